Source: an optimization exercise on an open RTL-to-GDS flow (aim: small area and a short achievable clock period). Production flows keep margins and buffers that such runs may drop. The RTL was checked by simulation tests, not by an equivalence proof against the original design. The runs stand in the order in which they began. Some may have run side by side, so a run need not build on the results above it, and the first need not be the original design. Some runs may be left out. An edit can pass the tests and still lose a function that they never use. No activity file was given, so power comes from the tool's default toggle rates.

==> design/flow/design.v <==
module  SingleCycleProcessor(DBtheRegVal, PC, DBtheReg, Instr, clk, reset);
	output  [31:0]  DBtheRegVal;
	output  [31:0]  PC;
	input   [3:0]   DBtheReg;
	input   [31:0]  Instr;
	input           clk, reset;
	wire            PCSrc, MemtoReg, MemWrite, ALUSrc, RegWrite;
	wire    [1:0]   ImmSrc, RegSrc;
	wire    [2:0]   ALUControl;
	wire    [31:0]  PCPrime, PCPlus4, PCPlus8, Result, ReadData,
                  ALUResult, SrcA, SrcB, RD2, WriteData, ExtImm;
	wire    [3:0]   RA1, RA2, ALUFlags;
	reg     [31:0]  PC;
	controlunit     u1(PCSrc, MemtoReg, MemWrite, ALUControl, ALUSrc, ImmSrc, RegWrite, RegSrc, Instr, ALUFlags, clk);
	regfile         u3(SrcA, RD2, RA1, RA2, Instr[15:12], Result, PCPlus8, RegWrite, clk, reset, DBtheRegVal, DBtheReg);
	extend          u4(ExtImm, Instr[23:0], ImmSrc);
	alu             u5(ALUResult, ALUFlags, ALUControl, SrcA, SrcB);
	dmem            u6(ReadData, ALUResult, WriteData, MemWrite, clk);
	always @(posedge clk, posedge reset) begin
		if(reset)
			PC <= 0;
		else
			PC <= PCPrime;
	end
	assign  PCPrime = PCSrc ? Result : PCPlus4;
	assign  PCPlus4 = PC + 4'h4;
	assign  PCPlus8 = PCPlus4 + 4'h4;
	assign  Result  = MemtoReg ? ReadData : ALUResult;
	assign  RA1     = RegSrc[0] ? 4'd15 : Instr[19:16];
	assign  RA2     = RegSrc[1] ? Instr[15:12] : Instr[3:0];
	assign  SrcB    = ALUSrc ? ExtImm : RD2;
	assign  WriteData = RD2;
endmodule
module controlunit(PCSrc, MemtoReg, MemWrite, ALUControl, ALUSrc, ImmSrc, RegWrite, RegSrc,
                   Instr, ALUFlags, clk);
	output          PCSrc, MemtoReg, MemWrite, ALUSrc, RegWrite;
	output [1:0]    ImmSrc, RegSrc;
	output [2:0]    ALUControl;
	input  [31:0]   Instr;
	input  [3:0]    ALUFlags;
	input           clk;
	reg             N,Z,C,V;
	reg             CondEx;
	reg    [1:0]    FlagW;
	reg    [2:0]    ALUControl;
	reg             NoWrite;
	wire   [3:0]    Cond, Rd;
	wire   [1:0]    Op;
	wire   [5:0]    Funct;
	wire            S;
	wire            Branch, MemW, RegW, ALUOp;
	wire            PCS;
	assign  Cond  = Instr[31:28];
	assign  Op    = Instr[27:26];
	assign  Funct = Instr[25:20];
	assign  Rd    = Instr[15:12];
	assign  S     = Instr[20];
	assign  Branch   = (Op == 2'b10);
	assign  MemtoReg = (Op == 2'b01) && (Funct[0]);
	assign  MemW     = (Op == 2'b01) && (!Funct[0]);
	assign  ALUSrc   = !((Op == 2'b00) && (!Funct[5]));
	assign  ImmSrc   = Op;
	assign  RegW     = (Op == 2'b00) || ((Op == 2'b01) && Funct[0]);
	assign  RegSrc[1]= (Op == 2'b01) && (!Funct[0]);
	assign  RegSrc[0]= (Op == 2'b10);
	assign  ALUOp    = (Op == 2'b00);
	assign  PCS = ((Rd==4'd15) && RegW) || Branch;
	always @(ALUOp,Funct,S) begin
		case(ALUOp)
			1'b0:   {ALUControl, FlagW, NoWrite} = 5'b000_00_0;
			1'b1:   case({Funct[4:1], S})
						5'b0100_0:  {ALUControl, FlagW, NoWrite} = 6'b000_00_0;   
						5'b0100_1:  {ALUControl, FlagW, NoWrite} = 6'b000_11_0;   
						5'b0010_0:  {ALUControl, FlagW, NoWrite} = 6'b001_00_0;   
						5'b0010_1:  {ALUControl, FlagW, NoWrite} = 6'b001_11_0;   
						5'b0000_0:  {ALUControl, FlagW, NoWrite} = 6'b010_00_0;   
						5'b0000_1:  {ALUControl, FlagW, NoWrite} = 6'b010_10_0;   
						5'b1100_0:  {ALUControl, FlagW, NoWrite} = 6'b011_00_0;   
						5'b1100_1:  {ALUControl, FlagW, NoWrite} = 6'b011_10_0;   
						5'b1010_1:  {ALUControl, FlagW, NoWrite} = 6'b001_11_1;   
						5'b0001_0:  {ALUControl, FlagW, NoWrite} = 6'b100_11_0;   
						5'b0001_1:  {ALUControl, FlagW, NoWrite} = 6'b100_11_0;   
						default:    {ALUControl, FlagW, NoWrite} = 6'b00_00_0;  
					endcase
			default: {ALUControl, FlagW, NoWrite} = 6'b00_00_0;
		endcase
	end
	always @(posedge clk) begin
		N <= (FlagW[1] && CondEx) ? ALUFlags[3] : N;
		Z <= (FlagW[1] && CondEx) ? ALUFlags[2] : Z;
		C <= (FlagW[0] && CondEx) ? ALUFlags[1] : C;
		V <= (FlagW[0] && CondEx) ? ALUFlags[0] : V;
    end
	always @(Cond, N, Z, C, V) begin
		case(Cond)
			4'b0000:    CondEx = Z;                      
			4'b0001:    CondEx = !Z;                     
			4'b0010:    CondEx = C;                      
			4'b0011:    CondEx = !C;                     
			4'b0100:    CondEx = N;                      
			4'b0101:    CondEx = !N;                     
			4'b0110:    CondEx = V;                      
			4'b0111:    CondEx = !V;                     
			4'b1000:    CondEx = (!Z) && C;              
			4'b1001:    CondEx = Z || (!C);              
			4'b1010:    CondEx = !(N ^ V);               
			4'b1011:    CondEx = N ^ V;                  
			4'b1100:    CondEx = (!Z) && (!(N ^ V));     
			4'b1101:    CondEx = Z || (N ^ V);           
			4'b1110:    CondEx = 1;                      
			default:    CondEx = 1;
		endcase
	end
	assign  PCSrc = PCS && CondEx;
	assign  RegWrite = RegW && CondEx && (!NoWrite);
	assign  MemWrite = MemW && CondEx;
endmodule
module regfile(RD1, RD2, A1, A2, A3, WD3, R15, WE3, clk, reset, DBtheRegVal, DBtheReg);
	output  [31:0]  RD1, RD2;
	input   [3:0]   A1, A2, A3;
	input   [31:0]  WD3, R15;
	input           WE3, clk, reset;
	output  [31:0]  DBtheRegVal;
	input   [3:0]   DBtheReg;
	reg     [31:0]  rf[14:0];
	always @(posedge clk, posedge reset) begin
		if(reset) begin
			rf[0] <= 32'b0; 
			rf[1] <= 32'b0;
			rf[2] <= 32'b0;
			rf[3] <= 32'b0;
			rf[4] <= 32'b0;
			rf[5] <= 32'b0;
			rf[6] <= 32'b0;
			rf[7] <= 32'b0;
			rf[8] <= 32'b0;
			rf[9] <= 32'b0;
			rf[10] <= 32'b0;
			rf[11] <= 32'b0;
			rf[12] <= 32'b0;
			rf[13] <= 32'b0;
			rf[14] <= 32'b0;
		end
		else if(WE3)
			rf[A3] <= WD3;
		else begin
			rf[0] <= rf[0];
			rf[1] <= rf[1];
			rf[2] <= rf[2];
			rf[3] <= rf[3];
			rf[4] <= rf[4];
			rf[5] <= rf[5];
			rf[6] <= rf[6];
			rf[7] <= rf[7];
			rf[8] <= rf[8];
			rf[9] <= rf[9];
			rf[10] <= rf[10];
			rf[11] <= rf[11];
			rf[12] <= rf[12];
			rf[13] <= rf[13];
			rf[14] <= rf[14];
		end
	end
	assign  RD1 = (A1 == 4'd15) ? R15 : rf[A1];
	assign  RD2 = (A2 == 4'd15) ? R15 : rf[A2];
	assign  DBtheRegVal = (DBtheReg == 4'd15) ? R15 : rf[DBtheReg];
endmodule
module  extend(ExtImm, theData, ImmSrc);
	output  [31:0]  ExtImm;
	input   [23:0]  theData;
	input   [1:0]   ImmSrc;
	reg     [31:0]  ExtImm;
	always  @(theData, ImmSrc) begin
		case(ImmSrc)
			2'b00:  ExtImm = {24'b0, theData[7:0]};                      
			2'b01:  ExtImm = {20'b0, theData[11:0]};                     
			2'b10:  ExtImm = { {6{theData[23]}}, theData[23:0], 2'b00};  
			default:  ExtImm = 32'b0;
		endcase
	end
endmodule
module alu(ALUResult, ALUFlags, ALUControl, SrcA, SrcB);
	output  [31:0]  ALUResult;
	output  [3:0]   ALUFlags;
	input   [2:0]   ALUControl;
	input   [31:0]  SrcA, SrcB;
	reg     [31:0]  ALUResult;
	reg             N,Z,C,V;
	always @(ALUControl,SrcA,SrcB) begin
		case(ALUControl)
			3'b000: begin   {C, ALUResult} = SrcA + SrcB;      
							Z = (ALUResult == 32'b0);
							N = ALUResult[31];
							V = SrcA[31] && SrcB[31] && (!ALUResult[31]) 
								|| (!SrcA[31]) && (!SrcB[31]) && ALUResult[31];
					end
			3'b001: begin   {C, ALUResult} = SrcA + (-SrcB);   
							C = !C;
							Z = (ALUResult == 32'b0);
							N = ALUResult[31];
							V = SrcA[31] && (!SrcB[31]) && (!ALUResult[31])
								|| (!SrcA[31]) && (SrcB[31]) && ALUResult[31];
					end
			3'b010: begin  ALUResult = SrcA & SrcB;           
							Z = (ALUResult == 32'b0);
							N = ALUResult[31];
							V = 0;     
							C = 0;     
					end
			3'b011: begin   ALUResult = SrcA | SrcB;           
							Z = (ALUResult == 32'b0);
							N = ALUResult[31];
							V = 0;     
							C = 0;     
					end
			3'b100: begin   ALUResult = SrcA ^ SrcB;           
							Z = (ALUResult == 32'b0);
							N = ALUResult[31];
							V = 0;     
							C = 0;     
					end
			default:begin ALUResult = 32'b0;
						  {N, Z, C, V} = 4'b0100; 
					end
		endcase
	end
	assign ALUFlags = {N,Z,C,V};
endmodule
module dmem(RD, A, WD, WE, clk);
	output  [31:0]  RD;
	input   [31:0]  A, WD;
	input           WE, clk;
	reg     [31:0]  RD;
	reg     [31:0]  dMem [7:0];
	always @(posedge clk) begin
		if(WE)
			dMem[A[4:2]] <= WD;
	end
	always @(A, dMem[A[4:2]]) begin
		RD = dMem[A[4:2]];
	end
endmodule
==> design/flow/run.sh <==
#!/bin/bash
# synth_recipe.tcl (not shown) runs the flow's synth.tcl, then flattens the netlist and writes it again
# the make line also repeats each setting of config.mk as NAME=value (left out here)
make -C /OpenROAD-flow-scripts/flow DESIGN_CONFIG=/design/flow/config.mk WORK_HOME=/design/flow/orfs CLKGATE_MAP_FILE= SYNTH_SCRIPT=/design/flow/synth_recipe.tcl finish
==> design/flow/config.mk <==
export PLATFORM = sky130hd
export DESIGN_NAME = SingleCycleProcessor
export DESIGN_NICKNAME = SingleCycleProcessor
export VERILOG_FILES = /design/flow/design.v
export SDC_FILE = /design/flow/constraint.sdc
export NUM_CORES = 4
export LEC_CHECK = 0
export CAP_MARGIN = 20
export CORE_MARGIN = 2
export CORE_UTILIZATION = 30
export SLEW_MARGIN = 20
==> design/flow/constraint.sdc <==
create_clock -name core_clock -period 10.0 [get_ports {clk}]
set_input_delay 2.0000 -clock core_clock [delete_from_list [all_inputs] [get_ports {clk}]]
set_output_delay 2.0000 -clock core_clock [all_outputs]
set_load 0.01 [all_outputs]
==> results of run 1 <==
## worst max-delay path, stage by stage
cell	delay (ns)
clkdlybuf4s50_1	0.49
nor3b_1	0.33
buf_4	0.29
mux2_2	0.49
nand2_1	0.33
nor2_4	0.16
buf_12	0.22
buf_4	0.18
a222oi_1	0.78
o21ai_1	0.51
nor3_1	0.35
o22ai_1	0.13
buf_4	0.21
a22oi_1	0.25
ha_1	0.35
buf_4	0.25
a221oi_1	0.32
nand3_1	0.23
a2111oi_1	0.80
and4b_1	0.30
nand4_1	0.17
a2111o_1	0.50
nor4b_1	0.48
nand4_1	0.14
nand2_1	0.14
## where the power goes
part | switching (mW) | internal, mW | leakage (nW)
logic | 3.82 | 2.24 | 11.0
registers | 1.25 | 4.14 | 9.03
clock network | 1.45 | 1.96 | 1.46
total | 6.52 | 8.34 | 21.4
## cells by family (layout without fill, tap and decap cells)
group	count (synthesis)	count (layout)	share of synthesized area
AO/OA/AOI/OAI	1413	1413	0.216
AND/OR/NAND/NOR	1098	1098	0.116
flip-flops	772	772	0.442
multiplexers	586	586	0.140
buffers and inverters	465	632	0.0403
adder cells (fa/ha/maj)	106	106	0.0287
XOR/XNOR	97	97	0.0182
other	0	5	0
## state kept, by name (all words and copies together), names as in the netlist
| register | flops |
|---|---|
| u1.N | 1 |
| u6.dMem | 256 |
| PC | 32 |
| u1.V | 1 |
| u1.C | 1 |
| u3.rf | 480 |
| u1.Z | 1 |
## cell type report
class	instances	area (um2)
Fill cell	15300	99500
Timing Repair Buffer	384	3570
Clock inverter	49	684
Clock buffer	109	2330
Tap cell	2044	2560
Antenna cell	5	12.5
Inverter	90	342
Multi-Input combinational cell	3300	24700
Sequential cell	772	20600
## through the flow
| step | std cells | power [mW] | hold slack [ns] | utilization | worst slack, ns |
|---|---|---|---|---|---|
| 2_1_floorplan | 4537 | 8.31 | 0.489 | - | 0.279 |
| 3_3_place_gp | 6588 | 11.1 | 0.546 | 0.335 | -0.606 |
| 3_5_place_dp | 6590 | 11.2 | 0.552 | 0.336 | -0.458 |
| 4_1_cts | 6748 | 14.6 | 0.566 | 0.355 | 0.261 |
| 5_1_grt | 6749 | 15.3 | 0.587 | 0.355 | 0.0229 |
| 6_report | 6753 | 14.9 | 0.569 | 0.355 | 0.121 |
## layer usage
layer  track usage  vias to the layer above  part of all wire
met3         0.100                     1028              0.13
met5       0.00484                        -            0.0011
met2         0.417                     3670              0.41
met4         0.162                       24             0.068
li1              -                    17800                 -
met1         0.376                    21900              0.39
## cells in the final DEF (no fill, tap or decap), types with 34 or more instances in the layout
master           instances
dfrtp_1                512
edfxtp_1               260
clkbuf_16               86
xnor2_1                 67
a221oi_1                56
nand2_1                272
o21a_1                  38
a31oi_1                 34
mux2_2                 437
o21ai_0                172
buf_4                  249
nand3_1                162
a21o_1                  37
nor2_4                  47
a222oi_1                92
inv_1                   87
nand2b_1                36
mux2i_1                139
nor3_1                  65
and3_1                  39
a22oi_1                454
clkdlybuf4s50_1        101
a22o_1                  54
o22ai_1                 74
nor2_1                 193
a21oi_1                214
nand4_1                103
ha_1                   104
## worst min-delay path by stage
stage	slack, ns	start	to	cells past startpoint
2_1_floorplan	0.49	u3.rf[4][9]$_DFFE_PP0P_	u3.rf[4][9]$_DFFE_PP0P_	2
3_3_place_gp	0.55	u3.rf[4][31]$_DFFE_PP0P_	u3.rf[4][31]$_DFFE_PP0P_	1
3_5_place_dp	0.55	u3.rf[8][11]$_DFFE_PP0P_	u3.rf[8][11]$_DFFE_PP0P_	2
4_1_cts	0.57	u3.rf[8][11]$_DFFE_PP0P_	u3.rf[8][11]$_DFFE_PP0P_	2
5_1_grt	0.59	u3.rf[5][27]$_DFFE_PP0P_	u3.rf[5][27]$_DFFE_PP0P_	1
6_report	0.57	u3.rf[3][31]$_DFFE_PP0P_	u3.rf[3][31]$_DFFE_PP0P_	1
## what timing repair did
| item | CTS | global route |
|---|---|---|
| gates resized for setup | 0 | 2 |
| endpoints found under the hold margin | 0 | 0 |
| hold buffers | 0 | 0 |
| setup endpoints to repair | 0 | 1 |
==> summary.txt, run 1 <==
Worst setup path
  – Crit end category: flop
  – R2r setup slk: 1.56 ns
  – Critical path class: in -> reg
  – Reg-to-Reg End: u1.Z$_DFFE_PP_
  – RR Startpoint: PC[2]$_DFF_PP0_
  – Critical Path RT: 10.59 ns
  – Reg2Reg Depth: 23
  – Worst setup endpoint: u1.Z$_DFFE_PP_
  – CP Launch Type: input port
  – Crit path DAT: 10.47 ns
  – CP max FO: 20
  – Crit path launch: Instr[26]

Logic synthesis
  – Synth Area per Inst: 10.3 um2
  – Seq/Total Area, Yosys: 0.442
  – Synth top cells by count: dfrtp_1, a22oi_1, mux2_2
  – Yosys top cell by area: dfrtp_1
  – #FFs+latches synth: 772
  – Yosys warning count: 7
  – Synth unique cells: 93
  – Async S/R FF share, synth: 0.663
  – Mapped Cells: 4537
  – Post-synth EDFFs: 260
  – Post-synth top area share: 0.274
  – Synthesized area: 46700 um2
  – Top_reg_cell synth: dfrtp_1
  – Cell with the most instances after synthesis: dfrtp_1
  – Syn nets: 4681
  – Ranking of synthesized cells by area: dfrtp_1, edfxtp_1, mux2_2

Layout
  – Share of cells above drive strength 1: 0.209
  – Nets: 4776
  – Finished Cell Area: 54900 um2
  – Syn-to-layout area delta: 17.5%

Timing
  – Final Setup Violations: 0
  – Final slew viol count: 0
  – Clk_skew: 0.0675 ns
  – Ratio of final minimum period to clock period: 0.988
  – Time the worst path needs with I/O delays and setup: 9.88 ns
  – Setup TNS: 0 ns
  – Slew HR: 0.180
  – Worst Tran Pin Value: 1.23 ns
  – RSZ-0062 raised after global routing: no
  – Fin. Hold Viols: 0
  – Fmax: 0.101 GHz

Routing
  – Drt wl/cell: 35.0 um
  – Starting DRT DRC Count: 8803
  – DRT antenna net count: 0
  – Number of vias in the routed layout: 44.5k
  – DR vias/cell: 6.59
  – Total wire length: 236000 um
  – Drc violations: 0
  – Drt first pass iters: 11

Die
  – Starting Density: 0.302
  – Die width: 399 um
  – Area of the die: 159000 um2
  – Top-level I/O count: 102
  – Chip height: 399 um
  – Core Area: 154000 um2
  – Num rows: 144

GRT
  – Gr ovfl total: 0
  – Initial antenna violation count: 16
  – GRT Util Overall: 0.290
  – Largest net degree at the start of global routing: 149
  – First-pass GRT wire length: 330000 um
  – Vias in the first global route: 42.5k

CTS
  – Htree depth: 3
  – Clock latency (worst-skew pair): 0.74 ns
  – Num CTS Buffers: 84
  – Root Buffer: clkbuf_16
  – CTS tree: built
  – Post-CTS setup buffer count: 0
  – CTS Sinks: 772
  – Worst-path clk slew: 0.07 ns
  – Clock buffer depth: 3

Placement
  – Dpl hpwl: 159000 um
  – Port buffer count: 101
  – Gpl congestion: 1.03
  – Post-DP Area: 51800 um2

Job
  – Max-cap violations: 0

Power and ir drop
  – Cell Pwr Density: 271 nW/um2
  – Maximum VDD drop: 0.161 mV
  – Static Leakage: 21.4 nW

Hold path
  – Hold/Removal Path Class: reg -> reg

Status
  – Status: complete, no violations
==> run 2, diff against run 1 <==
==> design/flow/design.v (replaced) <==
module  SingleCycleProcessor(DBtheRegVal, PC, DBtheReg, Instr, clk, reset);
	output  [31:0]  DBtheRegVal;
	output  [31:0]  PC;
	input   [3:0]   DBtheReg;
	input   [31:0]  Instr;
	input           clk, reset;
	reg     [31:0]  PC;
	wire    [3:0]   Rn = Instr[19:16];
	wire    [3:0]   Rd = Instr[15:12];
	wire    [3:0]   Rm = Instr[3:0];
	wire            CondEx, RegWrite, MemWrite, PCSrc, MemtoReg, Branch, IsStr;
	wire            UseRegB, Sub, FlagNZ, FlagCV;
	wire    [1:0]   LogicOp;
	wire            IsLogic;
	wire    [31:0]  PCPlus4 = {PC[31:2] + 30'd1, PC[1:0]};
	wire    [31:0]  PCPlus8 = {PC[31:2] + 30'd2, PC[1:0]};
	wire    [31:0]  SrcA, RD2, ALUResult, ReadData, ExtImm;
	wire    [3:0]   ALUFlags;
	wire    [31:0]  Result = MemtoReg ? ReadData : ALUResult;
	controlunit u1(.Instr(Instr), .ALUFlags(ALUFlags), .clk(clk),
	               .CondEx(CondEx), .RegWrite(RegWrite), .MemWrite(MemWrite),
	               .PCSrc(PCSrc), .MemtoReg(MemtoReg), .Branch(Branch), .IsStr(IsStr),
	               .UseRegB(UseRegB), .Sub(Sub), .IsLogic(IsLogic), .LogicOp(LogicOp),
	               .FlagNZ(FlagNZ), .FlagCV(FlagCV));
	regfile     u3(.clk(clk), .reset(reset), .Rn(Rn), .UseR15A(Branch),
	               .RB(IsStr ? Rd : Rm), .Rd(Rd), .WE(RegWrite), .WD(Result),
	               .R15(PCPlus8), .DBtheReg(DBtheReg),
	               .RDA(SrcA), .RDB(RD2), .DBtheRegVal(DBtheRegVal));
	extend      u4(.ExtImm(ExtImm), .theData(Instr[23:0]), .ImmSrc(Instr[27:26]));
	alu         u5(.ALUResult(ALUResult), .ALUFlags(ALUFlags), .Sub(Sub),
	               .IsLogic(IsLogic), .LogicOp(LogicOp),
	               .SrcA(SrcA), .SrcB(UseRegB ? RD2 : ExtImm));
	wire    [4:0]   AddrLo = SrcA[4:0] + Instr[4:0];
	dmem        u6(.RD(ReadData), .Addr(AddrLo[4:2]), .WD(RD2), .WE(MemWrite), .clk(clk));
	always @(posedge clk, posedge reset) begin
		if (reset)
			PC <= 32'b0;
		else
			PC <= PCSrc ? Result : PCPlus4;
	end
endmodule
module controlunit(Instr, ALUFlags, clk, CondEx, RegWrite, MemWrite, PCSrc, MemtoReg,
                   Branch, IsStr, UseRegB, Sub, IsLogic, LogicOp, FlagNZ, FlagCV);
	input  [31:0]   Instr;
	input  [3:0]    ALUFlags;
	input           clk;
	output          CondEx, RegWrite, MemWrite, PCSrc, MemtoReg, Branch, IsStr;
	output          UseRegB, Sub, IsLogic, FlagNZ, FlagCV;
	output [1:0]    LogicOp;
	reg             N, Z, C, V;
	reg             CondEx;
	wire   [3:0]    Cond = Instr[31:28];
	wire   [1:0]    Op   = Instr[27:26];
	wire   [3:0]    Cmd  = Instr[24:21];
	wire            S    = Instr[20];
	wire            RdIs15 = &Instr[15:12];
	wire            IsDP  = (Op == 2'b00);
	wire            IsMem = (Op == 2'b01);
	assign          Branch   = (Op == 2'b10);
	assign          MemtoReg = IsMem & S;
	assign          IsStr    = IsMem & ~S;
	assign          UseRegB  = IsDP & ~Instr[25];
	wire            cADD = (Cmd == 4'b0100);
	wire            cSUB = (Cmd == 4'b0010);
	wire            cAND = (Cmd == 4'b0000);
	wire            cORR = (Cmd == 4'b1100);
	wire            cCMP = (Cmd == 4'b1010) & S;
	wire            cEOR = (Cmd == 4'b0001);
	assign          Sub     = IsDP & (cSUB | cCMP);
	assign          IsLogic = IsDP & (cAND | cORR | cEOR);
	assign          LogicOp = {cEOR, cORR};       
	wire            NoWrite = IsDP & cCMP;
	wire            FW1 = IsDP & ((S & (cADD | cSUB | cAND | cORR | cCMP)) | cEOR);
	wire            FW0 = IsDP & ((S & (cADD | cSUB | cCMP)) | cEOR);
	wire            RegW = IsDP | MemtoReg;
	always @(posedge clk) begin
		if (FlagNZ) begin
			N <= ALUFlags[3];
			Z <= ALUFlags[2];
		end
		if (FlagCV) begin
			C <= ALUFlags[1];
			V <= ALUFlags[0];
		end
	end
	always @(*) begin
		case (Cond)
			4'b0000:    CondEx = Z;
			4'b0001:    CondEx = !Z;
			4'b0010:    CondEx = C;
			4'b0011:    CondEx = !C;
			4'b0100:    CondEx = N;
			4'b0101:    CondEx = !N;
			4'b0110:    CondEx = V;
			4'b0111:    CondEx = !V;
			4'b1000:    CondEx = (!Z) && C;
			4'b1001:    CondEx = Z || (!C);
			4'b1010:    CondEx = !(N ^ V);
			4'b1011:    CondEx = N ^ V;
			4'b1100:    CondEx = (!Z) && (!(N ^ V));
			4'b1101:    CondEx = Z || (N ^ V);
			default:    CondEx = 1'b1;
		endcase
	end
	assign  FlagNZ   = FW1 & CondEx;
	assign  FlagCV   = FW0 & CondEx;
	assign  PCSrc    = ((RdIs15 & RegW) | Branch) & CondEx;
	assign  RegWrite = RegW & ~NoWrite & ~RdIs15 & CondEx;
	assign  MemWrite = IsStr & CondEx;
endmodule
module regfile(clk, reset, Rn, UseR15A, RB, Rd, WE, WD, R15, DBtheReg, RDA, RDB, DBtheRegVal);
	input           clk, reset;
	input   [3:0]   Rn, RB, Rd, DBtheReg;
	input           UseR15A, WE;
	input   [31:0]  WD, R15;
	output  [31:0]  RDA, RDB, DBtheRegVal;
	reg     [31:0]  rf [0:14];
	reg     [14:0]  vld;
	wire    [14:0]  wen;
	genvar g;
	generate
		for (g = 0; g < 15; g = g + 1) begin : w
			assign wen[g] = WE & (Rd == g);
			always @(posedge clk)
				if (wen[g])
					rf[g] <= WD;
		end
	endgenerate
	always @(posedge clk, posedge reset) begin
		if (reset)
			vld <= 15'b0;
		else
			vld <= vld | wen;
	end
	reg     [31:0]  a, b, d;
	integer i;
	always @(*) begin
		a = UseR15A || Rn == 4'd15 ? R15 : 32'b0;
		b = RB == 4'd15 ? R15 : 32'b0;
		d = DBtheReg == 4'd15 ? R15 : 32'b0;
		for (i = 0; i < 15; i = i + 1) begin
			a = a | (rf[i] & {32{vld[i] && !UseR15A && Rn == i}});
			b = b | (rf[i] & {32{vld[i] && RB == i}});
			d = d | (rf[i] & {32{vld[i] && DBtheReg == i}});
		end
	end
	assign  RDA = a;
	assign  RDB = b;
	assign  DBtheRegVal = d;
endmodule
module  extend(ExtImm, theData, ImmSrc);
	output  [31:0]  ExtImm;
	input   [23:0]  theData;
	input   [1:0]   ImmSrc;
	reg     [31:0]  ExtImm;
	always  @(*) begin
		case(ImmSrc)
			2'b00:  ExtImm = {24'b0, theData[7:0]};                      
			2'b01:  ExtImm = {20'b0, theData[11:0]};                     
			2'b10:  ExtImm = { {6{theData[23]}}, theData[23:0], 2'b00};  
			default:  ExtImm = 32'b0;
		endcase
	end
endmodule
module alu(ALUResult, ALUFlags, Sub, IsLogic, LogicOp, SrcA, SrcB);
	output  [31:0]  ALUResult;
	output  [3:0]   ALUFlags;
	input           Sub, IsLogic;
	input   [1:0]   LogicOp;
	input   [31:0]  SrcA, SrcB;
	wire    [31:0]  B = SrcB ^ {32{Sub}};
	wire    [33:0]  s = {1'b0, SrcA, 1'b1} + {1'b0, B, Sub};
	wire    [31:0]  Sum = s[32:1];
	wire            Cout = s[33];
	reg     [31:0]  Logic;
	always @(*) begin
		case (LogicOp)
			2'b00:   Logic = SrcA & SrcB;
			2'b01:   Logic = SrcA | SrcB;
			default: Logic = SrcA ^ SrcB;
		endcase
	end
	assign  ALUResult = IsLogic ? Logic : Sum;
	wire    N = ALUResult[31];
	wire    Z = ~|ALUResult;
	wire    C = ~IsLogic & Cout;
	wire    V = ~IsLogic & ((SrcA[31] & B[31] & ~Sum[31]) | (~SrcA[31] & ~B[31] & Sum[31]));
	assign  ALUFlags = {N, Z, C, V};
endmodule
module dmem(RD, Addr, WD, WE, clk);
	output  [31:0]  RD;
	input   [2:0]   Addr;
	input   [31:0]  WD;
	input           WE, clk;
	reg     [31:0]  mem [0:7];
	genvar g;
	generate
		for (g = 0; g < 8; g = g + 1) begin : w
			always @(posedge clk)
				if (WE && Addr == g)
					mem[g] <= WD;
		end
	endgenerate
	reg     [31:0]  r;
	integer i;
	always @(*) begin
		r = 32'b0;
		for (i = 0; i < 8; i = i + 1)
			r = r | (mem[i] & {32{Addr == i}});
	end
	assign  RD = r;
endmodule
==> run 2 against run 1 <==
Net effect:
- sequential share of layout area grew 11 points
- largest cell class is now registers
- die area shrank 11%
- routed wire length shrank 18%
- combinational power shrank 48%
- clock-buffer cell count shrank 10
- power shrank 27%
- highest routed layer unchanged
- register-to-register slack gained 0.78 ns
- sequential power shrank about 20%
- final cell count shrank 20%
==> summary.txt, run 2 <==
Status
  – Status: complete, no violations

Worst setup path
  – Cell mode on critical path: o21ai_0
  – Crit path DAT: 9.70 ns (-0.77 ns)
  – CP max FO: 18 (-10%)
  – Slowest-stage cell, CP: or3b_1
  – Max incr delay on CP: 0.75 ns (-0.05 ns)
  – Critical path class: in -> reg
  – Crit path launch: Instr[26]
  – R2r setup slk: 2.34 ns (+0.78 ns)
  – Crit end category: flop
  – RR Startpoint: PC[3]$_DFF_PP0_
  – CP Launch Type: input port
  – Critical path cell sequence: clkdlybuf4s50_1 -> or3b_1 -> mux2i_1 -> and2b_1 -> buf_12 -> a221oi_1 -> nand4_1 -> a22oi_1 -> xor2_1 -> ha_1 -> a21oi_1 -> o21ai_0 -> a31o_2 -> a221oi_1 -> a31oi_1 -> o21ai_0 -> nand2b_1 -> xnor2_1 -> o21ai_0 -> buf_4 -> a211oi_1 -> nand4_1 -> or4b_1 -> nor3_2
  – Critical Path RT: 10.51 ns (-0.08 ns)

Die
  – Chip height: 375 um (-5.8%)
  – Core Area: 137000 um2 (-11%)
  – Area of the die: 141000 um2 (-11%)
  – Num rows: 136 (-5.6%)
  – Top-level I/O count: 102 (unchanged)
  – Starting Density: 0.302 (-0.000945)
  – Die width: 375 um (-5.8%)

Logic synthesis
  – Top_reg_cell synth: edfxtp_1
  – #FFs+latches synth: 787 (+1.9%)
  – Cell with the most instances after synthesis: edfxtp_1
  – Syn nets: 3583 (-23%)
  – Yosys top cell by area: edfxtp_1
  – Post-synth top area share: 0.537 (+0.263)
  – Mapped Cells: 3443 (-24%)
  – Yosys warning count: 8 (+1)
  – Ranking of synthesized cells by area: edfxtp_1, a22oi_1, ha_1
  – Post-synth EDFFs: 740 (+180%)
  – Synth top cells by count: edfxtp_1, a22oi_1, nand2_1
  – Seq/Total Area, Yosys: 0.566 (+0.124)
  – Synthesized area: 41400 um2 (-11%)
  – Async S/R FF share, synth: 0.0597 (-0.603)
  – Synth Area per Inst: 12.0 um2 (+17%)
  – Synth unique cells: 87 (-6.5%)

GRT
  – GRT Util Overall: 0.265 (-0.0241)
  – GR Util met3: 0.0897 (-0.0108)
  – Grt met1 use: 0.344 (-0.0320)
  – Gr ovfl total: 0 (unchanged)
  – First-pass GRT wire length: 267000 um (-19%)
  – Global routing's busiest layer: met2
  – Vias in the first global route: 34.3k (-19%)
  – Met2 usage: 0.393 (-0.0239)
  – Largest net degree at the start of global routing: 53 (-64%)
  – Initial antenna violation count: 9 (-7)

Placement
  – Port buffer count: 101 (unchanged)
  – Dpl hpwl: 124000 um (-22%)
  – Placed Cells: 5266 (-20%)
  – Post-DP Area: 45600 um2 (-12%)
  – Gpl congestion: 0.993 (-3.3%)

CTS
  – Clock latency (worst-skew pair): 0.70 ns (-0.04 ns)
  – Hold-fix buffers, CTS: 0 (unchanged)
  – PostCTS Resize Cnt: 0 (unchanged)
  – Post-CTS setup buffer count: 0 (unchanged)
  – Num CTS Buffers: 86 (+2.4%)
  – CTS Sinks: 787 (+1.9%)
  – Htree depth: 3 (unchanged)
  – CTS tree: built
  – Clock buffer depth: 3 (unchanged)
  – Worst-path clk slew: 0.06 ns (about the same)
  – Root Buffer: clkbuf_16

Hold path
  – Hold path startpoint: u3.vld[9]$_DFF_PP0_
  – Hold/Removal Path Class: reg -> reg

Power and ir drop
  – Total power: 10.8 mW (-27%)
  – Cell Pwr Density: 222 nW/um2 (-18%)
  – Static Leakage: 16.4 nW (-24%)
  – Maximum VDD drop: 0.119 mV (-26%)

Routing
  – Drc violations: 0 (unchanged)
  – Drt wl/cell: 35.5 um (+1.7%)
  – Drt first pass iters: 13 (+2)
  – Total wire length: 193000 um (-18%)
  – Starting DRT DRC Count: 8517 (-3.2%)
  – Number of vias in the routed layout: 36.4k (-18%)
  – DR vias/cell: 6.70 (+1.7%)
  – DRT antenna net count: 0 (unchanged)

Timing
  – Fmax: 0.109 GHz (+7.5%)
  – Time the worst path needs with I/O delays and setup: 9.19 ns (-0.691 ns)
  – Ratio of final minimum period to clock period: 0.919 (-0.0691)
  – Final Setup Violations: 0 (unchanged)
  – Worst Tran Pin Value: 1.22 ns (-0.00702 ns)
  – RSZ-0062 raised after global routing: no
  – Clk_skew: 0.0480 ns (-0.0195 ns)
  – Final slew viol count: 0 (unchanged)
  – Slew HR: 0.176 (-0.00393)
  – Setup TNS: 0 ns (unchanged)
  – Hold_ws: 0.605 ns (+0.0353 ns)
  – Fin. Hold Viols: 0 (unchanged)

Layout
  – Syn-to-layout area delta: 17.6% (about the same)
  – Max FFs per register: 480 (unchanged)
  – Finished Cell Area: 48600 um2 (-11%)
  – Most common cell after layout, fill and taps aside: edfxtp_1
  – Reg area: 23400 um2 (+13%)
  – Final Non-Filler Cells: 5433 (-20%)
  – Fillers: 13.3k (-13%)
  – Most frequent cells in the layout: edfxtp_1, a22oi_1, nand2_1
  – Top reg by flops: u3.rf
  – Share of cells above drive strength 1: 0.137 (-0.0723)
  – Nets: 3701 (-23%)
  – Area of the multi-input gates: 17100 um2 (-31%)

Job
  – Max-cap violations: 0 (unchanged)
[run 2: cell count changes in the layout (fill, tap and decap cells not counted), sizes merged, moves of 78 or more]
cell    before  now
edfxtp     260  740
dfrtp      512   47
mux2       438   21
mux2i      139   38
a22oi      455  365
buf        283  193
o21ai      185  107
[run 2: metrics by stage]
stage / setup WS, ns / util
6_report: 0.812 / 0.354
5_1_grt: 0.562 / 0.354
4_1_cts: 1.20 / 0.354
3_5_place_dp: 0.496 / 0.333
3_3_place_gp: 0.621 / 0.333
2_1_floorplan: 2.29 / -
[run 2: report_power, final]
part           total [mW]  switching, mW  internal [mW]
Clock                3.35           1.40           1.95
Combinational        3.13           2.10           1.03
Sequential           4.29          0.255           4.03
Total                10.8           3.75           7.02
[run 2: cell families (layout without fill, tap and decap cells)]
family          after synthesis  after routing  share of synthesized area
xor+xnor                    119            119                     0.0254
simple gates                856            856                      0.105
compound gates             1134           1134                      0.206
other cells                   0              9                          0
mux                          93             93                     0.0335
fa+ha+maj                   102            102                     0.0309
flops                       787            787                      0.566
buf+inv                     352            539                     0.0327
[run 2: worst max-delay path: cells and delay by family]
family | cells | cell delay, ns
AOI/OAI and AO/OA | 10 | 2.68
xor gates and xnor gates | 2 | 0.27
adders and majority gates | 1 | 0.44
buffers and inverters | 3 | 0.93
muxes | 1 | 0.40
and+or+nand+nor | 7 | 2.93
[run 2: final cells by class]
| type | count | share of cell area |
|---|---|---|
| tap | 1794 | 0.0462 |
| sequential | 787 | 0.481 |
| timing repair buffer | 294 | 0.0537 |
| antenna | 9 | 0.000463 |
| clock buffer | 99 | 0.0459 |
| multi-input combinational | 2304 | 0.351 |
| clock inverter | 58 | 0.0147 |
| inverter | 88 | 0.00679 |
[run 2: layer usage]
metal  wire, um  up-vias
met5         12        -
met4      12800        2
met3      28300      929
met2      81300     3430
met1      70800    17800
li1           -    14200
[run 2: worst paths after layout]
path                                  endpoint  cells after the start
hold reg to reg            u3.vld[9]$_DFF_PP0_                      1
setup reg to reg                u1.Z$_DFFE_PP_                     24
setup / recovery                u1.Z$_DFFE_PP_                     24
hold / removal             u3.vld[9]$_DFF_PP0_                      1
min in group asynchronous     PC[28]$_DFF_PP0_                      3
max in group asynchronous  u3.vld[0]$_DFF_PP0_                      3
==> run 3, diff against run 2 <==
==> design/flow/design.v (replaced) <==
module  SingleCycleProcessor(DBtheRegVal, PC, DBtheReg, Instr, clk, reset);
	output  [31:0]  DBtheRegVal;
	output  [31:0]  PC;
	input   [3:0]   DBtheReg;
	input   [31:0]  Instr;
	input           clk, reset;
	reg     [31:0]  PC;
	reg     [31:0]  rf [0:14];
	reg     [14:0]  vld;
	reg     [31:0]  mem [0:7];
	reg             N, Z, C, V;
	wire    [3:0]   Rn = Instr[19:16];
	wire    [3:0]   Rd = Instr[15:12];
	wire    [3:0]   Rm = Instr[3:0];
	wire            RegWrite, MemWrite, PCSrc, MemtoReg, Branch, IsStr;
	wire            UseRegB, Sub, IsLogic, FlagNZ, FlagCV;
	wire    [1:0]   LogicOp;
	controlunit u1(.Instr(Instr), .Flags({N, Z, C, V}),
	               .RegWrite(RegWrite), .MemWrite(MemWrite), .PCSrc(PCSrc),
	               .MemtoReg(MemtoReg), .Branch(Branch), .IsStr(IsStr),
	               .UseRegB(UseRegB), .Sub(Sub), .IsLogic(IsLogic), .LogicOp(LogicOp),
	               .FlagNZ(FlagNZ), .FlagCV(FlagCV));
	wire    [28:0]  PCHiInc = PC[31:3] + 29'd1;
	wire    [31:0]  PCPlus8 = {PCHiInc, PC[2:0]};
	wire    [31:0]  PCPlus4 = PC[2] ? {PCHiInc, 1'b0, PC[1:0]} : {PC[31:3], 1'b1, PC[1:0]};
	wire    [3:0]   RB = IsStr ? Rd : Rm;
	wire    [15:0]  selA, selB, selD;
	genvar g;
	generate
		for (g = 0; g < 15; g = g + 1) begin : sel
			assign selA[g] = vld[g] & ~Branch & (Rn == g);
			assign selB[g] = vld[g] & (RB == g);
			assign selD[g] = vld[g] & (DBtheReg == g);
		end
	endgenerate
	assign  selA[15] = Branch | (Rn == 4'd15);
	assign  selB[15] = (RB == 4'd15);
	assign  selD[15] = (DBtheReg == 4'd15);
	wire    [31:0]  SrcA, RD2;
	aor16   rda(.s(selA), .d0(rf[0]), .d1(rf[1]), .d2(rf[2]), .d3(rf[3]), .d4(rf[4]),
	            .d5(rf[5]), .d6(rf[6]), .d7(rf[7]), .d8(rf[8]), .d9(rf[9]), .d10(rf[10]),
	            .d11(rf[11]), .d12(rf[12]), .d13(rf[13]), .d14(rf[14]), .d15(PCPlus8), .y(SrcA));
	aor16   rdb(.s(selB), .d0(rf[0]), .d1(rf[1]), .d2(rf[2]), .d3(rf[3]), .d4(rf[4]),
	            .d5(rf[5]), .d6(rf[6]), .d7(rf[7]), .d8(rf[8]), .d9(rf[9]), .d10(rf[10]),
	            .d11(rf[11]), .d12(rf[12]), .d13(rf[13]), .d14(rf[14]), .d15(PCPlus8), .y(RD2));
	aor16   rdd(.s(selD), .d0(rf[0]), .d1(rf[1]), .d2(rf[2]), .d3(rf[3]), .d4(rf[4]),
	            .d5(rf[5]), .d6(rf[6]), .d7(rf[7]), .d8(rf[8]), .d9(rf[9]), .d10(rf[10]),
	            .d11(rf[11]), .d12(rf[12]), .d13(rf[13]), .d14(rf[14]), .d15(PCPlus8), .y(DBtheRegVal));
	wire    [31:0]  ExtImm, ALUResult;
	wire    [3:0]   ALUFlags;
	extend  u4(.ExtImm(ExtImm), .theData(Instr[23:0]), .ImmSrc(Instr[27:26]));
	alu     u5(.ALUResult(ALUResult), .ALUFlags(ALUFlags), .Sub(Sub),
	           .IsLogic(IsLogic), .LogicOp(LogicOp),
	           .SrcA(SrcA), .SrcB(UseRegB ? RD2 : ExtImm));
	wire    [4:0]   AddrLo = SrcA[4:0] + Instr[4:0];
	wire    [7:0]   selM;
	generate
		for (g = 0; g < 8; g = g + 1) begin : msel
			assign selM[g] = (AddrLo[4:2] == g);
		end
	endgenerate
	wire    [31:0]  ReadData;
	aor8    rdm(.s(selM), .d0(mem[0]), .d1(mem[1]), .d2(mem[2]), .d3(mem[3]),
	            .d4(mem[4]), .d5(mem[5]), .d6(mem[6]), .d7(mem[7]), .y(ReadData));
	wire    [31:0]  Result = MemtoReg ? ReadData : ALUResult;
	always @(posedge clk, posedge reset) begin
		if (reset)
			PC <= 32'b0;
		else
			PC <= PCSrc ? Result : PCPlus4;
	end
	wire    [14:0]  wen;
	generate
		for (g = 0; g < 15; g = g + 1) begin : wr
			assign wen[g] = RegWrite & (Rd == g);
			always @(posedge clk)
				if (wen[g])
					rf[g] <= Result;
		end
		for (g = 0; g < 8; g = g + 1) begin : mw
			always @(posedge clk)
				if (MemWrite & selM[g])
					mem[g] <= RD2;
		end
	endgenerate
	always @(posedge clk, posedge reset) begin
		if (reset)
			vld <= 15'b0;
		else
			vld <= vld | wen;
	end
	always @(posedge clk) begin
		if (FlagNZ) begin
			N <= ALUFlags[3];
			Z <= ALUFlags[2];
		end
		if (FlagCV) begin
			C <= ALUFlags[1];
			V <= ALUFlags[0];
		end
	end
endmodule
module controlunit(Instr, Flags, RegWrite, MemWrite, PCSrc, MemtoReg,
                   Branch, IsStr, UseRegB, Sub, IsLogic, LogicOp, FlagNZ, FlagCV);
	input  [31:0]   Instr;
	input  [3:0]    Flags;
	output          RegWrite, MemWrite, PCSrc, MemtoReg, Branch, IsStr;
	output          UseRegB, Sub, IsLogic, FlagNZ, FlagCV;
	output [1:0]    LogicOp;
	wire            N = Flags[3], Z = Flags[2], C = Flags[1], V = Flags[0];
	reg             CondEx;
	wire   [3:0]    Cond = Instr[31:28];
	wire   [1:0]    Op   = Instr[27:26];
	wire   [3:0]    Cmd  = Instr[24:21];
	wire            S    = Instr[20];
	wire            RdIs15 = &Instr[15:12];
	wire            IsDP  = (Op == 2'b00);
	wire            IsMem = (Op == 2'b01);
	assign          Branch   = (Op == 2'b10);
	assign          MemtoReg = IsMem & S;
	assign          IsStr    = IsMem & ~S;
	assign          UseRegB  = IsDP & ~Instr[25];
	wire            cADD = (Cmd == 4'b0100);
	wire            cSUB = (Cmd == 4'b0010);
	wire            cAND = (Cmd == 4'b0000);
	wire            cORR = (Cmd == 4'b1100);
	wire            cCMP = (Cmd == 4'b1010) & S;
	wire            cEOR = (Cmd == 4'b0001);
	assign          Sub     = IsDP & (cSUB | cCMP);
	assign          IsLogic = IsDP & (cAND | cORR | cEOR);
	assign          LogicOp = {cEOR, cORR};       
	wire            NoWrite = cCMP;
	wire            FW1 = IsDP & ((S & (cADD | cSUB | cAND | cORR | cCMP)) | cEOR);
	wire            FW0 = IsDP & ((S & (cADD | cSUB | cCMP)) | cEOR);
	wire            RegW = IsDP | MemtoReg;
	always @(*) begin
		case (Cond)
			4'b0000:    CondEx = Z;
			4'b0001:    CondEx = !Z;
			4'b0010:    CondEx = C;
			4'b0011:    CondEx = !C;
			4'b0100:    CondEx = N;
			4'b0101:    CondEx = !N;
			4'b0110:    CondEx = V;
			4'b0111:    CondEx = !V;
			4'b1000:    CondEx = (!Z) && C;
			4'b1001:    CondEx = Z || (!C);
			4'b1010:    CondEx = !(N ^ V);
			4'b1011:    CondEx = N ^ V;
			4'b1100:    CondEx = (!Z) && (!(N ^ V));
			4'b1101:    CondEx = Z || (N ^ V);
			default:    CondEx = 1'b1;
		endcase
	end
	assign  FlagNZ   = FW1 & CondEx;
	assign  FlagCV   = FW0 & CondEx;
	assign  PCSrc    = ((RdIs15 & RegW) | Branch) & CondEx;
	assign  RegWrite = RegW & ~(IsDP & NoWrite) & ~RdIs15 & CondEx;
	assign  MemWrite = IsStr & CondEx;
endmodule
module aor16(s, d0, d1, d2, d3, d4, d5, d6, d7, d8, d9, d10, d11, d12, d13, d14, d15, y);
	input   [15:0]  s;
	input   [31:0]  d0, d1, d2, d3, d4, d5, d6, d7, d8, d9, d10, d11, d12, d13, d14, d15;
	output  [31:0]  y;
	assign  y = ((d0  & {32{s[0]}})  | (d1  & {32{s[1]}}))  | ((d2  & {32{s[2]}})  | (d3  & {32{s[3]}}))
	          | ((d4  & {32{s[4]}})  | (d5  & {32{s[5]}}))  | ((d6  & {32{s[6]}})  | (d7  & {32{s[7]}}))
	          | ((d8  & {32{s[8]}})  | (d9  & {32{s[9]}}))  | ((d10 & {32{s[10]}}) | (d11 & {32{s[11]}}))
	          | ((d12 & {32{s[12]}}) | (d13 & {32{s[13]}})) | ((d14 & {32{s[14]}}) | (d15 & {32{s[15]}}));
endmodule
module  extend(ExtImm, theData, ImmSrc);
	output  [31:0]  ExtImm;
	input   [23:0]  theData;
	input   [1:0]   ImmSrc;
	reg     [31:0]  ExtImm;
	always  @(*) begin
		case(ImmSrc)
			2'b00:  ExtImm = {24'b0, theData[7:0]};                      
			2'b01:  ExtImm = {20'b0, theData[11:0]};                     
			2'b10:  ExtImm = { {6{theData[23]}}, theData[23:0], 2'b00};  
			default:  ExtImm = 32'b0;
		endcase
	end
endmodule
module alu(ALUResult, ALUFlags, Sub, IsLogic, LogicOp, SrcA, SrcB);
	output  [31:0]  ALUResult;
	output  [3:0]   ALUFlags;
	input           Sub, IsLogic;
	input   [1:0]   LogicOp;
	input   [31:0]  SrcA, SrcB;
	wire    [31:0]  B = SrcB ^ {32{Sub}};
	wire    [33:0]  s = {1'b0, SrcA, 1'b1} + {1'b0, B, Sub};
	wire    [31:0]  Sum = s[32:1];
	wire            Cout = s[33];
	reg     [31:0]  Logic;
	always @(*) begin
		case (LogicOp)
			2'b00:   Logic = SrcA & SrcB;
			2'b01:   Logic = SrcA | SrcB;
			default: Logic = SrcA ^ SrcB;
		endcase
	end
	assign  ALUResult = IsLogic ? Logic : Sum;
	wire    [31:0]  P = SrcA ^ B;
	wire    [31:0]  K = {SrcA[30:0] | B[30:0], Sub};
	wire            ZSum = ~|(P ^ K);
	wire            ZLogic = ~|Logic;
	wire    N = ALUResult[31];
	wire    Z = IsLogic ? ZLogic : ZSum;
	wire    C = ~IsLogic & Cout;
	wire    V = ~IsLogic & ((SrcA[31] & B[31] & ~Sum[31]) | (~SrcA[31] & ~B[31] & Sum[31]));
	assign  ALUFlags = {N, Z, C, V};
endmodule
module aor8(s, d0, d1, d2, d3, d4, d5, d6, d7, y);
	input   [7:0]   s;
	input   [31:0]  d0, d1, d2, d3, d4, d5, d6, d7;
	output  [31:0]  y;
	assign  y = ((d0 & {32{s[0]}}) | (d1 & {32{s[1]}})) | ((d2 & {32{s[2]}}) | (d3 & {32{s[3]}}))
	          | ((d4 & {32{s[4]}}) | (d5 & {32{s[5]}})) | ((d6 & {32{s[6]}}) | (d7 & {32{s[7]}}));
endmodule
--- a/design/flow/config.mk
+++ b/design/flow/config.mk
@@ -7,5 +7,6 @@
 export LEC_CHECK = 0
 export CAP_MARGIN = 20
 export CORE_MARGIN = 2
-export CORE_UTILIZATION = 30
+export CORE_UTILIZATION = 50
 export SLEW_MARGIN = 20
+export SYNTH_HIERARCHICAL = 1
==> run 3 against run 2 <==
Net effect:
- routed wire length down 12%
- clock skew up 0.010 ns
- critical path type unchanged
- clock power down 5%
- critical path depth up 2
- register-to-register slack better by 0.11 ns
- still clean
- flip-flop and latch count unchanged
- highest routed layer unchanged
- design area down 3.4%
- largest cell class unchanged
- power down 5.1%
- synthesized cell count down 2.6%
- sequential share of layout area up 1.7 points
- setup slack better by 0.10 ns
- global-route usage up 12 points
==> summary.txt, run 3 <==
Worst setup path
  – Crit path buffers/inverters: 6 (+3)
  – CP Launch Type: input port
  – RR Startpoint: PC[3]$_DFFE_PP0P_
  – CP max FO: 23 (+5)
  – Crit path launch: Instr[27]
  – Slowest-stage cell, CP: a2111oi_0
  – Reg2Reg Depth: 22 (-8.3%)
  – CP top delay family: compound AO/OA/AOI/OAI gates
  – Crit path DAT: 9.63 ns (-0.07 ns)
  – Reg-to-Reg End: PC[30]$_DFFE_PP0P_
  – Max incr delay on CP: 0.83 ns (+0.08 ns)
  – Critical path class: in -> reg
  – Critical Path RT: 10.54 ns (+0.03 ns)
  – Worst setup endpoint: PC[30]$_DFFE_PP0P_
  – Crit end category: flop
  – R2r setup slk: 2.45 ns (+0.11 ns)
  – Levels on crit path: 26 (+8.3%)

Layout
  – Most common cell after layout, fill and taps aside: edfxtp_1
  – Top reg by flops: rf
  – Most frequent cells in the layout: edfxtp_1, a22o_1, a221oi_1
  – Share of cells above drive strength 1: 0.118 (-0.0192)
  – Final Non-Filler Cells: 4586 (-16%)
  – Syn-to-layout area delta: 10.6%
  – Finished Cell Area: 47000 um2 (-3.4%)
  – Fillers: 6863 (-49%)
  – Max FFs per register: 480 (unchanged)
  – Nets: 3553 (-4.0%)

Logic synthesis
  – Synth Area per Inst: 12.7 um2 (+5.5%)
  – Syn nets: 3523 (-1.7%)
  – Top_reg_cell synth: edfxtp_1
  – Ranking of synthesized cells by area: edfxtp_1, a22o_1, a221oi_1
  – Post-synth EDFFs: 740 (unchanged)
  – Yosys top cell by area: edfxtp_1
  – Post-synth top area share: 0.523 (-0.0145)
  – Async S/R FF share, synth: 0.0597 (unchanged)
  – Synth top cells by count: edfxtp_1, a22o_1, a221oi_1
  – Mux cell area share after synthesis: 0.0221 (-0.0114)
  – Adder-cell share of the synthesized area: 0.0389 (+0.00800)
  – Seq/Total Area, Yosys: 0.551 (-0.0153)
  – Synth unique cells: 84 (-3.4%)
  – Yosys warning count: 14 (+6)
  – Synthesized area: 42500 um2 (+2.8%)
  – Simple-Gate Fraction of Synth Area: 0.0834 (-0.0218)
  – Cell with the most instances after synthesis: edfxtp_1
  – #FFs+latches synth: 787 (unchanged)
  – Largest family of logic cells by synthesized area: compound AO/OA/AOI/OAI gates
  – Mapped Cells: 3353 (-2.6%)
  – Synth Area in XOR/XNOR: 0.0278 (+0.00244)
  – Synth Area in Compound Gates: 0.222 (+0.0160)

CTS
  – Hold-fix buffers, CTS: 0 (unchanged)
  – Root Buffer: clkbuf_16
  – Post-CTS setup buffer count: 0 (unchanged)
  – Clock buffer depth: 3 (unchanged)
  – Worst-path clk slew: 0.06 ns (about the same)
  – PostCTS Resize Cnt: 0 (unchanged)
  – CTS tree: built
  – Num CTS Buffers: 83 (-3.5%)
  – Clock latency (worst-skew pair): 0.67 ns (-0.03 ns)
  – CTS Sinks: 787 (unchanged)
  – Htree depth: 3 (unchanged)

Die
  – Die width: 296 um (-21%)
  – Core Area: 84000 um2 (-39%)
  – Chip height: 296 um (-21%)
  – Top-level I/O count: 102 (unchanged)
  – Num rows: 106 (-22%)
  – Area of the die: 87300 um2 (-38%)
  – Starting Density: 0.506 (+0.205)

Power and ir drop
  – Cell Pwr Density: 217 nW/um2 (-1.8%)
  – Total power: 10.2 mW (-5.1%)
  – Static Leakage: 16.0 nW (-2.3%)
  – Maximum VDD drop: 0.157 mV (+32%)

Timing
  – Fmax: 0.110 GHz (+1.1%)
  – Time the worst path needs with I/O delays and setup: 9.09 ns (-0.0999 ns)
  – Worst Tran Pin Value: 1.32 ns (+0.102 ns)
  – Final Setup Violations: 0 (unchanged)
  – Slew HR: 0.117 (-0.0596)
  – Clk_skew: 0.0580 ns (+0.00999 ns)
  – Final slew viol count: 0 (unchanged)
  – Fin. Hold Viols: 0 (unchanged)
  – Ratio of final minimum period to clock period: 0.909 (-0.00999)
  – RSZ-0062 raised after global routing: no
  – Setup TNS: 0 ns (unchanged)
  – Hold_ws: 0.556 ns (-0.0490 ns)

GRT
  – GRT Util Overall: 0.383 (+0.118)
  – First-pass GRT wire length: 236000 um (-12%)
  – Global routing's busiest layer: met2
  – GR Util met3: 0.118 (+0.0280)
  – Largest net degree at the start of global routing: 66 (+25%)
  – Gr ovfl total: 0 (unchanged)
  – Grt met1 use: 0.498 (+0.154)
  – Initial antenna violation count: 4 (-5)
  – Met2 usage: 0.582 (+0.189)
  – Vias in the first global route: 32.9k (-4.1%)

Placement
  – Gpl congestion: 1.02 (+3.1%)
  – Post-DP Area: 44200 um2 (-3.1%)
  – Placed Cells: 4432 (-16%)
  – Dpl hpwl: 107000 um (-13%)
  – Port buffer count: 101 (unchanged)

Routing
  – Drt first pass iters: 7 (-6)
  – Total wire length: 170000 um (-12%)
  – DRT antenna net count: 0 (unchanged)
  – DR vias/cell: 7.49 (+12%)
  – Drc violations: 0 (unchanged)
  – Drt wl/cell: 37.1 um (+4.4%)
  – Number of vias in the routed layout: 34.3k (-5.6%)
  – Starting DRT DRC Count: 5238 (-38%)

Hold path
  – Hold/Removal Path Class: reg -> reg

Job
  – Max-cap violations: 0 (unchanged)

Status
  – Status: complete, no violations
==> run 3: changes by cell type in the layout (fill, tap and decap cells not counted), sizes merged, moves of 43 or more <==
cell | before | now
mux2 | 21 | 64
nand4 | 76 | 156
a222oi | 99 | 0
nand3 | 92 | 37
a22oi | 365 | 131
nor2 | 178 | 123
a21oi | 148 | 71
a221oi | 125 | 387
buf | 193 | 106
a22o | 109 | 394
inv | 89 | 136
nand2 | 250 | 105
==> run 3: per-stage QoR <==
stage               utilization  setup WS, ns
floorplan                     -          2.81
global placement          0.526         0.619
detailed placement        0.526         0.575
CTS                       0.559          1.20
global route              0.560         0.450
finish                    0.560         0.912
==> run 3: how the worst min path moves through the flow <==
stage	startpoint	end	slack, ns	depth (start not counted)
after global routing	vld[8]$_DFF_PP0_	vld[8]$_DFF_PP0_	0.56	1
after global placement	vld[8]$_DFF_PP0_	vld[8]$_DFF_PP0_	0.53	1
after CTS	vld[8]$_DFF_PP0_	vld[8]$_DFF_PP0_	0.54	1
final	vld[7]$_DFF_PP0_	vld[7]$_DFF_PP0_	0.56	1
after detailed placement	vld[8]$_DFF_PP0_	vld[8]$_DFF_PP0_	0.52	1
after floorplan	vld[0]$_DFF_PP0_	vld[0]$_DFF_PP0_	0.46	1
==> run 3: per-layer routing <==
| layer | vias up | part of all wire |
|---|---|---|
| met3 | 692 | 0.14 |
| met2 | 2834 | 0.43 |
| li1 | 13900 | - |
| met5 | - | 0.00015 |
| met4 | 4 | 0.059 |
| met1 | 16900 | 0.37 |
==> run 3: area by class of cell <==
class	instances	area (um2)	area share
Timing Repair Buffer	207	1830	0.0390
Antenna cell	2	5.00	0.000107
Tap cell	1134	1420	0.0302
Multi-Input combinational cell	2171	17100	0.363
Clock buffer	107	2250	0.0479
Sequential cell	787	23400	0.498
Clock inverter	45	527	0.0112
Inverter	133	499	0.0106
==> run 3: power breakdown <==
part | total, mW | internal [mW] | leakage (nW) | switching (mW)
Combinational | 2.80 | 0.857 | 7.37 | 1.94
Clock | 3.19 | 1.83 | 1.34 | 1.35
Sequential | 4.23 | 4.05 | 7.32 | 0.188
==> run 3: cell families after synthesis <==
group,count (synthesis)
buffers and inverters,395
XOR/XNOR,135
AND/OR/NAND/NOR,651
adder cells (fa/ha/maj),132
flip-flops,787
multiplexers,86
AO/OA/AOI/OAI,1167
==> run 3: Yosys stat by module, one instance, submodules excluded <==
module / area [um2] / copies in the design
alu: 5410 / 1
extend: 272 / 1
controlunit: 423 / 1
SingleCycleProcessor: 26600 / 1
aor8: 1320 / 1
aor16: 2820 / 3
==> run 3: worst reg2reg max path, stage by stage (launching register included) <==
cell,delay (ns)
dfrtp_1,0.52
ha_1,0.31
nand3_1,0.27
nor2_1,0.68
nand3_1,0.18
xnor2_1,0.31
a22o_1,0.25
a221oi_1,0.26
nand4_1,0.55
mux2_2,0.54
xor2_1,0.19
inv_1,0.07
ha_1,0.51
a21oi_1,0.15
o21ai_0,0.37
nor3_1,0.09
a2111oi_0,0.85
nor3_1,0.16
xnor2_1,0.20
o21ai_0,0.09
mux2_2,0.43
or2_2,0.34
o31a_1,0.11
==> run 4, diff against run 3 <==
--- a/design/flow/config.mk
+++ b/design/flow/config.mk
@@ -8,5 +8,7 @@
 export CAP_MARGIN = 20
 export CORE_MARGIN = 2
 export CORE_UTILIZATION = 50
+export SETUP_SLACK_MARGIN = 5
 export SLEW_MARGIN = 20
 export SYNTH_HIERARCHICAL = 1
+export TNS_END_PERCENT = 0
==> run 4 against run 3 <==
Net effect:
- critical path depth is 18 lower
- clock-buffer cell count fell by 4
- die area unchanged
- hold slack improved by 0.0097 ns
- sequential share of layout area is 3.3 points lower
- global-route usage is 2.0 points higher
- final cell count increased by 4.7%
- flip-flop and latch count is the same
- utilization grew 4.0 points
- fmax is 29% higher
==> summary.txt, run 4 <==
CTS
  – Clock buffer depth: 3 (unchanged)
  – Htree depth: 3 (unchanged)
  – CTS tree: built
  – CTS Sinks: 787 (unchanged)
  – Root Buffer: clkbuf_16
  – Hold-fix buffers, CTS: 0 (unchanged)
  – Clock latency (worst-skew pair): 0.67 ns (about the same)
  – Num CTS Buffers: 85 (+2.4%)
  – Worst-path clk slew: 0.06 ns (about the same)

Worst setup path
  – CP max FO: 32 (+39%)
  – Crit end category: output port
  – Reg2Reg Depth: 22 (unchanged)
  – Critical path cell sequence: clkdlybuf4s50_1 -> nor2_1 -> and3_1 -> buf_4 -> a22o_1 -> a221oi_1 -> nand4_1 -> clkdlybuf4s50_1
  – Critical path class: in -> out
  – Cell mode on critical path: clkdlybuf4s50_1
  – Max incr delay on CP: 0.69 ns (-0.14 ns)
  – Crit path DAT: 5.06 ns (-4.57 ns)
  – Critical Path RT: 8.00 ns (-2.54 ns)
  – Slowest-stage cell, CP: clkdlybuf4s50_1
  – CP Launch Type: input port

Status
  – Status: complete, no violations

Power and ir drop
  – Cell Pwr Density: 210 nW/um2 (-3.5%)
  – Static Leakage: 17.5 nW (+9.4%)
  – Maximum VDD drop: 0.195 mV (+24%)

Timing
  – Fmax: 0.142 GHz (+29%)
  – Time the worst path needs with I/O delays and setup: 7.06 ns (-2.03 ns)
  – Clk_skew: 0.0434 ns (-0.0146 ns)
  – Slew HR: 0.238 (+0.121)
  – Final Setup Violations: 0 (unchanged)
  – Setup TNS: 0 ns (unchanged)
  – RSZ-0062 raised after global routing: yes
  – Final slew viol count: 0 (unchanged)
  – Ratio of final minimum period to clock period: 0.706 (-0.203)
  – Fin. Hold Viols: 0 (unchanged)
  – Worst Tran Pin Value: 1.14 ns (-0.185 ns)

Die
  – Chip height: 296 um (unchanged)
  – Top-level I/O count: 102 (unchanged)
  – Starting Density: 0.506 (unchanged)
  – Num rows: 106 (unchanged)
  – Core Area: 84000 um2 (unchanged)
  – Die width: 296 um (unchanged)
  – Area of the die: 87300 um2 (unchanged)

Logic synthesis
  – Post-synth EDFFs: 740 (unchanged)
  – Cell with the most instances after synthesis: edfxtp_1
  – Post-synth top area share: 0.523 (unchanged)
  – Async S/R FF share, synth: 0.0597 (unchanged)
  – Yosys top cell by area: edfxtp_1
  – Yosys warning count: 14 (unchanged)
  – Ranking of synthesized cells by area: edfxtp_1, a22o_1, a221oi_1
  – #FFs+latches synth: 787 (unchanged)
  – Top_reg_cell synth: edfxtp_1
  – Seq/Total Area, Yosys: 0.551 (unchanged)
  – Mapped Cells: 3353 (unchanged)
  – Synth Area per Inst: 12.7 um2 (unchanged)
  – Synth top cells by count: edfxtp_1, a22o_1, a221oi_1
  – Synth unique cells: 84 (unchanged)
  – Synthesized area: 42500 um2 (unchanged)
  – Syn nets: 3523 (unchanged)

Routing
  – Drt first pass iters: 8 (+1)
  – Number of vias in the routed layout: 35.9k (+4.5%)
  – Top layer in use: met5
  – Total wire length: 180000 um (+5.8%)
  – Metal-1 WL: 65000 um (+3.0%)
  – Metal3 WL: 26800 um (+14%)
  – Starting DRT DRC Count: 5928 (+13%)
  – Drt wl/cell: 37.5 um (+1.0%)
  – Met2 wire length: 75900 um (+3.2%)
  – DRT antenna net count: 0 (unchanged)
  – Drc violations: 0 (unchanged)
  – DR vias/cell: 7.47 (-0.21%)

Placement
  – Port buffer count: 101 (unchanged)
  – Dpl hpwl: 107000 um (-0.26%)
  – Gpl congestion: 1.01 (-0.86%)

Layout
  – Syn-to-layout area delta: 18.4%
  – Most common cell after layout, fill and taps aside: edfxtp_1
  – Share of cells above drive strength 1: 0.216 (+0.0985)
  – Util after Layout: 0.599 (+0.0399)
  – Max FFs per register: 480 (unchanged)
  – Nets: 3764 (+5.9%)
  – Most frequent cells in the layout: edfxtp_1, a22o_1, a221oi_1
  – Top reg by flops: rf

GRT
  – First-pass GRT wire length: 248000 um (+4.8%)
  – Vias in the first global route: 34.3k (+4.5%)
  – GRT Util Overall: 0.403 (+0.0195)
  – Gr ovfl total: 0 (unchanged)
  – Largest net degree at the start of global routing: 66 (unchanged)
  – Initial antenna violation count: 5 (+1)

Hold path
  – Worst Hold Depth: 1 (unchanged)
  – Hold/Removal Path Class: reg -> reg

Job
  – Max-cap violations: 0 (unchanged)
[run 4: changes by cell type in the layout (fill, tap and decap cells not counted), moves of 23 or more]
cell / change
a221oi_1: -45
ha_1: -27
buf_4: +152
mux2_2: -23
a221oi_2: +44
mux2_4: +25
and3_4: +46
[run 4: layer usage]
metal | up-vias | global-route usage
met4 | 8 | 0.230
met3 | 822 | 0.149
li1 | 14400 | -
met5 | - | 0
met1 | 17700 | 0.512
met2 | 2988 | 0.592
[run 4: modules after synthesis, one instance, submodules excluded]
module                cells  flops+latches  copies in the design
SingleCycleProcessor   1273            787                     1
alu                     790              0                     1
aor16                   336              0                     3
aor8                    184              0                     1
controlunit              61              0                     1
extend                   37              0                     1
[run 4: cell families (layout without fill, tap and decap cells)]
| kind of cell | after synthesis | count (layout) | synth area share |
|---|---|---|---|
| compound gates | 1167 | 1168 | 0.222 |
| xor+xnor | 135 | 135 | 0.0278 |
| fa+ha+maj | 132 | 132 | 0.0389 |
| buf+inv | 395 | 690 | 0.0548 |
| flops | 787 | 787 | 0.551 |
| mux | 86 | 88 | 0.0221 |
| other cells | 0 | 4 | 0 |
| simple gates | 651 | 664 | 0.0834 |
[run 4: critical path, delay by kind of cell]
family / cells / cell delay [ns]
buffers and inverters: 3 / 1.54
AOI/OAI and AO/OA: 2 / 0.88
and+or+nand+nor: 3 / 0.60
[run 4: worst paths after layout]
kind                            slack, ns            endpoint               from
worst max-delay path                 2.94      DBtheRegVal[0]        DBtheReg[3]
worst min-delay path                 0.57    vld[2]$_DFF_PP0_   vld[2]$_DFF_PP0_
worst max register to register       3.56  PC[30]$_DFFE_PP0P_  PC[3]$_DFFE_PP0P_
worst min register to register       0.57    vld[2]$_DFF_PP0_   vld[2]$_DFF_PP0_
max in group asynchronous            7.58    vld[8]$_DFF_PP0_              reset
min in group asynchronous            1.88  PC[28]$_DFFE_PP0P_              reset
[run 4: timing repair]
item	4_1_cts	5_1_grt
endpoints found under the setup margin	1443	1096
setup buffers	159	22
pin swaps	88	19
gates resized for setup	273	32
gates cloned	15	2
[run 4: layout make-up]
cell class,count,area (um2)
diodes,4,10.0
clock buffers,103,2210
clock inverters,54,589
fillers,6648,33600
inverters,133,504
multi-input cells,2187,18500
flip-flops and latches,787,23400
well taps,1134,1420
repair buffers,400,3660
[run 4: where the power goes]
| group | internal (mW) | total, mW | switching, mW |
|---|---|---|---|
| combinational | 1.11 | 3.13 | 2.02 |
| clock | 1.79 | 3.19 | 1.40 |
| sequential | 4.04 | 4.24 | 0.200 |
[run 4: metrics by stage]
step | cells | hold WS [ns] | power [mW] | worst slack, ns | cell area (um2)
after global placement | 4441 | 0.516 | 6.94 | 0.599 | 44600
after CTS | 4774 | 0.552 | 10.4 | 3.13 | 50000
after detailed placement | 4443 | 0.509 | 6.99 | 0.379 | 44600
final | 4802 | 0.565 | 10.6 | 2.94 | 50300
after floorplan | 3353 | 0.460 | 5.82 | 3.38 | 42800
after global routing | 4798 | 0.565 | 10.9 | 2.89 | 50300
==> run 5, diff against run 4 <==
--- a/design/flow/design.v
+++ b/design/flow/design.v
@@ -23,51 +23,51 @@
 	wire    [28:0]  PCHiInc = PC[31:3] + 29'd1;
 	wire    [31:0]  PCPlus8 = {PCHiInc, PC[2:0]};
 	wire    [31:0]  PCPlus4 = PC[2] ? {PCHiInc, 1'b0, PC[1:0]} : {PC[31:3], 1'b1, PC[1:0]};
-	wire    [3:0]   RB = IsStr ? Rd : Rm;
 	wire    [15:0]  selA, selB, selD;
+	wire            selImm = ~UseRegB & ~IsStr;
 	genvar g;
 	generate
 		for (g = 0; g < 15; g = g + 1) begin : sel
 			assign selA[g] = vld[g] & ~Branch & (Rn == g);
-			assign selB[g] = vld[g] & (RB == g);
+			assign selB[g] = vld[g] & ((IsStr & (Rd == g)) | (UseRegB & (Rm == g)));
 			assign selD[g] = vld[g] & (DBtheReg == g);
 		end
 	endgenerate
 	assign  selA[15] = Branch | (Rn == 4'd15);
-	assign  selB[15] = (RB == 4'd15);
+	assign  selB[15] = (IsStr & (Rd == 4'd15)) | (UseRegB & (Rm == 4'd15));
 	assign  selD[15] = (DBtheReg == 4'd15);
-	wire    [31:0]  SrcA, RD2;
+	wire    [31:0]  ExtImm;
+	extend  u4(.ExtImm(ExtImm), .theData(Instr[23:0]), .ImmSrc(Instr[27:26]));
+	wire    [31:0]  SrcA, SrcB, RD2;
 	aor16   rda(.s(selA), .d0(rf[0]), .d1(rf[1]), .d2(rf[2]), .d3(rf[3]), .d4(rf[4]),
 	            .d5(rf[5]), .d6(rf[6]), .d7(rf[7]), .d8(rf[8]), .d9(rf[9]), .d10(rf[10]),
 	            .d11(rf[11]), .d12(rf[12]), .d13(rf[13]), .d14(rf[14]), .d15(PCPlus8), .y(SrcA));
 	aor16   rdb(.s(selB), .d0(rf[0]), .d1(rf[1]), .d2(rf[2]), .d3(rf[3]), .d4(rf[4]),
 	            .d5(rf[5]), .d6(rf[6]), .d7(rf[7]), .d8(rf[8]), .d9(rf[9]), .d10(rf[10]),
 	            .d11(rf[11]), .d12(rf[12]), .d13(rf[13]), .d14(rf[14]), .d15(PCPlus8), .y(RD2));
+	assign  SrcB = RD2 | (ExtImm & {32{selImm}});
 	aor16   rdd(.s(selD), .d0(rf[0]), .d1(rf[1]), .d2(rf[2]), .d3(rf[3]), .d4(rf[4]),
 	            .d5(rf[5]), .d6(rf[6]), .d7(rf[7]), .d8(rf[8]), .d9(rf[9]), .d10(rf[10]),
 	            .d11(rf[11]), .d12(rf[12]), .d13(rf[13]), .d14(rf[14]), .d15(PCPlus8), .y(DBtheRegVal));
-	wire    [31:0]  ExtImm, ALUResult;
+	wire    [31:0]  Sum, Logic;
 	wire    [3:0]   ALUFlags;
-	extend  u4(.ExtImm(ExtImm), .theData(Instr[23:0]), .ImmSrc(Instr[27:26]));
-	alu     u5(.ALUResult(ALUResult), .ALUFlags(ALUFlags), .Sub(Sub),
-	           .IsLogic(IsLogic), .LogicOp(LogicOp),
-	           .SrcA(SrcA), .SrcB(UseRegB ? RD2 : ExtImm));
-	wire    [4:0]   AddrLo = SrcA[4:0] + Instr[4:0];
+	alu     u5(.Sum(Sum), .Logic(Logic), .ALUFlags(ALUFlags), .Sub(Sub),
+	           .IsLogic(IsLogic), .LogicOp(LogicOp), .SrcA(SrcA), .SrcB(SrcB));
 	wire    [7:0]   selM;
-	generate
-		for (g = 0; g < 8; g = g + 1) begin : msel
-			assign selM[g] = (AddrLo[4:2] == g);
-		end
-	endgenerate
+	msel    ms(.a(SrcA[4:0]), .b(Instr[4:0]), .sel(selM));
 	wire    [31:0]  ReadData;
 	aor8    rdm(.s(selM), .d0(mem[0]), .d1(mem[1]), .d2(mem[2]), .d3(mem[3]),
 	            .d4(mem[4]), .d5(mem[5]), .d6(mem[6]), .d7(mem[7]), .y(ReadData));
-	wire    [31:0]  Result = MemtoReg ? ReadData : ALUResult;
+	wire            UseSum = ~MemtoReg & ~IsLogic;
+	wire    [31:0]  NotSum = MemtoReg ? ReadData : (Logic & {32{IsLogic}});
+	wire    [31:0]  Result, PCNext;
+	ao21x32 resw(.y(Result), .a(Sum), .s(UseSum), .b(NotSum));
+	ao21x32 resp(.y(PCNext), .a(Sum), .s(UseSum & PCSrc), .b(PCSrc ? NotSum : PCPlus4));
 	always @(posedge clk, posedge reset) begin
 		if (reset)
 			PC <= 32'b0;
 		else
-			PC <= PCSrc ? Result : PCPlus4;
+			PC <= PCNext;
 	end
 	wire    [14:0]  wen;
 	generate
@@ -167,6 +167,12 @@
 	          | ((d8  & {32{s[8]}})  | (d9  & {32{s[9]}}))  | ((d10 & {32{s[10]}}) | (d11 & {32{s[11]}}))
 	          | ((d12 & {32{s[12]}}) | (d13 & {32{s[13]}})) | ((d14 & {32{s[14]}}) | (d15 & {32{s[15]}}));
 endmodule
+module ao21x32(y, a, s, b);
+	output  [31:0]  y;
+	input   [31:0]  a, b;
+	input           s;
+	assign  y = (a & {32{s}}) | b;
+endmodule
 module  extend(ExtImm, theData, ImmSrc);
 	output  [31:0]  ExtImm;
 	input   [23:0]  theData;
@@ -181,16 +187,16 @@
 		endcase
 	end
 endmodule
-module alu(ALUResult, ALUFlags, Sub, IsLogic, LogicOp, SrcA, SrcB);
-	output  [31:0]  ALUResult;
+module alu(Sum, Logic, ALUFlags, Sub, IsLogic, LogicOp, SrcA, SrcB);
+	output  [31:0]  Sum, Logic;
 	output  [3:0]   ALUFlags;
 	input           Sub, IsLogic;
 	input   [1:0]   LogicOp;
 	input   [31:0]  SrcA, SrcB;
 	wire    [31:0]  B = SrcB ^ {32{Sub}};
-	wire    [33:0]  s = {1'b0, SrcA, 1'b1} + {1'b0, B, Sub};
-	wire    [31:0]  Sum = s[32:1];
-	wire            Cout = s[33];
+	wire    [31:0]  P = SrcA ^ B;
+	wire            Cout, C31;
+	ksadd   add(.a(SrcA), .b(B), .p(P), .ci(Sub), .s(Sum), .co(Cout), .c31(C31));
 	reg     [31:0]  Logic;
 	always @(*) begin
 		case (LogicOp)
@@ -199,17 +205,684 @@
 			default: Logic = SrcA ^ SrcB;
 		endcase
 	end
-	assign  ALUResult = IsLogic ? Logic : Sum;
-	wire    [31:0]  P = SrcA ^ B;
 	wire    [31:0]  K = {SrcA[30:0] | B[30:0], Sub};
 	wire            ZSum = ~|(P ^ K);
 	wire            ZLogic = ~|Logic;
-	wire    N = ALUResult[31];
+	wire    N = IsLogic ? Logic[31] : Sum[31];
 	wire    Z = IsLogic ? ZLogic : ZSum;
 	wire    C = ~IsLogic & Cout;
-	wire    V = ~IsLogic & ((SrcA[31] & B[31] & ~Sum[31]) | (~SrcA[31] & ~B[31] & Sum[31]));
+	wire    V = ~IsLogic & (Cout ^ C31);
 	assign  ALUFlags = {N, Z, C, V};
 endmodule
+module ksadd(a, b, p, ci, s, co, c31);
+	input   [31:0]  a, b, p;    
+	input           ci;
+	output  [31:0]  s;
+	output          co, c31;
+	wire g0_0;
+	wire t0_0;
+	wire g0_1;
+	wire t0_1;
+	wire g0_2;
+	wire t0_2;
+	wire g0_3;
+	wire t0_3;
+	wire g0_4;
+	wire t0_4;
+	wire g0_5;
+	wire t0_5;
+	wire g0_6;
+	wire t0_6;
+	wire g0_7;
+	wire t0_7;
+	wire g0_8;
+	wire t0_8;
+	wire g0_9;
+	wire t0_9;
+	wire g0_10;
+	wire t0_10;
+	wire g0_11;
+	wire t0_11;
+	wire g0_12;
+	wire t0_12;
+	wire g0_13;
+	wire t0_13;
+	wire g0_14;
+	wire t0_14;
+	wire g0_15;
+	wire t0_15;
+	wire g0_16;
+	wire t0_16;
+	wire g0_17;
+	wire t0_17;
+	wire g0_18;
+	wire t0_18;
+	wire g0_19;
+	wire t0_19;
+	wire g0_20;
+	wire t0_20;
+	wire g0_21;
+	wire t0_21;
+	wire g0_22;
+	wire t0_22;
+	wire g0_23;
+	wire t0_23;
+	wire g0_24;
+	wire t0_24;
+	wire g0_25;
+	wire t0_25;
+	wire g0_26;
+	wire t0_26;
+	wire g0_27;
+	wire t0_27;
+	wire g0_28;
+	wire t0_28;
+	wire g0_29;
+	wire t0_29;
+	wire g0_30;
+	wire t0_30;
+	wire g0_31;
+	wire t0_31;
+	wire g1_1;
+	wire ci_n;
+	wire g1_2;
+	wire t1_2;
+	wire g1_3;
+	wire t1_3;
+	wire g1_4;
+	wire t1_4;
+	wire g1_5;
+	wire t1_5;
+	wire g1_6;
+	wire t1_6;
+	wire g1_7;
+	wire t1_7;
+	wire g1_8;
+	wire t1_8;
+	wire g1_9;
+	wire t1_9;
+	wire g1_10;
+	wire t1_10;
+	wire g1_11;
+	wire t1_11;
+	wire g1_12;
+	wire t1_12;
+	wire g1_13;
+	wire t1_13;
+	wire g1_14;
+	wire t1_14;
+	wire g1_15;
+	wire t1_15;
+	wire g1_16;
+	wire t1_16;
+	wire g1_17;
+	wire t1_17;
+	wire g1_18;
+	wire t1_18;
+	wire g1_19;
+	wire t1_19;
+	wire g1_20;
+	wire t1_20;
+	wire g1_21;
+	wire t1_21;
+	wire g1_22;
+	wire t1_22;
+	wire g1_23;
+	wire t1_23;
+	wire g1_24;
+	wire t1_24;
+	wire g1_25;
+	wire t1_25;
+	wire g1_26;
+	wire t1_26;
+	wire g1_27;
+	wire t1_27;
+	wire g1_28;
+	wire t1_28;
+	wire g1_29;
+	wire t1_29;
+	wire g1_30;
+	wire t1_30;
+	wire g1_31;
+	wire t1_31;
+	wire g1_32;
+	wire t1_32;
+	wire g2_2;
+	wire g2_3;
+	wire g2_4;
+	wire t2_4;
+	wire g2_5;
+	wire t2_5;
+	wire g2_6;
+	wire t2_6;
+	wire g2_7;
+	wire t2_7;
+	wire g2_8;
+	wire t2_8;
+	wire g2_9;
+	wire t2_9;
+	wire g2_10;
+	wire t2_10;
+	wire g2_11;
+	wire t2_11;
+	wire g2_12;
+	wire t2_12;
+	wire g2_13;
+	wire t2_13;
+	wire g2_14;
+	wire t2_14;
+	wire g2_15;
+	wire t2_15;
+	wire g2_16;
+	wire t2_16;
+	wire g2_17;
+	wire t2_17;
+	wire g2_18;
+	wire t2_18;
+	wire g2_19;
+	wire t2_19;
+	wire g2_20;
+	wire t2_20;
+	wire g2_21;
+	wire t2_21;
+	wire g2_22;
+	wire t2_22;
+	wire g2_23;
+	wire t2_23;
+	wire g2_24;
+	wire t2_24;
+	wire g2_25;
+	wire t2_25;
+	wire g2_26;
+	wire t2_26;
+	wire g2_27;
+	wire t2_27;
+	wire g2_28;
+	wire t2_28;
+	wire g2_29;
+	wire t2_29;
+	wire g2_30;
+	wire t2_30;
+	wire g2_31;
+	wire t2_31;
+	wire g2_32;
+	wire t2_32;
+	wire g3_4;
+	wire g3_5;
+	wire g1_1_n;
+	wire g3_6;
+	wire g3_7;
+	wire g3_8;
+	wire t3_8;
+	wire g3_9;
+	wire t3_9;
+	wire g3_10;
+	wire t3_10;
+	wire g3_11;
+	wire t3_11;
+	wire g3_12;
+	wire t3_12;
+	wire g3_13;
+	wire t3_13;
+	wire g3_14;
+	wire t3_14;
+	wire g3_15;
+	wire t3_15;
+	wire g3_16;
+	wire t3_16;
+	wire g3_17;
+	wire t3_17;
+	wire g3_18;
+	wire t3_18;
+	wire g3_19;
+	wire t3_19;
+	wire g3_20;
+	wire t3_20;
+	wire g3_21;
+	wire t3_21;
+	wire g3_22;
+	wire t3_22;
+	wire g3_23;
+	wire t3_23;
+	wire g3_24;
+	wire t3_24;
+	wire g3_25;
+	wire t3_25;
+	wire g3_26;
+	wire t3_26;
+	wire g3_27;
+	wire t3_27;
+	wire g3_28;
+	wire t3_28;
+	wire g3_29;
+	wire t3_29;
+	wire g3_30;
+	wire t3_30;
+	wire g3_31;
+	wire t3_31;
+	wire g3_32;
+	wire t3_32;
+	wire g4_8;
+	wire g4_9;
+	wire g4_10;
+	wire g2_2_n;
+	wire g4_11;
+	wire g2_3_n;
+	wire g4_12;
+	wire g4_13;
+	wire g4_14;
+	wire g4_15;
+	wire g4_16;
+	wire t4_16;
+	wire g4_17;
+	wire t4_17;
+	wire g4_18;
+	wire t4_18;
+	wire g4_19;
+	wire t4_19;
+	wire g4_20;
+	wire t4_20;
+	wire g4_21;
+	wire t4_21;
+	wire g4_22;
+	wire t4_22;
+	wire g4_23;
+	wire t4_23;
+	wire g4_24;
+	wire t4_24;
+	wire g4_25;
+	wire t4_25;
+	wire g4_26;
+	wire t4_26;
+	wire g4_27;
+	wire t4_27;
+	wire g4_28;
+	wire t4_28;
+	wire g4_29;
+	wire t4_29;
+	wire g4_30;
+	wire t4_30;
+	wire g4_31;
+	wire t4_31;
+	wire g4_32;
+	wire t4_32;
+	wire g5_16;
+	wire g5_17;
+	wire g5_18;
+	wire g5_19;
+	wire g5_20;
+	wire g3_4_n;
+	wire g5_21;
+	wire g3_5_n;
+	wire g5_22;
+	wire g3_6_n;
+	wire g5_23;
+	wire g3_7_n;
+	wire g5_24;
+	wire g5_25;
+	wire g5_26;
+	wire g5_27;
+	wire g5_28;
+	wire g5_29;
+	wire g5_30;
+	wire g5_31;
+	wire g5_32;
+	wire t5_32;
+	wire g6_32;
+	wire g6_32_n;
+	c_nand2 k1(.y(g0_0), .a(a[0]), .b(b[0]));
+	c_nor2 k2(.y(t0_0), .a(a[0]), .b(b[0]));
+	c_nand2 k3(.y(g0_1), .a(a[1]), .b(b[1]));
+	c_nor2 k4(.y(t0_1), .a(a[1]), .b(b[1]));
+	c_nand2 k5(.y(g0_2), .a(a[2]), .b(b[2]));
+	c_nor2 k6(.y(t0_2), .a(a[2]), .b(b[2]));
+	c_nand2 k7(.y(g0_3), .a(a[3]), .b(b[3]));
+	c_nor2 k8(.y(t0_3), .a(a[3]), .b(b[3]));
+	c_nand2 k9(.y(g0_4), .a(a[4]), .b(b[4]));
+	c_nor2 k10(.y(t0_4), .a(a[4]), .b(b[4]));
+	c_nand2 k11(.y(g0_5), .a(a[5]), .b(b[5]));
+	c_nor2 k12(.y(t0_5), .a(a[5]), .b(b[5]));
+	c_nand2 k13(.y(g0_6), .a(a[6]), .b(b[6]));
+	c_nor2 k14(.y(t0_6), .a(a[6]), .b(b[6]));
+	c_nand2 k15(.y(g0_7), .a(a[7]), .b(b[7]));
+	c_nor2 k16(.y(t0_7), .a(a[7]), .b(b[7]));
+	c_nand2 k17(.y(g0_8), .a(a[8]), .b(b[8]));
+	c_nor2 k18(.y(t0_8), .a(a[8]), .b(b[8]));
+	c_nand2 k19(.y(g0_9), .a(a[9]), .b(b[9]));
+	c_nor2 k20(.y(t0_9), .a(a[9]), .b(b[9]));
+	c_nand2 k21(.y(g0_10), .a(a[10]), .b(b[10]));
+	c_nor2 k22(.y(t0_10), .a(a[10]), .b(b[10]));
+	c_nand2 k23(.y(g0_11), .a(a[11]), .b(b[11]));
+	c_nor2 k24(.y(t0_11), .a(a[11]), .b(b[11]));
+	c_nand2 k25(.y(g0_12), .a(a[12]), .b(b[12]));
+	c_nor2 k26(.y(t0_12), .a(a[12]), .b(b[12]));
+	c_nand2 k27(.y(g0_13), .a(a[13]), .b(b[13]));
+	c_nor2 k28(.y(t0_13), .a(a[13]), .b(b[13]));
+	c_nand2 k29(.y(g0_14), .a(a[14]), .b(b[14]));
+	c_nor2 k30(.y(t0_14), .a(a[14]), .b(b[14]));
+	c_nand2 k31(.y(g0_15), .a(a[15]), .b(b[15]));
+	c_nor2 k32(.y(t0_15), .a(a[15]), .b(b[15]));
+	c_nand2 k33(.y(g0_16), .a(a[16]), .b(b[16]));
+	c_nor2 k34(.y(t0_16), .a(a[16]), .b(b[16]));
+	c_nand2 k35(.y(g0_17), .a(a[17]), .b(b[17]));
+	c_nor2 k36(.y(t0_17), .a(a[17]), .b(b[17]));
+	c_nand2 k37(.y(g0_18), .a(a[18]), .b(b[18]));
+	c_nor2 k38(.y(t0_18), .a(a[18]), .b(b[18]));
+	c_nand2 k39(.y(g0_19), .a(a[19]), .b(b[19]));
+	c_nor2 k40(.y(t0_19), .a(a[19]), .b(b[19]));
+	c_nand2 k41(.y(g0_20), .a(a[20]), .b(b[20]));
+	c_nor2 k42(.y(t0_20), .a(a[20]), .b(b[20]));
+	c_nand2 k43(.y(g0_21), .a(a[21]), .b(b[21]));
+	c_nor2 k44(.y(t0_21), .a(a[21]), .b(b[21]));
+	c_nand2 k45(.y(g0_22), .a(a[22]), .b(b[22]));
+	c_nor2 k46(.y(t0_22), .a(a[22]), .b(b[22]));
+	c_nand2 k47(.y(g0_23), .a(a[23]), .b(b[23]));
+	c_nor2 k48(.y(t0_23), .a(a[23]), .b(b[23]));
+	c_nand2 k49(.y(g0_24), .a(a[24]), .b(b[24]));
+	c_nor2 k50(.y(t0_24), .a(a[24]), .b(b[24]));
+	c_nand2 k51(.y(g0_25), .a(a[25]), .b(b[25]));
+	c_nor2 k52(.y(t0_25), .a(a[25]), .b(b[25]));
+	c_nand2 k53(.y(g0_26), .a(a[26]), .b(b[26]));
+	c_nor2 k54(.y(t0_26), .a(a[26]), .b(b[26]));
+	c_nand2 k55(.y(g0_27), .a(a[27]), .b(b[27]));
+	c_nor2 k56(.y(t0_27), .a(a[27]), .b(b[27]));
+	c_nand2 k57(.y(g0_28), .a(a[28]), .b(b[28]));
+	c_nor2 k58(.y(t0_28), .a(a[28]), .b(b[28]));
+	c_nand2 k59(.y(g0_29), .a(a[29]), .b(b[29]));
+	c_nor2 k60(.y(t0_29), .a(a[29]), .b(b[29]));
+	c_nand2 k61(.y(g0_30), .a(a[30]), .b(b[30]));
+	c_nor2 k62(.y(t0_30), .a(a[30]), .b(b[30]));
+	c_nand2 k63(.y(g0_31), .a(a[31]), .b(b[31]));
+	c_nor2 k64(.y(t0_31), .a(a[31]), .b(b[31]));
+	c_inv k65(.y(ci_n), .a(ci));
+	c_oai21 k66(.y(g1_1), .a(g0_0), .b(t0_0), .c(ci_n));
+	c_oai21 k67(.y(g1_2), .a(g0_1), .b(t0_1), .c(g0_0));
+	c_nor2 k68(.y(t1_2), .a(t0_1), .b(t0_0));
+	c_oai21 k69(.y(g1_3), .a(g0_2), .b(t0_2), .c(g0_1));
+	c_nor2 k70(.y(t1_3), .a(t0_2), .b(t0_1));
+	c_oai21 k71(.y(g1_4), .a(g0_3), .b(t0_3), .c(g0_2));
+	c_nor2 k72(.y(t1_4), .a(t0_3), .b(t0_2));
+	c_oai21 k73(.y(g1_5), .a(g0_4), .b(t0_4), .c(g0_3));
+	c_nor2 k74(.y(t1_5), .a(t0_4), .b(t0_3));
+	c_oai21 k75(.y(g1_6), .a(g0_5), .b(t0_5), .c(g0_4));
+	c_nor2 k76(.y(t1_6), .a(t0_5), .b(t0_4));
+	c_oai21 k77(.y(g1_7), .a(g0_6), .b(t0_6), .c(g0_5));
+	c_nor2 k78(.y(t1_7), .a(t0_6), .b(t0_5));
+	c_oai21 k79(.y(g1_8), .a(g0_7), .b(t0_7), .c(g0_6));
+	c_nor2 k80(.y(t1_8), .a(t0_7), .b(t0_6));
+	c_oai21 k81(.y(g1_9), .a(g0_8), .b(t0_8), .c(g0_7));
+	c_nor2 k82(.y(t1_9), .a(t0_8), .b(t0_7));
+	c_oai21 k83(.y(g1_10), .a(g0_9), .b(t0_9), .c(g0_8));
+	c_nor2 k84(.y(t1_10), .a(t0_9), .b(t0_8));
+	c_oai21 k85(.y(g1_11), .a(g0_10), .b(t0_10), .c(g0_9));
+	c_nor2 k86(.y(t1_11), .a(t0_10), .b(t0_9));
+	c_oai21 k87(.y(g1_12), .a(g0_11), .b(t0_11), .c(g0_10));
+	c_nor2 k88(.y(t1_12), .a(t0_11), .b(t0_10));
+	c_oai21 k89(.y(g1_13), .a(g0_12), .b(t0_12), .c(g0_11));
+	c_nor2 k90(.y(t1_13), .a(t0_12), .b(t0_11));
+	c_oai21 k91(.y(g1_14), .a(g0_13), .b(t0_13), .c(g0_12));
+	c_nor2 k92(.y(t1_14), .a(t0_13), .b(t0_12));
+	c_oai21 k93(.y(g1_15), .a(g0_14), .b(t0_14), .c(g0_13));
+	c_nor2 k94(.y(t1_15), .a(t0_14), .b(t0_13));
+	c_oai21 k95(.y(g1_16), .a(g0_15), .b(t0_15), .c(g0_14));
+	c_nor2 k96(.y(t1_16), .a(t0_15), .b(t0_14));
+	c_oai21 k97(.y(g1_17), .a(g0_16), .b(t0_16), .c(g0_15));
+	c_nor2 k98(.y(t1_17), .a(t0_16), .b(t0_15));
+	c_oai21 k99(.y(g1_18), .a(g0_17), .b(t0_17), .c(g0_16));
+	c_nor2 k100(.y(t1_18), .a(t0_17), .b(t0_16));
+	c_oai21 k101(.y(g1_19), .a(g0_18), .b(t0_18), .c(g0_17));
+	c_nor2 k102(.y(t1_19), .a(t0_18), .b(t0_17));
+	c_oai21 k103(.y(g1_20), .a(g0_19), .b(t0_19), .c(g0_18));
+	c_nor2 k104(.y(t1_20), .a(t0_19), .b(t0_18));
+	c_oai21 k105(.y(g1_21), .a(g0_20), .b(t0_20), .c(g0_19));
+	c_nor2 k106(.y(t1_21), .a(t0_20), .b(t0_19));
+	c_oai21 k107(.y(g1_22), .a(g0_21), .b(t0_21), .c(g0_20));
+	c_nor2 k108(.y(t1_22), .a(t0_21), .b(t0_20));
+	c_oai21 k109(.y(g1_23), .a(g0_22), .b(t0_22), .c(g0_21));
+	c_nor2 k110(.y(t1_23), .a(t0_22), .b(t0_21));
+	c_oai21 k111(.y(g1_24), .a(g0_23), .b(t0_23), .c(g0_22));
+	c_nor2 k112(.y(t1_24), .a(t0_23), .b(t0_22));
+	c_oai21 k113(.y(g1_25), .a(g0_24), .b(t0_24), .c(g0_23));
+	c_nor2 k114(.y(t1_25), .a(t0_24), .b(t0_23));
+	c_oai21 k115(.y(g1_26), .a(g0_25), .b(t0_25), .c(g0_24));
+	c_nor2 k116(.y(t1_26), .a(t0_25), .b(t0_24));
+	c_oai21 k117(.y(g1_27), .a(g0_26), .b(t0_26), .c(g0_25));
+	c_nor2 k118(.y(t1_27), .a(t0_26), .b(t0_25));
+	c_oai21 k119(.y(g1_28), .a(g0_27), .b(t0_27), .c(g0_26));
+	c_nor2 k120(.y(t1_28), .a(t0_27), .b(t0_26));
+	c_oai21 k121(.y(g1_29), .a(g0_28), .b(t0_28), .c(g0_27));
+	c_nor2 k122(.y(t1_29), .a(t0_28), .b(t0_27));
+	c_oai21 k123(.y(g1_30), .a(g0_29), .b(t0_29), .c(g0_28));
+	c_nor2 k124(.y(t1_30), .a(t0_29), .b(t0_28));
+	c_oai21 k125(.y(g1_31), .a(g0_30), .b(t0_30), .c(g0_29));
+	c_nor2 k126(.y(t1_31), .a(t0_30), .b(t0_29));
+	c_oai21 k127(.y(g1_32), .a(g0_31), .b(t0_31), .c(g0_30));
+	c_nor2 k128(.y(t1_32), .a(t0_31), .b(t0_30));
+	c_aoi21 k129(.y(g2_2), .a(g1_2), .b(t1_2), .c(ci));
+	c_aoi21 k130(.y(g2_3), .a(g1_3), .b(t1_3), .c(g1_1));
+	c_aoi21 k131(.y(g2_4), .a(g1_4), .b(t1_4), .c(g1_2));
+	c_nand2 k132(.y(t2_4), .a(t1_4), .b(t1_2));
+	c_aoi21 k133(.y(g2_5), .a(g1_5), .b(t1_5), .c(g1_3));
+	c_nand2 k134(.y(t2_5), .a(t1_5), .b(t1_3));
+	c_aoi21 k135(.y(g2_6), .a(g1_6), .b(t1_6), .c(g1_4));
+	c_nand2 k136(.y(t2_6), .a(t1_6), .b(t1_4));
+	c_aoi21 k137(.y(g2_7), .a(g1_7), .b(t1_7), .c(g1_5));
+	c_nand2 k138(.y(t2_7), .a(t1_7), .b(t1_5));
+	c_aoi21 k139(.y(g2_8), .a(g1_8), .b(t1_8), .c(g1_6));
+	c_nand2 k140(.y(t2_8), .a(t1_8), .b(t1_6));
+	c_aoi21 k141(.y(g2_9), .a(g1_9), .b(t1_9), .c(g1_7));
+	c_nand2 k142(.y(t2_9), .a(t1_9), .b(t1_7));
+	c_aoi21 k143(.y(g2_10), .a(g1_10), .b(t1_10), .c(g1_8));
+	c_nand2 k144(.y(t2_10), .a(t1_10), .b(t1_8));
+	c_aoi21 k145(.y(g2_11), .a(g1_11), .b(t1_11), .c(g1_9));
+	c_nand2 k146(.y(t2_11), .a(t1_11), .b(t1_9));
+	c_aoi21 k147(.y(g2_12), .a(g1_12), .b(t1_12), .c(g1_10));
+	c_nand2 k148(.y(t2_12), .a(t1_12), .b(t1_10));
+	c_aoi21 k149(.y(g2_13), .a(g1_13), .b(t1_13), .c(g1_11));
+	c_nand2 k150(.y(t2_13), .a(t1_13), .b(t1_11));
+	c_aoi21 k151(.y(g2_14), .a(g1_14), .b(t1_14), .c(g1_12));
+	c_nand2 k152(.y(t2_14), .a(t1_14), .b(t1_12));
+	c_aoi21 k153(.y(g2_15), .a(g1_15), .b(t1_15), .c(g1_13));
+	c_nand2 k154(.y(t2_15), .a(t1_15), .b(t1_13));
+	c_aoi21 k155(.y(g2_16), .a(g1_16), .b(t1_16), .c(g1_14));
+	c_nand2 k156(.y(t2_16), .a(t1_16), .b(t1_14));
+	c_aoi21 k157(.y(g2_17), .a(g1_17), .b(t1_17), .c(g1_15));
+	c_nand2 k158(.y(t2_17), .a(t1_17), .b(t1_15));
+	c_aoi21 k159(.y(g2_18), .a(g1_18), .b(t1_18), .c(g1_16));
+	c_nand2 k160(.y(t2_18), .a(t1_18), .b(t1_16));
+	c_aoi21 k161(.y(g2_19), .a(g1_19), .b(t1_19), .c(g1_17));
+	c_nand2 k162(.y(t2_19), .a(t1_19), .b(t1_17));
+	c_aoi21 k163(.y(g2_20), .a(g1_20), .b(t1_20), .c(g1_18));
+	c_nand2 k164(.y(t2_20), .a(t1_20), .b(t1_18));
+	c_aoi21 k165(.y(g2_21), .a(g1_21), .b(t1_21), .c(g1_19));
+	c_nand2 k166(.y(t2_21), .a(t1_21), .b(t1_19));
+	c_aoi21 k167(.y(g2_22), .a(g1_22), .b(t1_22), .c(g1_20));
+	c_nand2 k168(.y(t2_22), .a(t1_22), .b(t1_20));
+	c_aoi21 k169(.y(g2_23), .a(g1_23), .b(t1_23), .c(g1_21));
+	c_nand2 k170(.y(t2_23), .a(t1_23), .b(t1_21));
+	c_aoi21 k171(.y(g2_24), .a(g1_24), .b(t1_24), .c(g1_22));
+	c_nand2 k172(.y(t2_24), .a(t1_24), .b(t1_22));
+	c_aoi21 k173(.y(g2_25), .a(g1_25), .b(t1_25), .c(g1_23));
+	c_nand2 k174(.y(t2_25), .a(t1_25), .b(t1_23));
+	c_aoi21 k175(.y(g2_26), .a(g1_26), .b(t1_26), .c(g1_24));
+	c_nand2 k176(.y(t2_26), .a(t1_26), .b(t1_24));
+	c_aoi21 k177(.y(g2_27), .a(g1_27), .b(t1_27), .c(g1_25));
+	c_nand2 k178(.y(t2_27), .a(t1_27), .b(t1_25));
+	c_aoi21 k179(.y(g2_28), .a(g1_28), .b(t1_28), .c(g1_26));
+	c_nand2 k180(.y(t2_28), .a(t1_28), .b(t1_26));
+	c_aoi21 k181(.y(g2_29), .a(g1_29), .b(t1_29), .c(g1_27));
+	c_nand2 k182(.y(t2_29), .a(t1_29), .b(t1_27));
+	c_aoi21 k183(.y(g2_30), .a(g1_30), .b(t1_30), .c(g1_28));
+	c_nand2 k184(.y(t2_30), .a(t1_30), .b(t1_28));
+	c_aoi21 k185(.y(g2_31), .a(g1_31), .b(t1_31), .c(g1_29));
+	c_nand2 k186(.y(t2_31), .a(t1_31), .b(t1_29));
+	c_aoi21 k187(.y(g2_32), .a(g1_32), .b(t1_32), .c(g1_30));
+	c_nand2 k188(.y(t2_32), .a(t1_32), .b(t1_30));
+	c_oai21 k189(.y(g3_4), .a(g2_4), .b(t2_4), .c(ci_n));
+	c_inv k190(.y(g1_1_n), .a(g1_1));
+	c_oai21 k191(.y(g3_5), .a(g2_5), .b(t2_5), .c(g1_1_n));
+	c_oai21 k192(.y(g3_6), .a(g2_6), .b(t2_6), .c(g2_2));
+	c_oai21 k193(.y(g3_7), .a(g2_7), .b(t2_7), .c(g2_3));
+	c_oai21 k194(.y(g3_8), .a(g2_8), .b(t2_8), .c(g2_4));
+	c_nor2 k195(.y(t3_8), .a(t2_8), .b(t2_4));
+	c_oai21 k196(.y(g3_9), .a(g2_9), .b(t2_9), .c(g2_5));
+	c_nor2 k197(.y(t3_9), .a(t2_9), .b(t2_5));
+	c_oai21 k198(.y(g3_10), .a(g2_10), .b(t2_10), .c(g2_6));
+	c_nor2 k199(.y(t3_10), .a(t2_10), .b(t2_6));
+	c_oai21 k200(.y(g3_11), .a(g2_11), .b(t2_11), .c(g2_7));
+	c_nor2 k201(.y(t3_11), .a(t2_11), .b(t2_7));
+	c_oai21 k202(.y(g3_12), .a(g2_12), .b(t2_12), .c(g2_8));
+	c_nor2 k203(.y(t3_12), .a(t2_12), .b(t2_8));
+	c_oai21 k204(.y(g3_13), .a(g2_13), .b(t2_13), .c(g2_9));
+	c_nor2 k205(.y(t3_13), .a(t2_13), .b(t2_9));
+	c_oai21 k206(.y(g3_14), .a(g2_14), .b(t2_14), .c(g2_10));
+	c_nor2 k207(.y(t3_14), .a(t2_14), .b(t2_10));
+	c_oai21 k208(.y(g3_15), .a(g2_15), .b(t2_15), .c(g2_11));
+	c_nor2 k209(.y(t3_15), .a(t2_15), .b(t2_11));
+	c_oai21 k210(.y(g3_16), .a(g2_16), .b(t2_16), .c(g2_12));
+	c_nor2 k211(.y(t3_16), .a(t2_16), .b(t2_12));
+	c_oai21 k212(.y(g3_17), .a(g2_17), .b(t2_17), .c(g2_13));
+	c_nor2 k213(.y(t3_17), .a(t2_17), .b(t2_13));
+	c_oai21 k214(.y(g3_18), .a(g2_18), .b(t2_18), .c(g2_14));
+	c_nor2 k215(.y(t3_18), .a(t2_18), .b(t2_14));
+	c_oai21 k216(.y(g3_19), .a(g2_19), .b(t2_19), .c(g2_15));
+	c_nor2 k217(.y(t3_19), .a(t2_19), .b(t2_15));
+	c_oai21 k218(.y(g3_20), .a(g2_20), .b(t2_20), .c(g2_16));
+	c_nor2 k219(.y(t3_20), .a(t2_20), .b(t2_16));
+	c_oai21 k220(.y(g3_21), .a(g2_21), .b(t2_21), .c(g2_17));
+	c_nor2 k221(.y(t3_21), .a(t2_21), .b(t2_17));
+	c_oai21 k222(.y(g3_22), .a(g2_22), .b(t2_22), .c(g2_18));
+	c_nor2 k223(.y(t3_22), .a(t2_22), .b(t2_18));
+	c_oai21 k224(.y(g3_23), .a(g2_23), .b(t2_23), .c(g2_19));
+	c_nor2 k225(.y(t3_23), .a(t2_23), .b(t2_19));
+	c_oai21 k226(.y(g3_24), .a(g2_24), .b(t2_24), .c(g2_20));
+	c_nor2 k227(.y(t3_24), .a(t2_24), .b(t2_20));
+	c_oai21 k228(.y(g3_25), .a(g2_25), .b(t2_25), .c(g2_21));
+	c_nor2 k229(.y(t3_25), .a(t2_25), .b(t2_21));
+	c_oai21 k230(.y(g3_26), .a(g2_26), .b(t2_26), .c(g2_22));
+	c_nor2 k231(.y(t3_26), .a(t2_26), .b(t2_22));
+	c_oai21 k232(.y(g3_27), .a(g2_27), .b(t2_27), .c(g2_23));
+	c_nor2 k233(.y(t3_27), .a(t2_27), .b(t2_23));
+	c_oai21 k234(.y(g3_28), .a(g2_28), .b(t2_28), .c(g2_24));
+	c_nor2 k235(.y(t3_28), .a(t2_28), .b(t2_24));
+	c_oai21 k236(.y(g3_29), .a(g2_29), .b(t2_29), .c(g2_25));
+	c_nor2 k237(.y(t3_29), .a(t2_29), .b(t2_25));
+	c_oai21 k238(.y(g3_30), .a(g2_30), .b(t2_30), .c(g2_26));
+	c_nor2 k239(.y(t3_30), .a(t2_30), .b(t2_26));
+	c_oai21 k240(.y(g3_31), .a(g2_31), .b(t2_31), .c(g2_27));
+	c_nor2 k241(.y(t3_31), .a(t2_31), .b(t2_27));
+	c_oai21 k242(.y(g3_32), .a(g2_32), .b(t2_32), .c(g2_28));
+	c_nor2 k243(.y(t3_32), .a(t2_32), .b(t2_28));
+	c_aoi21 k244(.y(g4_8), .a(g3_8), .b(t3_8), .c(ci));
+	c_aoi21 k245(.y(g4_9), .a(g3_9), .b(t3_9), .c(g1_1));
+	c_inv k246(.y(g2_2_n), .a(g2_2));
+	c_aoi21 k247(.y(g4_10), .a(g3_10), .b(t3_10), .c(g2_2_n));
+	c_inv k248(.y(g2_3_n), .a(g2_3));
+	c_aoi21 k249(.y(g4_11), .a(g3_11), .b(t3_11), .c(g2_3_n));
+	c_aoi21 k250(.y(g4_12), .a(g3_12), .b(t3_12), .c(g3_4));
+	c_aoi21 k251(.y(g4_13), .a(g3_13), .b(t3_13), .c(g3_5));
+	c_aoi21 k252(.y(g4_14), .a(g3_14), .b(t3_14), .c(g3_6));
+	c_aoi21 k253(.y(g4_15), .a(g3_15), .b(t3_15), .c(g3_7));
+	c_aoi21 k254(.y(g4_16), .a(g3_16), .b(t3_16), .c(g3_8));
+	c_nand2 k255(.y(t4_16), .a(t3_16), .b(t3_8));
+	c_aoi21 k256(.y(g4_17), .a(g3_17), .b(t3_17), .c(g3_9));
+	c_nand2 k257(.y(t4_17), .a(t3_17), .b(t3_9));
+	c_aoi21 k258(.y(g4_18), .a(g3_18), .b(t3_18), .c(g3_10));
+	c_nand2 k259(.y(t4_18), .a(t3_18), .b(t3_10));
+	c_aoi21 k260(.y(g4_19), .a(g3_19), .b(t3_19), .c(g3_11));
+	c_nand2 k261(.y(t4_19), .a(t3_19), .b(t3_11));
+	c_aoi21 k262(.y(g4_20), .a(g3_20), .b(t3_20), .c(g3_12));
+	c_nand2 k263(.y(t4_20), .a(t3_20), .b(t3_12));
+	c_aoi21 k264(.y(g4_21), .a(g3_21), .b(t3_21), .c(g3_13));
+	c_nand2 k265(.y(t4_21), .a(t3_21), .b(t3_13));
+	c_aoi21 k266(.y(g4_22), .a(g3_22), .b(t3_22), .c(g3_14));
+	c_nand2 k267(.y(t4_22), .a(t3_22), .b(t3_14));
+	c_aoi21 k268(.y(g4_23), .a(g3_23), .b(t3_23), .c(g3_15));
+	c_nand2 k269(.y(t4_23), .a(t3_23), .b(t3_15));
+	c_aoi21 k270(.y(g4_24), .a(g3_24), .b(t3_24), .c(g3_16));
+	c_nand2 k271(.y(t4_24), .a(t3_24), .b(t3_16));
+	c_aoi21 k272(.y(g4_25), .a(g3_25), .b(t3_25), .c(g3_17));
+	c_nand2 k273(.y(t4_25), .a(t3_25), .b(t3_17));
+	c_aoi21 k274(.y(g4_26), .a(g3_26), .b(t3_26), .c(g3_18));
+	c_nand2 k275(.y(t4_26), .a(t3_26), .b(t3_18));
+	c_aoi21 k276(.y(g4_27), .a(g3_27), .b(t3_27), .c(g3_19));
+	c_nand2 k277(.y(t4_27), .a(t3_27), .b(t3_19));
+	c_aoi21 k278(.y(g4_28), .a(g3_28), .b(t3_28), .c(g3_20));
+	c_nand2 k279(.y(t4_28), .a(t3_28), .b(t3_20));
+	c_aoi21 k280(.y(g4_29), .a(g3_29), .b(t3_29), .c(g3_21));
+	c_nand2 k281(.y(t4_29), .a(t3_29), .b(t3_21));
+	c_aoi21 k282(.y(g4_30), .a(g3_30), .b(t3_30), .c(g3_22));
+	c_nand2 k283(.y(t4_30), .a(t3_30), .b(t3_22));
+	c_aoi21 k284(.y(g4_31), .a(g3_31), .b(t3_31), .c(g3_23));
+	c_nand2 k285(.y(t4_31), .a(t3_31), .b(t3_23));
+	c_aoi21 k286(.y(g4_32), .a(g3_32), .b(t3_32), .c(g3_24));
+	c_nand2 k287(.y(t4_32), .a(t3_32), .b(t3_24));
+	c_oai21 k288(.y(g5_16), .a(g4_16), .b(t4_16), .c(ci_n));
+	c_oai21 k289(.y(g5_17), .a(g4_17), .b(t4_17), .c(g1_1_n));
+	c_oai21 k290(.y(g5_18), .a(g4_18), .b(t4_18), .c(g2_2));
+	c_oai21 k291(.y(g5_19), .a(g4_19), .b(t4_19), .c(g2_3));
+	c_inv k292(.y(g3_4_n), .a(g3_4));
+	c_oai21 k293(.y(g5_20), .a(g4_20), .b(t4_20), .c(g3_4_n));
+	c_inv k294(.y(g3_5_n), .a(g3_5));
+	c_oai21 k295(.y(g5_21), .a(g4_21), .b(t4_21), .c(g3_5_n));
+	c_inv k296(.y(g3_6_n), .a(g3_6));
+	c_oai21 k297(.y(g5_22), .a(g4_22), .b(t4_22), .c(g3_6_n));
+	c_inv k298(.y(g3_7_n), .a(g3_7));
+	c_oai21 k299(.y(g5_23), .a(g4_23), .b(t4_23), .c(g3_7_n));
+	c_oai21 k300(.y(g5_24), .a(g4_24), .b(t4_24), .c(g4_8));
+	c_oai21 k301(.y(g5_25), .a(g4_25), .b(t4_25), .c(g4_9));
+	c_oai21 k302(.y(g5_26), .a(g4_26), .b(t4_26), .c(g4_10));
+	c_oai21 k303(.y(g5_27), .a(g4_27), .b(t4_27), .c(g4_11));
+	c_oai21 k304(.y(g5_28), .a(g4_28), .b(t4_28), .c(g4_12));
+	c_oai21 k305(.y(g5_29), .a(g4_29), .b(t4_29), .c(g4_13));
+	c_oai21 k306(.y(g5_30), .a(g4_30), .b(t4_30), .c(g4_14));
+	c_oai21 k307(.y(g5_31), .a(g4_31), .b(t4_31), .c(g4_15));
+	c_oai21 k308(.y(g5_32), .a(g4_32), .b(t4_32), .c(g4_16));
+	c_nor2 k309(.y(t5_32), .a(t4_32), .b(t4_16));
+	c_aoi21 k310(.y(g6_32), .a(g5_32), .b(t5_32), .c(ci));
+	c_xor2 k311(.y(s[0]), .a(p[0]), .b(ci));
+	c_xor2 k312(.y(s[1]), .a(p[1]), .b(g1_1));
+	c_xnor2 k313(.y(s[2]), .a(p[2]), .b(g2_2));
+	c_xnor2 k314(.y(s[3]), .a(p[3]), .b(g2_3));
+	c_xor2 k315(.y(s[4]), .a(p[4]), .b(g3_4));
+	c_xor2 k316(.y(s[5]), .a(p[5]), .b(g3_5));
+	c_xor2 k317(.y(s[6]), .a(p[6]), .b(g3_6));
+	c_xor2 k318(.y(s[7]), .a(p[7]), .b(g3_7));
+	c_xnor2 k319(.y(s[8]), .a(p[8]), .b(g4_8));
+	c_xnor2 k320(.y(s[9]), .a(p[9]), .b(g4_9));
+	c_xnor2 k321(.y(s[10]), .a(p[10]), .b(g4_10));
+	c_xnor2 k322(.y(s[11]), .a(p[11]), .b(g4_11));
+	c_xnor2 k323(.y(s[12]), .a(p[12]), .b(g4_12));
+	c_xnor2 k324(.y(s[13]), .a(p[13]), .b(g4_13));
+	c_xnor2 k325(.y(s[14]), .a(p[14]), .b(g4_14));
+	c_xnor2 k326(.y(s[15]), .a(p[15]), .b(g4_15));
+	c_xor2 k327(.y(s[16]), .a(p[16]), .b(g5_16));
+	c_xor2 k328(.y(s[17]), .a(p[17]), .b(g5_17));
+	c_xor2 k329(.y(s[18]), .a(p[18]), .b(g5_18));
+	c_xor2 k330(.y(s[19]), .a(p[19]), .b(g5_19));
+	c_xor2 k331(.y(s[20]), .a(p[20]), .b(g5_20));
+	c_xor2 k332(.y(s[21]), .a(p[21]), .b(g5_21));
+	c_xor2 k333(.y(s[22]), .a(p[22]), .b(g5_22));
+	c_xor2 k334(.y(s[23]), .a(p[23]), .b(g5_23));
+	c_xor2 k335(.y(s[24]), .a(p[24]), .b(g5_24));
+	c_xor2 k336(.y(s[25]), .a(p[25]), .b(g5_25));
+	c_xor2 k337(.y(s[26]), .a(p[26]), .b(g5_26));
+	c_xor2 k338(.y(s[27]), .a(p[27]), .b(g5_27));
+	c_xor2 k339(.y(s[28]), .a(p[28]), .b(g5_28));
+	c_xor2 k340(.y(s[29]), .a(p[29]), .b(g5_29));
+	c_xor2 k341(.y(s[30]), .a(p[30]), .b(g5_30));
+	c_xor2 k342(.y(s[31]), .a(p[31]), .b(g5_31));
+	c_inv k343(.y(g6_32_n), .a(g6_32));
+	assign co = g6_32_n;
+	assign c31 = g5_31;
+endmodule
+module c_inv(y, a);        output y; input a;       assign y = ~a;              endmodule
+module c_nand2(y, a, b);   output y; input a, b;    assign y = ~(a & b);        endmodule
+module c_nor2(y, a, b);    output y; input a, b;    assign y = ~(a | b);        endmodule
+module c_aoi21(y, a, b, c); output y; input a, b, c; assign y = ~(a | (b & c)); endmodule
+module c_oai21(y, a, b, c); output y; input a, b, c; assign y = ~(a & (b | c)); endmodule
+module c_xor2(y, a, b);    output y; input a, b;    assign y = a ^ b;           endmodule
+module c_xnor2(y, a, b);   output y; input a, b;    assign y = ~(a ^ b);        endmodule
 module aor8(s, d0, d1, d2, d3, d4, d5, d6, d7, y);
 	input   [7:0]   s;
 	input   [31:0]  d0, d1, d2, d3, d4, d5, d6, d7;
@@ -217,3 +890,21 @@
 	assign  y = ((d0 & {32{s[0]}}) | (d1 & {32{s[1]}})) | ((d2 & {32{s[2]}}) | (d3 & {32{s[3]}}))
 	          | ((d4 & {32{s[4]}}) | (d5 & {32{s[5]}})) | ((d6 & {32{s[6]}}) | (d7 & {32{s[7]}}));
 endmodule
+module msel(a, b, sel);
+	input   [4:0]   a, b;
+	output  [7:0]   sel;
+	wire            c2 = (a[1] & b[1]) | ((a[1] | b[1]) & a[0] & b[0]);
+	wire    [2:0]   b1 = b[4:2] + 3'd1;
+	reg     [7:0]   sel;
+	reg     [7:0]   t;
+	integer j, k;
+	always @(*) begin
+		for (j = 0; j < 8; j = j + 1)
+			t[j] = c2 ? (b1 == j) : (b[4:2] == j);
+		for (j = 0; j < 8; j = j + 1) begin
+			sel[j] = 1'b0;
+			for (k = 0; k < 8; k = k + 1)
+				sel[j] = sel[j] | ((a[4:2] == k) & t[(j - k) & 7]);
+		end
+	end
+endmodule
==> run 5 against run 4 <==
Net effect:
- routed wire length is 9.6% higher
- critical path depth is 13 higher
- largest power group unchanged
- first-iteration DRC count decreased by 1.2%
- synthesized area rose by 1.6%
- non-clock buffer count grew 23
- largest cell class unchanged
- setup slack improved by 0.74 ns
- critical path type is now in -> reg
- clock-buffer cell count rose by 7
==> summary.txt, run 5 <==
CTS
  – Hold-fix buffers, CTS: 0 (unchanged)
  – Clock buffer depth: 3 (unchanged)
  – Root Buffer: clkbuf_16
  – Clock latency (worst-skew pair): 0.71 ns (+0.04 ns)
  – Htree depth: 3 (unchanged)
  – CTS tree: built
  – Num CTS Buffers: 84 (-1.2%)
  – Worst-path clk slew: 0.06 ns (about the same)
  – CTS Sinks: 787 (unchanged)

Routing
  – Drc violations: 0 (unchanged)
  – Number of vias in the routed layout: 37.9k (+5.6%)
  – DR vias/cell: 7.59 (+1.6%)
  – Drt wl/cell: 39.5 um (+5.4%)
  – Total wire length: 197000 um (+9.6%)
  – DRT antenna net count: 0 (unchanged)
  – Drt first pass iters: 8 (unchanged)
  – Starting DRT DRC Count: 5857 (-1.2%)

Worst setup path
  – Critical Path RT: 10.41 ns (+2.41 ns)
  – Reg-to-Reg End: Z$_DFFE_PP_
  – RR Startpoint: PC[3]$_DFF_PP0_
  – Crit end category: flop
  – Crit path DAT: 6.72 ns (+1.66 ns)
  – R2r setup slk: 4.41 ns (+0.85 ns)
  – Reg2Reg Depth: 18 (-18%)
  – CP Launch Type: input port
  – Critical path class: in -> reg
  – CP max FO: 11 (-66%)

GRT
  – GRT Util Overall: 0.429 (+0.0266)
  – First-pass GRT wire length: 269000 um (+8.6%)
  – Global routing's busiest layer: met2
  – Initial antenna violation count: 10 (+5)
  – Vias in the first global route: 36.4k (+6.0%)
  – Gr ovfl total: 0 (unchanged)
  – Largest net degree at the start of global routing: 67 (+1.5%)
  – Met2 usage: 0.643 (+0.0513)
  – Grt met1 use: 0.524 (+0.0118)
  – GR Util met3: 0.162 (+0.0127)

Logic synthesis
  – Mapped Cells: 3502 (+4.4%)
  – Post-synth top area share: 0.515 (-0.00809)
  – Seq/Total Area, Yosys: 0.542 (-0.00852)
  – Yosys warning count: 15 (+1)
  – #FFs+latches synth: 787 (unchanged)
  – Adder-cell share of the synthesized area: 0.0287 (-0.0102)
  – Async S/R FF share, synth: 0.0597 (unchanged)
  – Synth Area per Inst: 12.3 um2 (-2.7%)
  – Synth unique cells: 88 (+4.8%)
  – Mux cell area share after synthesis: 0.00583 (-0.0163)
  – Synthesized area: 43200 um2 (+1.6%)
  – Cell with the most instances after synthesis: edfxtp_1
  – Largest family of logic cells by synthesized area: compound AO/OA/AOI/OAI gates
  – Syn nets: 3639 (+3.3%)
  – Simple-Gate Fraction of Synth Area: 0.0931 (+0.00967)
  – Synth top cells by count: edfxtp_1, a22o_1, a221oi_1
  – Ranking of synthesized cells by area: edfxtp_1, a22o_1, a221oi_1
  – Synth Area in Compound Gates: 0.247 (+0.0249)
  – Post-synth EDFFs: 740 (unchanged)
  – Yosys top cell by area: edfxtp_1
  – Top_reg_cell synth: edfxtp_1
  – Synth Area in XOR/XNOR: 0.0290 (+0.00119)

Placement
  – Port buffer count: 101 (unchanged)
  – Dpl hpwl: 121000 um (+14%)
  – Post-DP Area: 45000 um2 (+0.84%)
  – Gpl congestion: 1.02 (+0.99%)
  – Placed Cells: 4606 (+3.7%)

Layout
  – Util after Layout: 0.611 (+0.0116)
  – Finished Cell Area: 52200 um2 (+3.7%)
  – Top reg by flops: rf
  – Max FFs per register: 480 (unchanged)
  – Area of the multi-input gates: 19900 um2 (+7.4%)
  – Reg area: 23400 um2 (unchanged)
  – Most common cell after layout, fill and taps aside: edfxtp_1
  – Most frequent cells in the layout: edfxtp_1, a22o_1, a221oi_1
  – Final Non-Filler Cells: 4994 (+4.0%)
  – Syn-to-layout area delta: 20.9%
  – Share of cells above drive strength 1: 0.257 (+0.0408)
  – Nets: 3916 (+4.0%)
  – Fillers: 6810 (+2.4%)

Hold path
  – Hold/Removal Path Class: reg -> reg
  – Hold path startpoint: vld[8]$_DFF_PP0_
  – Hold path endpoint: vld[8]$_DFF_PP0_
  – Worst Hold Depth: 1 (unchanged)

Die
  – Chip height: 298 um (+0.77%)
  – Area of the die: 88700 um2 (+1.6%)
  – Die width: 298 um (+0.77%)
  – Starting Density: 0.505 (-0.000839)
  – Core Area: 85400 um2 (+1.7%)
  – Top-level I/O count: 102 (unchanged)
  – Num rows: 107 (+0.94%)

Power and ir drop
  – Static Leakage: 18.3 nW (+4.2%)
  – Cell Pwr Density: 204 nW/um2 (-2.9%)
  – Maximum VDD drop: 0.161 mV (-18%)

Timing
  – RSZ-0062 raised after global routing: yes
  – Final Setup Violations: 0 (unchanged)
  – Slew HR: 0.317 (+0.0791)
  – Fmax: 0.158 GHz (+12%)
  – Fin. Hold Viols: 0 (unchanged)
  – Clk_skew: 0.0474 ns (+0.00400 ns)
  – Worst Tran Pin Value: 1.02 ns (-0.121 ns)
  – Time the worst path needs with I/O delays and setup: 6.32 ns (-0.744 ns)
  – Ratio of final minimum period to clock period: 0.632 (-0.0744)
  – Hold_ws: 0.555 ns (-0.00979 ns)
  – Final slew viol count: 0 (unchanged)
  – Setup TNS: 0 ns (unchanged)

Job
  – Max-cap violations: 0 (unchanged)

Status
  – Status: complete, no violations
[run 5: worst max-delay path, stage by stage]
cell and delay, ns:
dlygate4sd2_1 0.32, nor3b_1 0.23, buf_4 0.21, nand3b_1 0.19, o22ai_2 0.49, and2_4 0.34
buf_4 0.27, a221oi_1 0.15, nand4_1 0.14, buf_4 0.18, a21o_1 0.17, xor2_2 0.26
nand2_1 0.19, o21ai_2 0.24, a21oi_2 0.11, o21ai_2 0.25, a21oi_2 0.10, o21ai_4 0.30
xor2_2 0.09, buf_4 0.17, a21o_2 0.29
[run 5: report_power, final]
part / total, mW / switching [mW] / internal [mW]
logic: 3.23 / 2.11 / 1.13
clock network: 3.18 / 1.39 / 1.79
registers: 4.22 / 0.247 / 3.97
[run 5: final cells by class]
type,instances,area share
inverter,129,0.00942
clock inverter,42,0.0100
timing repair buffer,423,0.0799
antenna,5,0.000240
clock buffer,110,0.0433
sequential,787,0.448
tap,1144,0.0274
multi-input combinational,2354,0.381
[run 5: cells by family (layout without fill, tap and decap cells)]
family          count (synthesis)  in the layout
simple gates                  755            766
flops                         787            787
buf+inv                       380            704
compound gates               1314           1321
fa+ha+maj                      99             99
mux                            24             25
xor+xnor                      143            143
other cells                     0              5
[run 5: routing by layer]
layer | part of all wire | vias up
met5 | 0.0012 | -
met1 | 0.35 | 18800
met2 | 0.43 | 3175
met3 | 0.14 | 945
met4 | 0.077 | 12
li1 | - | 15000
[run 5: worst max-delay path by stage]
stage                   start                    to  cells past startpoint  slack, ns
finish              Instr[20]   rf[1][24]$_DFFE_PP_                     21       3.68
global route        Instr[20]   rf[1][24]$_DFFE_PP_                     21       3.67
CTS                 Instr[26]      PC[19]$_DFF_PP0_                     25       3.93
detailed placement  Instr[17]   rf[5][16]$_DFFE_PP_                     17       1.09
global placement    Instr[17]  rf[12][16]$_DFFE_PP_                     17       1.15
floorplan           Instr[26]      PC[28]$_DFF_PP0_                     22       4.06
[run 5: metrics by stage]
stage	power (mW)	setup WS [ns]
after floorplan	5.69	4.06
after global placement	6.82	1.15
after detailed placement	6.86	1.09
after CTS	10.4	3.93
after global routing	10.9	3.67
final	10.6	3.68
[run 5: Yosys stat by module, one instance, submodules excluded, excerpt]
| module | copies in the design | cells inside | cell area [um2] | flip-flops and latches |
|---|---|---|---|---|
| SingleCycleProcessor | 1 | 1265 | 26500 | 787 |
| alu | 1 | 431 | 3170 | 0 |
| aor16 | 3 | 336 | 2820 | 0 |
| aor8 | 1 | 184 | 1320 | 0 |
| msel | 1 | 103 | 677 | 0 |
| controlunit | 1 | 61 | 423 | 0 |
| ao21x32 | 2 | 35 | 277 | 0 |
| extend | 1 | 37 | 275 | 0 |
| c_aoi21 | 57 | 1 | 8.76 | 0 |
| c_xnor2 | 10 | 1 | 8.76 | 0 |
| c_xor2 | 22 | 1 | 8.76 | 0 |
| c_oai21 | 78 | 1 | 5.00 | 0 |
| c_inv | 9 | 1 | 3.75 | 0 |
| c_nand2 | 78 | 1 | 3.75 | 0 |
| c_nor2 | 89 | 1 | 3.75 | 0 |
[run 5: repair_timing]
item,CTS,global route
pin swaps,106,55
setup endpoints to repair,1467,1182
endpoints found under the hold margin,0,0
buffers inserted,169,41
gates resized for setup,521,130
cloned,16,5
==> run 6, diff against run 5 <==
--- a/design/flow/design.v
+++ b/design/flow/design.v
@@ -23,29 +23,22 @@
 	wire    [28:0]  PCHiInc = PC[31:3] + 29'd1;
 	wire    [31:0]  PCPlus8 = {PCHiInc, PC[2:0]};
 	wire    [31:0]  PCPlus4 = PC[2] ? {PCHiInc, 1'b0, PC[1:0]} : {PC[31:3], 1'b1, PC[1:0]};
-	wire    [15:0]  selA, selB, selD;
-	wire            selImm = ~UseRegB & ~IsStr;
 	genvar g;
-	generate
-		for (g = 0; g < 15; g = g + 1) begin : sel
-			assign selA[g] = vld[g] & ~Branch & (Rn == g);
-			assign selB[g] = vld[g] & ((IsStr & (Rd == g)) | (UseRegB & (Rm == g)));
-			assign selD[g] = vld[g] & (DBtheReg == g);
-		end
-	endgenerate
-	assign  selA[15] = Branch | (Rn == 4'd15);
-	assign  selB[15] = (IsStr & (Rd == 4'd15)) | (UseRegB & (Rm == 4'd15));
-	assign  selD[15] = (DBtheReg == 4'd15);
+	wire    [15:0]  selA, selB, selD;
+	wire            selImm;
+	controlsel  u2(.Instr(Instr), .vld(vld), .DBtheReg(DBtheReg),
+	               .selA(selA), .selB(selB), .selD(selD), .selImm(selImm));
 	wire    [31:0]  ExtImm;
 	extend  u4(.ExtImm(ExtImm), .theData(Instr[23:0]), .ImmSrc(Instr[27:26]));
 	wire    [31:0]  SrcA, SrcB, RD2;
 	aor16   rda(.s(selA), .d0(rf[0]), .d1(rf[1]), .d2(rf[2]), .d3(rf[3]), .d4(rf[4]),
 	            .d5(rf[5]), .d6(rf[6]), .d7(rf[7]), .d8(rf[8]), .d9(rf[9]), .d10(rf[10]),
 	            .d11(rf[11]), .d12(rf[12]), .d13(rf[13]), .d14(rf[14]), .d15(PCPlus8), .y(SrcA));
-	aor16   rdb(.s(selB), .d0(rf[0]), .d1(rf[1]), .d2(rf[2]), .d3(rf[3]), .d4(rf[4]),
+	aor17   rdb(.s(selB), .d0(rf[0]), .d1(rf[1]), .d2(rf[2]), .d3(rf[3]), .d4(rf[4]),
 	            .d5(rf[5]), .d6(rf[6]), .d7(rf[7]), .d8(rf[8]), .d9(rf[9]), .d10(rf[10]),
-	            .d11(rf[11]), .d12(rf[12]), .d13(rf[13]), .d14(rf[14]), .d15(PCPlus8), .y(RD2));
-	assign  SrcB = RD2 | (ExtImm & {32{selImm}});
+	            .d11(rf[11]), .d12(rf[12]), .d13(rf[13]), .d14(rf[14]), .d15(PCPlus8),
+	            .si(selImm), .di(ExtImm), .y(SrcB));
+	assign  RD2 = SrcB;
 	aor16   rdd(.s(selD), .d0(rf[0]), .d1(rf[1]), .d2(rf[2]), .d3(rf[3]), .d4(rf[4]),
 	            .d5(rf[5]), .d6(rf[6]), .d7(rf[7]), .d8(rf[8]), .d9(rf[9]), .d10(rf[10]),
 	            .d11(rf[11]), .d12(rf[12]), .d13(rf[13]), .d14(rf[14]), .d15(PCPlus8), .y(DBtheRegVal));
@@ -158,6 +151,60 @@
 	assign  RegWrite = RegW & ~(IsDP & NoWrite) & ~RdIs15 & CondEx;
 	assign  MemWrite = IsStr & CondEx;
 endmodule
+module controlsel(Instr, vld, DBtheReg, selA, selB, selD, selImm);
+	input   [31:0]  Instr;
+	input   [14:0]  vld;
+	input   [3:0]   DBtheReg;
+	output  [15:0]  selA, selB, selD;
+	output          selImm;
+	wire    [1:0]   Op = Instr[27:26];
+	wire            Branch  = Op[1] & ~Op[0];
+	wire            IsStr   = ~Op[1] & Op[0] & ~Instr[20];
+	wire            UseRegB = ~Op[1] & ~Op[0] & ~Instr[25];
+	assign          selImm  = ~(IsStr | UseRegB);
+	wire    [3:0]   loA, loAu, hiA, loD, hiD, loM, hiM, loX, hiX;
+	dec2q   p0(.a(Instr[17:16]), .q(~Branch), .y(loA));
+	dec2    p1(.a(Instr[17:16]), .y(loAu));
+	dec2    p2(.a(Instr[19:18]), .y(hiA));
+	dec2q   p3(.a(Instr[13:12]), .q(IsStr),   .y(loD));
+	dec2    p4(.a(Instr[15:14]), .y(hiD));
+	dec2q   p5(.a(Instr[1:0]),   .q(UseRegB), .y(loM));
+	dec2    p6(.a(Instr[3:2]), .y(hiM));
+	dec2    p7(.a(DBtheReg[1:0]), .y(loX));
+	dec2    p8(.a(DBtheReg[3:2]), .y(hiX));
+	genvar g;
+	generate
+		for (g = 0; g < 15; g = g + 1) begin : s
+			and3s  a(.y(selA[g]), .a(loA[g % 4]), .b(hiA[g / 4]), .c(vld[g]));
+			selb2  b(.y(selB[g]), .a(loD[g % 4]), .b(hiD[g / 4]), .c(loM[g % 4]), .d(hiM[g / 4]), .v(vld[g]));
+			and3s  d(.y(selD[g]), .a(loX[g % 4]), .b(hiX[g / 4]), .c(vld[g]));
+		end
+	endgenerate
+	assign  selA[15] = Branch | (loAu[3] & hiA[3]);
+	assign  selB[15] = (loD[3] & hiD[3]) | (loM[3] & hiM[3]);
+	assign  selD[15] = loX[3] & hiX[3];
+endmodule
+module dec2q(a, q, y);
+	input   [1:0]   a;
+	input           q;
+	output  [3:0]   y;
+	assign  y = {a[1] & a[0] & q, a[1] & ~a[0] & q, ~a[1] & a[0] & q, ~a[1] & ~a[0] & q};
+endmodule
+module and3s(y, a, b, c);
+	output  y;
+	input   a, b, c;
+	assign  y = a & b & c;
+endmodule
+module selb2(y, a, b, c, d, v);
+	output  y;
+	input   a, b, c, d, v;
+	assign  y = v & ((a & b) | (c & d));
+endmodule
+module dec2(a, y);
+	input   [1:0]   a;
+	output  [3:0]   y;
+	assign  y = {a[1] & a[0], a[1] & ~a[0], ~a[1] & a[0], ~a[1] & ~a[0]};
+endmodule
 module aor16(s, d0, d1, d2, d3, d4, d5, d6, d7, d8, d9, d10, d11, d12, d13, d14, d15, y);
 	input   [15:0]  s;
 	input   [31:0]  d0, d1, d2, d3, d4, d5, d6, d7, d8, d9, d10, d11, d12, d13, d14, d15;
@@ -173,6 +220,17 @@
 	input           s;
 	assign  y = (a & {32{s}}) | b;
 endmodule
+module aor17(s, d0, d1, d2, d3, d4, d5, d6, d7, d8, d9, d10, d11, d12, d13, d14, d15, si, di, y);
+	input   [15:0]  s;
+	input           si;
+	input   [31:0]  d0, d1, d2, d3, d4, d5, d6, d7, d8, d9, d10, d11, d12, d13, d14, d15, di;
+	output  [31:0]  y;
+	assign  y = ((d0  & {32{s[0]}})  | (d1  & {32{s[1]}}))  | ((d2  & {32{s[2]}})  | (d3  & {32{s[3]}}))
+	          | ((d4  & {32{s[4]}})  | (d5  & {32{s[5]}}))  | ((d6  & {32{s[6]}})  | (d7  & {32{s[7]}}))
+	          | ((d8  & {32{s[8]}})  | (d9  & {32{s[9]}}))  | ((d10 & {32{s[10]}}) | (d11 & {32{s[11]}}))
+	          | ((d12 & {32{s[12]}}) | (d13 & {32{s[13]}})) | ((d14 & {32{s[14]}}) | (d15 & {32{s[15]}}))
+	          | (di & {32{si}});
+endmodule
 module  extend(ExtImm, theData, ImmSrc);
 	output  [31:0]  ExtImm;
 	input   [23:0]  theData;
==> run 6 against run 5 <==
Net effect:
- sequential share of layout area is 0.44 points higher
- setup slack better by 0.030 ns
- clock power hardly changed
- via count is 3.3% higher
- power is 2.8% lower
- design area is 0.98% lower
- clock skew is 0.0061 ns lower
- still clean
- die area is 0.27% lower
- largest cell class unchanged
- highest routed layer unchanged
- synthesized cell count is 0.40% higher
- register-to-register slack better by 0.09 ns
==> summary.txt, run 6 <==
Routing
  – DRT antenna net count: 0 (unchanged)
  – Total wire length: 208000 um (+5.5%)
  – Drt first pass iters: 14 (+6)
  – Drc violations: 0 (unchanged)
  – Starting DRT DRC Count: 7840 (+34%)
  – DR vias/cell: 7.87 (+3.8%)
  – Number of vias in the routed layout: 39.1k (+3.3%)
  – Drt wl/cell: 41.9 um (+6.0%)

Layout
  – Nets: 3885 (-0.79%)
  – Most common cell after layout, fill and taps aside: edfxtp_1
  – Most frequent cells in the layout: edfxtp_1, a22o_1, a221oi_1
  – Max FFs per register: 480 (unchanged)
  – Top reg by flops: rf
  – Share of cells above drive strength 1: 0.240 (-0.0166)
  – Syn-to-layout area delta: 20.1%

Worst setup path
  – Reg2Reg Depth: 14 (-4)
  – Critical Path RT: 10.39 ns (-0.02 ns)
  – Crit path buffers/inverters: 5 (unchanged)
  – Max incr delay on CP: 0.45 ns (-0.04 ns)
  – Crit path DAT: 6.68 ns (-0.04 ns)
  – Cell mode on critical path: nor2_4
  – Levels on crit path: 20 (-4.8%)
  – Crit end category: flop
  – Slowest-stage cell, CP: a311o_2
  – Critical path cell sequence: buf_2 -> nor2_4 -> and3_4 -> a22o_1 -> a221oi_2 -> nand4_1 -> buf_6 -> a31oi_4 -> nor2_4 -> mux2i_4 -> buf_12 -> buf_6 -> nor2_4 -> a221o_2 -> a311o_2 -> clkbuf_16 -> a22oi_1 -> nand4_1 -> a22o_2 -> a21o_2
  – CP Launch Type: input port
  – CP max FO: 8 (-3)
  – CP top delay family: compound AO/OA/AOI/OAI gates
  – Critical path class: in -> reg

CTS
  – Num CTS Buffers: 85 (+1.2%)
  – CTS Sinks: 787 (unchanged)
  – Clock latency (worst-skew pair): 0.69 ns (-0.02 ns)
  – CTS tree: built
  – Htree depth: 3 (unchanged)
  – Hold-fix buffers, CTS: 0 (unchanged)
  – Clock buffer depth: 3 (unchanged)
  – Root Buffer: clkbuf_16
  – Worst-path clk slew: 0.06 ns (about the same)

Die
  – Core Area: 85300 um2 (-0.16%)
  – Chip height: 297 um (-0.13%)
  – Die width: 297 um (-0.13%)
  – Top-level I/O count: 102 (unchanged)
  – Area of the die: 88500 um2 (-0.27%)
  – Num rows: 107 (unchanged)
  – Starting Density: 0.505 (-0.000586)

Logic synthesis
  – Syn nets: 3653 (+0.38%)
  – Mapped Cells: 3516 (+0.40%)
  – Synth Area per Inst: 12.2 um2 (-0.67%)
  – Yosys warning count: 15 (unchanged)
  – Synthesized area: 43100 um2 (-0.27%)

GRT
  – GRT Util Overall: 0.452 (+0.0228)
  – Gr ovfl total: 0 (unchanged)
  – First-pass GRT wire length: 281000 um (+4.5%)
  – Initial antenna violation count: 15 (+5)
  – Largest net degree at the start of global routing: 55 (-18%)
  – Vias in the first global route: 36.7k (+0.92%)

Status
  – Status: complete, no violations

Timing
  – Time the worst path needs with I/O delays and setup: 6.29 ns (-0.0298 ns)
  – Worst Tran Pin Value: 1.05 ns (+0.0314 ns)
  – Hold_ws: 0.589 ns (+0.0334 ns)
  – Fin. Hold Viols: 0 (unchanged)
  – Slew HR: 0.299 (-0.0178)
  – Ratio of final minimum period to clock period: 0.629 (-0.00298)
  – Fmax: 0.159 GHz (+0.47%)
  – Final slew viol count: 0 (unchanged)
  – Final Setup Violations: 0 (unchanged)
  – Setup TNS: 0 ns (unchanged)
  – RSZ-0062 raised after global routing: yes
  – Clk_skew: 0.0413 ns (-0.00609 ns)

Hold path
  – Worst Hold Depth: 1 (unchanged)
  – Hold/Removal Path Class: reg -> reg

Power and ir drop
  – Sw frac: 0.350 (-0.00193)
  – Maximum VDD drop: 0.166 mV (+2.9%)
  – Static Leakage: 18.0 nW (-1.6%)
  – Sequential group share of total power: 0.407 (+0.010)
  – Part of the power in combinational logic: 0.288 (-0.016)
  – Total power: 10.3 mW (-2.8%)
  – Cell Pwr Density: 200 nW/um2 (-1.8%)
  – Clock Power Share: 0.305 (+0.006)
  – Switching Power: 3.62 mW (-3.3%)
  – Internal: 6.73 mW (-2.5%)

Placement
  – Port buffer count: 101 (unchanged)
  – Dpl hpwl: 117000 um (-3.9%)
  – Gpl congestion: 1.03 (+0.14%)

Job
  – Max-cap violations: 0 (unchanged)
-- run 6: metrics by stage --
stage               utilization  area (um2)  std cells  worst slack (ns)
floorplan                     -       43100       3516              3.97
global placement          0.529       45100       4617              1.36
detailed placement        0.529       45100       4617              1.18
CTS                       0.593       50500       4911              3.97
global route              0.606       51700       4960              3.75
finish                    0.606       51700       4970              3.71
-- run 6: final timing paths --
check / startpoint / to / slack, ns
max: Instr[18] / rf[3][23]$_DFFE_PP_ / 3.71
min: vld[8]$_DFF_PP0_ / vld[8]$_DFF_PP0_ / 0.59
max reg2reg: PC[12]$_DFF_PP0_ / Z$_DFFE_PP_ / 4.50
min reg2reg: vld[8]$_DFF_PP0_ / vld[8]$_DFF_PP0_ / 0.59
max in group asynchronous: reset / PC[11]$_DFF_PP0_ / 7.57
min in group asynchronous: reset / PC[4]$_DFF_PP0_ / 1.89
-- run 6: power groups by stage --
stage / clock (mW) / combinational (mW) / sequential [mW]
6_report: 3.15 / 2.98 / 4.21
5_1_grt: 3.27 / 3.07 / 4.21
4_1_cts: 3.14 / 2.70 / 4.19
3_5_place_dp: 0 / 2.49 / 4.24
3_3_place_gp: 0 / 2.46 / 4.24
2_1_floorplan: 0 / 1.42 / 4.15
-- run 6: area by class of cell --
cell class	instances	area (um2)
inverter	126	477
sequential	787	23400
clock inverter	50	488
timing repair buffer	371	3930
tap	1144	1430
multi-input combinational	2377	19700
clock buffer	104	2240
antenna	11	27.5
fill	6756	33600
-- run 6: timing repair --
action	in CTS	in global routing
resized for setup	442	136
setup buffers	120	42
pin swaps	74	59
endpoints found under the setup margin	1518	1010
cloned	20	6
-- run 6: metal layers --
layer  routed length [um]  track usage  share of wire
met5                  214       0.0124         0.0010
met4                18800        0.317          0.090
met3                31800        0.188           0.15
met2                86200        0.650           0.41
met1                71200        0.549           0.34
==> run 7, diff against run 6 <==
==> design/flow/flow/run.sh (new file) <==
#!/bin/bash
# The standard layout, with plain buffers (sky130_fd_sc_hd__buf_2) on the
# ports instead of the resizer's default choice (a delay cell).
set -o pipefail
cp standard.sh standard_copy.sh.txt 2>/dev/null
export BUFFER_PORTS_ARGS="-buffer_cell sky130_fd_sc_hd__buf_2"
bash standard.sh > standard_flow.log 2>&1
==> design/flow/standard.sh (new file) <==
#!/bin/bash
# synth_recipe.tcl (not shown) runs the flow's synth.tcl, then flattens the netlist and writes it again
# the make line also repeats each setting of config.mk as NAME=value (left out here)
make -C /OpenROAD-flow-scripts/flow DESIGN_CONFIG=/design/flow/config.mk WORK_HOME=/design/flow/orfs CLKGATE_MAP_FILE= SYNTH_SCRIPT=/design/flow/synth_recipe.tcl "${@:-finish}"
removed: design/flow/run.sh
==> run 7 against run 6 <==
Net effect:
- highest routed layer unchanged
- synthesized area is the same
- critical path depth shrank 1
- global-route usage shrank 0.66 points
- fmax grew 2.6%
- largest cell class unchanged
- setup slack gained 0.16 ns
- sequential power is essentially flat
==> summary.txt, run 7 <==
Layout
  – Most common cell after layout, fill and taps aside: edfxtp_1
  – Fillers: 6935 (+2.6%)
  – Syn-to-layout area delta: 16.2%
  – Top reg by flops: rf
  – Most frequent cells in the layout: edfxtp_1, a22o_1, a221oi_1
  – Share of cells above drive strength 1: 0.227 (-0.0136)
  – Max FFs per register: 480 (unchanged)
  – Nets: 3818 (-1.7%)

GRT
  – First-pass GRT wire length: 278000 um (-1.2%)
  – Gr ovfl total: 0 (unchanged)
  – Grt met1 use: 0.539 (-0.00962)
  – Met2 usage: 0.647 (-0.00245)
  – Vias in the first global route: 36.5k (-0.55%)
  – Global routing's busiest layer: met2
  – Largest net degree at the start of global routing: 55 (unchanged)
  – Initial antenna violation count: 14 (-1)
  – GRT Util Overall: 0.445 (-0.00661)
  – GR Util met3: 0.199 (+0.0111)

CTS
  – Hold-fix buffers, CTS: 0 (unchanged)
  – CTS tree: built
  – Worst-path clk slew: 0.06 ns (about the same)
  – Htree depth: 3 (unchanged)
  – CTS Sinks: 787 (unchanged)
  – Clock latency (worst-skew pair): 0.70 ns (about the same)
  – Num CTS Buffers: 85 (unchanged)
  – Root Buffer: clkbuf_16
  – Clock buffer depth: 3 (unchanged)

Power and ir drop
  – Maximum VDD drop: 0.150 mV (-9.7%)
  – Sw frac: 0.344 (-0.00619)
  – Total power: 10.4 mW (+0.38%)
  – Static Leakage: 17.5 nW (-2.6%)
  – Part of the power in combinational logic: 0.275 (-0.013)
  – Switching Power: 3.57 mW (-1.4%)
  – Sequential group share of total power: 0.406 (about the same)
  – Internal: 6.82 mW (+1.3%)
  – Cell Pwr Density: 208 nW/um2 (+3.7%)
  – Clock Power Share: 0.319 (+0.014)

Placement
  – Dpl hpwl: 116000 um (-0.56%)
  – Port buffer count: 101 (unchanged)
  – Gpl congestion: 1.06 (+3.5%)

Logic synthesis
  – Syn nets: 3653 (unchanged)
  – Mapped Cells: 3516 (unchanged)
  – Synth Area per Inst: 12.2 um2 (unchanged)
  – Yosys warning count: 15 (unchanged)
  – Synthesized area: 43100 um2 (unchanged)

Timing
  – RSZ-0062 raised after global routing: yes
  – Fmax: 0.163 GHz (+2.6%)
  – Clk_skew: 0.0487 ns (+0.00746 ns)
  – Final Setup Violations: 0 (unchanged)
  – Final slew viol count: 0 (unchanged)
  – Time the worst path needs with I/O delays and setup: 6.13 ns (-0.159 ns)
  – Slew HR: 0.303 (+0.00332)
  – Ratio of final minimum period to clock period: 0.613 (-0.0159)
  – Setup TNS: 0 ns (unchanged)
  – Fin. Hold Viols: 0 (unchanged)
  – Worst Tran Pin Value: 1.04 ns (-0.00713 ns)

Die
  – Starting Density: 0.505 (unchanged)
  – Chip height: 297 um (unchanged)
  – Die width: 297 um (unchanged)
  – Num rows: 107 (unchanged)
  – Core Area: 85300 um2 (unchanged)
  – Top-level I/O count: 102 (unchanged)
  – Area of the die: 88500 um2 (unchanged)

Routing
  – Drc violations: 0 (unchanged)
  – Drt first pass iters: 14 (unchanged)
  – Total wire length: 203000 um (-2.6%)
  – Number of vias in the routed layout: 38.4k (-1.9%)
  – Drt wl/cell: 41.3 um (-1.3%)
  – DRT antenna net count: 0 (unchanged)
  – Starting DRT DRC Count: 7419 (-5.4%)
  – DR vias/cell: 7.83 (-0.58%)

Hold path
  – Hold/Removal Path Class: reg -> reg
  – Hold path startpoint: vld[6]$_DFF_PP0_
  – Hold path endpoint: vld[6]$_DFF_PP0_
  – Worst Hold Depth: 1 (unchanged)

Worst setup path
  – Crit end category: flop
  – Critical path cell sequence: buf_4 -> nor3b_2 -> and3b_1 -> a22oi_1 -> nor2b_4 -> buf_6 -> a22o_1 -> a221oi_2 -> and3_1 -> nand3_2 -> xor2_1 -> nor2_1 -> nor2_1 -> nand2_1 -> nor2_1 -> a21oi_2 -> o21ai_2 -> xor2_2 -> a21o_2
  – Reg2Reg Depth: 19 (+5)
  – CP Launch Type: input port
  – Critical path class: in -> reg
  – Slowest-stage cell, CP: buf_6
  – RR Startpoint: PC[11]$_DFF_PP0_
  – Cell mode on critical path: nor2_1
  – Reg-to-Reg End: V$_DFFE_PP_
  – Crit path DAT: 6.63 ns (-0.05 ns)
  – Max incr delay on CP: 0.38 ns (-0.07 ns)
  – R2r setup slk: 4.48 ns (-0.02 ns)
  – CP max FO: 22 (+14)
  – Critical Path RT: 10.50 ns (+0.11 ns)

Status
  – Status: complete, no violations

Job
  – Max-cap violations: 0 (unchanged)
run 7: cell count changes in the layout (fill, tap and decap cells not counted), moves of 11 or more:
cell             before  now
clkdlybuf4s15_2      12    0
nor2_2               30    8
a221oi_2             54   31
nor2_1              105  127
buf_12               53   24
buf_2                19   95
clkdlybuf4s50_1      50    0
xor2_1               74   89
xor2_2               31   20
buf_4               184  151
a221oi_1            266  289
run 7: power groups by stage:
stage	Clock (mW)	Sequential [mW]	Combinational [mW]
2_1_floorplan	0	4.15	1.42
3_3_place_gp	0	4.24	2.36
3_5_place_dp	0	4.24	2.40
4_1_cts	3.32	4.19	2.69
5_1_grt	3.46	4.21	2.95
6_report	3.31	4.21	2.86
run 7: metrics by stage:
stage          hold WS, ns  setup slack, ns  utilization  std cells  area (um2)
2_1_floorplan        0.463             3.97            -       3516       43100
3_3_place_gp         0.554             1.65        0.521       4601       44400
3_5_place_dp         0.538             1.74        0.521       4602       44500
4_1_cts              0.566             4.10        0.582       4877       49600
5_1_grt              0.600             3.90        0.587       4895       50000
6_report             0.583             3.87        0.587       4904       50000
run 7: layer usage:
metal | vias up | routed length (um)
li1 | 14800 | -
met1 | 18600 | 70000
met2 | 3781 | 84300
met3 | 1262 | 31200
met4 | 6 | 17100
met5 | - | 237
run 7: layout make-up:
| cell class | count | area [um2] | share of cell area |
|---|---|---|---|
| clock inverters | 53 | 658 | 0.0132 |
| diodes | 11 | 27.5 | 0.000550 |
| well taps | 1144 | 1430 | 0.0286 |
| inverters | 126 | 473 | 0.00945 |
| flip-flops and latches | 787 | 23400 | 0.468 |
| repair buffers | 308 | 2610 | 0.0522 |
| clock buffers | 102 | 2250 | 0.0450 |
| multi-input cells | 2373 | 19200 | 0.383 |
run 7: how the worst max path moves through the flow:
| stage | start | end |
|---|---|---|
| 3_5_place_dp | Instr[26] | rf[9][17]$_DFFE_PP_ |
| 2_1_floorplan | Instr[26] | PC[21]$_DFF_PP0_ |
| 3_3_place_gp | Instr[27] | mem[7][20]$_DFFE_PP_ |
| 6_report | Instr[20] | rf[7][26]$_DFFE_PP_ |
| 4_1_cts | Instr[26] | PC[29]$_DFF_PP0_ |
| 5_1_grt | Instr[26] | PC[29]$_DFF_PP0_ |
run 7: worst max-delay path: cells and delay by family:
kind	cells	cell delay [ns]
xor gates and xnor gates	2	0.67
and+or+nand+nor	9	2.15
buffers and inverters	2	0.56
AOI/OAI and AO/OA	6	1.20
run 7: what timing repair did:
item,4_1_cts,5_1_grt
setup buffers,105,15
gates cloned,15,1
endpoints found under the setup margin,935,1173
pin swaps,59,27
gates resized for setup,257,52
==> run 8, diff against run 7 <==
--- a/design/flow/design.v
+++ b/design/flow/design.v
@@ -51,11 +51,13 @@
 	wire    [31:0]  ReadData;
 	aor8    rdm(.s(selM), .d0(mem[0]), .d1(mem[1]), .d2(mem[2]), .d3(mem[3]),
 	            .d4(mem[4]), .d5(mem[5]), .d6(mem[6]), .d7(mem[7]), .y(ReadData));
-	wire            UseSum = ~MemtoReg & ~IsLogic;
-	wire    [31:0]  NotSum = MemtoReg ? ReadData : (Logic & {32{IsLogic}});
+	wire            uR = MemtoReg;
+	wire            uL = IsLogic;
+	wire            uS = ~MemtoReg & ~IsLogic;
 	wire    [31:0]  Result, PCNext;
-	ao21x32 resw(.y(Result), .a(Sum), .s(UseSum), .b(NotSum));
-	ao21x32 resp(.y(PCNext), .a(Sum), .s(UseSum & PCSrc), .b(PCSrc ? NotSum : PCPlus4));
+	sel3x32 resw(.y(Result), .a(Sum), .sa(uS), .b(ReadData), .sb(uR), .c(Logic), .sc(uL));
+	sel4x32 resp(.y(PCNext), .a(Sum), .sa(uS & PCSrc), .b(ReadData), .sb(uR & PCSrc),
+	             .c(Logic), .sc(uL & PCSrc), .d(PCPlus4), .sd(~PCSrc));
 	always @(posedge clk, posedge reset) begin
 		if (reset)
 			PC <= 32'b0;
@@ -214,11 +216,17 @@
 	          | ((d8  & {32{s[8]}})  | (d9  & {32{s[9]}}))  | ((d10 & {32{s[10]}}) | (d11 & {32{s[11]}}))
 	          | ((d12 & {32{s[12]}}) | (d13 & {32{s[13]}})) | ((d14 & {32{s[14]}}) | (d15 & {32{s[15]}}));
 endmodule
-module ao21x32(y, a, s, b);
+module sel3x32(y, a, sa, b, sb, c, sc);
 	output  [31:0]  y;
-	input   [31:0]  a, b;
-	input           s;
-	assign  y = (a & {32{s}}) | b;
+	input   [31:0]  a, b, c;
+	input           sa, sb, sc;
+	assign  y = (a & {32{sa}}) | (b & {32{sb}}) | (c & {32{sc}});
+endmodule
+module sel4x32(y, a, sa, b, sb, c, sc, d, sd);
+	output  [31:0]  y;
+	input   [31:0]  a, b, c, d;
+	input           sa, sb, sc, sd;
+	assign  y = ((a & {32{sa}}) | (b & {32{sb}})) | ((c & {32{sc}}) | (d & {32{sd}}));
 endmodule
 module aor17(s, d0, d1, d2, d3, d4, d5, d6, d7, d8, d9, d10, d11, d12, d13, d14, d15, si, di, y);
 	input   [15:0]  s;
@@ -951,18 +959,46 @@
 module msel(a, b, sel);
 	input   [4:0]   a, b;
 	output  [7:0]   sel;
-	wire            c2 = (a[1] & b[1]) | ((a[1] | b[1]) & a[0] & b[0]);
-	wire    [2:0]   b1 = b[4:2] + 3'd1;
-	reg     [7:0]   sel;
-	reg     [7:0]   t;
-	integer j, k;
-	always @(*) begin
-		for (j = 0; j < 8; j = j + 1)
-			t[j] = c2 ? (b1 == j) : (b[4:2] == j);
-		for (j = 0; j < 8; j = j + 1) begin
-			sel[j] = 1'b0;
-			for (k = 0; k < 8; k = k + 1)
-				sel[j] = sel[j] | ((a[4:2] == k) & t[(j - k) & 7]);
+	wire            c2;
+	wire    [7:0]   da, t0, t;
+	carry2  u0(.a(a[1:0]), .b(b[1:0]), .c(c2));
+	dec3    u1(.a(a[4:2]), .y(da));
+	dec3    u2(.a(b[4:2]), .y(t0));
+	rot1    u3(.t0(t0), .c(c2), .t(t));
+	xbar8   u4(.da(da), .t(t), .sel(sel));
+endmodule
+module carry2(a, b, c);
+	input   [1:0]   a, b;
+	output          c;
+	assign  c = (a[1] & b[1]) | ((a[1] | b[1]) & a[0] & b[0]);
+endmodule
+module dec3(a, y);
+	input   [2:0]   a;
+	output  [7:0]   y;
+	genvar k;
+	generate
+		for (k = 0; k < 8; k = k + 1) begin : d
+			assign y[k] = (a == k);
 		end
-	end
+	endgenerate
+endmodule
+module rot1(t0, c, t);
+	input   [7:0]   t0;
+	input           c;
+	output  [7:0]   t;
+	assign  t = c ? {t0[6:0], t0[7]} : t0;
+endmodule
+module xbar8(da, t, sel);
+	input   [7:0]   da, t;
+	output  [7:0]   sel;
+	genvar j, k;
+	generate
+		for (j = 0; j < 8; j = j + 1) begin : s
+			wire [7:0] p;
+			for (k = 0; k < 8; k = k + 1) begin : pk
+				assign p[k] = da[k] & t[(j - k) & 7];
+			end
+			assign sel[j] = |p;
+		end
+	endgenerate
 endmodule
==> design/flow/flow/run.sh (replaced) <==
#!/bin/bash
# The standard layout (standard.sh) with two changes:
#  - plain buffers (sky130_fd_sc_hd__buf_2) on the ports instead of the
#    resizer's default choice (a delay cell);
#  - clock tree synthesis without dummy loads.
# The full output of the flow goes to standard_flow.log (ORFS's own per-step
# logs are under orfs/logs).
set -o pipefail
export BUFFER_PORTS_ARGS="-buffer_cell sky130_fd_sc_hd__buf_2"
export CTS_ARGS="-sink_clustering_enable -repair_clock_nets -dont_use_dummy_load"
bash standard.sh > standard_flow.log 2>&1
==> run 8 against run 7 <==
Net effect:
- still clean
- clock power is 19% lower
- sequential power hardly changed
- routed wire length is 0.32% lower
- sequential share of layout area is 0.50 points higher
- synthesized cell count is 0.51% lower
- first-iteration DRC count is 4.6% higher
- synthesized area hardly changed
- critical path type unchanged
- highest routed layer unchanged
==> summary.txt, run 8 <==
Worst setup path
  – R2r setup slk: 3.80 ns (-0.68 ns)
  – Crit end category: flop
  – CP Launch Type: input port
  – Crit path DAT: 7.05 ns (+0.42 ns)
  – Reg2Reg Depth: 20 (+1)
  – Critical Path RT: 10.33 ns (-0.17 ns)
  – CP max FO: 26 (+18%)
  – Reg-to-Reg End: rf[13][30]$_DFFE_PP_
  – Critical path class: in -> reg
  – RR Startpoint: PC[3]$_DFF_PP0_

Die
  – Top-level I/O count: 102 (unchanged)
  – Die width: 298 um (about the same)
  – Starting Density: 0.505 (about the same)
  – Core Area: 85300 um2 (unchanged)
  – Area of the die: 88500 um2 (about the same)
  – Num rows: 107 (unchanged)
  – Chip height: 298 um (about the same)

Hold path
  – Hold path endpoint: vld[9]$_DFF_PP0_
  – Hold/Removal Path Class: reg -> reg
  – Worst Hold Depth: 1 (unchanged)
  – Hold path startpoint: vld[9]$_DFF_PP0_

GRT
  – Initial antenna violation count: 17 (+3)
  – GRT Util Overall: 0.444 (-0.00115)
  – Gr ovfl total: 0 (unchanged)
  – Vias in the first global route: 36.7k (+0.37%)
  – First-pass GRT wire length: 277000 um (-0.17%)
  – Largest net degree at the start of global routing: 69 (+25%)

Power and ir drop
  – Static Leakage: 17.3 nW (-1.4%)
  – Cell Pwr Density: 199 nW/um2 (-4.3%)
  – Maximum VDD drop: 0.138 mV (-7.5%)

Timing
  – Clk_skew: 0.103 ns (+0.0542 ns)
  – Final slew viol count: 0 (unchanged)
  – Worst Tran Pin Value: 1.32 ns (+0.272 ns)
  – Fmax: 0.149 GHz (-8.9%)
  – Worst Slack Setup Final: 3.28 ns (-0.595 ns)
  – Time the worst path needs with I/O delays and setup: 6.72 ns (+0.595 ns)
  – Ratio of final minimum period to clock period: 0.672 (+0.0595)
  – Slew HR: 0.123 (-0.180)
  – RSZ-0062 raised after global routing: yes
  – Fin. Hold Viols: 0 (unchanged)
  – Final Setup Violations: 0 (unchanged)
  – Setup TNS: 0 ns (unchanged)

Routing
  – Drt first pass iters: 15 (+1)
  – Starting DRT DRC Count: 7761 (+4.6%)
  – Drc violations: 0 (unchanged)
  – DR vias/cell: 7.85 (+0.30%)
  – Number of vias in the routed layout: 38.1k (-0.66%)
  – DRT antenna net count: 0 (unchanged)
  – Total wire length: 202000 um (-0.32%)
  – Drt wl/cell: 41.6 um (+0.64%)

CTS
  – Worst-path clk slew: 0.05 ns (about the same)
  – Hold-fix buffers, CTS: 0 (unchanged)
  – Clock buffer depth: 3 (unchanged)
  – CTS tree: built
  – Htree depth: 3 (unchanged)
  – Root Buffer: clkbuf_16
  – Num CTS Buffers: 84 (-1.2%)
  – CTS Sinks: 787 (unchanged)
  – Clock latency (worst-skew pair): 0.69 ns (about the same)

Layout
  – Max FFs per register: 480 (unchanged)
  – Most frequent cells in the layout: edfxtp_1, a22oi_1, a22o_1, a221oi_1, buf_4
  – Most common cell after layout, fill and taps aside: edfxtp_1
  – Nets: 3843 (+0.65%)
  – Reg area: 23400 um2 (unchanged)
  – Top reg by flops: rf
  – Share of cells above drive strength 1: 0.236 (+0.00877)
  – Syn-to-layout area delta: 15.0%
  – Area of the multi-input gates: 18700 um2 (-2.7%)
  – Fillers: 6875 (-0.87%)

Logic synthesis
  – Yosys warning count: 14 (-1)
  – Synth Area per Inst: 12.3 um2 (+0.57%)
  – Synthesized area: 43100 um2 (about the same)
  – Mapped Cells: 3498 (-0.51%)
  – Syn nets: 3632 (-0.57%)

Placement
  – Place WS: 1.45 ns (-0.287 ns)
  – Dpl hpwl: 116000 um (+0.22%)
  – Port buffer count: 101 (unchanged)
  – Gpl congestion: 1.02 (-3.9%)

Job
  – Max-cap violations: 0 (unchanged)

Status
  – Status: complete, no violations
-- run 8: per-stage QoR --
| stage | hold slack, ns | util | power [mW] | instances | cell area (um2) |
|---|---|---|---|---|---|
| after floorplan | 0.462 | - | 5.61 | 3498 | 43200 |
| after global placement | 0.544 | 0.520 | 6.61 | 4583 | 44300 |
| after detailed placement | 0.544 | 0.520 | 6.65 | 4584 | 44300 |
| after CTS | 0.576 | 0.577 | 9.61 | 4838 | 49200 |
| after global routing | 0.587 | 0.581 | 10.0 | 4853 | 49500 |
| final | 0.572 | 0.581 | 9.83 | 4857 | 49500 |
-- run 8: cell type report --
class | instances | share of cell area
repair buffers | 374 | 0.0670
diodes | 6 | 0.000303
multi-input cells | 2307 | 0.377
inverters | 155 | 0.0117
flip-flops and latches | 787 | 0.472
well taps | 1144 | 0.0289
clock buffers | 84 | 0.0424
-- run 8: worst max path at each step --
stage              start              endpoint  slack [ns]  cells past startpoint
3_3_place_gp   Instr[20]  rf[10][21]$_DFFE_PP_        1.43                     17
2_1_floorplan  Instr[26]    rf[0][5]$_DFFE_PP_        4.27                     19
5_1_grt        Instr[26]  rf[12][19]$_DFFE_PP_        3.35                     24
3_5_place_dp   Instr[20]   rf[9][30]$_DFFE_PP_        1.45                     18
4_1_cts        Instr[26]  rf[11][10]$_DFFE_PP_        3.75                     20
6_report       Instr[19]    rf[8][3]$_DFFE_PP_        3.28                     16
-- run 8: report_power, final --
| part | internal (mW) | total (mW) | leakage [nW] | switching (mW) |
|---|---|---|---|---|
| clock network | 1.47 | 2.69 | 1.04 | 1.22 |
| registers | 3.98 | 4.23 | 7.36 | 0.249 |
| logic | 0.956 | 2.92 | 8.86 | 1.96 |
| total | 6.40 | 9.83 | 17.3 | 3.44 |
-- run 8: critical path, cell delays in order --
cell	delay, ns
buf_2	0.18
nor2_4	0.36
and3_2	0.54
buf_6	0.47
a221oi_1	0.22
nand4_1	0.11
buf_4	0.20
and3b_2	0.30
a22oi_1	0.27
nand4_1	0.12
buf_4	0.19
bufbuf_16	0.29
a22oi_1	0.15
nand4_1	0.23
a222oi_1	1.06
inv_2	0.32
-- run 8: layer usage --
metal,part of all wire,vias up,global-route usage
met4,0.089,16,0.297
met5,0.0018,-,0.0244
met3,0.16,1194,0.201
li1,-,14700,-
met2,0.42,3763,0.644
met1,0.33,18500,0.528
-- run 8: timing repair --
action                      CTS  global route
pin swaps                    79            25
setup endpoints to repair  1276          1179
cloned                       17             0
buffers inserted            153            12
hold endpoints to repair      0             0
gates resized for setup     254            44
==> run 9, diff against run 8 <==
--- a/design/flow/design.v
+++ b/design/flow/design.v
@@ -55,7 +55,9 @@
 	wire            uL = IsLogic;
 	wire            uS = ~MemtoReg & ~IsLogic;
 	wire    [31:0]  Result, PCNext;
-	sel3x32 resw(.y(Result), .a(Sum), .sa(uS), .b(ReadData), .sb(uR), .c(Logic), .sc(uL));
+	wire    [31:0]  NotSum;
+	sel2x32 resn(.y(NotSum), .a(ReadData), .sa(uR), .b(Logic), .sb(uL));
+	ao21x32 resw(.y(Result), .a(Sum), .s(uS), .b(NotSum));
 	sel4x32 resp(.y(PCNext), .a(Sum), .sa(uS & PCSrc), .b(ReadData), .sb(uR & PCSrc),
 	             .c(Logic), .sc(uL & PCSrc), .d(PCPlus4), .sd(~PCSrc));
 	always @(posedge clk, posedge reset) begin
@@ -216,11 +218,17 @@
 	          | ((d8  & {32{s[8]}})  | (d9  & {32{s[9]}}))  | ((d10 & {32{s[10]}}) | (d11 & {32{s[11]}}))
 	          | ((d12 & {32{s[12]}}) | (d13 & {32{s[13]}})) | ((d14 & {32{s[14]}}) | (d15 & {32{s[15]}}));
 endmodule
-module sel3x32(y, a, sa, b, sb, c, sc);
+module sel2x32(y, a, sa, b, sb);
 	output  [31:0]  y;
-	input   [31:0]  a, b, c;
-	input           sa, sb, sc;
-	assign  y = (a & {32{sa}}) | (b & {32{sb}}) | (c & {32{sc}});
+	input   [31:0]  a, b;
+	input           sa, sb;
+	assign  y = (a & {32{sa}}) | (b & {32{sb}});
+endmodule
+module ao21x32(y, a, s, b);
+	output  [31:0]  y;
+	input   [31:0]  a, b;
+	input           s;
+	assign  y = (a & {32{s}}) | b;
 endmodule
 module sel4x32(y, a, sa, b, sb, c, sc, d, sd);
 	output  [31:0]  y;
==> design/flow/flow/run.sh (replaced) <==
#!/bin/bash
# The standard layout (standard.sh) with these changes:
#  - plain buffers (sky130_fd_sc_hd__buf_2) on the ports instead of the
#    resizer's default choice (a delay cell);
#  - clock tree synthesis without dummy loads, with clkbuf_8 buffers and
#    sink clusters of up to 20 registers within 50 um (the clock-pin slew
#    stays near 110 ps and the insertion delay near the standard tree's).
# The full output of the flow goes to standard_flow.log (ORFS's own per-step
# logs are under orfs/logs).
set -o pipefail
export BUFFER_PORTS_ARGS="-buffer_cell sky130_fd_sc_hd__buf_2"
export CTS_ARGS="-sink_clustering_enable -repair_clock_nets -dont_use_dummy_load -buf_list sky130_fd_sc_hd__clkbuf_8 -sink_clustering_size 20 -sink_clustering_max_diameter 50"
bash standard.sh > standard_flow.log 2>&1
==> run 9 against run 8 <==
Net effect:
- global-route usage is 2.1 points higher
- utilization is 0.37 points lower
- synthesized area is 0.24% higher
- critical path depth grew 5
- hold slack gained 0.048 ns
- clock-buffer cell count grew 7
- fmax grew 11%
- critical endpoint is now rf[12][23]$_DFFE_PP_
- largest cell class unchanged
- largest power group unchanged
==> summary.txt, run 9 <==
Timing
  – Time the worst path needs with I/O delays and setup: 6.07 ns (-0.656 ns)
  – Final Setup Violations: 0 (unchanged)
  – Setup TNS: 0 ns (unchanged)
  – Slew HR: 0.316 (+0.193)
  – Worst Slack Setup Final: 3.93 ns (+0.656 ns)
  – Worst Tran Pin Value: 1.02 ns (-0.297 ns)
  – Clk_skew: 0.109 ns (+0.00580 ns)
  – Fin. Hold Viols: 0 (unchanged)
  – RSZ-0062 raised after global routing: yes
  – Final slew viol count: 0 (unchanged)
  – Fmax: 0.165 GHz (+11%)
  – Ratio of final minimum period to clock period: 0.607 (-0.0656)

Routing
  – Drc violations: 0 (unchanged)
  – Total wire length: 214000 um (+6.1%)
  – DR vias/cell: 8.00 (+1.9%)
  – Starting DRT DRC Count: 7994 (+3.0%)
  – Number of vias in the routed layout: 39.0k (+2.3%)
  – DRT antenna net count: 0 (unchanged)
  – Drt wl/cell: 44.0 um (+5.7%)
  – Drt first pass iters: 13 (-2)

Worst setup path
  – CP max FO: 16 (-38%)
  – Critical Path RT: 10.42 ns (+0.09 ns)
  – Reg-to-Reg End: Z$_DFFE_PP_
  – Slowest-stage cell, CP: mux2_4
  – Critical path cell sequence: buf_4 -> nand2b_4 -> and3b_2 -> and3_4 -> buf_4 -> a22o_2 -> a221oi_2 -> nand4_1 -> a31oi_2 -> nor2_4 -> buf_12 -> mux2_4 -> a22oi_1 -> nand4_1 -> buf_4 -> buf_6 -> buf_6 -> a22oi_1 -> nand4_1 -> a22o_1 -> a21o_4
  – Critical path class: in -> reg
  – Reg2Reg Depth: 13 (-35%)
  – Max incr delay on CP: 0.36 ns (-0.70 ns)
  – CP Launch Type: input port
  – R2r setup slk: 4.35 ns (+0.55 ns)
  – RR Startpoint: PC[6]$_DFF_PP0_
  – Crit end category: flop
  – Crit path DAT: 6.49 ns (-0.56 ns)

Layout
  – Top reg by flops: rf
  – Fillers: 7121 (+3.6%)
  – Most common cell after layout, fill and taps aside: edfxtp_1
  – Most frequent cells in the layout: edfxtp_1, a22oi_1, a22o_1
  – Util after Layout: 0.577 (-0.00368)
  – Final Non-Filler Cells: 4874 (+0.35%)
  – Max FFs per register: 480 (unchanged)
  – Syn-to-layout area delta: 14.1%
  – Share of cells above drive strength 1: 0.240 (+0.00463)
  – Nets: 3859 (+0.42%)

Job
  – Max-cap violations: 0 (unchanged)

Power and ir drop
  – Maximum VDD drop: 0.127 mV (-8.5%)
  – Total power: 9.13 mW (-7.2%)
  – Sequential group share of total power: 0.465 (+0.035)
  – Part of the power in combinational logic: 0.324 (+0.027)
  – Sw frac: 0.371 (+0.0220)
  – Internal: 5.74 mW (-10%)
  – Static Leakage: 17.1 nW (-1.2%)
  – Cell Pwr Density: 185 nW/um2 (-6.7%)
  – Switching Power: 3.39 mW (-1.3%)
  – Clock Power Share: 0.212 (-0.062)

CTS
  – Htree depth: 3 (unchanged)
  – Hold-fix buffers, CTS: 0 (unchanged)
  – CTS tree: built
  – Clock buffer depth: 3 (unchanged)
  – Root Buffer: clkbuf_8
  – Worst-path clk slew: 0.10 ns (+0.05 ns)
  – CTS Sinks: 787 (unchanged)
  – Clock latency (worst-skew pair): 0.78 ns (+0.09 ns)
  – Num CTS Buffers: 91 (+8.3%)

Die
  – Num rows: 107 (unchanged)
  – Core Area: 85400 um2 (+0.16%)
  – Starting Density: 0.505 (about the same)
  – Top-level I/O count: 102 (unchanged)
  – Area of the die: 88700 um2 (+0.24%)
  – Die width: 298 um (+0.12%)
  – Chip height: 298 um (+0.12%)

GRT
  – Initial antenna violation count: 12 (-5)
  – First-pass GRT wire length: 287000 um (+3.6%)
  – Gr ovfl total: 0 (unchanged)
  – Vias in the first global route: 36.7k (+0.057%)
  – Largest net degree at the start of global routing: 65 (-5.8%)
  – GRT Util Overall: 0.465 (+0.0207)

Placement
  – Placed Cells: 4572 (-0.26%)
  – Dpl hpwl: 120000 um (+2.9%)
  – Port buffer count: 101 (unchanged)
  – Place WS: 1.89 ns (+0.438 ns)
  – Gpl congestion: 1.02 (-0.19%)

Logic synthesis
  – Yosys warning count: 14 (unchanged)
  – Syn nets: 3632 (unchanged)
  – Synth Area per Inst: 12.3 um2 (+0.24%)
  – Mapped Cells: 3498 (unchanged)
  – Synthesized area: 43200 um2 (+0.24%)

Hold path
  – Hold path startpoint: mem[5][7]$_DFFE_PP_
  – Hold path endpoint: PC[7]$_DFF_PP0_
  – Worst Hold Depth: 4 (+3)
  – Hold/Removal Path Class: reg -> reg

Status
  – Status: complete, no violations
[run 9: changes by cell type in the layout (fill, tap and decap cells not counted), moves of 6 or more]
cell	before	now
clkbuf_16	84	2
a22o_1	293	322
nor2_1	79	99
inv_1	133	121
a222oi_1	64	32
clkbuf_8	0	91
inv_2	22	2
a21o_4	0	31
nor2_2	35	20
o21ai_2	23	17
[run 9: cell type report]
type                       count  area (um2)  area share
tap                         1144        1430      0.0290
timing repair buffer         376        3500      0.0711
multi-input combinational   2346       19200       0.390
clock buffer                  91        1250      0.0254
antenna                        7        17.5    0.000355
sequential                   787       23400       0.475
inverter                     123         462     0.00937
[run 9: stage by stage]
stage	cell area, um2	hold WS [ns]
global placement	44500	0.573
floorplan	43500	0.462
global route	49300	0.632
detailed placement	44500	0.568
CTS	48700	0.608
finish	49300	0.620
[run 9: what timing repair did]
| action | CTS | global route |
|---|---|---|
| setup buffers | 145 | 28 |
| setup endpoints to repair | 1270 | 1299 |
| gates resized for setup | 235 | 63 |
| cloned | 26 | 5 |
| pin swaps | 58 | 20 |
[run 9: how the worst max path moves through the flow]
stage	start	end	slack (ns)	depth (start not counted)
floorplan	Instr[26]	rf[0][1]$_DFFE_PP_	4.34	19
global placement	Instr[20]	rf[11][31]$_DFFE_PP_	2.00	18
detailed placement	Instr[20]	rf[1][31]$_DFFE_PP_	1.89	18
CTS	DBtheReg[2]	DBtheRegVal[31]	4.22	8
global route	Instr[26]	rf[0][16]$_DFFE_PP_	3.91	20
finish	Instr[26]	rf[12][23]$_DFFE_PP_	3.93	21
[run 9: layer usage]
layer,track usage,vias to the layer above,share of wire
met5,0.0168,-,0.0012
li1,-,14700,-
met1,0.570,18900,0.34
met4,0.307,8,0.087
met2,0.667,4052,0.41
met3,0.199,1273,0.16
[run 9: critical path, delay by kind of cell]
kind	cells	cell delay [ns]
AOI/OAI and AO/OA	7	1.68
buffers and inverters	6	0.96
muxes	1	0.36
and+or+nand+nor	7	1.42
[run 9: power groups by stage]
stage / clock [mW] / sequential [mW] / combinational, mW
floorplan: 0 / 4.16 / 1.52
global placement: 0 / 4.26 / 2.45
detailed placement: 0 / 4.26 / 2.48
CTS: 1.92 / 4.22 / 2.70
global route: 2.02 / 4.23 / 3.03
finish: 1.93 / 4.24 / 2.95
==> run 10, diff against run 9 <==
--- a/design/flow/design.v
+++ b/design/flow/design.v
@@ -20,7 +20,8 @@
 	               .MemtoReg(MemtoReg), .Branch(Branch), .IsStr(IsStr),
 	               .UseRegB(UseRegB), .Sub(Sub), .IsLogic(IsLogic), .LogicOp(LogicOp),
 	               .FlagNZ(FlagNZ), .FlagCV(FlagCV));
-	wire    [28:0]  PCHiInc = PC[31:3] + 29'd1;
+	wire    [28:0]  PCHiInc;
+	pcinc   u0(.x(PC[31:3]), .y(PCHiInc));
 	wire    [31:0]  PCPlus8 = {PCHiInc, PC[2:0]};
 	wire    [31:0]  PCPlus4 = PC[2] ? {PCHiInc, 1'b0, PC[1:0]} : {PC[31:3], 1'b1, PC[1:0]};
 	genvar g;
@@ -950,6 +951,283 @@
 	assign co = g6_32_n;
 	assign c31 = g5_31;
 endmodule
+module pcinc(x, y);
+	input   [28:0]  x;
+	output  [28:0]  y;
+	wire a1_1;
+	wire a1_2;
+	wire a1_3;
+	wire a1_4;
+	wire a1_5;
+	wire a1_6;
+	wire a1_7;
+	wire a1_8;
+	wire a1_9;
+	wire a1_10;
+	wire a1_11;
+	wire a1_12;
+	wire a1_13;
+	wire a1_14;
+	wire a1_15;
+	wire a1_16;
+	wire a1_17;
+	wire a1_18;
+	wire a1_19;
+	wire a1_20;
+	wire a1_21;
+	wire a1_22;
+	wire a1_23;
+	wire a1_24;
+	wire a1_25;
+	wire a1_26;
+	wire a1_27;
+	wire a1_28;
+	wire a2_2;
+	wire x_0_n;
+	wire a2_3;
+	wire a2_4;
+	wire a2_5;
+	wire a2_6;
+	wire a2_7;
+	wire a2_8;
+	wire a2_9;
+	wire a2_10;
+	wire a2_11;
+	wire a2_12;
+	wire a2_13;
+	wire a2_14;
+	wire a2_15;
+	wire a2_16;
+	wire a2_17;
+	wire a2_18;
+	wire a2_19;
+	wire a2_20;
+	wire a2_21;
+	wire a2_22;
+	wire a2_23;
+	wire a2_24;
+	wire a2_25;
+	wire a2_26;
+	wire a2_27;
+	wire a2_28;
+	wire a3_4;
+	wire a3_5;
+	wire a1_1_n;
+	wire a3_6;
+	wire a3_7;
+	wire a3_8;
+	wire a3_9;
+	wire a3_10;
+	wire a3_11;
+	wire a3_12;
+	wire a3_13;
+	wire a3_14;
+	wire a3_15;
+	wire a3_16;
+	wire a3_17;
+	wire a3_18;
+	wire a3_19;
+	wire a3_20;
+	wire a3_21;
+	wire a3_22;
+	wire a3_23;
+	wire a3_24;
+	wire a3_25;
+	wire a3_26;
+	wire a3_27;
+	wire a3_28;
+	wire a4_8;
+	wire a4_9;
+	wire a4_10;
+	wire a2_2_n;
+	wire a4_11;
+	wire a2_3_n;
+	wire a4_12;
+	wire a4_13;
+	wire a4_14;
+	wire a4_15;
+	wire a4_16;
+	wire a4_17;
+	wire a4_18;
+	wire a4_19;
+	wire a4_20;
+	wire a4_21;
+	wire a4_22;
+	wire a4_23;
+	wire a4_24;
+	wire a4_25;
+	wire a4_26;
+	wire a4_27;
+	wire a4_28;
+	wire a5_16;
+	wire a5_17;
+	wire a5_18;
+	wire a5_19;
+	wire a5_20;
+	wire a3_4_n;
+	wire a5_21;
+	wire a3_5_n;
+	wire a5_22;
+	wire a3_6_n;
+	wire a5_23;
+	wire a3_7_n;
+	wire a5_24;
+	wire a5_25;
+	wire a5_26;
+	wire a5_27;
+	wire a5_28;
+	c_nand2 i1(.y(a1_1), .a(x[1]), .b(x[0]));
+	c_nand2 i2(.y(a1_2), .a(x[2]), .b(x[1]));
+	c_nand2 i3(.y(a1_3), .a(x[3]), .b(x[2]));
+	c_nand2 i4(.y(a1_4), .a(x[4]), .b(x[3]));
+	c_nand2 i5(.y(a1_5), .a(x[5]), .b(x[4]));
+	c_nand2 i6(.y(a1_6), .a(x[6]), .b(x[5]));
+	c_nand2 i7(.y(a1_7), .a(x[7]), .b(x[6]));
+	c_nand2 i8(.y(a1_8), .a(x[8]), .b(x[7]));
+	c_nand2 i9(.y(a1_9), .a(x[9]), .b(x[8]));
+	c_nand2 i10(.y(a1_10), .a(x[10]), .b(x[9]));
+	c_nand2 i11(.y(a1_11), .a(x[11]), .b(x[10]));
+	c_nand2 i12(.y(a1_12), .a(x[12]), .b(x[11]));
+	c_nand2 i13(.y(a1_13), .a(x[13]), .b(x[12]));
+	c_nand2 i14(.y(a1_14), .a(x[14]), .b(x[13]));
+	c_nand2 i15(.y(a1_15), .a(x[15]), .b(x[14]));
+	c_nand2 i16(.y(a1_16), .a(x[16]), .b(x[15]));
+	c_nand2 i17(.y(a1_17), .a(x[17]), .b(x[16]));
+	c_nand2 i18(.y(a1_18), .a(x[18]), .b(x[17]));
+	c_nand2 i19(.y(a1_19), .a(x[19]), .b(x[18]));
+	c_nand2 i20(.y(a1_20), .a(x[20]), .b(x[19]));
+	c_nand2 i21(.y(a1_21), .a(x[21]), .b(x[20]));
+	c_nand2 i22(.y(a1_22), .a(x[22]), .b(x[21]));
+	c_nand2 i23(.y(a1_23), .a(x[23]), .b(x[22]));
+	c_nand2 i24(.y(a1_24), .a(x[24]), .b(x[23]));
+	c_nand2 i25(.y(a1_25), .a(x[25]), .b(x[24]));
+	c_nand2 i26(.y(a1_26), .a(x[26]), .b(x[25]));
+	c_nand2 i27(.y(a1_27), .a(x[27]), .b(x[26]));
+	c_nand2 i28(.y(a1_28), .a(x[28]), .b(x[27]));
+	c_inv i29(.y(x_0_n), .a(x[0]));
+	c_nor2 i30(.y(a2_2), .a(a1_2), .b(x_0_n));
+	c_nor2 i31(.y(a2_3), .a(a1_3), .b(a1_1));
+	c_nor2 i32(.y(a2_4), .a(a1_4), .b(a1_2));
+	c_nor2 i33(.y(a2_5), .a(a1_5), .b(a1_3));
+	c_nor2 i34(.y(a2_6), .a(a1_6), .b(a1_4));
+	c_nor2 i35(.y(a2_7), .a(a1_7), .b(a1_5));
+	c_nor2 i36(.y(a2_8), .a(a1_8), .b(a1_6));
+	c_nor2 i37(.y(a2_9), .a(a1_9), .b(a1_7));
+	c_nor2 i38(.y(a2_10), .a(a1_10), .b(a1_8));
+	c_nor2 i39(.y(a2_11), .a(a1_11), .b(a1_9));
+	c_nor2 i40(.y(a2_12), .a(a1_12), .b(a1_10));
+	c_nor2 i41(.y(a2_13), .a(a1_13), .b(a1_11));
+	c_nor2 i42(.y(a2_14), .a(a1_14), .b(a1_12));
+	c_nor2 i43(.y(a2_15), .a(a1_15), .b(a1_13));
+	c_nor2 i44(.y(a2_16), .a(a1_16), .b(a1_14));
+	c_nor2 i45(.y(a2_17), .a(a1_17), .b(a1_15));
+	c_nor2 i46(.y(a2_18), .a(a1_18), .b(a1_16));
+	c_nor2 i47(.y(a2_19), .a(a1_19), .b(a1_17));
+	c_nor2 i48(.y(a2_20), .a(a1_20), .b(a1_18));
+	c_nor2 i49(.y(a2_21), .a(a1_21), .b(a1_19));
+	c_nor2 i50(.y(a2_22), .a(a1_22), .b(a1_20));
+	c_nor2 i51(.y(a2_23), .a(a1_23), .b(a1_21));
+	c_nor2 i52(.y(a2_24), .a(a1_24), .b(a1_22));
+	c_nor2 i53(.y(a2_25), .a(a1_25), .b(a1_23));
+	c_nor2 i54(.y(a2_26), .a(a1_26), .b(a1_24));
+	c_nor2 i55(.y(a2_27), .a(a1_27), .b(a1_25));
+	c_nor2 i56(.y(a2_28), .a(a1_28), .b(a1_26));
+	c_nand2 i57(.y(a3_4), .a(a2_4), .b(x[0]));
+	c_inv i58(.y(a1_1_n), .a(a1_1));
+	c_nand2 i59(.y(a3_5), .a(a2_5), .b(a1_1_n));
+	c_nand2 i60(.y(a3_6), .a(a2_6), .b(a2_2));
+	c_nand2 i61(.y(a3_7), .a(a2_7), .b(a2_3));
+	c_nand2 i62(.y(a3_8), .a(a2_8), .b(a2_4));
+	c_nand2 i63(.y(a3_9), .a(a2_9), .b(a2_5));
+	c_nand2 i64(.y(a3_10), .a(a2_10), .b(a2_6));
+	c_nand2 i65(.y(a3_11), .a(a2_11), .b(a2_7));
+	c_nand2 i66(.y(a3_12), .a(a2_12), .b(a2_8));
+	c_nand2 i67(.y(a3_13), .a(a2_13), .b(a2_9));
+	c_nand2 i68(.y(a3_14), .a(a2_14), .b(a2_10));
+	c_nand2 i69(.y(a3_15), .a(a2_15), .b(a2_11));
+	c_nand2 i70(.y(a3_16), .a(a2_16), .b(a2_12));
+	c_nand2 i71(.y(a3_17), .a(a2_17), .b(a2_13));
+	c_nand2 i72(.y(a3_18), .a(a2_18), .b(a2_14));
+	c_nand2 i73(.y(a3_19), .a(a2_19), .b(a2_15));
+	c_nand2 i74(.y(a3_20), .a(a2_20), .b(a2_16));
+	c_nand2 i75(.y(a3_21), .a(a2_21), .b(a2_17));
+	c_nand2 i76(.y(a3_22), .a(a2_22), .b(a2_18));
+	c_nand2 i77(.y(a3_23), .a(a2_23), .b(a2_19));
+	c_nand2 i78(.y(a3_24), .a(a2_24), .b(a2_20));
+	c_nand2 i79(.y(a3_25), .a(a2_25), .b(a2_21));
+	c_nand2 i80(.y(a3_26), .a(a2_26), .b(a2_22));
+	c_nand2 i81(.y(a3_27), .a(a2_27), .b(a2_23));
+	c_nand2 i82(.y(a3_28), .a(a2_28), .b(a2_24));
+	c_nor2 i83(.y(a4_8), .a(a3_8), .b(x_0_n));
+	c_nor2 i84(.y(a4_9), .a(a3_9), .b(a1_1));
+	c_inv i85(.y(a2_2_n), .a(a2_2));
+	c_nor2 i86(.y(a4_10), .a(a3_10), .b(a2_2_n));
+	c_inv i87(.y(a2_3_n), .a(a2_3));
+	c_nor2 i88(.y(a4_11), .a(a3_11), .b(a2_3_n));
+	c_nor2 i89(.y(a4_12), .a(a3_12), .b(a3_4));
+	c_nor2 i90(.y(a4_13), .a(a3_13), .b(a3_5));
+	c_nor2 i91(.y(a4_14), .a(a3_14), .b(a3_6));
+	c_nor2 i92(.y(a4_15), .a(a3_15), .b(a3_7));
+	c_nor2 i93(.y(a4_16), .a(a3_16), .b(a3_8));
+	c_nor2 i94(.y(a4_17), .a(a3_17), .b(a3_9));
+	c_nor2 i95(.y(a4_18), .a(a3_18), .b(a3_10));
+	c_nor2 i96(.y(a4_19), .a(a3_19), .b(a3_11));
+	c_nor2 i97(.y(a4_20), .a(a3_20), .b(a3_12));
+	c_nor2 i98(.y(a4_21), .a(a3_21), .b(a3_13));
+	c_nor2 i99(.y(a4_22), .a(a3_22), .b(a3_14));
+	c_nor2 i100(.y(a4_23), .a(a3_23), .b(a3_15));
+	c_nor2 i101(.y(a4_24), .a(a3_24), .b(a3_16));
+	c_nor2 i102(.y(a4_25), .a(a3_25), .b(a3_17));
+	c_nor2 i103(.y(a4_26), .a(a3_26), .b(a3_18));
+	c_nor2 i104(.y(a4_27), .a(a3_27), .b(a3_19));
+	c_nor2 i105(.y(a4_28), .a(a3_28), .b(a3_20));
+	c_nand2 i106(.y(a5_16), .a(a4_16), .b(x[0]));
+	c_nand2 i107(.y(a5_17), .a(a4_17), .b(a1_1_n));
+	c_nand2 i108(.y(a5_18), .a(a4_18), .b(a2_2));
+	c_nand2 i109(.y(a5_19), .a(a4_19), .b(a2_3));
+	c_inv i110(.y(a3_4_n), .a(a3_4));
+	c_nand2 i111(.y(a5_20), .a(a4_20), .b(a3_4_n));
+	c_inv i112(.y(a3_5_n), .a(a3_5));
+	c_nand2 i113(.y(a5_21), .a(a4_21), .b(a3_5_n));
+	c_inv i114(.y(a3_6_n), .a(a3_6));
+	c_nand2 i115(.y(a5_22), .a(a4_22), .b(a3_6_n));
+	c_inv i116(.y(a3_7_n), .a(a3_7));
+	c_nand2 i117(.y(a5_23), .a(a4_23), .b(a3_7_n));
+	c_nand2 i118(.y(a5_24), .a(a4_24), .b(a4_8));
+	c_nand2 i119(.y(a5_25), .a(a4_25), .b(a4_9));
+	c_nand2 i120(.y(a5_26), .a(a4_26), .b(a4_10));
+	c_nand2 i121(.y(a5_27), .a(a4_27), .b(a4_11));
+	c_nand2 i122(.y(a5_28), .a(a4_28), .b(a4_12));
+	c_inv o0(.y(y[0]), .a(x[0]));
+	c_xor2 o1(.y(y[1]), .a(x[1]), .b(x[0]));
+	c_xnor2 o2(.y(y[2]), .a(x[2]), .b(a1_1));
+	c_xor2 o3(.y(y[3]), .a(x[3]), .b(a2_2));
+	c_xor2 o4(.y(y[4]), .a(x[4]), .b(a2_3));
+	c_xnor2 o5(.y(y[5]), .a(x[5]), .b(a3_4));
+	c_xnor2 o6(.y(y[6]), .a(x[6]), .b(a3_5));
+	c_xnor2 o7(.y(y[7]), .a(x[7]), .b(a3_6));
+	c_xnor2 o8(.y(y[8]), .a(x[8]), .b(a3_7));
+	c_xor2 o9(.y(y[9]), .a(x[9]), .b(a4_8));
+	c_xor2 o10(.y(y[10]), .a(x[10]), .b(a4_9));
+	c_xor2 o11(.y(y[11]), .a(x[11]), .b(a4_10));
+	c_xor2 o12(.y(y[12]), .a(x[12]), .b(a4_11));
+	c_xor2 o13(.y(y[13]), .a(x[13]), .b(a4_12));
+	c_xor2 o14(.y(y[14]), .a(x[14]), .b(a4_13));
+	c_xor2 o15(.y(y[15]), .a(x[15]), .b(a4_14));
+	c_xor2 o16(.y(y[16]), .a(x[16]), .b(a4_15));
+	c_xnor2 o17(.y(y[17]), .a(x[17]), .b(a5_16));
+	c_xnor2 o18(.y(y[18]), .a(x[18]), .b(a5_17));
+	c_xnor2 o19(.y(y[19]), .a(x[19]), .b(a5_18));
+	c_xnor2 o20(.y(y[20]), .a(x[20]), .b(a5_19));
+	c_xnor2 o21(.y(y[21]), .a(x[21]), .b(a5_20));
+	c_xnor2 o22(.y(y[22]), .a(x[22]), .b(a5_21));
+	c_xnor2 o23(.y(y[23]), .a(x[23]), .b(a5_22));
+	c_xnor2 o24(.y(y[24]), .a(x[24]), .b(a5_23));
+	c_xnor2 o25(.y(y[25]), .a(x[25]), .b(a5_24));
+	c_xnor2 o26(.y(y[26]), .a(x[26]), .b(a5_25));
+	c_xnor2 o27(.y(y[27]), .a(x[27]), .b(a5_26));
+	c_xnor2 o28(.y(y[28]), .a(x[28]), .b(a5_27));
+endmodule
 module c_inv(y, a);        output y; input a;       assign y = ~a;              endmodule
 module c_nand2(y, a, b);   output y; input a, b;    assign y = ~(a & b);        endmodule
 module c_nor2(y, a, b);    output y; input a, b;    assign y = ~(a | b);        endmodule
==> run 10 against run 9 <==
Net effect:
- critical path depth down 2
- largest power group unchanged
- register-to-register slack gained 0.44 ns
- non-clock buffer count is 4 higher
- combinational power decreased by 3%
- design area up 0.36%
- hold slack got worse by 0.0010 ns
- critical endpoint is now rf[2][25]$_DFFE_PP_
- fmax increased by 2.1%
- global-route usage fell by 0.94 points
- clock-buffer cell count is 7 lower
- flip-flop and latch count stayed put
- sequential power is essentially flat
- setup slack better by 0.12 ns
==> summary.txt, run 10 <==
Status
  – Status: complete, no violations

Worst setup path
  – R2r setup slk: 4.79 ns (+0.44 ns)
  – Critical path class: in -> reg
  – Reg2Reg Depth: 16 (+3)
  – CP max FO: 18 (+2)
  – Crit path DAT: 6.41 ns (-0.08 ns)
  – Reg-to-Reg End: rf[13][29]$_DFFE_PP_
  – Max incr delay on CP: 0.40 ns (+0.04 ns)
  – Slowest-stage cell, CP: buf_4
  – CP Launch Type: input port
  – RR Startpoint: PC[3]$_DFF_PP0_
  – Critical Path RT: 10.46 ns (+0.04 ns)
  – Crit end category: flop
  – Critical path cell sequence: buf_4 -> nor3b_4 -> and3b_1 -> a22oi_1 -> nor2b_4 -> buf_12 -> buf_4 -> a221oi_1 -> and3_1 -> nand3_4 -> xor2_2 -> nor2_1 -> nor2_1 -> nand2_1 -> nor2_2 -> a21oi_4 -> o21ai_2 -> xor2_1 -> a21o_4

CTS
  – Worst-path clk slew: 0.05 ns (-0.05 ns)
  – CTS tree: built
  – Num CTS Buffers: 84 (-7.7%)
  – Htree depth: 3 (unchanged)
  – CTS Sinks: 787 (unchanged)
  – Clock latency (worst-skew pair): 0.79 ns (about the same)
  – Clock buffer depth: 3 (unchanged)
  – Root Buffer: clkbuf_8
  – Hold-fix buffers, CTS: 0 (unchanged)

GRT
  – GRT Util Overall: 0.456 (-0.00940)
  – Largest net degree at the start of global routing: 66 (+1.5%)
  – Vias in the first global route: 36.3k (-1.0%)
  – Initial antenna violation count: 23 (+11)
  – First-pass GRT wire length: 283000 um (-1.4%)
  – Gr ovfl total: 0 (unchanged)

Logic synthesis
  – Yosys warning count: 14 (unchanged)
  – Synth Area per Inst: 12.3 um2 (-0.62%)
  – Synthesized area: 43200 um2 (about the same)
  – Syn nets: 3656 (+0.66%)
  – Mapped Cells: 3523 (+0.71%)

Hold path
  – Hold path startpoint: vld[1]$_DFF_PP0_
  – Hold/Removal Path Class: reg -> reg
  – Worst Hold Depth: 1 (-3)
  – Hold path endpoint: vld[1]$_DFF_PP0_

Routing
  – Total wire length: 208000 um (-2.8%)
  – Drc violations: 0 (unchanged)
  – Number of vias in the routed layout: 38.6k (-0.91%)
  – Drt first pass iters: 15 (+2)
  – Drt wl/cell: 42.4 um (-3.5%)
  – Starting DRT DRC Count: 7666 (-4.1%)
  – DRT antenna net count: 0 (unchanged)
  – DR vias/cell: 7.87 (-1.6%)

Power and ir drop
  – Internal: 5.65 mW (-1.5%)
  – Static Leakage: 17.1 nW (+0.44%)
  – Switching Power: 3.27 mW (-3.6%)
  – Maximum VDD drop: 0.148 mV (+17%)
  – Sequential group share of total power: 0.471 (+0.006)
  – Cell Pwr Density: 180 nW/um2 (-2.6%)
  – Part of the power in combinational logic: 0.322 (-0.002)
  – Sw frac: 0.366 (-0.00508)
  – Clock Power Share: 0.207 (-0.005)

Placement
  – Dpl hpwl: 119000 um (-0.69%)
  – Post-DP Area: 44600 um2 (+0.22%)
  – Gpl congestion: 1.04 (+1.7%)
  – Port buffer count: 101 (unchanged)

Layout
  – Syn-to-layout area delta: 14.5%
  – Nets: 3889 (+0.78%)
  – Top reg by flops: rf
  – Max FFs per register: 480 (unchanged)
  – Share of cells above drive strength 1: 0.245 (+0.00468)
  – Most common cell after layout, fill and taps aside: edfxtp_1
  – Most frequent cells in the layout: edfxtp_1, a22oi_1, a22o_1
  – Finished Cell Area: 49500 um2 (+0.36%)

Job
  – Max-cap violations: 0 (unchanged)

Timing
  – Clk_skew: 0.151 ns (+0.0419 ns)
  – Worst Tran Pin Value: 0.987 ns (-0.0318 ns)
  – RSZ-0062 raised after global routing: yes
  – Setup TNS: 0 ns (unchanged)
  – Final Setup Violations: 0 (unchanged)
  – Fin. Hold Viols: 0 (unchanged)
  – Final slew viol count: 0 (unchanged)
  – Fmax: 0.168 GHz (+2.1%)
  – Ratio of final minimum period to clock period: 0.595 (-0.0122)
  – Slew HR: 0.342 (+0.0261)
  – Time the worst path needs with I/O delays and setup: 5.95 ns (-0.122 ns)

Die
  – Starting Density: 0.506 (about the same)
  – Area of the die: 88800 um2 (about the same)
  – Core Area: 85400 um2 (unchanged)
  – Chip height: 298 um (about the same)
  – Top-level I/O count: 102 (unchanged)
  – Num rows: 107 (unchanged)
  – Die width: 298 um (about the same)
## run 10: cell count changes in the layout (fill, tap and decap cells not counted), moves of 20 or more
cell      before  now
mux2_2         2   30
nor2_1        99  134
nand3_1       30    0
nand2_1      181  234
xnor2_1       81   60
a221oi_1     291  271
## run 10: per-layer routing
metal	global-route usage	part of all wire	up-vias
met4	0.314	0.094	20
li1	-	-	14800
met3	0.189	0.15	1184
met5	0	0.00093	-
met1	0.553	0.34	18900
met2	0.659	0.41	3807
## run 10: metrics by stage
step                      instances  total power, mW  utilization  hold WS [ns]  worst slack [ns]
after floorplan                3523             5.65            -         0.465              4.34
after global placement         4611             6.66        0.523         0.546              1.77
after detailed placement       4611             6.70        0.523         0.534              1.73
after CTS                      4880             8.70        0.574         0.595              4.27
after global routing           4901             9.13        0.579         0.608              4.02
final                          4909             8.92        0.579         0.619              4.05
## run 10: final cells by class
cell class	count	area [um2]
clock buffer	84	1160
timing repair buffer	380	3420
inverter	132	495
multi-input combinational	2371	19500
sequential	787	23400
antenna	11	27.5
fill	7019	36000
tap	1144	1430
## run 10: how the worst max path moves through the flow
stage	from	to	slack, ns	cells after the start
global route	Instr[12]	V$_DFFE_PP_	4.02	23
floorplan	Instr[26]	rf[0][1]$_DFFE_PP_	4.34	19
global placement	Instr[20]	rf[5][31]$_DFFE_PP_	1.77	18
finish	Instr[20]	rf[2][25]$_DFFE_PP_	4.05	19
detailed placement	Instr[20]	rf[9][31]$_DFFE_PP_	1.73	18
CTS	DBtheReg[3]	DBtheRegVal[31]	4.27	8
## run 10: what timing repair did
action | 4_1_cts | 5_1_grt
pin swaps | 72 | 21
gates resized for setup | 274 | 53
cloned | 25 | 3
endpoints found under the hold margin | 0 | 0
setup endpoints to repair | 920 | 1055
setup buffers | 160 | 15
## run 10: power by group through the flow
stage / Clock (mW) / Combinational (mW) / Sequential [mW]
finish: 1.85 / 2.87 / 4.21
global placement: 0 / 2.43 / 4.23
floorplan: 0 / 1.51 / 4.14
detailed placement: 0 / 2.47 / 4.23
CTS: 1.84 / 2.67 / 4.18
global route: 1.96 / 2.97 / 4.20
## run 10: worst max-delay path, delay by kind of cell
family          cells  cell delay (ns)
buf+inv             3             0.75
simple gates        9             2.17
compound gates      5             1.08
xor+xnor            2             0.36
==> run 11, diff against run 10 <==
==> design/flow/flow/run.sh (replaced) <==
#!/bin/bash
# The standard layout (standard.sh) with these changes:
#  - plain buffers (sky130_fd_sc_hd__buf_2) on the ports instead of the
#    resizer's default choice (a delay cell);
#  - clock tree synthesis without dummy loads, with clkbuf_8 buffers and
#    sink clusters of up to 20 registers within 40 um (the clock-pin slew
#    stays near 100 ps and the insertion delay near the standard tree's).
# The full output of the flow goes to standard_flow.log (ORFS's own per-step
# logs are under orfs/logs).
set -o pipefail
export BUFFER_PORTS_ARGS="-buffer_cell sky130_fd_sc_hd__buf_2"
export CTS_ARGS="-sink_clustering_enable -repair_clock_nets -dont_use_dummy_load -buf_list sky130_fd_sc_hd__clkbuf_8 -sink_clustering_size 20 -sink_clustering_max_diameter 40"
bash standard.sh > standard_flow.log 2>&1
==> run 11 against run 10 <==
Net effect:
- critical path depth is 6 lower
- still clean on timing, DRC and antenna
- fmax is 0.62% lower
- sequential share of layout area is 0.71 points lower
- first-iteration DRC count is 3.6% higher
- power is 3.4% higher
- synthesized area stayed put
- non-clock buffer count is 15 higher
- clock skew is 0.011 ns lower
- sequential power hardly changed
- combinational power hardly changed
- hold slack worse by 0.010 ns
==> summary.txt, run 11 <==
Routing
  – Drt wl/cell: 42.4 um (-0.17%)
  – Total wire length: 210000 um (+0.60%)
  – DR vias/cell: 7.79 (-1.1%)
  – Drc violations: 0 (unchanged)
  – Starting DRT DRC Count: 7943 (+3.6%)
  – Drt first pass iters: 13 (-2)
  – Number of vias in the routed layout: 38.5k (-0.31%)
  – DRT antenna net count: 0 (unchanged)

Die
  – Top-level I/O count: 102 (unchanged)
  – Starting Density: 0.506 (unchanged)
  – Chip height: 298 um (unchanged)
  – Die width: 298 um (unchanged)
  – Num rows: 107 (unchanged)
  – Area of the die: 88800 um2 (unchanged)
  – Core Area: 85400 um2 (unchanged)

Timing
  – Final slew viol count: 0 (unchanged)
  – Hold_ws: 0.609 ns (-0.0101 ns)
  – Setup TNS: 0 ns (unchanged)
  – Clk_skew: 0.140 ns (-0.0110 ns)
  – Fmax: 0.167 GHz (-0.62%)
  – Worst Tran Pin Value: 1.11 ns (+0.121 ns)
  – Slew HR: 0.261 (-0.0808)
  – Fin. Hold Viols: 0 (unchanged)
  – RSZ-0062 raised after global routing: yes
  – Ratio of final minimum period to clock period: 0.598 (+0.00374)
  – Final Setup Violations: 0 (unchanged)
  – Time the worst path needs with I/O delays and setup: 5.98 ns (+0.0374 ns)

Logic synthesis
  – Syn nets: 3656 (unchanged)
  – Synth Area per Inst: 12.3 um2 (unchanged)
  – Synthesized area: 43200 um2 (unchanged)
  – Yosys warning count: 14 (unchanged)
  – Mapped Cells: 3523 (unchanged)

Placement
  – Port buffer count: 101 (unchanged)
  – Dpl hpwl: 119000 um (unchanged)
  – Post-DP Area: 44600 um2 (unchanged)
  – Gpl congestion: 1.04 (unchanged)

Power and ir drop
  – Cell Pwr Density: 184 nW/um2 (+1.8%)
  – Sequential group share of total power: 0.456 (-0.015)
  – Maximum VDD drop: 0.145 mV (-2.5%)
  – Static Leakage: 17.4 nW (+1.9%)
  – Switching Power: 3.32 mW (+1.6%)
  – Sw frac: 0.360 (-0.00643)
  – Clock Power Share: 0.229 (+0.022)
  – Internal: 5.91 mW (+4.4%)
  – Part of the power in combinational logic: 0.315 (-0.007)

GRT
  – Largest net degree at the start of global routing: 66 (unchanged)
  – Initial antenna violation count: 18 (-22%)
  – Vias in the first global route: 36.3k (+0.066%)
  – Gr ovfl total: 0 (unchanged)
  – First-pass GRT wire length: 280000 um (-0.96%)
  – GRT Util Overall: 0.450 (-0.00543)

Layout
  – Util after Layout: 0.588 (+0.00880)
  – Share of cells above drive strength 1: 0.264 (+0.0197)
  – Nets: 3931 (+1.1%)
  – Top reg by flops: rf
  – Syn-to-layout area delta: 16.2%
  – Finished Cell Area: 50200 um2 (+1.5%)
  – Most frequent cells in the layout: edfxtp_1, a22oi_1, a22o_1
  – Max FFs per register: 480 (unchanged)
  – Fillers: 6969 (-0.71%)
  – Most common cell after layout, fill and taps aside: edfxtp_1

CTS
  – CTS tree: built
  – Clock latency (worst-skew pair): 0.82 ns (+0.03 ns)
  – Root Buffer: clkbuf_8
  – Htree depth: 3 (unchanged)
  – Worst-path clk slew: 0.06 ns (about the same)
  – Clock buffer depth: 3 (unchanged)
  – Num CTS Buffers: 111 (+32%)
  – CTS Sinks: 787 (unchanged)

Hold path
  – Hold path endpoint: vld[10]$_DFF_PP0_
  – Worst Hold Depth: 1 (unchanged)
  – Hold/Removal Path Class: reg -> reg
  – Hold path startpoint: vld[10]$_DFF_PP0_

Worst setup path
  – Crit path launch: Instr[19]
  – Reg-to-Reg End: Z$_DFFE_PP_
  – Crit path buffers/inverters: 3 (unchanged)
  – CP Launch Type: input port
  – Crit end category: flop
  – R2r setup slk: 4.80 ns (about the same)
  – CP top delay family: simple AND/OR/NAND/NOR gates
  – Crit path DAT: 6.54 ns (+0.13 ns)
  – Critical Path RT: 10.56 ns (+0.10 ns)
  – Critical path cell sequence: buf_2 -> nor2_4 -> and3_2 -> buf_4 -> a221oi_1 -> nand4_1 -> inv_1 -> ha_1 -> nand2_1 -> o31ai_1 -> or4_1 -> nor4_2 -> a41o_1
  – Max incr delay on CP: 0.65 ns (+0.25 ns)
  – RR Startpoint: PC[3]$_DFF_PP0_
  – CP max FO: 25 (+7)
  – Slowest-stage cell, CP: or4_1
  – Reg2Reg Depth: 16 (unchanged)
  – Critical path class: in -> reg

Status
  – Status: complete, no violations

Job
  – Max-cap violations: 0 (unchanged)
==> run 11: power by group through the flow <==
stage	sequential, mW	clock (mW)	combinational [mW]
2_1_floorplan	4.14	0	1.51
3_5_place_dp	4.23	0	2.47
4_1_cts	4.19	2.12	2.62
6_report	4.21	2.11	2.90
5_1_grt	4.21	2.23	3.00
3_3_place_gp	4.23	0	2.43
==> run 11: routing by layer <==
metal,up-vias,GRT usage,wire (um)
li1,14800,-,-
met2,3807,0.651,87200
met4,14,0.319,19900
met1,18700,0.550,70600
met3,1154,0.176,31500
met5,-,0.00433,300
==> run 11: layout make-up <==
| cell class | count | area (um2) | share of cell area |
|---|---|---|---|
| inverters | 132 | 495 | 0.00987 |
| flip-flops and latches | 787 | 23400 | 0.466 |
| repair buffers | 395 | 3560 | 0.0709 |
| multi-input cells | 2371 | 19800 | 0.394 |
| diodes | 7 | 17.5 | 0.000349 |
| clock buffers | 111 | 1530 | 0.0304 |
| well taps | 1144 | 1430 | 0.0285 |
==> run 11: worst reg2reg max path, cell delays in order (launching register included) <==
cell and delay, ns:
dfrtp_1 0.56, nand2_1 0.23, nor2_1 0.36, nand2_1 0.29, nor2_1 0.20, xor2_1 0.08, buf_4 0.20, a22o_1 0.18
a221oi_1 0.22, nand4_1 0.63, inv_1 0.28, ha_1 0.26, nand2_1 0.06, o31ai_1 0.15, or4_1 0.66, nor4_2 0.34
a41o_1 0.32
==> run 11: worst max-delay path by stage <==
stage / to / slack [ns] / cells after the start
6_report: Z$_DFFE_PP_ / 4.02 / 13
2_1_floorplan: rf[0][1]$_DFFE_PP_ / 4.34 / 19
3_5_place_dp: rf[9][31]$_DFFE_PP_ / 1.73 / 18
5_1_grt: rf[2][13]$_DFFE_PP_ / 4.09 / 19
3_3_place_gp: rf[5][31]$_DFFE_PP_ / 1.77 / 18
4_1_cts: DBtheRegVal[22] / 4.26 / 8
==> run 11: metrics by stage <==
stage	power [mW]	setup WS (ns)	std cells
6_report	9.22	4.02	4947
5_1_grt	9.43	4.09	4942
4_1_cts	8.92	4.26	4880
3_5_place_dp	6.70	1.73	4611
3_3_place_gp	6.66	1.77	4611
2_1_floorplan	5.65	4.34	3523
==> run 11: what timing repair did <==
item,4_1_cts,5_1_grt
gates resized for setup,228,163
buffers inserted,137,51
hold buffers,0,0
pin swaps,62,45
setup endpoints to repair,888,1051
cloned,21,9
==> run 12, diff against run 11 <==
--- a/design/flow/design.v
+++ b/design/flow/design.v
@@ -164,14 +164,14 @@
 	output          selImm;
 	wire    [1:0]   Op = Instr[27:26];
 	wire            Branch  = Op[1] & ~Op[0];
-	wire            IsStr   = ~Op[1] & Op[0] & ~Instr[20];
+	wire            IsMem   = ~Op[1] & Op[0];
 	wire            UseRegB = ~Op[1] & ~Op[0] & ~Instr[25];
-	assign          selImm  = ~(IsStr | UseRegB);
+	assign          selImm  = ~(IsMem | UseRegB);
 	wire    [3:0]   loA, loAu, hiA, loD, hiD, loM, hiM, loX, hiX;
 	dec2q   p0(.a(Instr[17:16]), .q(~Branch), .y(loA));
 	dec2    p1(.a(Instr[17:16]), .y(loAu));
 	dec2    p2(.a(Instr[19:18]), .y(hiA));
-	dec2q   p3(.a(Instr[13:12]), .q(IsStr),   .y(loD));
+	dec2q   p3(.a(Instr[13:12]), .q(IsMem),   .y(loD));
 	dec2    p4(.a(Instr[15:14]), .y(hiD));
 	dec2q   p5(.a(Instr[1:0]),   .q(UseRegB), .y(loM));
 	dec2    p6(.a(Instr[3:2]), .y(hiM));
@@ -1246,12 +1246,12 @@
 	input   [4:0]   a, b;
 	output  [7:0]   sel;
 	wire            c2;
-	wire    [7:0]   da, t0, t;
+	wire    [7:0]   da, t0, s0;
 	carry2  u0(.a(a[1:0]), .b(b[1:0]), .c(c2));
 	dec3    u1(.a(a[4:2]), .y(da));
 	dec3    u2(.a(b[4:2]), .y(t0));
-	rot1    u3(.t0(t0), .c(c2), .t(t));
-	xbar8   u4(.da(da), .t(t), .sel(sel));
+	xbar8   u4(.da(da), .t(t0), .sel(s0));
+	rot1    u3(.t0(s0), .c(c2), .t(sel));
 endmodule
 module carry2(a, b, c);
 	input   [1:0]   a, b;
==> run 12 against run 11 <==
Net effect:
- still clean on timing, DRC and antenna
- synthesized cell count stayed put
- design area is 0.21% higher
- register-to-register slack better by 0.11 ns
- first-iteration DRC count grew 5.7%
==> summary.txt, run 12 <==
Logic synthesis
  – Mapped Cells: 3523 (unchanged)
  – Syn nets: 3656 (unchanged)
  – Yosys warning count: 14 (unchanged)
  – Synth Area per Inst: 12.3 um2 (about the same)
  – Synthesized area: 43200 um2 (about the same)

Timing
  – Final Setup Violations: 0 (unchanged)
  – Setup TNS: 0 ns (unchanged)
  – Clk_skew: 0.128 ns (-0.0114 ns)
  – Final slew viol count: 0 (unchanged)
  – Slew HR: 0.256 (-0.00471)
  – Time the worst path needs with I/O delays and setup: 5.94 ns (-0.0461 ns)
  – Fin. Hold Viols: 0 (unchanged)
  – RSZ-0062 raised after global routing: yes
  – Hold_ws: 0.596 ns (-0.0128 ns)
  – Worst Slack Setup Final: 4.06 ns (+0.0461 ns)
  – Fmax: 0.168 GHz (+0.78%)
  – Worst Tran Pin Value: 1.11 ns (-0.00145 ns)
  – Ratio of final minimum period to clock period: 0.594 (-0.00461)

Hold path
  – Hold path startpoint: vld[7]$_DFF_PP0_
  – Worst Hold Depth: 1 (unchanged)
  – Hold/Removal Path Class: reg -> reg
  – Hold path endpoint: vld[7]$_DFF_PP0_

Power and ir drop
  – Part of the power in combinational logic: 0.330 (+0.015)
  – Switching Power: 3.52 mW (+6.1%)
  – Sequential group share of total power: 0.444 (-0.012)
  – Clock Power Share: 0.226 (-0.003)
  – Static Leakage: 17.4 nW (-0.24%)
  – Maximum VDD drop: 0.119 mV (-17%)
  – Sw frac: 0.371 (+0.0117)
  – Total power: 9.48 mW (+2.8%)
  – Cell Pwr Density: 188 nW/um2 (+2.5%)
  – Internal: 5.96 mW (+0.89%)

CTS
  – Clock buffer depth: 3 (unchanged)
  – Clock latency (worst-skew pair): 0.82 ns (about the same)
  – CTS Sinks: 787 (unchanged)
  – Num CTS Buffers: 111 (unchanged)
  – Htree depth: 3 (unchanged)
  – Hold-fix buffers, CTS: 0 (unchanged)
  – CTS tree: built
  – Worst-path clk slew: 0.05 ns (about the same)
  – Root Buffer: clkbuf_8

Die
  – Core Area: 85400 um2 (unchanged)
  – Starting Density: 0.506 (about the same)
  – Die width: 298 um (about the same)
  – Chip height: 298 um (about the same)
  – Top-level I/O count: 102 (unchanged)
  – Area of the die: 88800 um2 (about the same)
  – Num rows: 107 (unchanged)

Placement
  – Post-DP Area: 44600 um2 (about the same)
  – Place WS: 2.23 ns (+0.497 ns)
  – Gpl congestion: 1.00 (-3.1%)
  – Dpl hpwl: 119000 um (about the same)
  – Placed Cells: 4609 (-0.043%)
  – Port buffer count: 101 (unchanged)

Routing
  – Starting DRT DRC Count: 8392 (+5.7%)
  – Drc violations: 0 (unchanged)
  – Drt first pass iters: 15 (+2)
  – Total wire length: 218000 um (+3.9%)
  – DRT antenna net count: 0 (unchanged)
  – Number of vias in the routed layout: 39.4k (+2.3%)
  – DR vias/cell: 7.97 (+2.3%)
  – Drt wl/cell: 44.0 um (+3.9%)

Layout
  – Most frequent cells in the layout: edfxtp_1, a22oi_1, a22o_1
  – Max FFs per register: 480 (unchanged)
  – Nets: 3923 (-0.20%)
  – Top reg by flops: rf
  – Finished Cell Area: 50300 um2 (+0.21%)
  – Final Non-Filler Cells: 4945 (-0.040%)
  – Util after Layout: 0.589 (+0.00122)
  – Syn-to-layout area delta: 16.5%
  – Most common cell after layout, fill and taps aside: edfxtp_1
  – Share of cells above drive strength 1: 0.267 (+0.00214)
  – Fillers: 6889 (-1.1%)

Worst setup path
  – CP max FO: 15 (-40%)
  – Crit end category: output port
  – R2r setup slk: 4.91 ns (+0.11 ns)
  – Max incr delay on CP: 0.45 ns (-0.20 ns)
  – Critical path class: in -> out
  – CP Launch Type: input port
  – Critical path cell sequence: buf_8 -> nor2b_1 -> and3_4 -> buf_12 -> a22o_2 -> a221oi_2 -> nand4_1 -> buf_2
  – Crit path buffers/inverters: 3 (unchanged)
  – Slowest-stage cell, CP: nand4_1
  – Reg2Reg Depth: 17 (+1)
  – Crit path DAT: 3.94 ns (-2.60 ns)
  – CP top delay family: simple AND/OR/NAND/NOR gates
  – RR Startpoint: PC[3]$_DFF_PP0_
  – Reg-to-Reg End: Z$_DFFE_PP_
  – Critical Path RT: 8.00 ns (-2.56 ns)

Job
  – Max-cap violations: 0 (unchanged)

GRT
  – Largest net degree at the start of global routing: 67 (+1.5%)
  – First-pass GRT wire length: 291000 um (+3.8%)
  – GRT Util Overall: 0.471 (+0.0206)
  – Gr ovfl total: 0 (unchanged)
  – Initial antenna violation count: 18 (unchanged)
  – Vias in the first global route: 37.4k (+3.0%)

Status
  – Status: complete, no violations
run 12: timing repair:
action | CTS | global route
buffers inserted | 116 | 54
pin swaps | 56 | 49
gates resized for setup | 231 | 174
endpoints found under the setup margin | 1040 | 1221
cloned | 35 | 7
run 12: worst max path at each step:
stage	slack, ns	from	to	cells after the start
final	4.06	DBtheReg[1]	DBtheRegVal[31]	8
after global routing	4.08	Instr[26]	rf[3][4]$_DFFE_PP_	18
after CTS	4.26	DBtheReg[0]	DBtheRegVal[31]	8
after detailed placement	2.23	Instr[27]	rf[13][31]$_DFFE_PP_	19
after global placement	2.30	Instr[27]	rf[11][31]$_DFFE_PP_	19
after floorplan	4.52	Instr[26]	rf[0][1]$_DFFE_PP_	17
run 12: cell type report:
| type | count | area (um2) | share of cell area |
|---|---|---|---|
| multi-input cells | 2386 | 20100 | 0.400 |
| clock buffers | 111 | 1530 | 0.0304 |
| flip-flops and latches | 787 | 23400 | 0.465 |
| inverters | 133 | 499 | 0.00992 |
| well taps | 1144 | 1430 | 0.0284 |
| diodes | 13 | 32.5 | 0.000647 |
| repair buffers | 371 | 3290 | 0.0653 |
run 12: worst register-to-register path, delay by kind of cell (launching register included):
kind / cells / cell delay [ns]
AO/OA/AOI/OAI: 3 / 0.65
adder cells (fa/ha/maj): 1 / 0.37
buffers and inverters: 3 / 0.65
AND/OR/NAND/NOR: 8 / 2.37
flip-flops: 1 / 0.51
XOR/XNOR: 2 / 0.34
run 12: power by group through the flow:
stage	Combinational (mW)	Sequential, mW	Clock (mW)
CTS	2.84	4.19	2.12
floorplan	1.56	4.15	0
global route	3.20	4.20	2.25
detailed placement	2.56	4.22	0
finish	3.13	4.21	2.14
global placement	2.52	4.22	0
run 12: routing by layer:
layer,GRT usage,part of all wire
met4,0.336,0.097
met5,0,0.00063
met1,0.565,0.33
met2,0.679,0.41
met3,0.199,0.16
==> run 13, diff against run 12 <==
--- a/design/flow/design.v
+++ b/design/flow/design.v
@@ -272,15 +272,17 @@
 	wire    [31:0]  P = SrcA ^ B;
 	wire            Cout, C31;
 	ksadd   add(.a(SrcA), .b(B), .p(P), .ci(Sub), .s(Sum), .co(Cout), .c31(C31));
+	wire    [31:0]  K = {SrcA[30:0] | B[30:0], Sub};
+	wire    [31:0]  AndAB = SrcA & B;
+	wire    [31:0]  OrAB = SrcA | B;
 	reg     [31:0]  Logic;
 	always @(*) begin
 		case (LogicOp)
-			2'b00:   Logic = SrcA & SrcB;
-			2'b01:   Logic = SrcA | SrcB;
-			default: Logic = SrcA ^ SrcB;
+			2'b00:   Logic = AndAB;
+			2'b01:   Logic = OrAB;
+			default: Logic = P;
 		endcase
 	end
-	wire    [31:0]  K = {SrcA[30:0] | B[30:0], Sub};
 	wire            ZSum = ~|(P ^ K);
 	wire            ZLogic = ~|Logic;
 	wire    N = IsLogic ? Logic[31] : Sum[31];
==> run 13 against run 12 <==
Net effect:
- global-route usage decreased by 0.15 points
- combinational power increased by 1%
- register-to-register slack got worse by 0.09 ns
- via count increased by 0.24%
- synthesized cell count decreased by 1.4%
- hold slack improved by 0.0060 ns
- first-iteration DRC count increased by 1.0%
- flip-flop and latch count unchanged
- die area decreased by 1.4%
- clock skew increased by 0.011 ns
- clock-buffer cell count decreased by 7
==> summary.txt, run 13 <==
Status
  – Status: complete, no violations

Worst setup path
  – Critical path class: in -> out
  – CP max FO: 32 (+17)
  – Max incr delay on CP: 0.43 ns (-0.02 ns)
  – Cell mode on critical path: buf_2
  – Slowest-stage cell, CP: nand4_1
  – CP top delay family: simple AND/OR/NAND/NOR gates
  – Crit end category: output port
  – Crit path buffers/inverters: 3 (unchanged)
  – Critical Path RT: 8.00 ns (about the same)
  – Critical path cell sequence: buf_2 -> and2b_2 -> and3_2 -> buf_8 -> a221oi_2 -> nand4_1 -> buf_2
  – CP Launch Type: input port
  – Crit path DAT: 3.92 ns (-0.02 ns)

GRT
  – Vias in the first global route: 36.8k (-1.6%)
  – Initial antenna violation count: 16 (-2)
  – GRT Util Overall: 0.469 (-0.00151)
  – Largest net degree at the start of global routing: 54 (-19%)
  – GR Util met3: 0.201 (+0.00170)
  – Gr ovfl total: 0 (unchanged)
  – Met2 usage: 0.682 (+0.00255)
  – Global routing's busiest layer: met2
  – First-pass GRT wire length: 284000 um (-2.3%)
  – Grt met1 use: 0.564 (-0.000954)

Timing
  – Ratio of final minimum period to clock period: 0.592 (-0.00194)
  – Setup TNS: 0 ns (unchanged)
  – Final slew viol count: 0 (unchanged)
  – Time the worst path needs with I/O delays and setup: 5.92 ns (-0.0194 ns)
  – Clk_skew: 0.140 ns (+0.0114 ns)
  – Slew HR: 0.260 (+0.00343)
  – Worst Tran Pin Value: 1.11 ns (+0.000979 ns)
  – Fmax: 0.169 GHz (+0.33%)
  – Hold_ws: 0.602 ns (+0.00604 ns)
  – Fin. Hold Viols: 0 (unchanged)
  – RSZ-0062 raised after global routing: yes
  – Final Setup Violations: 0 (unchanged)

Layout
  – Final Non-Filler Cells: 4887 (-1.2%)
  – Top reg by flops: rf
  – Nets: 3797 (-3.2%)
  – Area of the multi-input gates: 19800 um2 (-1.6%)
  – Most common cell after layout, fill and taps aside: edfxtp_1
  – Share of cells above drive strength 1: 0.265 (-0.00167)
  – Reg area: 23400 um2 (unchanged)
  – Fillers: 6832 (-0.83%)
  – Most frequent cells in the layout: edfxtp_1, a22oi_1, a22o_1
  – Max FFs per register: 480 (unchanged)
  – Syn-to-layout area delta: 16.8%

Logic synthesis
  – Syn nets: 3543 (-3.1%)
  – Synthesized area: 42600 um2 (-1.4%)
  – Yosys warning count: 14 (unchanged)
  – Mapped Cells: 3473 (-1.4%)
  – Synth Area per Inst: 12.3 um2 (about the same)

CTS
  – Num CTS Buffers: 104 (-6.3%)
  – Worst-path clk slew: 0.06 ns (about the same)
  – CTS Sinks: 787 (unchanged)
  – CTS tree: built
  – Clock buffer depth: 3 (unchanged)
  – Root Buffer: clkbuf_8
  – Hold-fix buffers, CTS: 0 (unchanged)
  – Htree depth: 3 (unchanged)
  – Clock latency (worst-skew pair): 0.85 ns (+0.03 ns)

Power and ir drop
  – Cell Pwr Density: 190 nW/um2 (+0.62%)
  – Sequential group share of total power: 0.445 (about the same)
  – Sw frac: 0.373 (+0.00114)
  – Switching Power: 3.51 mW (-0.20%)
  – Clock Power Share: 0.219 (-0.007)
  – Internal: 5.92 mW (-0.69%)
  – Part of the power in combinational logic: 0.336 (+0.006)
  – Static Leakage: 17.2 nW (-1.1%)
  – Maximum VDD drop: 0.132 mV (+10%)

Job
  – Max-cap violations: 0 (unchanged)

Routing
  – DR vias/cell: 8.08 (+1.4%)
  – DRT antenna net count: 0 (unchanged)
  – Drc violations: 0 (unchanged)
  – Drt first pass iters: 12 (-3)
  – Starting DRT DRC Count: 8478 (+1.0%)
  – Number of vias in the routed layout: 39.5k (+0.24%)
  – Drt wl/cell: 44.6 um (+1.4%)
  – Total wire length: 218000 um (+0.17%)

Die
  – Core Area: 84700 um2 (-0.78%)
  – Area of the die: 87600 um2 (-1.4%)
  – Top-level I/O count: 102 (unchanged)
  – Num rows: 107 (unchanged)
  – Chip height: 296 um (-0.68%)
  – Starting Density: 0.503 (-0.00302)
  – Die width: 296 um (-0.68%)

Placement
  – Dpl hpwl: 124000 um (+4.3%)
  – Port buffer count: 101 (unchanged)
  – Gpl congestion: 1.10 (+9.7%)
  – Placed Cells: 4556 (-1.1%)

Hold path
  – Hold/Removal Path Class: reg -> reg
run 13: cell types whose count changed in the layout (fill, tap and decap cells not counted), moves of 23 or more:
cell,previous run,this run
a22oi_1,344,368
ha_1,94,26
inv_1,132,51
nor2_1,104,150
o21ai_0,15,38
xnor2_1,61,26
run 13: power by group through the flow:
stage,Combinational [mW],Sequential (mW),Clock [mW]
final,3.17,4.20,2.06
after global placement,2.51,4.22,0
after detailed placement,2.55,4.22,0
after floorplan,1.54,4.15,0
after CTS,2.73,4.17,2.06
after global routing,3.22,4.19,2.18
run 13: worst reg2reg max path: cells and delay by family (launching register included):
family | cells | cell delay (ns)
xor+xnor | 2 | 0.54
compound gates | 4 | 0.96
fa+ha+maj | 1 | 0.42
flops | 1 | 0.58
simple gates | 10 | 2.54
run 13: path summary, 6_finish.rpt:
path,slack [ns],end,cells past startpoint,from
worst min register to register,0.60,vld[10]$_DFF_PP0_,1,vld[10]$_DFF_PP0_
min in group asynchronous,1.45,PC[1]$_DFF_PP0_,3,reset
max in group asynchronous,7.96,PC[22]$_DFF_PP0_,3,reset
worst max-delay path,4.08,DBtheRegVal[31],7,DBtheReg[0]
worst min-delay path,0.60,vld[10]$_DFF_PP0_,1,vld[10]$_DFF_PP0_
worst max register to register,4.82,Z$_DFFE_PP_,17,PC[9]$_DFF_PP0_
run 13: routing by layer:
layer | vias up | wire length (um)
met5 | - | 198
met4 | 10 | 20300
met3 | 1292 | 33700
met1 | 19200 | 71900
met2 | 4079 | 91900
li1 | 14900 | -
run 13: metrics by stage:
stage / util / area [um2] / worst slack, ns / total power, mW
finish: 0.587 / 49800 / 4.08 / 9.43
global route: 0.587 / 49700 / 4.14 / 9.59
CTS: 0.568 / 48100 / 4.29 / 8.96
detailed placement: 0.522 / 44200 / 2.28 / 6.77
global placement: 0.522 / 44200 / 2.35 / 6.73
floorplan: - / 43200 / 4.46 / 5.69
run 13: area by class of cell:
class / instances / share of cell area
timing repair buffer: 375 / 0.0689
sequential: 787 / 0.470
tap: 1144 / 0.0288
inverter: 52 / 0.00392
antenna: 18 / 0.000905
multi-input combinational: 2407 / 0.398
clock buffer: 104 / 0.0288
run 13: timing repair:
item / CTS / global route
pin swaps: 56 / 64
setup endpoints to repair: 1094 / 1261
gates cloned: 19 / 16
setup buffers: 100 / 74
resized for setup: 230 / 117
==> run 14, diff against run 13 <==
--- a/design/flow/config.mk
+++ b/design/flow/config.mk
@@ -8,7 +8,7 @@
 export CAP_MARGIN = 20
 export CORE_MARGIN = 2
 export CORE_UTILIZATION = 50
-export SETUP_SLACK_MARGIN = 5
+export SETUP_SLACK_MARGIN = 4.2
 export SLEW_MARGIN = 20
 export SYNTH_HIERARCHICAL = 1
 export TNS_END_PERCENT = 0
==> run 14 against run 13 <==
Net effect:
- still clean
- synthesized cell count unchanged
- first-iteration DRC count down 7.0%
- setup slack worse by 0.12 ns
- clock-buffer cell count up 1
- sequential share of layout area up 1.1 points
- final cell count down 1.3%
- flip-flop and latch count unchanged
- clock skew down 0.029 ns
- combinational power down 3%
- global-route usage down 2.4 points
- critical endpoint is now rf[5][23]$_DFFE_PP_
- largest cell class unchanged
==> summary.txt, run 14 <==
GRT
  – Gr ovfl total: 0 (unchanged)
  – First-pass GRT wire length: 270000 um (-4.8%)
  – Initial antenna violation count: 4 (-12)
  – GRT Util Overall: 0.446 (-0.0236)
  – Largest net degree at the start of global routing: 66 (+22%)
  – Vias in the first global route: 35.4k (-3.7%)

Die
  – Num rows: 107 (unchanged)
  – Top-level I/O count: 102 (unchanged)
  – Chip height: 296 um (unchanged)
  – Core Area: 84700 um2 (unchanged)
  – Die width: 296 um (unchanged)
  – Starting Density: 0.503 (unchanged)
  – Area of the die: 87600 um2 (unchanged)

Power and ir drop
  – Static Leakage: 16.8 nW (-2.5%)
  – Total power: 9.30 mW (-1.4%)
  – Clock Power Share: 0.221 (+0.002)
  – Cell Pwr Density: 191 nW/um2 (+0.84%)
  – Sw frac: 0.366 (-0.00691)
  – Sequential group share of total power: 0.448 (+0.003)
  – Maximum VDD drop: 0.122 mV (-7.3%)
  – Part of the power in combinational logic: 0.331 (-0.005)
  – Internal: 5.90 mW (-0.34%)
  – Switching Power: 3.40 mW (-3.3%)

Placement
  – Dpl hpwl: 124000 um (about the same)
  – Placed Cells: 4561 (+0.11%)
  – Port buffer count: 101 (unchanged)
  – Gpl congestion: 1.03 (-6.7%)
  – Post-DP Area: 43800 um2 (-0.91%)

Logic synthesis
  – Yosys warning count: 14 (unchanged)
  – Mapped Cells: 3473 (unchanged)
  – Synth Area per Inst: 12.3 um2 (unchanged)
  – Synthesized area: 42600 um2 (unchanged)
  – Syn nets: 3543 (unchanged)

Timing
  – Clk_skew: 0.110 ns (-0.0293 ns)
  – Ratio of final minimum period to clock period: 0.604 (+0.0124)
  – Setup TNS: 0 ns (unchanged)
  – Worst Tran Pin Value: 1.09 ns (-0.0141 ns)
  – Final Setup Violations: 0 (unchanged)
  – Slew HR: 0.269 (+0.00941)
  – Final slew viol count: 0 (unchanged)
  – Fin. Hold Viols: 0 (unchanged)
  – RSZ-0062 raised after global routing: yes
  – Fmax: 0.166 GHz (-2.1%)
  – Time the worst path needs with I/O delays and setup: 6.04 ns (+0.124 ns)

Routing
  – Drt wl/cell: 43.0 um (-3.7%)
  – Number of vias in the routed layout: 38.3k (-3.1%)
  – Total wire length: 207000 um (-4.9%)
  – Starting DRT DRC Count: 7881 (-7.0%)
  – Drt first pass iters: 13 (+1)
  – DRT antenna net count: 0 (unchanged)
  – Drc violations: 0 (unchanged)
  – DR vias/cell: 7.93 (-1.8%)

Worst setup path
  – CP Launch Type: input port
  – Critical Path RT: 10.52 ns (+2.52 ns)
  – Worst setup endpoint: rf[5][23]$_DFFE_PP_
  – Crit path launch: Instr[26]
  – Critical path class: in -> reg
  – Reg2Reg Depth: 16 (-1)
  – R2r setup slk: 4.68 ns (-0.14 ns)
  – Reg-to-Reg End: rf[10][29]$_DFFE_PP_
  – CP max FO: 19 (-41%)
  – Crit end category: flop
  – Crit path DAT: 6.56 ns (+2.64 ns)
  – RR Startpoint: PC[3]$_DFF_PP0_

CTS
  – CTS Sinks: 787 (unchanged)
  – Worst-path clk slew: 0.05 ns (about the same)
  – Htree depth: 3 (unchanged)
  – Hold-fix buffers, CTS: 0 (unchanged)
  – Num CTS Buffers: 105 (+0.96%)
  – Clock buffer depth: 3 (unchanged)
  – Clock latency (worst-skew pair): 0.79 ns (-0.06 ns)
  – CTS tree: built
  – Root Buffer: clkbuf_8

Layout
  – Most common cell after layout, fill and taps aside: edfxtp_1
  – Top reg by flops: rf
  – Max FFs per register: 480 (unchanged)
  – Final Non-Filler Cells: 4825 (-1.3%)
  – Most frequent cells in the layout: edfxtp_1, a22oi_1, a22o_1
  – Reg area: 23400 um2 (about the same)
  – Util after Layout: 0.574 (-0.0132)
  – Share of cells above drive strength 1: 0.240 (-0.0250)
  – Area of the multi-input gates: 19300 um2 (-2.5%)
  – Fillers: 6933 (+1.5%)
  – Finished Cell Area: 48600 um2 (-2.3%)
  – Syn-to-layout area delta: 14.1%
  – Nets: 3751 (-1.2%)

Status
  – Status: complete, no violations

Job
  – Max-cap violations: 0 (unchanged)

Hold path
  – Hold/Removal Path Class: reg -> reg
-- run 14: cell count changes in the layout (fill, tap and decap cells not counted), moves of 6 or more --
| cell | change |
|---|---|
| a21o_4 | -10 |
| and3_4 | -12 |
| nor2_1 | +11 |
| buf_16 | -6 |
| buf_4 | -25 |
| a221oi_1 | +32 |
| nor2_2 | -7 |
| diode_2 | -16 |
| buf_12 | -13 |
| a221oi_2 | -31 |
| a21o_2 | +9 |
-- run 14: area by class of cell --
cell class / instances / share of cell area
flip-flops and latches: 787 / 0.481
multi-input cells: 2397 / 0.397
repair buffers: 338 / 0.0584
clock buffers: 105 / 0.0297
well taps: 1144 / 0.0294
inverters: 52 / 0.00401
diodes: 2 / 0.000103
-- run 14: what timing repair did --
item,in CTS,in global routing
pin swaps,13,69
hold endpoints to repair,0,0
gates cloned,2,17
setup buffers,51,87
setup endpoints to repair,804,802
gates resized for setup,125,243
-- run 14: worst min path at each step --
stage	from	to	slack, ns	cells past startpoint
6_report	vld[2]$_DFF_PP0_	vld[2]$_DFF_PP0_	0.57	1
5_1_grt	vld[2]$_DFF_PP0_	vld[2]$_DFF_PP0_	0.60	1
4_1_cts	vld[2]$_DFF_PP0_	vld[2]$_DFF_PP0_	0.55	1
3_5_place_dp	vld[2]$_DFF_PP0_	vld[2]$_DFF_PP0_	0.53	1
3_3_place_gp	vld[10]$_DFF_PP0_	vld[10]$_DFF_PP0_	0.54	1
2_1_floorplan	vld[11]$_DFF_PP0_	vld[11]$_DFF_PP0_	0.46	2
-- run 14: per-layer routing --
layer | track usage | share of wire | vias up
met5 | 0 | 0 | -
met4 | 0.274 | 0.081 | 0
met3 | 0.152 | 0.15 | 1118
met2 | 0.667 | 0.43 | 3785
met1 | 0.557 | 0.33 | 18600
li1 | - | - | 14800
-- run 14: metrics by stage --
step / hold slack (ns) / setup WS (ns)
after global placement: 0.538 / 1.57
after CTS: 0.551 / 3.89
after detailed placement: 0.531 / 1.47
after floorplan: 0.458 / 4.10
final: 0.566 / 3.96
after global routing: 0.600 / 3.97
-- run 14: critical path, stage by stage --
cell and delay (ns):
buf_2 0.16, inv_1 0.10, nor2_2 0.07, and3_2 0.26
a22o_4 0.41, buf_6 0.27, a22o_1 0.24, a221oi_1 0.31
and3_1 0.28, nand3_4 0.19, xnor2_4 0.24, inv_1 0.11
nor2_1 0.07, nor2_1 0.28, nand2_1 0.20, nor2_1 0.27
nand2_1 0.11, o21ai_1 0.27, xor2_1 0.18, a21o_2 0.29
buf_4 0.16
-- run 14: power groups by stage --
stage	clock network [mW]	registers, mW	logic (mW)
after floorplan	0	4.15	1.44
after global placement	0	4.22	2.45
after detailed placement	0	4.22	2.48
after CTS	2.06	4.16	2.59
after global routing	2.17	4.17	3.15
final	2.06	4.17	3.07
==> run 15, diff against run 14 <==
--- a/design/flow/config.mk
+++ b/design/flow/config.mk
@@ -8,7 +8,7 @@
 export CAP_MARGIN = 20
 export CORE_MARGIN = 2
 export CORE_UTILIZATION = 50
-export SETUP_SLACK_MARGIN = 4.2
+export SETUP_SLACK_MARGIN = 3.5
 export SLEW_MARGIN = 20
 export SYNTH_HIERARCHICAL = 1
 export TNS_END_PERCENT = 0
==> run 15 against run 14 <==
Net effect:
- still clean on timing, DRC and antenna
- clock power barely moved
- via count is 1.3% lower
- power decreased by 4.3%
- sequential share of layout area grew 2.4 points
- combinational power shrank 12%
- hold slack lost 0.023 ns
- design area shrank 4.8%
- non-clock buffer count is 88 lower
- clock-buffer cell count unchanged
- flip-flop and latch count did not move
- sequential power hardly changed
- critical endpoint is now rf[12][11]$_DFFE_PP_
- largest power group unchanged
==> summary.txt, run 15 <==
Hold path
  – Worst Hold Depth: 1 (unchanged)
  – Hold/Removal Path Class: reg -> reg

Layout
  – Fillers: 7152 (+3.2%)
  – Most frequent cells in the layout: edfxtp_1, a22oi_1, a22o_1
  – Finished Cell Area: 46300 um2 (-4.8%)
  – Share of cells above drive strength 1: 0.190 (-0.0502)
  – Most common cell after layout, fill and taps aside: edfxtp_1
  – Top reg by flops: rf
  – Reg area: 23400 um2 (unchanged)
  – Syn-to-layout area delta: 8.64%
  – Max FFs per register: 480 (unchanged)
  – Nets: 3654 (-2.6%)
  – Area of the multi-input gates: 18000 um2 (-6.6%)

Routing
  – Drt wl/cell: 41.5 um (-3.4%)
  – Drc violations: 0 (unchanged)
  – DR vias/cell: 7.99 (+0.68%)
  – Drt first pass iters: 13 (unchanged)
  – Starting DRT DRC Count: 7653 (-2.9%)
  – Total wire length: 196000 um (-5.2%)
  – Number of vias in the routed layout: 37.8k (-1.3%)
  – DRT antenna net count: 0 (unchanged)

CTS
  – Clock latency (worst-skew pair): 0.81 ns (+0.02 ns)
  – Num CTS Buffers: 105 (unchanged)
  – CTS Sinks: 787 (unchanged)
  – Worst-path clk slew: 0.06 ns (about the same)
  – Clock buffer depth: 3 (unchanged)
  – Root Buffer: clkbuf_8
  – Hold-fix buffers, CTS: 0 (unchanged)
  – CTS tree: built
  – Htree depth: 3 (unchanged)

Placement
  – Gpl congestion: 1.09 (+5.8%)
  – Dpl hpwl: 121000 um (-2.6%)
  – Port buffer count: 101 (unchanged)
  – Post-DP Area: 43800 um2 (about the same)

GRT
  – GRT Util Overall: 0.438 (-0.00751)
  – Gr ovfl total: 0 (unchanged)
  – Initial antenna violation count: 5 (+1)
  – Vias in the first global route: 35.9k (+1.5%)
  – First-pass GRT wire length: 268000 um (-0.94%)
  – Largest net degree at the start of global routing: 54 (-18%)

Worst setup path
  – Slowest-stage cell, CP: a21o_1
  – Crit end category: flop
  – CP Launch Type: input port
  – Max incr delay on CP: 0.61 ns (+0.20 ns)
  – Cell mode on critical path: nor2_1
  – Critical path cell sequence: buf_2 -> inv_1 -> nor2_1 -> and3b_1 -> a22oi_1 -> nor2b_4 -> buf_6 -> a22o_1 -> a221oi_2 -> and3_1 -> nand3_2 -> xor2_1 -> nor2_1 -> nor2_1 -> nand2_1 -> o21ai_1 -> a21oi_2 -> xnor2_1 -> a21o_1
  – Critical Path RT: 10.41 ns (-0.11 ns)
  – Critical path class: in -> reg
  – CP max FO: 24 (+5)
  – Crit path DAT: 7.14 ns (+0.58 ns)
  – Reg2Reg Depth: 18 (+2)

Timing
  – Hold_ws: 0.542 ns (-0.0234 ns)
  – Final slew viol count: 0 (unchanged)
  – Fmax: 0.149 GHz (-10%)
  – Clk_skew: 0.171 ns (+0.0608 ns)
  – Worst Tran Pin Value: 1.39 ns (+0.300 ns)
  – Setup TNS: 0 ns (unchanged)
  – Ratio of final minimum period to clock period: 0.673 (+0.0684)
  – Final Setup Violations: 0 (unchanged)
  – Time the worst path needs with I/O delays and setup: 6.73 ns (+0.684 ns)
  – Slew HR: 0.0712 (-0.198)
  – Fin. Hold Viols: 0 (unchanged)
  – RSZ-0062 raised after global routing: yes

Logic synthesis
  – Synthesized area: 42600 um2 (unchanged)
  – Syn nets: 3543 (unchanged)
  – Mapped Cells: 3473 (unchanged)
  – Synth Area per Inst: 12.3 um2 (unchanged)
  – Yosys warning count: 14 (unchanged)

Power and ir drop
  – Static Leakage: 16.0 nW (-4.7%)
  – Sequential group share of total power: 0.469 (+0.021)
  – Internal: 5.68 mW (-3.7%)
  – Cell Pwr Density: 192 nW/um2 (+0.51%)
  – Part of the power in combinational logic: 0.303 (-0.028)
  – Total power: 8.89 mW (-4.3%)
  – Maximum VDD drop: 0.113 mV (-7.7%)
  – Sw frac: 0.361 (-0.00432)
  – Clock Power Share: 0.228 (+0.007)
  – Switching Power: 3.21 mW (-5.4%)

Die
  – Num rows: 107 (unchanged)
  – Area of the die: 87600 um2 (unchanged)
  – Top-level I/O count: 102 (unchanged)
  – Die width: 296 um (unchanged)
  – Starting Density: 0.503 (unchanged)
  – Chip height: 296 um (unchanged)
  – Core Area: 84700 um2 (unchanged)

Status
  – Status: complete, no violations

Job
  – Max-cap violations: 0 (unchanged)
[run 15: power by group through the flow]
stage	combinational [mW]	clock, mW	sequential, mW
after floorplan	1.44	0	4.15
after global placement	2.45	0	4.21
after detailed placement	2.48	0	4.22
after CTS	2.52	2.04	4.16
after global routing	2.78	2.16	4.17
final	2.70	2.03	4.17
[run 15: worst max-delay path: cells and delay by family]
family / cells / cell delay, ns
compound gates: 6 / 1.65
xor+xnor: 2 / 0.66
simple gates: 8 / 2.09
buf+inv: 3 / 0.70
[run 15: per-layer routing]
| metal | vias to the layer above | wire [um] | GRT usage |
|---|---|---|---|
| met5 | - | 100 | 0.00499 |
| met3 | 1151 | 31400 | 0.177 |
| met4 | 8 | 18000 | 0.309 |
| li1 | 14600 | - | - |
| met1 | 18300 | 66300 | 0.536 |
| met2 | 3794 | 80800 | 0.630 |
[run 15: path summary, 6_finish.rpt]
kind / startpoint / end / slack (ns)
worst max-delay path: Instr[26] / rf[12][11]$_DFFE_PP_ / 3.27
worst min-delay path: vld[2]$_DFF_PP0_ / vld[2]$_DFF_PP0_ / 0.54
worst max register to register: PC[3]$_DFF_PP0_ / rf[0][16]$_DFFE_PP_ / 3.64
worst min register to register: vld[2]$_DFF_PP0_ / vld[2]$_DFF_PP0_ / 0.54
max in group asynchronous: reset / PC[21]$_DFF_PP0_ / 7.90
min in group asynchronous: reset / vld[6]$_DFF_PP0_ / 1.46
[run 15: per-stage QoR]
| step | setup WS, ns | util | std cells |
|---|---|---|---|
| after global placement | 1.71 | 0.517 | 4565 |
| after CTS | 3.30 | 0.541 | 4713 |
| after floorplan | 3.74 | - | 3473 |
| after global routing | 3.31 | 0.546 | 4727 |
| final | 3.27 | 0.546 | 4732 |
| after detailed placement | 1.64 | 0.517 | 4565 |
[run 15: repair_timing]
action	CTS	global route
buffers inserted	37	13
pin swaps	5	5
resized for setup	33	61
endpoints found under the setup margin	761	757
gates cloned	6	0
[run 15: final cells by class]
cell class / instances / area share
antenna: 6 / 0.000324
clock buffer: 105 / 0.0312
inverter: 52 / 0.00422
multi-input combinational: 2388 / 0.390
sequential: 787 / 0.505
tap: 1144 / 0.0309
timing repair buffer: 250 / 0.0383
==> run 16, diff against run 15 <==
==> design/flow/flow/run.sh (replaced) <==
#!/bin/bash
# The standard layout (standard.sh) with these changes:
#  - plain buffers (sky130_fd_sc_hd__buf_2) on the ports instead of the
#    resizer's default choice (a delay cell);
#  - clock tree synthesis without dummy loads, with clkbuf_8 buffers and
#    sink clusters of up to 20 registers within 45 um (the clock-pin slew
#    stays near 110 ps and the insertion delay near the standard tree's).
# The full output of the flow goes to standard_flow.log (ORFS's own per-step
# logs are under orfs/logs).
set -o pipefail
export BUFFER_PORTS_ARGS="-buffer_cell sky130_fd_sc_hd__buf_2"
export CTS_ARGS="-sink_clustering_enable -repair_clock_nets -dont_use_dummy_load -buf_list sky130_fd_sc_hd__clkbuf_8 -sink_clustering_size 20 -sink_clustering_max_diameter 45"
bash standard.sh > standard_flow.log 2>&1
--- a/design/flow/config.mk
+++ b/design/flow/config.mk
@@ -8,7 +8,7 @@
 export CAP_MARGIN = 20
 export CORE_MARGIN = 2
 export CORE_UTILIZATION = 50
-export SETUP_SLACK_MARGIN = 3.5
+export SETUP_SLACK_MARGIN = 5
 export SLEW_MARGIN = 20
 export SYNTH_HIERARCHICAL = 1
 export TNS_END_PERCENT = 0
==> run 16 against run 15 <==
Net effect:
- utilization up 3.9 points
- highest routed layer unchanged
- still clean on timing, DRC and antenna
- register-to-register slack improved by 1.2 ns
- combinational power up 14%
- largest power group unchanged
- final cell count rose by 2.6%
- clock skew shrank 0.037 ns
- setup slack better by 0.75 ns
==> summary.txt, run 16 <==
Layout
  – Most frequent cells in the layout: edfxtp_1, a22oi_1, a22o_1
  – Nets: 3770 (+3.2%)
  – Top reg by flops: rf
  – Syn-to-layout area delta: 16.4%
  – Share of cells above drive strength 1: 0.272 (+0.0819)
  – Util after Layout: 0.585 (+0.0391)
  – Final Non-Filler Cells: 4853 (+2.6%)
  – Fillers: 6882 (-3.8%)
  – Max FFs per register: 480 (unchanged)
  – Most common cell after layout, fill and taps aside: edfxtp_1

Worst setup path
  – Crit path DAT: 6.41 ns (-0.73 ns)
  – CP max FO: 22 (-8.3%)
  – Crit end category: flop
  – Critical path class: in -> reg
  – CP Launch Type: input port
  – RR Startpoint: PC[9]$_DFF_PP0_
  – R2r setup slk: 4.80 ns (+1.16 ns)
  – Reg2Reg Depth: 17 (-1)
  – Crit path launch: Instr[19]
  – Worst setup endpoint: rf[0][18]$_DFFE_PP_
  – Reg-to-Reg End: Z$_DFFE_PP_
  – Critical Path RT: 10.43 ns (+0.02 ns)

CTS
  – Worst-path clk slew: 0.06 ns (about the same)
  – Num CTS Buffers: 93 (-11%)
  – CTS Sinks: 787 (unchanged)
  – CTS tree: built
  – Htree depth: 3 (unchanged)
  – Root Buffer: clkbuf_8
  – Clock buffer depth: 3 (unchanged)
  – Clock latency (worst-skew pair): 0.78 ns (-0.03 ns)

Logic synthesis
  – Synthesized area: 42600 um2 (unchanged)
  – Mapped Cells: 3473 (unchanged)
  – Synth Area per Inst: 12.3 um2 (unchanged)
  – Yosys warning count: 14 (unchanged)
  – Syn nets: 3543 (unchanged)

Power and ir drop
  – Maximum VDD drop: 0.138 mV (+23%)
  – Static Leakage: 17.1 nW (+6.9%)
  – Cell Pwr Density: 186 nW/um2 (-3.3%)
  – Total power: 9.22 mW (+3.6%)

Die
  – Starting Density: 0.503 (unchanged)
  – Area of the die: 87600 um2 (unchanged)
  – Core Area: 84700 um2 (unchanged)
  – Top-level I/O count: 102 (unchanged)
  – Num rows: 107 (unchanged)
  – Die width: 296 um (unchanged)
  – Chip height: 296 um (unchanged)

Timing
  – Final slew viol count: 0 (unchanged)
  – Fmax: 0.167 GHz (+13%)
  – Worst Slack Setup Final: 4.02 ns (+0.749 ns)
  – RSZ-0062 raised after global routing: yes
  – Final Setup Violations: 0 (unchanged)
  – Fin. Hold Viols: 0 (unchanged)
  – Time the worst path needs with I/O delays and setup: 5.98 ns (-0.749 ns)
  – Slew HR: 0.277 (+0.206)
  – Worst Tran Pin Value: 1.08 ns (-0.311 ns)
  – Setup TNS: 0 ns (unchanged)
  – Clk_skew: 0.134 ns (-0.0373 ns)
  – Ratio of final minimum period to clock period: 0.598 (-0.0749)

Placement
  – Place WS: 2.28 ns (+0.645 ns)
  – Placed Cells: 4556 (-0.20%)
  – Gpl congestion: 1.10 (+1.3%)
  – Port buffer count: 101 (unchanged)
  – Dpl hpwl: 124000 um (+2.6%)

Job
  – Max-cap violations: 0 (unchanged)

Status
  – Status: complete, no violations

Routing
  – Drt wl/cell: 44.2 um (+6.5%)
  – DR vias/cell: 8.17 (+2.2%)
  – DRT antenna net count: 0 (unchanged)
  – Total wire length: 215000 um (+9.2%)
  – Number of vias in the routed layout: 39.6k (+4.9%)
  – Drc violations: 0 (unchanged)
  – Drt first pass iters: 11 (-2)
  – Starting DRT DRC Count: 8154 (+6.5%)

GRT
  – Vias in the first global route: 37.1k (+3.1%)
  – GRT Util Overall: 0.472 (+0.0334)
  – Gr ovfl total: 0 (unchanged)
  – First-pass GRT wire length: 285000 um (+6.4%)
  – Largest net degree at the start of global routing: 54 (unchanged)
  – Initial antenna violation count: 23 (+18)

Hold path
  – Hold/Removal Path Class: reg -> reg
## run 16: layout make-up
class                           count  area [um2]  share of cell area
Sequential cell                   787       23400               0.472
Multi-Input combinational cell   2395       19900               0.401
Timing Repair Buffer              371        3380              0.0681
Tap cell                         1144        1430              0.0289
Clock buffer                       93        1280              0.0258
Inverter                           52         195             0.00393
Antenna cell                       11        27.5            0.000555
## run 16: per-layer routing
metal	GRT usage	vias up	part of all wire	wire (um)
li1	-	14800	-	-
met1	0.567	19200	0.33	71000
met2	0.683	4253	0.42	89500
met3	0.193	1335	0.16	34600
met4	0.335	8	0.090	19400
met5	0.0316	-	0.00024	51
## run 16: worst min path at each step
stage | to | slack, ns | cells after the start | start
after detailed placement | vld[12]$_DFF_PP0_ | 0.54 | 1 | vld[12]$_DFF_PP0_
final | vld[3]$_DFF_PP0_ | 0.59 | 1 | vld[3]$_DFF_PP0_
after floorplan | vld[1]$_DFF_PP0_ | 0.47 | 1 | vld[1]$_DFF_PP0_
after global placement | vld[12]$_DFF_PP0_ | 0.54 | 1 | vld[12]$_DFF_PP0_
after global routing | vld[1]$_DFF_PP0_ | 0.62 | 1 | vld[1]$_DFF_PP0_
after CTS | vld[6]$_DFF_PP0_ | 0.58 | 1 | vld[6]$_DFF_PP0_
## run 16: repair_timing
action | in CTS | in global routing
setup endpoints to repair | 1115 | 1271
hold buffers | 0 | 0
cloned | 20 | 4
setup buffers | 113 | 56
pin swaps | 67 | 63
gates resized for setup | 269 | 131
hold endpoints to repair | 0 | 0
## run 16: power by group
| group | internal, mW | total (mW) | switching [mW] |
|---|---|---|---|
| clock network | 0.819 | 1.94 | 1.12 |
| logic | 1.01 | 3.08 | 2.08 |
| registers | 3.98 | 4.19 | 0.213 |
| total | 5.80 | 9.22 | 3.41 |
## run 16: critical path, cell delays in order
cell	delay [ns]
buf_2	0.20
nor2b_2	0.61
and3_4	0.58
buf_4	0.52
a221oi_1	0.19
nand4_1	0.42
nor2_2	0.15
nor2_2	0.21
nand2_1	0.20
nor2_1	0.23
nand2_1	0.15
o21ai_4	0.35
xor2_4	0.11
buf_4	0.15
a21o_4	0.28
## run 16: through the flow
step	hold slack (ns)	cell area, um2
floorplan	0.465	43200
global placement	0.541	44200
detailed placement	0.537	44200
CTS	0.582	48400
global route	0.618	49600
finish	0.594	49600

-- port drivers added, routing unchanged --
Ports are ideal in the flow. The routed layouts listed here were re-timed in OpenROAD. Step 1, drivers: a clkbuf_16 drives clk and a buf_2 each remaining input, both assumed. Step 2 adds t to the input delays and takes it off the output delays; t is the mean of the earliest and latest rising clock arrival at the registers after step 1. Input paths then give back, and output paths get back, about the clock's delay inside the block. Three values: no drivers, after step 1, after step 2; two values: the first two.
| run | shift t [ns] | slack for setup (ns) | slew at the worst register clock pin (ns) | pins driven straight from the clock port |
|---|---|---|---|---|
| run 1 | 0.794 | 0.121 / 0.178 / -0.616 | 0.07 / 0.07 | 1 |
| run 2 | 0.760 | 0.812 / 0.866 / 0.105 | 0.07 / 0.07 | 1 |
| run 3 | 0.707 | 0.912 / 0.947 / 0.240 | 0.06 / 0.06 | 1 |
| run 4 | 0.715 | 2.938 / 2.908 / 2.274 | 0.07 / 0.07 | 1 |
| run 5 | 0.760 | 3.683 / 3.733 / 2.973 | 0.07 / 0.07 | 1 |
| run 6 | 0.736 | 3.712 / 3.728 / 3.014 | 0.07 / 0.07 | 1 |
| run 7 | 0.750 | 3.872 / 3.769 / 3.019 | 0.07 / 0.07 | 1 |
| run 8 | 0.713 | 3.276 / 3.292 / 2.580 | 0.07 / 0.07 | 1 |
| run 9 | 0.798 | 3.932 / 3.922 / 3.124 | 0.12 / 0.12 | 1 |
| run 10 | 0.788 | 4.054 / 4.014 / 3.308 | 0.11 / 0.11 | 1 |
| run 11 | 0.826 | 4.017 / 3.955 / 3.238 | 0.09 / 0.09 | 1 |
| run 12 | 0.825 | 4.063 / 4.009 / 3.301 | 0.09 / 0.09 | 1 |
| run 13 | 0.849 | 4.082 / 4.032 / 3.290 | 0.10 / 0.10 | 1 |
| run 14 | 0.808 | 3.958 / 3.941 / 3.196 | 0.09 / 0.09 | 1 |
| run 15 | 0.798 | 3.275 / 3.317 / 2.519 | 0.10 / 0.10 | 1 |
| run 16 | 0.783 | 4.024 / 4.031 / 3.278 | 0.12 / 0.12 | 1 |
Met with ideal ports but missed after step 2: setup timing in run 1. For run 7, which loses most, drivers alone change the setup slack by -0.103 ns; drivers and shift together by -0.853 ns.
